This design comes from an exercise in tuning for small area on the open sky130 flow, not from production work. At most, simulation tests tie the RTL to the original design; equivalence was not proved. Order is by start time. A run may have started before the one above it ended, and the first run may already hold edits. Not every run is shown, and edits may drop behaviour that the tests do not exercise. Only the layout flow was run in runs 1 to 5, 16 and 18; the RTL was not checked for function there. No driver is modelled on the clock port, so clocking that relies on it looks cheaper here than on a real chip.

==> flow/design.v <==
module FIR_FILTER (clk, rst, data_valid, data, fir_valid, fir_d);
  input clk, rst;
  input data_valid;
  input signed [15:0] data;
  output fir_valid;
  output signed [15:0] fir_d;
  parameter signed [19:0] FIR_C00 = 20'hFFF9E ;   
  parameter signed [19:0] FIR_C01 = 20'hFFF86 ;   
  parameter signed [19:0] FIR_C02 = 20'hFFFA7 ;   
  parameter signed [19:0] FIR_C03 = 20'h0003B ;   
  parameter signed [19:0] FIR_C04 = 20'h0014B ;   
  parameter signed [19:0] FIR_C05 = 20'h0024A ;   
  parameter signed [19:0] FIR_C06 = 20'h00222 ;   
  parameter signed [19:0] FIR_C07 = 20'hFFFE4 ;   
  parameter signed [19:0] FIR_C08 = 20'hFFBC5 ;   
  parameter signed [19:0] FIR_C09 = 20'hFF7CA ;   
  parameter signed [19:0] FIR_C10 = 20'hFF74E ;   
  parameter signed [19:0] FIR_C11 = 20'hFFD74 ;   
  parameter signed [19:0] FIR_C12 = 20'h00B1A ;   
  parameter signed [19:0] FIR_C13 = 20'h01DAC ;   
  parameter signed [19:0] FIR_C14 = 20'h02F9E ;   
  parameter signed [19:0] FIR_C15 = 20'h03AA9 ;   
  parameter signed [19:0] FIR_C16 = 20'h03AA9 ;   
  parameter signed [19:0] FIR_C17 = 20'h02F9E ;   
  parameter signed [19:0] FIR_C18 = 20'h01DAC ;   
  parameter signed [19:0] FIR_C19 = 20'h00B1A ;   
  parameter signed [19:0] FIR_C20 = 20'hFFD74 ;   
  parameter signed [19:0] FIR_C21 = 20'hFF74E ;   
  parameter signed [19:0] FIR_C22 = 20'hFF7CA ;   
  parameter signed [19:0] FIR_C23 = 20'hFFBC5 ;   
  parameter signed [19:0] FIR_C24 = 20'hFFFE4 ;   
  parameter signed [19:0] FIR_C25 = 20'h00222 ;   
  parameter signed [19:0] FIR_C26 = 20'h0024A ;   
  parameter signed [19:0] FIR_C27 = 20'h0014B ;   
  parameter signed [19:0] FIR_C28 = 20'h0003B ;   
  parameter signed [19:0] FIR_C29 = 20'hFFFA7 ;   
  parameter signed [19:0] FIR_C30 = 20'hFFF86 ;   
  parameter signed [19:0] FIR_C31 = 20'hFFF9E ;   
  reg [5:0] fir_cnt_r, fir_cnt_w;
  reg signed [66:0] sum_r, sum_w;
  reg signed [15:0] x_00_r, x_01_r, x_02_r, x_03_r, x_04_r, x_05_r, x_06_r, x_07_r,
                    x_08_r, x_09_r, x_10_r, x_11_r, x_12_r, x_13_r, x_14_r, x_15_r,
                    x_16_r, x_17_r, x_18_r, x_19_r, x_20_r, x_21_r, x_22_r, x_23_r,
                    x_24_r, x_25_r, x_26_r, x_27_r, x_28_r, x_29_r, x_30_r, x_31_r;
  reg signed [15:0] x_00_w, x_01_w, x_02_w, x_03_w, x_04_w, x_05_w, x_06_w, x_07_w,
                    x_08_w, x_09_w, x_10_w, x_11_w, x_12_w, x_13_w, x_14_w, x_15_w,
                    x_16_w, x_17_w, x_18_w, x_19_w, x_20_w, x_21_w, x_22_w, x_23_w,
                    x_24_w, x_25_w, x_26_w, x_27_w, x_28_w, x_29_w, x_30_w, x_31_w;
  assign fir_valid = (fir_cnt_r > 33);
  assign fir_d = sum_r >= 0 ? {sum_r[66], sum_r[30:24], sum_r[23:16]} : {sum_r[66], sum_r[30:24], sum_r[23:16]} + 16'd1;
  always@ (*) begin
    x_00_w    = x_00_r; 
    x_01_w    = x_01_r; 
    x_02_w    = x_02_r; 
    x_03_w    = x_03_r; 
    x_04_w    = x_04_r;  
    x_05_w    = x_05_r;  
    x_06_w    = x_06_r;  
    x_07_w    = x_07_r;  
    x_08_w    = x_08_r;  
    x_09_w    = x_09_r;  
    x_10_w    = x_10_r;  
    x_11_w    = x_11_r;  
    x_12_w    = x_12_r;  
    x_13_w    = x_13_r;  
    x_14_w    = x_14_r;  
    x_15_w    = x_15_r;  
    x_16_w    = x_16_r;  
    x_17_w    = x_17_r;  
    x_18_w    = x_18_r;  
    x_19_w    = x_19_r;  
    x_20_w    = x_20_r;  
    x_21_w    = x_21_r;  
    x_22_w    = x_22_r;  
    x_23_w    = x_23_r;  
    x_24_w    = x_24_r;  
    x_25_w    = x_25_r;  
    x_26_w    = x_26_r;  
    x_27_w    = x_27_r;  
    x_28_w    = x_28_r;  
    x_29_w    = x_29_r;  
    x_30_w    = x_30_r;  
    x_31_w    = x_31_r;  
    sum_w     = sum_r;
    fir_cnt_w = fir_cnt_r;
    if (data_valid) begin
      if (fir_cnt_r <= 33) begin 
        fir_cnt_w = fir_cnt_r + 1;
      end
      x_31_w = data;
      x_30_w = x_31_r;
      x_29_w = x_30_r;
      x_28_w = x_29_r;
      x_27_w = x_28_r;
      x_26_w = x_27_r;
      x_25_w = x_26_r;
      x_24_w = x_25_r;
      x_23_w = x_24_r;
      x_22_w = x_23_r;
      x_21_w = x_22_r;
      x_20_w = x_21_r;
      x_19_w = x_20_r;
      x_18_w = x_19_r;
      x_17_w = x_18_r;
      x_16_w = x_17_r;
      x_15_w = x_16_r;
      x_14_w = x_15_r;
      x_13_w = x_14_r;
      x_12_w = x_13_r;
      x_11_w = x_12_r;
      x_10_w = x_11_r;
      x_09_w = x_10_r;
      x_08_w = x_09_r;
      x_07_w = x_08_r;
      x_06_w = x_07_r;
      x_05_w = x_06_r;
      x_04_w = x_05_r;
      x_03_w = x_04_r;
      x_02_w = x_03_r;
      x_01_w = x_02_r;
      x_00_w = x_01_r;
      sum_w = x_31_r * FIR_C00
            + x_30_r * FIR_C01
            + x_29_r * FIR_C02
            + x_28_r * FIR_C03
            + x_27_r * FIR_C04
            + x_26_r * FIR_C05
            + x_25_r * FIR_C06
            + x_24_r * FIR_C07
            + x_23_r * FIR_C08
            + x_22_r * FIR_C09
            + x_21_r * FIR_C10
            + x_20_r * FIR_C11
            + x_19_r * FIR_C12
            + x_18_r * FIR_C13
            + x_17_r * FIR_C14
            + x_16_r * FIR_C15
            + x_15_r * FIR_C16
            + x_14_r * FIR_C17
            + x_13_r * FIR_C18
            + x_12_r * FIR_C19
            + x_11_r * FIR_C20
            + x_10_r * FIR_C21
            + x_09_r * FIR_C22
            + x_08_r * FIR_C23
            + x_07_r * FIR_C24
            + x_06_r * FIR_C25
            + x_05_r * FIR_C26
            + x_04_r * FIR_C27
            + x_03_r * FIR_C28
            + x_02_r * FIR_C29
            + x_01_r * FIR_C30
            + x_00_r * FIR_C31;
    end else begin
      sum_w     = 0;
      fir_cnt_w = 0;
    end
  end
  always@ (posedge clk or posedge rst) begin 
    if (rst) begin
      x_00_r    <= 0;
      x_01_r    <= 0;
      x_02_r    <= 0;
      x_03_r    <= 0;
      x_04_r    <= 0;
      x_05_r    <= 0;
      x_06_r    <= 0;
      x_07_r    <= 0;
      x_08_r    <= 0;
      x_09_r    <= 0;
      x_10_r    <= 0;
      x_11_r    <= 0;
      x_12_r    <= 0;
      x_13_r    <= 0;
      x_14_r    <= 0;
      x_15_r    <= 0;
      x_16_r    <= 0;
      x_17_r    <= 0;
      x_18_r    <= 0;
      x_19_r    <= 0;
      x_20_r    <= 0;
      x_21_r    <= 0;
      x_22_r    <= 0;
      x_23_r    <= 0;
      x_24_r    <= 0;
      x_25_r    <= 0;
      x_26_r    <= 0;
      x_27_r    <= 0;
      x_28_r    <= 0;
      x_29_r    <= 0;
      x_30_r    <= 0;
      x_31_r    <= 0;
      sum_r     <= 0;
      fir_cnt_r <= 0;
    end else begin
      x_00_r    <= x_00_w;   
      x_01_r    <= x_01_w;   
      x_02_r    <= x_02_w;   
      x_03_r    <= x_03_w;   
      x_04_r    <= x_04_w;   
      x_05_r    <= x_05_w;   
      x_06_r    <= x_06_w;   
      x_07_r    <= x_07_w;   
      x_08_r    <= x_08_w;   
      x_09_r    <= x_09_w;   
      x_10_r    <= x_10_w;  
      x_11_r    <= x_11_w;  
      x_12_r    <= x_12_w;  
      x_13_r    <= x_13_w;  
      x_14_r    <= x_14_w;  
      x_15_r    <= x_15_w;  
      x_16_r    <= x_16_w;  
      x_17_r    <= x_17_w;  
      x_18_r    <= x_18_w;  
      x_19_r    <= x_19_w;  
      x_20_r    <= x_20_w;  
      x_21_r    <= x_21_w;  
      x_22_r    <= x_22_w;  
      x_23_r    <= x_23_w;  
      x_24_r    <= x_24_w;  
      x_25_r    <= x_25_w;  
      x_26_r    <= x_26_w;  
      x_27_r    <= x_27_w;  
      x_28_r    <= x_28_w;  
      x_29_r    <= x_29_w;  
      x_30_r    <= x_30_w;  
      x_31_r    <= x_31_w;  
      sum_r     <= sum_w;
      fir_cnt_r <= fir_cnt_w;
    end
  end
endmodule
==> flow/run.sh <==
#!/bin/bash
# synth_recipe.tcl (not shown) runs the flow's synth.tcl, then flattens the netlist and writes it again
# the make line also repeats each setting of config.mk as NAME=value (left out here)
make -C /OpenROAD-flow-scripts/flow DESIGN_CONFIG=/design/flow/config.mk WORK_HOME=/design/flow/orfs CLKGATE_MAP_FILE= SYNTH_SCRIPT=/design/flow/synth_recipe.tcl finish
==> flow/config.mk <==
export PLATFORM = sky130hd
export DESIGN_NAME = FIR_FILTER
export DESIGN_NICKNAME = FIR_FILTER
export VERILOG_FILES = /design/flow/design.v
export SDC_FILE = /design/flow/constraint.sdc
export NUM_CORES = 4
export LEC_CHECK = 0
export CAP_MARGIN = 20
export CORE_MARGIN = 2
export CORE_UTILIZATION = 40
export SLEW_MARGIN = 20
==> flow/constraint.sdc <==
create_clock -name core_clock -period 15.0 [get_ports {clk}]
set_input_delay 3.0000 -clock core_clock [delete_from_list [all_inputs] [get_ports {clk}]]
set_output_delay 3.0000 -clock core_clock [all_outputs]
set_load 0.01 [all_outputs]
==> key figures, run 1 <==
Setup path
  • CP required: 15790 ps
  • R2R Setup Slk: about 1300 ps
  • Crit path DAT: ~15000 ps
  • WS Path Type: register to register
  • Crit Reg-Reg Startpoint: x_17_r[7]
  • Reg-to-Reg End: sum_r[65]
  • CP max stage delay: between 800 and 900 ps
  • CP most frequent cell: fa_1
  • Delay-heaviest family, CP: adder cells
  • CP Capture Type: register
  • Worst reg2reg path depth: 47
  • Crit-path slowest cell: fa_1
  • WP buf/inv: 12
  • Crit-path max FO: 9
  • Startpoint Class: register

Timing
  • Final setup viols: 0
  • Max Freq: 0.07278 GHz
  • Final Critical Period: ~14000 ps
  • Final Max Tran Viols: 0
  • Fin. Hold Viols: 0
  • Relative slew slack: about 21%
  • Period utilization: 91.60%
  • Final Skew: between 70 and 80 ps
  • Setup TNS: 0 ps
  • Unrepaired setup endpoints after global routing: no
  • Least-Margin Pin Slew: 1181 ps

Placed design
  • Post-DP HPWL: ~380000 um
  • IO buf count: 35
  • Placer Congestion: roughly 1.0

Synthesis
  • #FFs+latches synth: about 530
  • Mapped cell area: ~140000 um2
  • Synth async-reset ratio: 100.0%
  • Ys Warns: 1
  • Synth Flop Type: dfrtp_1
  • Number of synthesized flops with an enable pin: 0
  • Cell variety after synth: 84
  • Sequential area share after synthesis: 9.270%
  • Syn Nets: ~20000
  • Post-Synthesis Cells: between 10000 and 15000
  • Syn avg cell area: around 10 um2

Min path
  • WHS Path Cells: 1
  • Hold Startpoint: x_16_r[13]
  • Hold crit path type: register to register
  • Hold Crit Endpoint: x_16_r[13]

Route
  • Antenna Nets Post-Route: 0
  • DRC viols: 0
  • Initial DRC Count: approximately 6900
  • Vias: about 94000
  • Final WL: roughly 430000 um
  • WL/cell: around 22 um
  • First-pass DRT Iterations: 12
  • Avg Vias per Cell: 4.914

Clocking
  • Clock slew at reported path FFs: 60 ps
  • Skew-Pair Late Insertion Delay: around 860 ps
  • Post-CTS Resized: 0
  • Post-CTS setup buffers: 0
  • CTS Root Cell: clkbuf_16
  • Total CTS buffers: 86
  • TritonCTS clock tree: built
  • H-tree Lvls: 3
  • Clock buffer depth: 4
  • Cts hold-fix bufs: 0
  • Clock sink total: ~530

Status
  • Run status: no timing/DRC/antenna violations

Global routing
  • Overflow left after global routing: 0
  • First-pass GRT wire length: between 600000 and 700000 um
  • Total GRT Usage: between 20% and 30%
  • Largest net degree at the start of global routing: between 150 and 200
  • Vias in the first global route: ~100000
  • Initial antenna violation count: 19

Finish
  • Layout cells sized above 1: about 3.3%
  • Nets: 19770
  • P&R area growth vs syn: 6.471%

Die
  • Core ar.: roughly 360000 um2
  • Area of the die: 365200 um2
  • Die width: ~600 um
  • Chip Height: 604.3 um
  • Rows: between 200 and 250
  • Initial Utilization: between 40% and 50%
  • IO Pins: 36

Run
  • Maximum capacitance violations: 0
cells in the mapped netlist, types with 25 or more instances:
| cell | instances | area share, % |
|---|---|---|
| a211oi_1 | 40 | 0.21 |
| a21o_1 | 167 | 0.87 |
| a21oi_1 | 319 | 1.1 |
| a31oi_1 | 33 | 0.14 |
| and2_1 | 36 | 0.16 |
| and3_1 | 37 | 0.16 |
| clkbuf_1 | 118 | 0.31 |
| dfrtp_1 | 534 | 9.3 |
| fa_1 | 2970 | 41 |
| ha_1 | 2558 | 22 |
| inv_1 | 4559 | 12 |
| mux2_2 | 199 | 1.6 |
| nand2_1 | 518 | 1.3 |
| nand2b_1 | 43 | 0.19 |
| nand3_1 | 80 | 0.28 |
| nand4_1 | 25 | 0.11 |
| nor2_1 | 254 | 0.66 |
| nor2b_1 | 53 | 0.23 |
| nor3_1 | 87 | 0.30 |
| o21a_1 | 74 | 0.39 |
| o21ai_0 | 508 | 1.8 |
| o21bai_1 | 55 | 0.29 |
| or2_2 | 35 | 0.15 |
| or3_1 | 25 | 0.11 |
| xnor2_1 | 405 | 2.5 |
| xor2_1 | 161 | 0.98 |
worst max-delay path by stage:
stage / cells after the start / from / end
after floorplan: 47 / x_14_r[15] / sum_r[65]
after global placement: 44 / x_14_r[4] / sum_r[65]
after detailed placement: 44 / x_14_r[4] / sum_r[65]
after CTS: 44 / x_14_r[4] / sum_r[65]
after global routing: 45 / x_09_r[5] / sum_r[30]
final: 47 / x_17_r[7] / sum_r[65]
layer usage:
metal | wire length, um | share of wire, % | vias up | global-route usage [%]
li1 | - | - | 42980 | -
met2 | 190000 | 45 | 2188 | 37.66
met3 | 24900 | 5.9 | 404 | 3.171
met5 | 43 | 0.010 | - | 0
met1 | 190700 | 45 | 48190 | 33.71
met4 | 19420 | 4.6 | 6 | 9.099
final cells by class:
type | count | area [um2]
fill | 34930 | 205500
multi-input combinational | 8954 | 113200
inverter | 4559 | 17120
sequential | 534 | 13370
tap | 4773 | 5972
clock buffer | 106 | 2349
timing repair buffer | 91 | 838.3
clock inverter | 45 | 593.1
antenna | 17 | 42.54
kinds of logic (layout without fill, tap and decap cells):
| group | Yosys count | count (layout) | synth area share [%] |
|---|---|---|---|
| xor+xnor | 566 | 566 | 3.439 |
| compound gates | 1407 | 1407 | 6.021 |
| flops | 534 | 534 | 9.270 |
| fa+ha+maj | 5528 | 5528 | 63.45 |
| simple gates | 1239 | 1239 | 3.949 |
| mux | 214 | 214 | 1.659 |
| buf+inv | 4689 | 4801 | 12.21 |
| other cells | 0 | 17 | 0 |
stage by stage:
stage                     area [um2]  instances  util, %  setup slack (ps)  hold WS [ps]
after floorplan               144100      14180        -              1737         478.2
after global placement        150500      18910    41.92              1215         495.2
after detailed placement      150500      18910    41.92              1250         496.7
after CTS                     153400      19060    42.74              1276         508.3
after global routing          153500      19070    42.75             636.5         540.2
final                         153500      19080    42.76              1260         517.6
worst register-to-register path, delay by kind of cell, from the launching register on:
family,cells,cell delay (ps)
buffers and inverters,12,680
flip-flops,1,640
AND/OR/NAND/NOR,4,440
AO/OA/AOI/OAI,11,2680
adder cells (fa/ha/maj),19,9100
XOR/XNOR,1,190
layout by cell type, fill, tap and decap left out, drive strengths merged, types with 80 or more instances in the layout:
| master | count |
|---|---|
| a21o | 167 |
| a21oi | 324 |
| clkbuf | 106 |
| dfrtp | 534 |
| fa | 2970 |
| ha | 2558 |
| inv | 4565 |
| mux2 | 199 |
| nand2 | 518 |
| nand3 | 80 |
| nor2 | 254 |
| nor3 | 88 |
| o21ai | 521 |
| xnor2 | 405 |
| xor2 | 161 |
Power of run 1 is left out: the tool's default activity adds up to more than one toggle a clock period on the data nets, which glitch-free logic cannot reach.
--- run 2: outline of the changes from run 1 ---
flow/design.v: 232 -> 1477 lines; modules unchanged: 0
  FIR_FILTER: edited, 232 -> 1465 lines, shown in part
  fir_fa: new, 6 lines
  fir_ha: new, 6 lines
==> module FIR_FILTER as of run 2, first 48 of 1465 lines <==
module FIR_FILTER (clk, rst, data_valid, data, fir_valid, fir_d);
  input clk, rst;
  input data_valid;
  input signed [15:0] data;
  output fir_valid;
  output signed [15:0] fir_d;
  reg [15:0] x0, x1, x2, x3, x4, x5, x6, x7, x8, x9, x10, x11, x12, x13, x14, x15, x16, x17, x18, x19, x20, x21, x22, x23, x24, x25, x26, x27, x28, x29, x30, x31;
  always @(posedge clk) begin
    x31 <= {~data[15], data[14:0]};
    x0 <= x1;
    x1 <= x2;
    x2 <= x3;
    x3 <= x4;
    x4 <= x5;
    x5 <= x6;
    x6 <= x7;
    x7 <= x8;
    x8 <= x9;
    x9 <= x10;
    x10 <= x11;
    x11 <= x12;
    x12 <= x13;
    x13 <= x14;
    x14 <= x15;
    x15 <= x16;
    x16 <= x17;
    x17 <= x18;
    x18 <= x19;
    x19 <= x20;
    x20 <= x21;
    x21 <= x22;
    x22 <= x23;
    x23 <= x24;
    x24 <= x25;
    x25 <= x26;
    x26 <= x27;
    x27 <= x28;
    x28 <= x29;
    x29 <= x30;
    x30 <= x31;
  end
  reg [5:0] cnt;
  always @(posedge clk or posedge rst) begin
    if (rst) cnt <= 6'd0;
    else if (!data_valid) cnt <= 6'd0;
    else if (cnt != 6'd34) cnt <= cnt + 6'd1;
  end
  assign fir_valid = (cnt == 6'd34);
==> module fir_fa as of run 2 <==
module fir_fa (a, b, c, s, co);
  input a, b, c;
  output s, co;
  assign s = a ^ b ^ c;
  assign co = (a & b) | (c & (a ^ b));
endmodule
==> module fir_ha as of run 2 <==
module fir_ha (a, b, s, co);
  input a, b;
  output s, co;
  assign s = a ^ b;
  assign co = a & b;
endmodule
--- a/flow/config.mk
+++ b/flow/config.mk
@@ -10,2 +10,3 @@
 export CORE_UTILIZATION = 40
 export SLEW_MARGIN = 20
+export SYNTH_HIERARCHICAL = 1
==> run 2 against run 1 <==
  * Worst setup slack worse by 5000 ps
  * Non-clock buffer count grew 374
  * Global-route usage rose by 5.4 points
  * Now fails the layout checks on setup timing
  * Routed wire length shrank 68%
  * Utilization grew 6.1 points
  * Register-to-register slack lost 5000 ps
  * Critical path type unchanged
  * Clock skew fell by 34 ps
  * Sequential cell count is the same
  * Clock-buffer cell count decreased by 28
==> key figures, run 2 <==
Finish
  • Layout cells sized above 1: 24.26% (+21 points)
  • Commonest non-fill, non-tap cell in the layout: fa_1
  • Final Non-Filler Cells: 3895 (-80%)
  • Nets: 3983 (-80%)
  • Flip-flop and latch area: 10730 um2 (-20%)
  • Total of fill cells in the finished design: 8027 (-77%)
  • Area of the multi-input gates: 28290 um2 (-75%)
  • Most frequent cells in the layout: fa_1, dfxtp_1, buf_4, clkbuf_16, fa_2
  • P&R area growth vs syn: 21.27%

Min path
  • Hold Startpoint: x8[0]
  • Hold crit path type: register to register

Synthesis
  • Syn avg cell area: 19.09 um2 (+88%)
  • Synth async-reset ratio: 1.124% (-99 points)
  • Syn Nets: 3456 (-82%)
  • Sequential area share after synthesis: 27.55% (+18 points)
  • Most common library cells after synthesis: fa_1, dfxtp_1, ha_1
  • Synth Flop Type: dfxtp_1
  • #FFs+latches synth: 534 (unchanged)
  • Largest cells by area after synthesis: fa_1, dfxtp_1, ha_1
  • Cell variety after synth: 25 (-70%)
  • Ys Warns: 7 (+6)
  • Mapped cell area: 38910 um2 (-73%)
  • Cell with the most instances after synthesis: fa_1
  • Number of synthesized flops with an enable pin: 0 (unchanged)
  • Leading area contributor after synthesis: fa_1
  • Post-Synthesis Cells: 2038 (-86%)
  • Synth top area share: 69.24% (+28 points)

Global routing
  • Total GRT Usage: 29.39% (+5.4 points)
  • Overflow left after global routing: 0 (unchanged)
  • First-pass GRT wire length: 192500 um (-70%)
  • Largest net degree at the start of global routing: 19 (-90%)
  • Initial antenna violation count: 2 (-17)
  • Vias in the first global route: 24200 (-76%)

Die
  • Rows: 114 (-48%)
  • Area of the die: 99800 um2 (-73%)
  • IO Pins: 36 (unchanged)
  • Initial Utilization: 40.30% (+0.14 points)
  • Die width: 315.9 um (-48%)
  • Core ar.: 96570 um2 (-73%)
  • Chip Height: 315.9 um (-48%)

Placed design
  • IO buf count: 35 (unchanged)
  • Post-DP HPWL: 126600 um (-66%)
  • Placer Congestion: 1.015 (about the same)
  • Worst slack at placement: -3960 ps (-5210 ps)
  • Dpl cells: 3775 (-80%)

Clocking
  • H-tree Lvls: 2 (-1)
  • CTS Root Cell: clkbuf_16
  • Total CTS buffers: 61 (-29%)
  • Cts hold-fix bufs: 0 (unchanged)
  • Clock sink total: 534 (unchanged)
  • TritonCTS clock tree: built
  • Clock slew at reported path FFs: 70 ps (about the same)
  • Clock buffer depth: 3 (-1)
  • Skew-Pair Late Insertion Delay: 700 ps (-160 ps)

Timing
  • Final Skew: 39.32 ps (-33.95 ps)
  • Final Max Tran Viols: 0 (unchanged)
  • Final setup viols: 8 (+8)
  • Final Critical Period: 18760 ps (+5021 ps)
  • Max Freq: 0.05330 GHz (-27%)
  • Final setup margin: -3762 ps (-5021 ps)
  • Period utilization: 125.1% (+33 points)
  • Fin. Hold Viols: 0 (unchanged)
  • Unrepaired setup endpoints after global routing: yes

Status
  • Failed Checks: setup timing
  • Run status: failed layout checks

Route
  • Initial DRC Count: 1781 (-74%)
  • Avg Vias per Cell: 4.999 (+1.7%)
  • First-pass DRT Iterations: 5 (-7)
  • Final WL: 138100 um (-68%)
  • Antenna Nets Post-Route: 0 (unchanged)
  • WL/cell: 35.46 um (+59%)
  • Vias: 19470 (-79%)
  • DRC viols: 0 (unchanged)

Setup path
  • Crit-path slowest cell: fa_2
  • CP required: 15610 ps (-180 ps)
  • Crit Reg-Reg Startpoint: x29[0]
  • CP max stage delay: 560 ps (-280 ps)
  • Crit-path max FO: 2 (-7)
  • WS Path Type: register to register
  • Crit path DAT: 19370 ps (+4840 ps)
  • Crit path from: x29[0]
  • Startpoint Class: register
  • CP most frequent cell: fa_2
  • CP Capture Type: register
  • R2R Setup Slk: -3760 ps (-5020 ps)

Run
  • Maximum capacitance violations: 0 (unchanged)
run 2: stage by stage:
stage | setup TNS [ps] | util [%] | hold WS, ps | cell area, um2
after floorplan | -12610 | - | 334.3 | 39070
after global placement | -18460 | 46.37 | 335.8 | 44780
after detailed placement | -19150 | 46.37 | 345.0 | 44780
after CTS | -18620 | 48.81 | 350.6 | 47130
after global routing | -20590 | 48.86 | 359.9 | 47190
final | -17740 | 48.87 | 353.7 | 47190
run 2: path summary, 6_finish.rpt:
path,endpoint,cells past startpoint
worst max-delay path,r[15],53
worst min-delay path,x7[0],0
worst max register to register,r[15],53
worst min register to register,x7[0],0
max in group asynchronous,cnt[3],2
min in group asynchronous,cnt[4],2
run 2: logic make-up (layout without fill, tap and decap cells):
logic type | Yosys count | count (layout) | share of synthesized area (%)
buf+inv | 47 | 626 | 0.4566
fa+ha+maj | 1399 | 1399 | 70.95
simple gates | 35 | 35 | 0.5787
other cells | 1 | 3 | 0.009636
xor+xnor | 17 | 17 | 0.3826
compound gates | 5 | 5 | 0.07714
flops | 534 | 534 | 27.55
run 2: layout make-up:
type | count | area share (%)
clock inverters | 37 | 1.108
multi-input cells | 1457 | 59.96
clock buffers | 78 | 3.667
well taps | 1276 | 3.383
repair buffers | 465 | 8.776
flip-flops and latches | 534 | 22.73
inverters | 46 | 0.3659
diodes | 2 | 0.01061
run 2: layer usage:
metal,part of all wire (%),track usage [%]
met5,0.22,2.131
met2,41,39.02
met4,1.6,5.213
met1,43,42.44
met3,14,16.16
run 2: critical path, delay by kind of cell, from the launching register on:
family                     cells  cell delay [ps]
buffers and inverters          3              170
DFF                            1              340
adders and majority gates     50            18150
run 2: Yosys stat by module (local to each module, per instance):
module	times used	cells	area (um2)	flops+latches
FIR_FILTER	1	643	11360	534
fir_fa	1346	1	20.02	0
fir_ha	49	1	12.51	0
run 2: what timing repair did:
item                                   in CTS  in global routing
buffers inserted                            2                  1
setup endpoints to repair                   9                  9
endpoints found under the hold margin       0                  0
pin swaps                                   3                  4
gates resized for setup                    20                 13
Power of run 2 is left out for the same reason.
--- run 3: outline of the changes from run 2 ---
flow/design.v: 1477 -> 1526 lines; modules unchanged: 2
  FIR_FILTER: edited, 1465 -> 1514 lines, shown in part
==> module FIR_FILTER as of run 3, first 48 of 1514 lines <==
module FIR_FILTER (clk, rst, data_valid, data, fir_valid, fir_d);
  input clk, rst;
  input data_valid;
  input signed [15:0] data;
  output fir_valid;
  output signed [15:0] fir_d;
  reg [15:0] x0, x1, x2, x3, x4, x5, x6, x7, x8, x9, x10, x11, x12, x13, x14, x15, x16, x17, x18, x19, x20, x21, x22, x23, x24, x25, x26, x27, x28, x29, x30, x31;
  always @(posedge clk) begin
    x31 <= {~data[15], data[14:0]};
    x0 <= x1;
    x1 <= x2;
    x2 <= x3;
    x3 <= x4;
    x4 <= x5;
    x5 <= x6;
    x6 <= x7;
    x7 <= x8;
    x8 <= x9;
    x9 <= x10;
    x10 <= x11;
    x11 <= x12;
    x12 <= x13;
    x13 <= x14;
    x14 <= x15;
    x15 <= x16;
    x16 <= x17;
    x17 <= x18;
    x18 <= x19;
    x19 <= x20;
    x20 <= x21;
    x21 <= x22;
    x22 <= x23;
    x23 <= x24;
    x24 <= x25;
    x25 <= x26;
    x26 <= x27;
    x27 <= x28;
    x28 <= x29;
    x29 <= x30;
    x30 <= x31;
  end
  reg [5:0] cnt;
  always @(posedge clk or posedge rst) begin
    if (rst) cnt <= 6'd0;
    else if (!data_valid) cnt <= 6'd0;
    else if (cnt != 6'd34) cnt <= cnt + 6'd1;
  end
  assign fir_valid = (cnt == 6'd34);
==> run 3 against run 2 <==
  * The run now finishes clean
  * Cell count down 7.3%
  * Non-clock buffer count shrank 368
  * Routed wire length fell by 13%
  * Critical path depth shrank 20
  * Worst setup slack better by 4700 ps
  * Register-to-register slack improved by 4700 ps
  * Global-route usage is 4.5 points lower
  * Synthesized cell count is 3.9% higher
==> key figures, run 3 <==
Timing
  • Fin. Hold Viols: 0 (unchanged)
  • Final Skew: 23.29 ps (-16.03 ps)
  • Final setup viols: 0 (-8)
  • Max Freq: 0.07111 GHz (+33%)
  • Period utilization: 93.75% (-31 points)
  • Least-Margin Pin Slew: 727.6 ps
  • Final Critical Period: 14060 ps (-4700 ps)
  • Relative slew slack: approximately half
  • Unrepaired setup endpoints after global routing: no
  • Final hold slack: 356.0 ps (+2.240 ps)
  • Setup TNS: 0 ps (+17740 ps)
  • Final Max Tran Viols: 0 (unchanged)

Placed design
  • Post-DP HPWL: 109500 um (-14%)
  • IO buf count: 35 (unchanged)
  • Placer Congestion: 0.9953 (-2.0%)
  • Placed Area: 41790 um2 (-6.7%)

Clocking
  • Clock sink total: 534 (unchanged)
  • Clock slew at reported path FFs: 60 ps (about the same)
  • Cts hold-fix bufs: 0 (unchanged)
  • Total CTS buffers: 60 (-1.6%)
  • Post-CTS Resized: 0 (-100%)
  • Clock buffer depth: 3 (unchanged)
  • H-tree Lvls: 2 (unchanged)
  • CTS Root Cell: clkbuf_16
  • Post-CTS setup buffers: 0 (-2)
  • TritonCTS clock tree: built
  • Skew-Pair Late Insertion Delay: 670 ps (-30 ps)

Route
  • DRC viols: 0 (unchanged)
  • Final WL: 119800 um (-13%)
  • WL/cell: 33.16 um (-6.5%)
  • Vias: 18430 (-5.4%)
  • Antenna Nets Post-Route: 0 (unchanged)
  • First-pass DRT Iterations: 5 (unchanged)
  • Avg Vias per Cell: 5.101 (+2.0%)
  • Initial DRC Count: 1715 (-3.7%)

Synthesis
  • Cell variety after synth: 32 (+28%)
  • Leading area contributor after synthesis: fa_1
  • Synth async-reset ratio: 1.124% (unchanged)
  • Mapped cell area: 39380 um2 (+1.2%)
  • Number of synthesized flops with an enable pin: 0 (unchanged)
  • Cell with the most instances after synthesis: fa_1
  • Synth Flop Type: dfxtp_1
  • #FFs+latches synth: 534 (unchanged)
  • Largest cells by area after synthesis: fa_1, dfxtp_1, ha_1
  • Sequential area share after synthesis: 27.23% (-0.32 points)
  • Most common library cells after synthesis: fa_1, dfxtp_1, inv_1
  • Ys Warns: 7 (unchanged)
  • Syn avg cell area: 18.59 um2 (-2.6%)
  • Post-Synthesis Cells: 2118 (+3.9%)
  • Syn Nets: 3543 (+2.5%)
  • Synth top area share: 68.33% (-0.91 points)

Die
  • IO Pins: 36 (unchanged)
  • Die width: 317.8 um (+0.58%)
  • Rows: 115 (+0.88%)
  • Chip Height: 317.8 um (+0.58%)
  • Area of the die: 101000 um2 (+1.2%)
  • Initial Utilization: 40.18% (-0.12 points)
  • Core ar.: 97990 um2 (+1.5%)

Min path
  • Hold crit path type: register to register
  • Hold Crit Endpoint: x11[0]
  • WHS Path Cells: 0 (unchanged)
  • Hold Startpoint: x12[0]

Global routing
  • Overflow left after global routing: 0 (unchanged)
  • Total GRT Usage: 24.88% (-4.5 points)
  • Largest net degree at the start of global routing: 18 (-1)
  • First-pass GRT wire length: 171000 um (-11%)
  • Initial antenna violation count: 2 (unchanged)
  • Vias in the first global route: 23100 (-4.5%)

Setup path
  • Crit-path slowest cell: fa_1
  • CP Capture Type: register
  • Crit path DAT: 14640 ps (-4730 ps)
  • Reg-to-Reg End: r[15]
  • Worst reg2reg path depth: 33 (-38%)
  • Crit path from: x16[0]
  • R2R Setup Slk: 940 ps (+4700 ps)
  • CP required: 15580 ps (-30 ps)
  • Crit Reg-Reg Startpoint: x16[0]
  • CP most frequent cell: fa_1
  • CP max stage delay: 960 ps (+400 ps)
  • WS Path Type: register to register
  • Startpoint Class: register
  • Crit-path max FO: 7 (+5)

Finish
  • Total of fill cells in the finished design: 8379 (+4.4%)
  • P&R area growth vs syn: 11.53%
  • Post-layout util: 44.82% (-4.1 points)
  • Commonest non-fill, non-tap cell in the layout: fa_1
  • Post-route cell area: 43910 um2 (-6.9%)
  • Most frequent cells in the layout: fa_1, dfxtp_1, inv_1, ha_1, buf_4
  • Area of the multi-input gates: 28290 um2 (about the same)
  • Flip-flop and latch area: 10720 um2 (about the same)
  • Nets: 3701 (-7.1%)
  • Layout cells sized above 1: 7.447% (-17 points)

Run
  • Maximum capacitance violations: 0 (unchanged)

Status
  • Run status: no timing/DRC/antenna violations
run 3: cell types whose count changed in the layout (fill, tap and decap cells not counted), moves of 8 or more:
cell and change:
fa_1 +56, ha_4 -9, xor2_1 -8, ha_2 -8, inv_1 +55, xnor2_1 +10, ha_1 +26, buf_12 -45
fa_2 -58, buf_4 -323
run 3: how the worst max path moves through the flow:
stage                     depth (start not counted)     to  slack, ps
after CTS                                        33  r[15]        830
after global placement                           33  r[15]        960
final                                            33  r[15]        940
after floorplan                                  35  r[15]       2010
after detailed placement                         33  r[15]        870
after global routing                             33  r[15]        520
run 3: per-stage QoR:
stage	worst slack [ps]	std cells
2_1_floorplan	2009	2118
3_3_place_gp	962.6	3501
3_5_place_dp	865.5	3501
4_1_cts	830.8	3610
5_1_grt	517.7	3610
6_report	937.9	3612
run 3: worst max-delay path, delay by kind of cell, from the launching register on:
kind / cells / cell delay (ps)
flip-flops: 1 / 320
buffers and inverters: 2 / 100
AO/OA/AOI/OAI: 1 / 100
multiplexers: 2 / 660
AND/OR/NAND/NOR: 1 / 70
adder cells (fa/ha/maj): 27 / 12710
run 3: per-layer routing:
| metal | global-route usage, % | share of wire, % | vias to the layer above |
|---|---|---|---|
| met5 | 0 | 0 | - |
| met2 | 33.65 | 42 | 791 |
| met4 | 4.603 | 1.6 | 0 |
| met3 | 10.32 | 12 | 93 |
| met1 | 37.73 | 45 | 10750 |
| li1 | - | - | 6789 |
run 3: layout make-up:
| cell class | instances | area share [%] |
|---|---|---|
| Timing Repair Buffer | 97 | 1.858 |
| Tap cell | 1287 | 3.667 |
| Multi-Input combinational cell | 1489 | 64.42 |
| Antenna cell | 2 | 0.01140 |
| Inverter | 94 | 0.8035 |
| Clock inverter | 36 | 1.134 |
| Sequential cell | 534 | 24.41 |
| Clock buffer | 73 | 3.690 |
run 3: modules after synthesis, one instance, submodules excluded:
module	times used	flip-flops and latches
FIR_FILTER	1	534
fir_fa	1344	0
fir_ha	52	0
run 3: cell families after synthesis:
| group | count (synthesis) | synth area share, % |
|---|---|---|
| flip-flops | 534 | 27.23 |
| adder cells (fa/ha/maj) | 1407 | 70.33 |
| AO/OA/AOI/OAI | 9 | 0.1748 |
| AND/OR/NAND/NOR | 43 | 0.6037 |
| multiplexers | 11 | 0.3209 |
| buffers and inverters | 95 | 0.9247 |
| XOR/XNOR | 19 | 0.4226 |
Power of run 3 is left out for the same reason.
==> run 4, diff against run 3 <==
--- a/flow/config.mk
+++ b/flow/config.mk
@@ -8,5 +8,7 @@
 export CAP_MARGIN = 20
 export CORE_MARGIN = 2
-export CORE_UTILIZATION = 40
+export CORE_UTILIZATION = 55
+export CTS_BUF_LIST = sky130_fd_sc_hd__clkbuf_8
+export CTS_CLUSTER_SIZE = 30
 export SLEW_MARGIN = 20
 export SYNTH_HIERARCHICAL = 1
==> run 4 against run 3 <==
  * Still clean on timing, DRC and antenna
  * Sequential share of layout area is 0.40 points higher
  * Hold slack worse by 29 ps
  * Worst setup slack worse by 76 ps
  * Clock skew is 29 ps higher
  * Area after synthesis stayed put
  * Utilization is 16 points higher
  * First-iteration DRC count is 2.9% lower
  * Sequential cell count stayed put
  * Critical endpoint unchanged
==> key figures, run 4 <==
Status
  • Run status: no timing/DRC/antenna violations

Clocking
  • Cts hold-fix bufs: 0 (unchanged)
  • H-tree Lvls: 3 (+1)
  • CTS Root Cell: clkbuf_8
  • Clock buffer depth: 3 (unchanged)
  • Total CTS buffers: 87 (+45%)
  • Post-CTS Resized: 0 (unchanged)
  • TritonCTS clock tree: built
  • Skew-Pair Late Insertion Delay: 710 ps (+40 ps)
  • Clock slew at reported path FFs: 60 ps (about the same)
  • Clock sink total: 534 (unchanged)
  • Post-CTS setup buffers: 0 (unchanged)

Run
  • Maximum capacitance violations: 0 (unchanged)

Finish
  • Most frequent cells in the layout: fa_1, dfxtp_1, inv_1, clkbuf_8, ha_1
  • Post-route cell area: 43210 um2 (-1.6%)
  • Layout cells sized above 1: 8.277% (+0.83 points)
  • P&R area growth vs syn: 9.739%
  • Post-layout util: 60.65% (+16 points)
  • Nets: 3712 (+0.30%)
  • Commonest non-fill, non-tap cell in the layout: fa_1

Timing
  • Least-Margin Pin Slew: 851.7 ps (+124.1 ps)
  • Fin. Hold Viols: 0 (unchanged)
  • Final Max Tran Viols: 0 (unchanged)
  • Unrepaired setup endpoints after global routing: no
  • Max Freq: 0.07073 GHz (-0.54%)
  • Final Skew: 52.67 ps (+29.38 ps)
  • Final setup viols: 0 (unchanged)
  • Relative slew slack: 43.15% (-8.3 points)
  • Final Critical Period: 14140 ps (+75.77 ps)
  • Period utilization: 94.25% (+0.51 points)
  • Setup TNS: 0 ps (unchanged)

Min path
  • Hold crit path type: register to register

Setup path
  • WS Path Type: register to register
  • Startpoint Class: register
  • CP required: 15550 ps (-30 ps)
  • WP buf/inv: 3 (+1)
  • CP Capture Type: register
  • CP most frequent cell: fa_1
  • Crit-path max FO: 6 (-1)
  • Delay-heaviest family, CP: adder cells
  • Crit path DAT: 14680 ps (+40 ps)
  • Crit-path slowest cell: fa_1
  • CP max stage delay: 980 ps (+20 ps)

Route
  • Initial DRC Count: 1666 (-2.9%)
  • WL/cell: 38.55 um (+16%)
  • Final WL: 127500 um (+6.4%)
  • First-pass DRT Iterations: 5 (unchanged)
  • DRC viols: 0 (unchanged)
  • Avg Vias per Cell: 5.763 (+13%)
  • Vias: 19060 (+3.4%)
  • Antenna Nets Post-Route: 0 (unchanged)

Synthesis
  • Cell variety after synth: 32 (unchanged)
  • Leading area contributor after synthesis: fa_1
  • Syn Nets: 3543 (unchanged)
  • Synth Flop Type: dfxtp_1
  • Synth async-reset ratio: 1.124% (unchanged)
  • Cell with the most instances after synthesis: fa_1
  • Number of synthesized flops with an enable pin: 0 (unchanged)
  • Most common library cells after synthesis: fa_1, dfxtp_1, inv_1
  • Synth top area share: 68.33% (unchanged)
  • Largest cells by area after synthesis: fa_1, dfxtp_1, ha_1
  • Ys Warns: 7 (unchanged)
  • Sequential area share after synthesis: 27.23% (unchanged)
  • Post-Synthesis Cells: 2118 (unchanged)
  • #FFs+latches synth: 534 (unchanged)
  • Syn avg cell area: 18.59 um2 (unchanged)
  • Mapped cell area: 39380 um2 (unchanged)

Die
  • Core ar.: 71240 um2 (-27%)
  • Die width: 271.6 um (-15%)
  • Initial Utilization: 55.27% (+15 points)
  • Chip Height: 271.6 um (-15%)
  • Rows: 98 (-15%)
  • Area of the die: 73750 um2 (-27%)
  • IO Pins: 36 (unchanged)

Global routing
  • First-pass GRT wire length: 183800 um (+7.5%)
  • Initial antenna violation count: 2 (unchanged)
  • Total GRT Usage: 37.49% (+13 points)
  • Overflow left after global routing: 0 (unchanged)
  • Vias in the first global route: 23960 (+3.7%)
  • Largest net degree at the start of global routing: 15 (-3)

Placed design
  • Placer Congestion: 1.026 (+3.1%)
  • IO buf count: 35 (unchanged)
  • Post-DP HPWL: 116500 um (+6.4%)
  • Placed Area: 41250 um2 (-1.3%)
[run 4: cell families after synthesis]
| family | synth area share [%] |
|---|---|
| AOI/OAI and AO/OA | 0.1748 |
| adders and majority gates | 70.33 |
| xor gates and xnor gates | 0.4226 |
| and+or+nand+nor | 0.6037 |
| muxes | 0.3209 |
| buffers and inverters | 0.9247 |
| DFF | 27.23 |
[run 4: final timing paths]
path	from	end	slack [ps]	cells past startpoint
max	x17[0]	r[15]	860	34
min	x2[0]	x1[0]	330	0
max reg2reg	x17[0]	r[15]	860	34
min reg2reg	x2[0]	x1[0]	330	0
max in group asynchronous	rst	cnt[2]	12290	2
min in group asynchronous	rst	cnt[3]	2520	2
[run 4: stage by stage]
step,cells,hold WS [ps],setup slack [ps]
CTS,3306,323.3,720.0
detailed placement,3148,346.5,783.1
global placement,3148,343.1,751.4
floorplan,2118,334.5,2009
global route,3307,336.5,365.7
finish,3307,326.6,862.1
[run 4: cell type report]
cell class / count / area [um2]
tap: 950 / 1189
clock inverter: 48 / 445.4
clock buffer: 110 / 1514
inverter: 94 / 352.8
antenna: 1 / 2.502
fill: 5293 / 28030
multi-input combinational: 1489 / 28290
timing repair buffer: 81 / 695.7
sequential: 534 / 10720
[run 4: Yosys stat by module (local to each module, per instance)]
| module | copies in the design | cell area [um2] | cells inside | flops+latches |
|---|---|---|---|---|
| FIR_FILTER | 1 | 11820 | 722 | 534 |
| fir_ha | 52 | 12.51 | 1 | 0 |
| fir_fa | 1344 | 20.02 | 1 | 0 |
[run 4: metal layers]
layer	vias to the layer above	wire (um)	track usage [%]
met3	297	9275	7.943
met2	960	62130	59.57
met1	10960	47760	49.43
met4	0	8339	19.71
li1	6836	-	-
met5	-	0	0
Power of run 4 is left out for the same reason.
==> run 5, diff against run 4 <==
--- a/flow/config.mk
+++ b/flow/config.mk
@@ -8,7 +8,7 @@
 export CAP_MARGIN = 20
 export CORE_MARGIN = 2
-export CORE_UTILIZATION = 55
-export CTS_BUF_LIST = sky130_fd_sc_hd__clkbuf_8
-export CTS_CLUSTER_SIZE = 30
+export CORE_UTILIZATION = 65
+export CTS_BUF_LIST = sky130_fd_sc_hd__clkbuf_4
+export GPL_TIMING_DRIVEN = 0
 export SLEW_MARGIN = 20
 export SYNTH_HIERARCHICAL = 1
==> run 5 against run 4 <==
  * Via count is 1.6% higher
  * First-iteration DRC count rose by 12%
  * Hold slack worse by 3.8 ps
  * Routed wire length down 9.6%
  * Synthesized cell count stayed put
  * Critical endpoint unchanged
  * Largest cell class unchanged
==> key figures, run 5 <==
Synthesis
  • Synth async-reset ratio: 1.124% (unchanged)
  • Synth Flop Type: dfxtp_1
  • Most common library cells after synthesis: fa_1, dfxtp_1, inv_1
  • Syn Nets: 3543 (unchanged)
  • Ys Warns: 7 (unchanged)
  • Sequential area share after synthesis: 27.23% (unchanged)
  • Largest cells by area after synthesis: fa_1, dfxtp_1, ha_1
  • Leading area contributor after synthesis: fa_1
  • Cell variety after synth: 32 (unchanged)
  • Cell with the most instances after synthesis: fa_1
  • Syn avg cell area: 18.59 um2 (unchanged)
  • Number of synthesized flops with an enable pin: 0 (unchanged)
  • Synth top area share: 68.33% (unchanged)
  • Post-Synthesis Cells: 2118 (unchanged)
  • #FFs+latches synth: 534 (unchanged)
  • Mapped cell area: 39380 um2 (unchanged)

Global routing
  • Initial antenna violation count: 2 (unchanged)
  • Overflow left after global routing: 0 (unchanged)
  • Largest net degree at the start of global routing: 17 (+2)
  • Vias in the first global route: 23720 (-1.0%)
  • Total GRT Usage: 40.26% (+2.8 points)
  • First-pass GRT wire length: 167900 um (-8.7%)

Clocking
  • Post-CTS setup buffers: 0 (unchanged)
  • Clock slew at reported path FFs: 60 ps (about the same)
  • Clock buffer depth: 3 (unchanged)
  • Cts hold-fix bufs: 0 (unchanged)
  • Clock sink total: 534 (unchanged)
  • CTS Root Cell: clkbuf_4
  • H-tree Lvls: 4 (+1)
  • Skew-Pair Late Insertion Delay: 970 ps (+260 ps)
  • TritonCTS clock tree: built
  • Total CTS buffers: 135 (+55%)
  • Post-CTS Resized: 0 (unchanged)

Status
  • Run status: no timing/DRC/antenna violations

Die
  • Chip Height: 250.1 um (-7.9%)
  • Core ar.: 60130 um2 (-16%)
  • Die width: 250.1 um (-7.9%)
  • IO Pins: 36 (unchanged)
  • Initial Utilization: 65.48% (+10 points)
  • Rows: 90 (-8.2%)
  • Area of the die: 62560 um2 (-15%)

Timing
  • Final Critical Period: 14430 ps (+294.2 ps)
  • Least-Margin Pin Slew: 979.0 ps (+127.3 ps)
  • Unrepaired setup endpoints after global routing: no
  • Final setup margin: 567.9 ps (-294.2 ps)
  • Final hold slack: 322.8 ps (-3.787 ps)
  • Period utilization: 96.21% (+2.0 points)
  • Final setup viols: 0 (unchanged)
  • Fin. Hold Viols: 0 (unchanged)
  • Setup TNS: 0 ps (unchanged)
  • Final Max Tran Viols: 0 (unchanged)
  • Max Freq: 0.06929 GHz (-2.0%)
  • Final Skew: 59.17 ps (+6.501 ps)
  • Relative slew slack: 34.66% (-8.5 points)

Setup path
  • WS Path Type: register to register
  • CP required: 15830 ps (+280 ps)
  • Crit-path slowest cell: fa_1
  • CP most frequent cell: fa_1
  • CP Capture Type: register
  • Delay-heaviest family, CP: adder cells
  • WP buf/inv: 4 (+1)
  • Crit-path max FO: 6 (unchanged)
  • Startpoint Class: register
  • Crit path DAT: 15260 ps (+580 ps)
  • CP max stage delay: 960 ps (-20 ps)
  • R2R Setup Slk: 570 ps (-290 ps)

Route
  • Avg Vias per Cell: 6.138 (+6.5%)
  • Initial DRC Count: 1866 (+12%)
  • First-pass DRT Iterations: 7 (+2)
  • DRC viols: 0 (unchanged)
  • Vias: 19360 (+1.6%)
  • Antenna Nets Post-Route: 0 (unchanged)
  • Final WL: 115200 um (-9.6%)
  • WL/cell: 36.51 um (-5.3%)

Placed design
  • Post-DP HPWL: 102900 um (-12%)
  • Worst slack at placement: 632.5 ps (-150.6 ps)
  • Placer Congestion: 1.083 (+5.6%)
  • IO buf count: 35 (unchanged)

Min path
  • Hold crit path type: register to register

Finish
  • Layout cells sized above 1: 8.653% (+0.38 points)
  • Total of fill cells in the finished design: 3930 (-26%)
  • Most frequent cells in the layout: fa_1, dfxtp_1, clkbuf_4, inv_1, ha_1
  • Nets: 3715 (+0.081%)
  • Commonest non-fill, non-tap cell in the layout: fa_1
  • P&R area growth vs syn: 7.572%

Run
  • Maximum capacitance violations: 0 (unchanged)
-- run 5: per-layer routing --
metal  GRT usage [%]  part of all wire, %
met1           55.92                   38
met2           57.47                   45
met3           15.69                   12
met4           18.46                  5.0
met5               0                    0
-- run 5: per-module statistics from Yosys (local to each module, per instance) --
module      times used  cells inside  flops+latches  cell area [um2]
fir_ha              52             1              0            12.51
FIR_FILTER           1           722            534            11820
fir_fa            1344             1              0            20.02
-- run 5: kinds of logic (layout without fill, tap and decap cells) --
kind of cell,after synthesis,after routing,synth area share [%]
flops,534,534,27.23
xor+xnor,19,19,0.4226
mux,11,11,0.3209
fa+ha+maj,1407,1407,70.33
buf+inv,95,346,0.9247
simple gates,43,43,0.6037
compound gates,9,9,0.1748
other cells,0,4,0
-- run 5: final cells by class --
class | count | area [um2] | area share [%]
inverter | 94 | 352.8 | 0.8330
clock buffer | 178 | 1336 | 3.155
multi-input combinational | 1489 | 28290 | 66.79
antenna | 4 | 10.01 | 0.02363
buffer | 1 | 11.26 | 0.02659
sequential | 534 | 10720 | 25.31
clock inverter | 38 | 306.5 | 0.7237
tap | 782 | 978.4 | 2.310
timing repair buffer | 35 | 350.3 | 0.8271
-- run 5: worst paths after layout --
kind                             start  endpoint  cells after the start
worst min-delay path            x15[2]    x14[2]                      0
worst max-delay path            x17[0]     r[15]                     36
worst max register to register  x17[0]     r[15]                     36
max in group asynchronous          rst    cnt[0]                      2
worst min register to register  x15[2]    x14[2]                      0
min in group asynchronous          rst    cnt[4]                      2
-- run 5: stage by stage --
step | instances | utilization, % | cell area (um2)
detailed placement | 2935 | 67.69 | 40700
floorplan | 2118 | - | 39380
global route | 3155 | 70.44 | 42360
global placement | 2935 | 67.69 | 40700
CTS | 3151 | 70.42 | 42350
finish | 3155 | 70.44 | 42360
Power of run 5 is left out for the same reason.
==> run 6: too many edits to list; what changed since run 5 <==
flow/design.v: 1526 -> 1252 lines; modules unchanged: 2
  FIR_FILTER: edited, 1514 -> 1240 lines, shown in part
==> module FIR_FILTER as of run 6, first 48 of 1240 lines <==
module FIR_FILTER (clk, rst, data_valid, data, fir_valid, fir_d);
  input clk, rst;
  input data_valid;
  input signed [15:0] data;
  output fir_valid;
  output signed [15:0] fir_d;
  reg [15:0] x0, x1, x2, x3, x4, x5, x6, x7, x8, x9, x10, x11, x12, x13, x14, x15, x16, x17, x18, x19, x20, x21, x22, x23, x24, x25, x26, x27, x28, x29, x30, x31;
  always @(posedge clk) begin
    x31 <= {~data[15], data[14:0]};
    x0 <= x1;
    x1 <= x2;
    x2 <= x3;
    x3 <= x4;
    x4 <= x5;
    x5 <= x6;
    x6 <= x7;
    x7 <= x8;
    x8 <= x9;
    x9 <= x10;
    x10 <= x11;
    x11 <= x12;
    x12 <= x13;
    x13 <= x14;
    x14 <= x15;
    x15 <= x16;
    x16 <= x17;
    x17 <= x18;
    x18 <= x19;
    x19 <= x20;
    x20 <= x21;
    x21 <= x22;
    x22 <= x23;
    x23 <= x24;
    x24 <= x25;
    x25 <= x26;
    x26 <= x27;
    x27 <= x28;
    x28 <= x29;
    x29 <= x30;
    x30 <= x31;
  end
  reg [5:0] cnt;
  always @(posedge clk or posedge rst) begin
    if (rst) cnt <= 6'd0;
    else if (!data_valid) cnt <= 6'd0;
    else if (cnt != 6'd34) cnt <= cnt + 6'd1;
  end
  assign fir_valid = (cnt == 6'd34);
==> run 6 against run 5 <==
  * Die area down 13%
  * Hold slack lost 9.1 ps
  * Fmax shrank 1.8%
  * Design area down 13%
  * Largest cell class unchanged
  * Critical path depth is 2 lower
  * Clock skew grew 25 ps
  * Clock-buffer cell count shrank 2
  * Via count fell by 14%
  * Cell count fell by 9.7%
  * Non-clock buffer count is 4 higher
  * Synthesized cell count is 9.9% lower
  * Global-route usage fell by 1.9 points
  * Highest routed layer unchanged
==> key figures, run 6 <==
Synthesis
  • Leading area contributor after synthesis: fa_1
  • Cell variety after synth: 31 (-3.1%)
  • Syn Nets: 3060 (-14%)
  • Largest cells by area after synthesis: fa_1, dfxtp_1, ha_1
  • Cell with the most instances after synthesis: fa_1
  • Mapped cell area: 34020 um2 (-14%)
  • Post-Synthesis Cells: 1909 (-9.9%)
  • Synth async-reset ratio: 1.124% (unchanged)
  • Most common library cells after synthesis: fa_1, dfxtp_1, inv_1
  • Syn avg cell area: 17.82 um2 (-4.1%)
  • Number of synthesized flops with an enable pin: 0 (unchanged)
  • #FFs+latches synth: 534 (unchanged)
  • Ys Warns: 7 (unchanged)
  • Synth Flop Type: dfxtp_1
  • Synth top area share: 62.08% (-6.3 points)
  • Sequential area share after synthesis: 31.51% (+4.3 points)

Setup path
  • WS Path Type: register to register
  • R2R Setup Slk: 300 ps (-270 ps)
  • CP Capture Type: register
  • Startpoint Class: register
  • Delay-heaviest family, CP: adder cells
  • Crit Reg-Reg Startpoint: x17[0]
  • Crit path DAT: 15570 ps (+310 ps)
  • Crit-path max FO: 5 (-1)
  • Crit-path slowest cell: fa_1
  • WP buf/inv: 2 (-2)
  • Worst reg2reg path depth: 34 (-5.6%)
  • CP most frequent cell: fa_1
  • CP max stage delay: 650 ps (-310 ps)
  • CP required: 15870 ps (+40 ps)
  • Reg-to-Reg End: r[15]

Route
  • Avg Vias per Cell: 5.826 (-5.1%)
  • First-pass DRT Iterations: 6 (-1)
  • Antenna Nets Post-Route: 0 (unchanged)
  • DRC viols: 0 (unchanged)
  • Initial DRC Count: 1415 (-24%)
  • WL/cell: 33.16 um (-9.2%)
  • Vias: 16600 (-14%)
  • Final WL: 94490 um (-18%)

Die
  • Rows: 83 (-7.8%)
  • Area of the die: 54180 um2 (-13%)
  • Die width: 232.8 um (-6.9%)
  • Initial Utilization: 66.05% (+0.57 points)
  • Core ar.: 51510 um2 (-14%)
  • IO Pins: 36 (unchanged)
  • Chip Height: 232.8 um (-6.9%)

Placed design
  • IO buf count: 35 (unchanged)
  • Post-DP HPWL: 82690 um (-20%)
  • Placer Congestion: 0.9983 (-7.9%)

Global routing
  • Vias in the first global route: 20400 (-14%)
  • Initial antenna violation count: 2 (unchanged)
  • First-pass GRT wire length: 137700 um (-18%)
  • Overflow left after global routing: 0 (unchanged)
  • Total GRT Usage: 38.35% (-1.9 points)
  • Largest net degree at the start of global routing: 17 (unchanged)

Status
  • Run status: no timing/DRC/antenna violations

Clocking
  • Clock sink total: 534 (unchanged)
  • Cts hold-fix bufs: 0 (unchanged)
  • Clock slew at reported path FFs: 90 ps (+30 ps)
  • CTS Root Cell: clkbuf_4
  • TritonCTS clock tree: built
  • Total CTS buffers: 134 (-0.74%)
  • Skew-Pair Late Insertion Delay: 970 ps (about the same)
  • Clock buffer depth: 3 (unchanged)
  • H-tree Lvls: 4 (unchanged)

Min path
  • Hold Crit Endpoint: x30[0]
  • Hold Startpoint: x31[0]
  • Hold crit path type: register to register
  • WHS Path Cells: 0 (unchanged)

Finish
  • Most frequent cells in the layout: fa_1, dfxtp_1, clkbuf_4, inv_1, ha_1
  • Total of fill cells in the finished design: 3140 (-20%)
  • Commonest non-fill, non-tap cell in the layout: fa_1
  • Nets: 3235 (-13%)
  • P&R area growth vs syn: 8.588%
  • Layout cells sized above 1: 10.75% (+2.1 points)

Timing
  • Final setup viols: 0 (unchanged)
  • Least-Margin Pin Slew: 665.7 ps (-313.3 ps)
  • Final Critical Period: 14700 ps (+265.1 ps)
  • Relative slew slack: 55.57% (+21 points)
  • Fin. Hold Viols: 0 (unchanged)
  • Final Skew: 84.06 ps (+24.89 ps)
  • Max Freq: 0.06804 GHz (-1.8%)
  • Setup TNS: 0 ps (unchanged)
  • Final Max Tran Viols: 0 (unchanged)
  • Period utilization: 97.98% (+1.8 points)

Run
  • Maximum capacitance violations: 0 (unchanged)
## run 6: cell families after synthesis
kind of cell    synth area share (%)
fa+ha+maj                      64.97
mux                           0.2317
flops                          31.51
compound gates                0.2942
simple gates                  0.8533
buf+inv                        1.648
xor+xnor                      0.4892
## run 6: worst max path at each step
stage | start | to | slack (ps) | depth (start not counted)
floorplan | x29[0] | r[15] | 1510 | 35
global placement | x16[0] | r[15] | 70 | 37
detailed placement | x16[0] | r[15] | -30 | 39
CTS | x16[0] | r[15] | 20 | 37
global route | x27[0] | r[15] | -7 | 38
finish | x17[0] | r[15] | 300 | 34
## run 6: layer usage
layer	GRT usage (%)	up-vias	wire, um
met3	19.80	166	12870
met4	11.84	0	2808
met1	52.58	9230	37540
li1	-	6217	-
met5	0	-	0
met2	54.17	991	41270
## run 6: final cells by class
cell class              count  area [um2]  area share, %
multi-input cells        1226       22800          61.71
flip-flops and latches    534       10720          29.02
clock buffers             176        1321          3.577
well taps                 680       850.8          2.303
inverters                 148       555.5          1.504
repair buffers             39       380.4          1.030
clock inverters            44       306.5         0.8298
plain buffers               1       5.005        0.01355
diodes                      2       5.005        0.01355
## run 6: repair_timing
action,CTS,global route
gates cloned,0,0
gates resized for setup,3,20
endpoints found under the setup margin,1,3
buffers inserted,0,4
pin swaps,0,2
## run 6: per-module statistics from Yosys, one instance, submodules excluded
| module | times used | cells | cell area [um2] |
|---|---|---|---|
| fir_fa | 1055 | 1 | 20.02 |
| FIR_FILTER | 1 | 787 | 12060 |
| fir_ha | 67 | 1 | 12.51 |
## run 6: stage by stage
stage	worst slack (ps)	util (%)	hold WS [ps]	instance area (um2)	std cells
5_1_grt	-6.560	71.72	317.8	36940	2850
2_1_floorplan	1509	-	334.5	34020	1909
3_5_place_dp	-34.96	68.38	347.0	35220	2624
4_1_cts	22.18	71.55	316.4	36860	2844
3_3_place_gp	72.71	68.38	343.2	35220	2624
6_report	302.8	71.72	313.7	36940	2850
Power of run 6 is left out for the same reason.
==> run 7, diff against run 6 <==
==> flow/flow/run.sh (new file) <==
#!/bin/bash
set -euo pipefail
export CTS_ARGS="-sink_clustering_enable -repair_clock_nets -buf_list sky130_fd_sc_hd__clkbuf_4 -dont_use_dummy_load"
bash standard.sh > standard.log 2>&1
==> flow/standard.sh (new file) <==
#!/bin/bash
# synth_recipe.tcl (not shown) runs the flow's synth.tcl, then flattens the netlist and writes it again
# the make line also repeats each setting of config.mk as NAME=value (left out here)
make -C /OpenROAD-flow-scripts/flow DESIGN_CONFIG=/design/flow/config.mk WORK_HOME=/design/flow/orfs CLKGATE_MAP_FILE= SYNTH_SCRIPT=/design/flow/synth_recipe.tcl "${@:-finish}"
removed: flow/run.sh
==> run 7 against run 6 <==
  * Global-route usage decreased by 1.0 points
  * Still clean
  * Critical path depth up 5
  * Largest cell class unchanged
  * Design area decreased by 1.7%
==> key figures, run 7 <==
Clocking
  • TritonCTS clock tree: built
  • Clock slew at reported path FFs: 70 ps (-20 ps)
  • Skew-Pair Late Insertion Delay: 950 ps (-20 ps)
  • CTS Root Cell: clkbuf_4
  • H-tree Lvls: 4 (unchanged)
  • Clock sink total: 534 (unchanged)
  • Cts hold-fix bufs: 0 (unchanged)
  • Clock buffer depth: 3 (unchanged)
  • Total CTS buffers: 134 (unchanged)

Global routing
  • First-pass GRT wire length: 133500 um (-3.0%)
  • Initial antenna violation count: 3 (+1)
  • M2 GR Usage: 52.56% (-1.6 points)
  • Grt met1 use: 51.53% (-1.0 points)
  • Largest net degree at the start of global routing: 17 (unchanged)
  • Vias in the first global route: 19990 (-2.0%)
  • Total GRT Usage: 37.34% (-1.0 points)
  • Met3 usage: 19.28% (-0.53 points)
  • Overflow left after global routing: 0 (unchanged)
  • Gr busiest metal: met2

Route
  • DRC viols: 0 (unchanged)
  • Final WL: 91850 um (-2.8%)
  • Vias: 16290 (-1.9%)
  • Initial DRC Count: 1397 (-1.3%)
  • First-pass DRT Iterations: 5 (-1)
  • WL/cell: 33.20 um (+0.15%)
  • Avg Vias per Cell: 5.888 (+1.1%)
  • Antenna Nets Post-Route: 0 (unchanged)

Synthesis
  • #FFs+latches synth: 534 (unchanged)
  • Synth Flop Type: dfxtp_1
  • Syn avg cell area: 17.82 um2 (unchanged)
  • Syn Nets: 3060 (unchanged)
  • Synth top area share: 62.08% (unchanged)
  • Sequential area share after synthesis: 31.51% (unchanged)
  • Largest cells by area after synthesis: fa_1, dfxtp_1, ha_1
  • Cell with the most instances after synthesis: fa_1
  • Most common library cells after synthesis: fa_1, dfxtp_1, inv_1
  • Number of synthesized flops with an enable pin: 0 (unchanged)
  • Post-Synthesis Cells: 1909 (unchanged)
  • Ys Warns: 7 (unchanged)
  • Cell variety after synth: 31 (unchanged)
  • Leading area contributor after synthesis: fa_1
  • Mapped cell area: 34020 um2 (unchanged)
  • Synth async-reset ratio: 1.124% (unchanged)

Die
  • Area of the die: 54180 um2 (unchanged)
  • Die width: 232.8 um (unchanged)
  • Initial Utilization: 66.05% (unchanged)
  • Core ar.: 51510 um2 (unchanged)
  • Chip Height: 232.8 um (unchanged)
  • IO Pins: 36 (unchanged)
  • Rows: 83 (unchanged)

Setup path
  • Delay-heaviest family, CP: adder cells
  • CP required: 15840 ps (-30 ps)
  • Crit-path slowest cell: fa_1
  • CP Capture Type: register
  • Startpoint Class: register
  • CP max stage delay: 550 ps (-100 ps)
  • Crit-path max FO: 5 (unchanged)
  • Crit path DAT: 15530 ps (-40 ps)
  • WS Path Type: register to register
  • WP buf/inv: 3 (+1)
  • CP most frequent cell: fa_1

Placed design
  • IO buf count: 35 (unchanged)
  • Placed Area: 35220 um2 (unchanged)
  • Placer Congestion: 0.9983 (unchanged)
  • Post-DP HPWL: 82690 um (unchanged)

Timing
  • Final hold slack: 287.1 ps (-26.60 ps)
  • Final Critical Period: 14680 ps (-13.97 ps)
  • Max Freq: 0.06810 GHz (about the same)
  • Least-Margin Pin Slew: 671.3 ps (+5.603 ps)
  • Final Max Tran Viols: 0 (unchanged)
  • Relative slew slack: 55.20% (-0.37 points)
  • Fin. Hold Viols: 0 (unchanged)
  • Period utilization: 97.89% (about the same)
  • Final Skew: 118.5 ps (+34.48 ps)
  • Final setup viols: 0 (unchanged)

Finish
  • Nets: 3236 (+0.031%)
  • Total of fill cells in the finished design: 3255 (+3.7%)
  • Commonest non-fill, non-tap cell in the layout: fa_1
  • Flip-flop and latch area: 10720 um2 (unchanged)
  • Area of the multi-input gates: 22790 um2 (about the same)
  • Post-route cell area: 36330 um2 (-1.7%)
  • P&R area growth vs syn: 6.782%
  • Layout cells sized above 1: 8.209% (-2.5 points)
  • Most frequent cells in the layout: fa_1, dfxtp_1, inv_1, clkbuf_4, ha_1

Min path
  • Hold crit path type: register to register

Status
  • Run status: no timing/DRC/antenna violations

Run
  • Maximum capacitance violations: 0 (unchanged)
==> run 7: cell families (layout without fill, tap and decap cells) <==
kind of cell	Yosys count	count (layout)	synth area share (%)
other	0	3	0
muxes	6	6	0.2317
adders and majority gates	1134	1134	64.97
buffers and inverters	149	323	1.648
AOI/OAI and AO/OA	15	15	0.2942
xor gates and xnor gates	19	19	0.4892
and+or+nand+nor	52	52	0.8533
DFF	534	534	31.51
==> run 7: timing repair <==
item / 4_1_cts / 5_1_grt
setup endpoints to repair: 1 / 1
buffers inserted: 0 / 5
pin swaps: 0 / 1
hold endpoints to repair: 0 / 0
resized for setup: 4 / 18
==> run 7: area by class of cell <==
cell class              instances  share of cell area [%]
multi-input cells            1226                   62.75
repair buffers                 40                   1.068
diodes                          3                 0.02067
plain buffers                   1                 0.01378
well taps                     680                   2.342
inverters                     148                   1.529
clock buffers                 134                   2.769
flip-flops and latches        534                   29.51
==> run 7: metrics by stage <==
stage	util [%]	setup slack, ps	TNS (ps)	std cells
after global placement	68.38	72.71	0	2624
after CTS	70.35	25.55	0	2758
after floorplan	-	1509	0	1909
after detailed placement	68.38	-34.96	-34.96	2624
after global routing	70.52	-4.249	-4.249	2765
final	70.53	316.7	0	2766
==> run 7: per-layer routing <==
metal | up-vias | share of wire [%]
met3 | 148 | 14
met1 | 9085 | 40
met5 | - | 0.11
met4 | 2 | 2.8
met2 | 917 | 43
li1 | 6133 | -
==> run 7: worst paths after layout <==
check	slack, ps	cells past startpoint	from	end
worst max-delay path	320	39	x26[0]	r[15]
worst min-delay path	290	0	x24[15]	x23[15]
worst max register to register	320	39	x26[0]	r[15]
worst min register to register	290	0	x24[15]	x23[15]
max in group asynchronous	12510	2	rst	cnt[2]
min in group asynchronous	2280	2	rst	cnt[0]
==> run 7: Yosys stat by module, one instance, submodules excluded <==
| module | copies in the design | cells inside | cell area, um2 | flops+latches |
|---|---|---|---|---|
| FIR_FILTER | 1 | 787 | 12060 | 534 |
| fir_fa | 1055 | 1 | 20.02 | 0 |
| fir_ha | 67 | 1 | 12.51 | 0 |
Power of run 7 is left out for the same reason.
## Run 8: large edit since run 7, in outline
flow/design.v: 1252 -> 1242 lines; modules unchanged: 2
  FIR_FILTER: edited, 1240 -> 1230 lines, shown in part
==> module FIR_FILTER as of run 8, first 48 of 1230 lines <==
module FIR_FILTER (clk, rst, data_valid, data, fir_valid, fir_d);
  input clk, rst;
  input data_valid;
  input signed [15:0] data;
  output fir_valid;
  output signed [15:0] fir_d;
  reg [15:0] x0, x1, x2, x3, x4, x5, x6, x7, x8, x9, x10, x11, x12, x13, x14, x15, x16, x17, x18, x19, x20, x21, x22, x23, x24, x25, x26, x27, x28, x29, x30, x31;
  always @(posedge clk) begin
    x31 <= {~data[15], data[14:0]};
    x0 <= x1;
    x1 <= x2;
    x2 <= x3;
    x3 <= x4;
    x4 <= x5;
    x5 <= x6;
    x6 <= x7;
    x7 <= x8;
    x8 <= x9;
    x9 <= x10;
    x10 <= x11;
    x11 <= x12;
    x12 <= x13;
    x13 <= x14;
    x14 <= x15;
    x15 <= x16;
    x16 <= x17;
    x17 <= x18;
    x18 <= x19;
    x19 <= x20;
    x20 <= x21;
    x21 <= x22;
    x22 <= x23;
    x23 <= x24;
    x24 <= x25;
    x25 <= x26;
    x26 <= x27;
    x27 <= x28;
    x28 <= x29;
    x29 <= x30;
    x30 <= x31;
  end
  reg [5:0] cnt;
  always @(posedge clk or posedge rst) begin
    if (rst) cnt <= 6'd0;
    else if (!data_valid) cnt <= 6'd0;
    else if (cnt != 6'd34) cnt <= cnt + 6'd1;
  end
  assign fir_valid = (cnt == 6'd34);
==> flow/flow/run.sh (replaced) <==
#!/bin/bash
set -euo pipefail
export CTS_ARGS="-sink_clustering_enable -repair_clock_nets -buf_list sky130_fd_sc_hd__clkbuf_8 -sink_clustering_size 14 -sink_clustering_max_diameter 80 -dont_use_dummy_load"
export BUFFER_PORTS_ARGS="-buffer_cell sky130_fd_sc_hd__buf_1"
bash standard.sh > standard.log 2>&1
--- a/flow/config.mk
+++ b/flow/config.mk
@@ -8,6 +8,5 @@
 export CAP_MARGIN = 20
 export CORE_MARGIN = 2
-export CORE_UTILIZATION = 65
-export CTS_BUF_LIST = sky130_fd_sc_hd__clkbuf_4
+export CORE_UTILIZATION = 60
 export GPL_TIMING_DRIVEN = 0
 export SLEW_MARGIN = 20
==> run 8 against run 7 <==
  * Die area grew 7.2%
  * Routed wire length fell by 2.7%
  * Register-to-register slack improved by 40 ps
  * Critical endpoint unchanged
  * Still clean on timing, DRC and antenna
  * Hold slack gained 21 ps
  * Utilization decreased by 6.1 points
  * Non-clock buffer count up 7
  * Sequential cell count unchanged
  * Via count is 7.0% lower
==> key figures, run 8 <==
Status
  • Run status: no timing/DRC/antenna violations

Synthesis
  • Cell variety after synth: 34 (+9.7%)
  • Synth Flop Type: dfxtp_1
  • Leading area contributor after synthesis: fa_1
  • Mapped cell area: 33720 um2 (-0.89%)
  • Ys Warns: 7 (unchanged)
  • Largest cells by area after synthesis: fa_1, dfxtp_1, ha_1
  • Post-Synthesis Cells: 1858 (-2.7%)
  • Number of synthesized flops with an enable pin: 0 (unchanged)
  • Most common library cells after synthesis: fa_1, dfxtp_1, inv_1
  • #FFs+latches synth: 534 (unchanged)
  • Synth top area share: 62.04% (about the same)
  • Cell with the most instances after synthesis: fa_1
  • Syn Nets: 3003 (-1.9%)
  • Sequential area share after synthesis: 31.79% (+0.28 points)
  • Syn avg cell area: 18.15 um2 (+1.8%)
  • Synth async-reset ratio: 1.124% (unchanged)

Die
  • Area of the die: 58110 um2 (+7.2%)
  • IO Pins: 36 (unchanged)
  • Die width: 241.1 um (+3.6%)
  • Initial Utilization: 60.97% (-5.1 points)
  • Chip Height: 241.1 um (+3.6%)
  • Rows: 86 (+3.6%)
  • Core ar.: 55310 um2 (+7.4%)

Clocking
  • TritonCTS clock tree: built
  • H-tree Lvls: 2 (-2)
  • Clock slew at reported path FFs: 90 ps (+20 ps)
  • Skew-Pair Late Insertion Delay: 680 ps (-270 ps)
  • CTS Root Cell: clkbuf_8
  • Total CTS buffers: 46 (-66%)
  • Clock sink total: 534 (unchanged)
  • Clock buffer depth: 3 (unchanged)

Timing
  • Final Skew: 76.95 ps (-41.59 ps)
  • Final setup viols: 0 (unchanged)
  • Max Freq: 0.06830 GHz (+0.29%)
  • Final hold slack: 307.8 ps (+20.70 ps)
  • Least-Margin Pin Slew: 590.3 ps (-81.01 ps)
  • Period utilization: 97.61% (-0.28 points)
  • Relative slew slack: 60.60% (+5.4 points)
  • Final Critical Period: 14640 ps (-42.06 ps)
  • Final Max Tran Viols: 0 (unchanged)
  • Fin. Hold Viols: 0 (unchanged)

Setup path
  • Crit Reg-Reg Startpoint: x5[0]
  • WS Path Type: register to register
  • Crit-path slowest cell: fa_1
  • CP Capture Type: register
  • CP most frequent cell: fa_1
  • Crit path DAT: 15170 ps (-360 ps)
  • Crit-path max FO: 5 (unchanged)
  • CP max stage delay: 700 ps (+150 ps)
  • Startpoint Class: register
  • Crit path from: x5[0]
  • CP required: 15530 ps (-310 ps)

Finish
  • Most frequent cells in the layout: fa_1, dfxtp_1, inv_1, ha_1, clkbuf_8
  • Layout cells sized above 1: 5.638% (-2.6 points)
  • P&R area growth vs syn: 5.644%
  • Commonest non-fill, non-tap cell in the layout: fa_1
  • Post-route cell area: 35620 um2 (-1.9%)
  • Total of fill cells in the finished design: 3921 (+20%)
  • Nets: 3098 (-4.3%)
  • Post-layout util: 64.41% (-6.1 points)

Min path
  • Hold crit path type: register to register
  • Hold Startpoint: x1[9]

Route
  • DRC viols: 0 (unchanged)
  • Initial DRC Count: 1262 (-9.7%)
  • First-pass DRT Iterations: 5 (unchanged)
  • Final WL: 89410 um (-2.7%)
  • Avg Vias per Cell: 5.607 (-4.8%)
  • WL/cell: 33.11 um (-0.27%)
  • Vias: 15140 (-7.0%)
  • Antenna Nets Post-Route: 0 (unchanged)

Global routing
  • Vias in the first global route: 18660 (-6.6%)
  • Initial antenna violation count: 1 (-2)
  • Overflow left after global routing: 0 (unchanged)
  • First-pass GRT wire length: 128400 um (-3.8%)
  • Total GRT Usage: 33.42% (-3.9 points)
  • Largest net degree at the start of global routing: 16 (-1)

Placed design
  • Placed Area: 34790 um2 (-1.2%)
  • Post-DP HPWL: 81660 um (-1.2%)
  • IO buf count: 35 (unchanged)
  • Placer Congestion: 0.9832 (-1.5%)

Run
  • Maximum capacitance violations: 0 (unchanged)
-- run 8: area by class of cell --
class,instances,area (um2),share of cell area [%]
tap,748,935.9,2.627
antenna,1,2.502,0.007025
sequential,534,10720,30.09
timing repair buffer,47,221.5,0.6217
buffer,1,11.26,0.03161
multi-input combinational,1209,22670,63.64
clock buffer,46,633.1,1.777
inverter,114,427.9,1.201
-- run 8: final timing paths --
| path | endpoint | slack (ps) | cells after the start |
|---|---|---|---|
| setup / recovery | r[15] | 360 | 36 |
| hold / removal | x0[9] | 310 | 0 |
| setup reg to reg | r[15] | 360 | 36 |
| hold reg to reg | x0[9] | 310 | 0 |
| max in group asynchronous | cnt[0] | 12550 | 2 |
| min in group asynchronous | cnt[5] | 2250 | 2 |
-- run 8: logic make-up after synthesis --
kind of cell / after synthesis / share of synthesized area [%]
xor gates and xnor gates: 19 / 0.4935
adders and majority gates: 1129 / 65.14
muxes: 11 / 0.3859
and+or+nand+nor: 41 / 0.6865
AOI/OAI and AO/OA: 9 / 0.2004
DFF: 534 / 31.79
buffers and inverters: 115 / 1.302
-- run 8: per-stage QoR --
| stage | TNS [ps] | setup WS [ps] | std cells |
|---|---|---|---|
| after floorplan | 0 | 1369 | 1858 |
| after global placement | 0 | 9.410 | 2641 |
| after detailed placement | -83.81 | -83.81 | 2641 |
| after CTS | 0 | 15.56 | 2687 |
| after global routing | -2.759 | -2.759 | 2700 |
| final | 0 | 358.8 | 2700 |
-- run 8: per-module statistics from Yosys (local to each module, per instance) --
module,times used,area [um2],flip-flops and latches
fir_ha,73,12.51,0
FIR_FILTER,1,11890,534
fir_fa,1045,20.02,0
-- run 8: routing by layer --
metal	track usage [%]	wire, um
met3	17.39	12400
met1	49.05	38280
met5	0	0
met2	45.27	37200
met4	6.528	1529
-- run 8: repair_timing --
action,4_1_cts,5_1_grt
pin swaps,0,7
hold buffers,0,0
endpoints found under the setup margin,1,2
setup buffers,0,12
gates resized for setup,3,42
-- run 8: critical path, delay by kind of cell (launching register included) --
kind	cells	cell delay, ps
fa+ha+maj	31	13200
mux	3	870
flops	1	330
buf+inv	2	130
Power of run 8 is left out for the same reason.
==> run 9, diff against run 8 <==
==> flow/flow/run.sh (replaced) <==
#!/bin/bash
set -euo pipefail
export CTS_ARGS="-sink_clustering_enable -repair_clock_nets -buf_list sky130_fd_sc_hd__clkbuf_4 -sink_clustering_size 10 -sink_clustering_max_diameter 60 -dont_use_dummy_load"
export BUFFER_PORTS_ARGS="-buffer_cell sky130_fd_sc_hd__buf_1"
bash standard.sh > standard.log 2>&1
==> run 9 against run 8 <==
  * Die area unchanged
  * Hold slack lost 35 ps
  * Cell count grew 0.78%
  * Sequential share of layout area increased by 0.10 points
  * Fmax fell by 0.49%
  * Still clean on timing, DRC and antenna
  * Synthesized cell count is the same
  * Register-to-register slack worse by 70 ps
  * Critical path type unchanged
  * Design area shrank 0.34%
  * Area after synthesis did not move
  * Worst setup slack got worse by 72 ps
  * Clock skew up 60 ps
  * Sequential cell count did not move
==> key figures, run 9 <==
Clocking
  • CTS Root Cell: clkbuf_4
  • H-tree Lvls: 3 (+1)
  • TritonCTS clock tree: built
  • Skew-Pair Late Insertion Delay: 860 ps (+180 ps)
  • Clock buffer depth: 3 (unchanged)
  • Clock sink total: 534 (unchanged)
  • Clock slew at reported path FFs: 100 ps (about the same)
  • Total CTS buffers: 66 (+43%)

Finish
  • Layout cells sized above 1: 6.900% (+1.3 points)
  • Nets: 3118 (+0.65%)
  • P&R area growth vs syn: 5.288%
  • Commonest non-fill, non-tap cell in the layout: fa_1
  • Final Non-Filler Cells: 2721 (+0.78%)
  • Post-layout util: 64.19% (-0.22 points)
  • Most frequent cells in the layout: fa_1, dfxtp_1, inv_1, ha_1, clkbuf_4

Synthesis
  • Mux cell area share after synthesis: 0.3859% (unchanged)
  • Cell with the most instances after synthesis: fa_1
  • Number of synthesized flops with an enable pin: 0 (unchanged)
  • Simple-gate share of the synthesized area: 0.6865% (unchanged)
  • Largest family of logic cells by synthesized area: adder cells
  • Synth top area share: 62.04% (unchanged)
  • Synth async-reset ratio: 1.124% (unchanged)
  • Synth Flop Type: dfxtp_1
  • Most common library cells after synthesis: fa_1, dfxtp_1, inv_1
  • Sequential area share after synthesis: 31.79% (unchanged)
  • #FFs+latches synth: 534 (unchanged)
  • Post-synthesis adder-cell area fraction: 65.14% (unchanged)
  • Cell variety after synth: 34 (unchanged)
  • Leading area contributor after synthesis: fa_1
  • Largest cells by area after synthesis: fa_1, dfxtp_1, ha_1
  • Mapped cell area: 33720 um2 (unchanged)
  • Syn avg cell area: 18.15 um2 (unchanged)
  • XOR/XNOR Fraction of Synth Area: 0.4935% (unchanged)
  • Ys Warns: 7 (unchanged)
  • Post-Synthesis Cells: 1858 (unchanged)
  • Post-synthesis compound-gate area fraction: 0.2004% (unchanged)
  • Syn Nets: 3003 (unchanged)

Timing
  • Relative slew slack: 60.38% (-0.22 points)
  • Final setup viols: 0 (unchanged)
  • Least-Margin Pin Slew: 593.6 ps (+3.359 ps)
  • Final setup margin: 286.5 ps (-72.26 ps)
  • Max Freq: 0.06797 GHz (-0.49%)
  • Fin. Hold Viols: 0 (unchanged)
  • Final Skew: 136.9 ps (+59.94 ps)
  • Period utilization: 98.09% (+0.48 points)
  • Setup TNS: 0 ps (unchanged)
  • Final Critical Period: 14710 ps (+72.26 ps)
  • Final Max Tran Viols: 0 (unchanged)

Route
  • Initial DRC Count: 1202 (-4.8%)
  • M1 WL: 37720 um (-1.5%)
  • Antenna Nets Post-Route: 0 (unchanged)
  • Top sig layer: met5
  • DRC viols: 0 (unchanged)
  • DR WL met2: 37120 um (-0.22%)
  • Final WL: 89730 um (+0.36%)
  • Avg Vias per Cell: 5.671 (+1.1%)
  • Met3 wire length: 12850 um (+3.7%)
  • First-pass DRT Iterations: 5 (unchanged)
  • WL/cell: 32.98 um (-0.42%)
  • Vias: 15430 (+1.9%)

Die
  • Area of the die: 58110 um2 (unchanged)
  • Core ar.: 55310 um2 (unchanged)
  • Initial Utilization: 60.97% (unchanged)
  • IO Pins: 36 (unchanged)
  • Chip Height: 241.1 um (unchanged)
  • Die width: 241.1 um (unchanged)
  • Rows: 86 (unchanged)

Setup path
  • Crit-path max FO: 5 (unchanged)
  • Delay-heaviest family, CP: adder cells
  • Crit-path slowest cell: fa_1
  • CP Capture Type: register
  • WP buf/inv: 2 (unchanged)
  • CP most frequent cell: fa_1
  • Startpoint Class: register
  • CP required: 15640 ps (+110 ps)
  • CP max stage delay: 750 ps (+50 ps)
  • Crit path DAT: 15350 ps (+180 ps)
  • WS Path Type: register to register

Global routing
  • First-pass GRT wire length: 128600 um (+0.11%)
  • Overflow left after global routing: 0 (unchanged)
  • Total GRT Usage: 33.59% (+0.18 points)
  • Initial antenna violation count: 3 (+2)
  • Vias in the first global route: 18820 (+0.85%)
  • Largest net degree at the start of global routing: 13 (-3)

Placed design
  • Placer Congestion: 0.9832 (unchanged)
  • Dpl cells: 2641 (unchanged)
  • Worst slack at placement: -83.81 ps (unchanged)
  • IO buf count: 35 (unchanged)
  • Post-DP HPWL: 81660 um (unchanged)

Run
  • Maximum capacitance violations: 0 (unchanged)

Status
  • Run status: no timing/DRC/antenna violations

Min path
  • Hold crit path type: register to register
-- run 9: cell types whose count changed in the layout (fill, tap and decap cells not counted) --
cell,change
clkbuf_8,-46
diode_2,+1
clkbuf_4,+66
fa_1,-6
fa_2,+6
-- run 9: path summary, 6_finish.rpt --
kind                              from     end  slack (ps)  cells after the start
worst min register to register  x26[2]  x25[2]         270                      0
worst min-delay path            x26[2]  x25[2]         270                      0
min in group asynchronous          rst  cnt[5]        2120                      2
worst max-delay path             x5[0]   r[15]         290                     36
worst max register to register   x5[0]   r[15]         290                     36
max in group asynchronous          rst  cnt[3]       12690                      2
-- run 9: what timing repair did --
action | in CTS | in global routing
hold buffers | 0 | 0
resized for setup | 3 | 48
endpoints found under the setup margin | 1 | 2
endpoints found under the hold margin | 0 | 0
pin swaps | 0 | 7
setup buffers | 0 | 12
-- run 9: cells by family (layout without fill, tap and decap cells) --
| logic type | after synthesis | in the layout |
|---|---|---|
| AO/OA/AOI/OAI | 9 | 9 |
| XOR/XNOR | 19 | 19 |
| adder cells (fa/ha/maj) | 1129 | 1129 |
| buffers and inverters | 115 | 228 |
| flip-flops | 534 | 534 |
| multiplexers | 11 | 11 |
| other | 0 | 2 |
| AND/OR/NAND/NOR | 41 | 41 |
-- run 9: area by class of cell --
type / count / area (um2)
Sequential cell: 534 / 10720
Tap cell: 748 / 935.9
Inverter: 114 / 427.9
Multi-Input combinational cell: 1209 / 22680
Timing Repair Buffer: 47 / 221.5
Buffer: 1 / 11.26
Fill cell: 3944 / 19810
Antenna cell: 2 / 5.005
Clock buffer: 66 / 495.5
-- run 9: metal layers --
metal	global-route usage (%)	vias to the layer above
met1	49.29	8722
met4	7.669	4
li1	-	5882
met2	45.12	707
met5	0	-
met3	17.34	115
-- run 9: modules after synthesis (local to each module, per instance) --
module,times used,cells,flip-flops and latches,area [um2]
fir_fa,1045,1,0,20.02
FIR_FILTER,1,740,534,11890
fir_ha,73,1,0,12.51
-- run 9: through the flow --
stage,cell area [um2],hold slack (ps)
floorplan,33720,334.5
global placement,34790,345.8
detailed placement,34790,346.9
CTS,35290,276.2
global route,35500,317.6
finish,35500,273.1
Power of run 9 is left out for the same reason.
==> run 10, diff against run 9 <==
==> flow/flow/run.sh (replaced) <==
#!/bin/bash
# The standard layout, run stage by stage:
# - floorplan: pre-CTS setup repair only for paths worse than -3 ns (the clock skew
#   added after CTS gives the adder paths into the output register more time)
# - CTS: no dummy loads, sink clusters of up to 10 flops on clkbuf_4, then
#   flow/skew.tcl delays the output register's clock and repairs timing
# - port buffers: buf_1
set -euo pipefail
here=$(pwd)
export CTS_ARGS="-sink_clustering_enable -repair_clock_nets -buf_list sky130_fd_sc_hd__clkbuf_4 -sink_clustering_size 10 -sink_clustering_max_diameter 60 -dont_use_dummy_load"
export BUFFER_PORTS_ARGS="-buffer_cell sky130_fd_sc_hd__buf_1"
export SKEW_CELLS="dlygate4sd3_1 dlygate4sd3_1 dlygate4sd3_1 clkbuf_4"
SETUP_SLACK_MARGIN=-3 bash standard.sh floorplan > floorplan.log 2>&1
bash standard.sh place > place.log 2>&1
SKIP_CTS_REPAIR_TIMING=1 POST_CTS_TCL=$here/flow/skew.tcl bash standard.sh cts > cts.log 2>&1
bash standard.sh > finish.log 2>&1
==> flow/flow/skew.tcl (new file) <==
# Post-CTS hook: delay the clock of the output register r (its D inputs end the
# long adder paths; its Q outputs only feed the output ports through a short
# incrementer). Useful skew on the register-to-register paths into r.
set block [ord::get_db_block]
set db [ord::get_db]
set rinsts {}
foreach inst [$block getInsts] {
  if {[regexp {^r\[\d+\]\$_DFF_P_$} [$inst getName]]} { lappend rinsts $inst }
}
puts "skew: [llength $rinsts] output-register flops"
set srcnet [[[lindex $rinsts 0] findITerm CLK] getNet]
set sx 0; set sy 0
foreach r $rinsts { set loc [$r getLocation]; set sx [expr {$sx + [lindex $loc 0]}]; set sy [expr {$sy + [lindex $loc 1]}] }
set cx [expr {int($sx / [llength $rinsts])}]
set cy [expr {int($sy / [llength $rinsts])}]
set prev $srcnet
set i 0
foreach c $::env(SKEW_CELLS) {
  set m [$db findMaster sky130_fd_sc_hd__$c]
  set inst [odb::dbInst_create $block $m "skew_dly_$i"]
  set net [odb::dbNet_create $block "skew_net_$i"]
  $net setSigType CLOCK
  [$inst findITerm A] connect $prev
  [$inst findITerm X] connect $net
  $inst setLocation $cx $cy
  $inst setPlacementStatus PLACED
  set prev $net
  incr i
}
foreach r $rinsts {
  set it [$r findITerm CLK]
  $it disconnect
  $it connect $prev
}
global_connect
detailed_placement
estimate_parasitics -placement
report_clock_skew
repair_timing_helper
detailed_placement
check_placement -verbose
estimate_parasitics -placement
report_checks -path_delay max -format end
report_checks -path_delay min -format end
==> run 10 against run 9 <==
  * The flow now stops in clock tree synthesis
  * Synthesized cell count unchanged
  * Area after synthesis unchanged
==> key figures, run 10 <==
Status
  • Run status: aborted with a tool error
  • Failing step: clock tree synthesis
  • Err: Error: cts.tcl, 90 Empty command name ""

Synthesis
  • Largest cells by area after synthesis: fa_1, dfxtp_1, ha_1
  • Ys Warns: 7 (unchanged)
  • Synth async-reset ratio: 1.124% (unchanged)
  • Mapped cell area: 33720 um2 (unchanged)
  • Most common library cells after synthesis: fa_1, dfxtp_1, inv_1
  • Syn Nets: 3003 (unchanged)
  • Sequential area share after synthesis: 31.79% (unchanged)
  • Synth top area share: 62.04% (unchanged)
  • Post-Synthesis Cells: 1858 (unchanged)
  • Cell with the most instances after synthesis: fa_1
  • Synth Flop Type: dfxtp_1
  • #FFs+latches synth: 534 (unchanged)
  • Leading area contributor after synthesis: fa_1
  • Cell variety after synth: 34 (unchanged)
  • Number of synthesized flops with an enable pin: 0 (unchanged)
  • Syn avg cell area: 18.15 um2 (unchanged)

Die
  • IO Pins: 36 (unchanged)
  • Die width: 241.1 um (unchanged)
  • Chip Height: 241.1 um (unchanged)
  • Initial Utilization: 60.97% (unchanged)
  • Rows: 86 (unchanged)

Placed design
  • Placed Area: 34790 um2 (unchanged)
  • Placer Congestion: 0.9832 (unchanged)
  • IO buf count: 35 (unchanged)
  • Post-DP HPWL: 81660 um (unchanged)

Clocking
  • Clock sink total: 534 (unchanged)
## run 10: cell counts after synthesis
Identical to the previous run, type by type.
## run 10: worst min-delay path by stage
stage	start	to	slack [ps]	cells past startpoint
2_1_floorplan	x1[0]	x0[0]	330	0
3_3_place_gp	x22[0]	x21[0]	350	0
3_5_place_dp	x17[0]	x16[0]	350	0
## run 10: metrics by stage
step | worst slack, ps | std cells | setup TNS (ps) | util [%]
after floorplan | 1369 | 1858 | 0 | -
after global placement | 9.410 | 2641 | 0 | 62.89
after detailed placement | -83.81 | 2641 | -83.81 | 62.89
## run 10: modules after synthesis (local to each module, per instance)
module | cells | cell area, um2 | copies in the design | flip-flops and latches
FIR_FILTER | 740 | 11890 | 1 | 534
fir_fa | 1 | 20.02 | 1045 | 0
fir_ha | 1 | 12.51 | 73 | 0
## run 10: logic make-up after synthesis
| group | synth area share, % |
|---|---|
| buffers and inverters | 1.302 |
| XOR/XNOR | 0.4935 |
| AND/OR/NAND/NOR | 0.6865 |
| flip-flops | 31.79 |
| multiplexers | 0.3859 |
| adder cells (fa/ha/maj) | 65.14 |
| AO/OA/AOI/OAI | 0.2004 |
==> run 11: too many edits to list; what changed since run 10 <==
flow/design.v: 1242 -> 1209 lines; modules unchanged: 2
  FIR_FILTER: edited, 1230 -> 1197 lines, shown in part
==> module FIR_FILTER as of run 11, first 48 of 1197 lines <==
module FIR_FILTER (clk, rst, data_valid, data, fir_valid, fir_d);
  input clk, rst;
  input data_valid;
  input signed [15:0] data;
  output fir_valid;
  output signed [15:0] fir_d;
  reg [15:0] x0, x1, x2, x3, x4, x5, x6, x7, x8, x9, x10, x11, x12, x13, x14, x15, x16, x17, x18, x19, x20, x21, x22, x23, x24, x25, x26, x27, x28, x29, x30, x31;
  always @(posedge clk) begin
    x31 <= {~data[15], data[14:0]};
    x0 <= x1;
    x1 <= x2;
    x2 <= x3;
    x3 <= x4;
    x4 <= x5;
    x5 <= x6;
    x6 <= x7;
    x7 <= x8;
    x8 <= x9;
    x9 <= x10;
    x10 <= x11;
    x11 <= x12;
    x12 <= x13;
    x13 <= x14;
    x14 <= x15;
    x15 <= x16;
    x16 <= x17;
    x17 <= x18;
    x18 <= x19;
    x19 <= x20;
    x20 <= x21;
    x21 <= x22;
    x22 <= x23;
    x23 <= x24;
    x24 <= x25;
    x25 <= x26;
    x26 <= x27;
    x27 <= x28;
    x28 <= x29;
    x29 <= x30;
    x30 <= x31;
  end
  reg [5:0] cnt;
  always @(posedge clk or posedge rst) begin
    if (rst) cnt <= 6'd0;
    else if (!data_valid) cnt <= 6'd0;
    else if (cnt != 6'd34) cnt <= cnt + 6'd1;
  end
  assign fir_valid = (cnt == 6'd34);
--- a/flow/flow/run.sh
+++ b/flow/flow/run.sh
@@ -10,5 +10,5 @@
 export CTS_ARGS="-sink_clustering_enable -repair_clock_nets -buf_list sky130_fd_sc_hd__clkbuf_4 -sink_clustering_size 10 -sink_clustering_max_diameter 60 -dont_use_dummy_load"
 export BUFFER_PORTS_ARGS="-buffer_cell sky130_fd_sc_hd__buf_1"
-export SKEW_CELLS="dlygate4sd3_1 dlygate4sd3_1 dlygate4sd3_1 clkbuf_4"
+export SKEW_CELLS="dlygate4sd3_1 dlygate4sd3_1 dlygate4sd3_1 dlygate4sd3_1 clkbuf_8"
 SETUP_SLACK_MARGIN=-3 bash standard.sh floorplan > floorplan.log 2>&1
 bash standard.sh place > place.log 2>&1
--- a/flow/flow/skew.tcl
+++ b/flow/flow/skew.tcl
@@ -6,7 +6,8 @@
 set rinsts {}
 foreach inst [$block getInsts] {
-  if {[regexp {^r\[\d+\]\$_DFF_P_$} [$inst getName]]} { lappend rinsts $inst }
+  if {[regexp {^r\\?\[\d+\\?\]\$_DFF_P_$} [$inst getName]]} { lappend rinsts $inst }
 }
 puts "skew: [llength $rinsts] output-register flops"
+if {[llength $rinsts] != 16} { error "skew: expected 16 output-register flops" }
 set srcnet [[[lindex $rinsts 0] findITerm CLK] getNet]
 set sx 0; set sy 0
==> run 11 against run 10 <==
  * Now clean on timing, DRC and antenna
  * Area after synthesis is 1.3% lower
  * Synthesized cell count is 0.91% lower
==> key figures, run 11 <==
Global routing
  • Largest net degree at the start of global routing: 20
  • Total GRT Usage: roughly 33%
  • Initial antenna violation count: 2
  • Overflow left after global routing: 0
  • Vias in the first global route: around 19000
  • First-pass GRT wire length: ~130000 um

Synthesis
  • Simple-gate share of the synthesized area: 0.8722% (+0.19 points)
  • Mapped cell area: 33280 um2 (-1.3%)
  • Post-Synthesis Cells: 1841 (-0.91%)
  • Sequential area share after synthesis: 32.21% (+0.42 points)
  • Syn avg cell area: 18.08 um2 (-0.38%)
  • Cell with the most instances after synthesis: fa_1
  • Mux cell area share after synthesis: 0.1278% (-0.26 points)
  • Most common library cells after synthesis: fa_1, dfxtp_1, inv_1
  • Largest family of logic cells by synthesized area: adder cells
  • #FFs+latches synth: 534 (unchanged)
  • Syn Nets: 2963 (-1.3%)
  • Post-synthesis adder-cell area fraction: 64.63% (-0.51 points)
  • Cell variety after synth: 36 (+5.9%)
  • Largest cells by area after synthesis: fa_1, dfxtp_1, ha_1
  • Synth Flop Type: dfxtp_1
  • XOR/XNOR Fraction of Synth Area: 0.5000% (+0.0065 points)
  • Post-synthesis compound-gate area fraction: 0.2970% (+0.097 points)
  • Synth async-reset ratio: 1.124% (unchanged)
  • Synth top area share: 61.59% (-0.45 points)
  • Ys Warns: 7 (unchanged)
  • Number of synthesized flops with an enable pin: 0 (unchanged)
  • Leading area contributor after synthesis: fa_1

Finish
  • Layout cells sized above 1: 4.474%
  • Most frequent cells in the layout: fa_1, dfxtp_1, inv_1, dlygate4sd3_1, ha_1
  • Post-layout util: between 60% and 70%
  • Nets: roughly 3200
  • Commonest non-fill, non-tap cell in the layout: fa_1
  • Total of fill cells in the finished design: 3975
  • P&R area growth vs syn: 7.654%
  • Area of the multi-input gates: between 20000 and 25000 um2
  • Flip-flop and latch area: 10720 um2
  • Final Non-Filler Cells: around 2800

Timing
  • Relative slew slack: 47.32%
  • Final hold slack: 29.36 ps
  • Final Critical Period: about 15000 ps
  • Setup TNS: 0 ps
  • Final setup viols: 0
  • Max Freq: a little under 0.07 GHz
  • Final Skew: 2378 ps
  • Least-Margin Pin Slew: just under 800 ps
  • Unrepaired setup endpoints after global routing: no
  • Fin. Hold Viols: 0
  • Period utilization: 98.09%
  • Final Max Tran Viols: 0

Placed design
  • IO buf count: 35 (unchanged)
  • Post-DP HPWL: 78950 um (-3.3%)
  • Placer Congestion: 0.9683 (-1.5%)
  • Dpl cells: 2624 (-0.64%)

Route
  • Vias: 15390
  • Initial DRC Count: about 1200
  • First-pass DRT Iterations: 5
  • Final WL: a little under 90000 um
  • WL/cell: between 30 and 40 um
  • Avg Vias per Cell: ~5.5
  • DRC viols: 0
  • Antenna Nets Post-Route: 0

Setup path
  • WP buf/inv: 7
  • Crit path DAT: between 15000 and 20000 ps
  • R2R Setup Slk: 290 ps
  • CP most frequent cell: fa_1
  • CP required: 18030 ps
  • WS Path Type: register to register
  • Reg-to-Reg End: r[15]
  • Crit Reg-Reg Startpoint: x19[0]
  • Crit-path max FO: 4
  • CP Capture Type: register
  • Startpoint Class: register
  • CP max stage delay: roughly 640 ps
  • Crit-path slowest cell: dlygate4sd3_1
  • Delay-heaviest family, CP: adder cells
  • Worst reg2reg path depth: 39

Min path
  • Hold Startpoint: x3[0]
  • WHS Path Cells: 9
  • Hold crit path type: register to register
  • Hold Crit Endpoint: r[0]

Clocking
  • Skew-Pair Late Insertion Delay: 3130 ps
  • TritonCTS clock tree: built
  • Clock sink total: 534 (unchanged)
  • Clock slew at reported path FFs: roughly 100 ps

Status
  • Run status: no timing/DRC/antenna violations

Die
  • Core ar.: between 50000 and 60000 um2
  • Area of the die: ~57000 um2
  • Chip Height: 239.5 um (-0.64%)
  • Rows: 86 (unchanged)
  • Die width: 239.5 um (-0.64%)
  • Initial Utilization: 60.53% (-0.44 points)
  • IO Pins: 36 (unchanged)

Run
  • Maximum capacitance violations: 0
==> run 11: metal layers <==
layer / vias to the layer above / wire length [um] / track usage, %
met5: - / 0 / 0
met4: 0 / 1676 / 6.629
met3: 104 / 9212 / 12.32
met2: 642 / 38220 / 47.08
met1: 8675 / 37570 / 48.58
li1: 5965 / - / -
==> run 11: worst max path at each step <==
stage	from	end	cells past startpoint
final	x19[0]	r[15]	39
after global routing	x27[0]	r[15]	38
after detailed placement	x25[0]	r[13]	35
after global placement	x25[0]	r[13]	35
after floorplan	x23[0]	r[13]	38
==> run 11: modules after synthesis (local to each module, per instance) <==
module	flops+latches	cells	copies in the design	area (um2)
fir_fa	0	1	1024	20.02
FIR_FILTER	534	746	1	11890
fir_ha	0	1	71	12.51
==> run 11: layout make-up, without the clock buffers <==
type	instances	share of cell area (%)
Multi-Input combinational cell	1186	61.82
Sequential cell	534	29.92
Timing Repair Buffer	127	2.937
Tap cell	748	2.612
Inverter	121	1.268
Buffer	5	0.1502
Antenna cell	2	0.01397
==> run 11: kinds of logic after synthesis <==
family	count (synthesis)
DFF	534
and+or+nand+nor	46
muxes	4
adders and majority gates	1105
xor gates and xnor gates	19
buffers and inverters	121
AOI/OAI and AO/OA	12
==> run 11: worst register-to-register path, delay by kind of cell, from the launching register on <==
family / cells / cell delay, ps
adders and majority gates: 31 / 13250
DFF: 1 / 340
muxes: 1 / 290
buffers and inverters: 7 / 3050
==> run 11: per-stage QoR <==
stage	cell area [um2]	worst slack, ps
finish	35830	286.9
global route	35830	30.49
detailed placement	34350	-1125
global placement	34350	-1099
floorplan	33280	260.8
Power of run 11 is left out for the same reason.
==> run 12, diff against run 11 <==
--- a/flow/flow/run.sh
+++ b/flow/flow/run.sh
@@ -10,5 +10,5 @@
 export CTS_ARGS="-sink_clustering_enable -repair_clock_nets -buf_list sky130_fd_sc_hd__clkbuf_4 -sink_clustering_size 10 -sink_clustering_max_diameter 60 -dont_use_dummy_load"
 export BUFFER_PORTS_ARGS="-buffer_cell sky130_fd_sc_hd__buf_1"
-export SKEW_CELLS="dlygate4sd3_1 dlygate4sd3_1 dlygate4sd3_1 dlygate4sd3_1 clkbuf_8"
+export SKEW_CELLS="dlygate4sd3_1 dlygate4sd3_1 dlygate4sd3_1 clkbuf_8"
 SETUP_SLACK_MARGIN=-3 bash standard.sh floorplan > floorplan.log 2>&1
 bash standard.sh place > place.log 2>&1
==> run 12 against run 11 <==
  * Still clean
  * Routed wire length decreased by 0.89%
  * Synthesized cell count unchanged
  * Die area unchanged
  * Design area decreased by 2.4%
  * Area after synthesis unchanged
  * Worst setup slack got worse by 58 ps
  * Sequential share of layout area increased by 0.74 points
  * Clock skew decreased by 520 ps
  * Critical path depth decreased by 3
  * Critical path type unchanged
  * Critical endpoint unchanged
  * Highest routed layer unchanged
==> key figures, run 12 <==
Finish
  • Final Non-Filler Cells: 2701 (-3.0%)
  • Most frequent cells in the layout: fa_1, dfxtp_1, inv_1, ha_1, clkbuf_4
  • Commonest non-fill, non-tap cell in the layout: fa_1
  • Nets: 3075 (-2.6%)
  • Post-route cell area: 34970 um2 (-2.4%)
  • P&R area growth vs syn: 5.068%
  • Layout cells sized above 1: 4.049% (-0.42 points)

Timing
  • Final Critical Period: 14770 ps (+58.39 ps)
  • Final Skew: 1854 ps (-524.2 ps)
  • Period utilization: 98.48% (+0.39 points)
  • Fin. Hold Viols: 0 (unchanged)
  • Final Max Tran Viols: 0 (unchanged)
  • Final hold slack: 27.60 ps (-1.759 ps)
  • Final setup viols: 0 (unchanged)
  • Max Freq: 0.06770 GHz (-0.40%)
  • Relative slew slack: 47.44% (+0.12 points)
  • Unrepaired setup endpoints after global routing: no
  • Least-Margin Pin Slew: 768.5 ps (-1.772 ps)
  • Final setup margin: 228.5 ps (-58.39 ps)

Synthesis
  • Post-Synthesis Cells: 1841 (unchanged)
  • Cell variety after synth: 36 (unchanged)
  • Leading area contributor after synthesis: fa_1
  • Synth Flop Type: dfxtp_1
  • Ys Warns: 7 (unchanged)
  • Synth top area share: 61.59% (unchanged)
  • Sequential area share after synthesis: 32.21% (unchanged)
  • Most common library cells after synthesis: fa_1, dfxtp_1, inv_1
  • Synth async-reset ratio: 1.124% (unchanged)
  • Cell with the most instances after synthesis: fa_1
  • Syn avg cell area: 18.08 um2 (unchanged)
  • #FFs+latches synth: 534 (unchanged)
  • Largest cells by area after synthesis: fa_1, dfxtp_1, ha_1
  • Number of synthesized flops with an enable pin: 0 (unchanged)
  • Mapped cell area: 33280 um2 (unchanged)
  • Syn Nets: 2963 (unchanged)

Placed design
  • Dpl cells: 2624 (unchanged)
  • Placer Congestion: 0.9683 (unchanged)
  • Placed Area: 34350 um2 (unchanged)
  • IO buf count: 35 (unchanged)
  • Worst slack at placement: -1125 ps (unchanged)
  • Post-DP HPWL: 78950 um (unchanged)

Global routing
  • First-pass GRT wire length: 124200 um (-1.3%)
  • Total GRT Usage: 32.41% (-0.31 points)
  • Vias in the first global route: 18330 (-2.8%)
  • Largest net degree at the start of global routing: 20 (unchanged)
  • Initial antenna violation count: 2 (unchanged)
  • Overflow left after global routing: 0 (unchanged)

Setup path
  • WP buf/inv: 1 (-6)
  • CP Capture Type: register
  • Crit path DAT: 17270 ps (-470 ps)
  • Crit-path max FO: 4 (unchanged)
  • WS Path Type: register to register
  • Crit-path slowest cell: fa_2
  • Delay-heaviest family, CP: adder cells
  • Startpoint Class: register
  • CP most frequent cell: fa_1
  • CP max stage delay: 640 ps (about the same)
  • CP required: 17500 ps (-530 ps)

Route
  • Final WL: 85910 um (-0.89%)
  • WL/cell: 31.81 um (+2.2%)
  • Initial DRC Count: 1240 (+0.57%)
  • First-pass DRT Iterations: 5 (unchanged)
  • Avg Vias per Cell: 5.600 (+1.3%)
  • DRC viols: 0 (unchanged)
  • Vias: 15130 (-1.7%)
  • Antenna Nets Post-Route: 0 (unchanged)

Clocking
  • Clock slew at reported path FFs: 100 ps (about the same)
  • Clock sink total: 534 (unchanged)
  • Skew-Pair Late Insertion Delay: 2600 ps (-530 ps)
  • TritonCTS clock tree: built

Die
  • Die width: 239.5 um (unchanged)
  • Area of the die: 57370 um2 (unchanged)
  • Initial Utilization: 60.53% (unchanged)
  • Core ar.: 54990 um2 (unchanged)
  • IO Pins: 36 (unchanged)
  • Rows: 86 (unchanged)
  • Chip Height: 239.5 um (unchanged)

Min path
  • Hold crit path type: register to register

Run
  • Maximum capacitance violations: 0 (unchanged)

Status
  • Run status: no timing/DRC/antenna violations
## run 12: cell counts after synthesis
No cell type changed its count.
## run 12: area by class of cell, without the clock buffers
type / instances / area [um2]
Timing Repair Buffer: 45 / 231.5
Multi-Input combinational cell: 1186 / 22120
Fill cell: 4023 / 20020
Buffer: 4 / 43.79
Tap cell: 748 / 935.9
Antenna cell: 2 / 5.005
Inverter: 121 / 454.2
Sequential cell: 534 / 10720
## run 12: worst reg2reg max path: cells and delay by family, from the launching register on
kind	cells	cell delay, ps
adder cells (fa/ha/maj)	34	15310
buffers and inverters	1	550
flip-flops	1	330
multiplexers	1	310
## run 12: through the flow
| stage | util [%] | TNS [ps] |
|---|---|---|
| after floorplan | - | 0 |
| after global placement | 62.47 | -5181 |
| after detailed placement | 62.47 | -5304 |
| after global routing | 63.60 | 0 |
| final | 63.60 | 0 |
## run 12: logic make-up after synthesis
logic type	share of synthesized area [%]
AO/OA/AOI/OAI	0.2970
multiplexers	0.1278
XOR/XNOR	0.5000
buffers and inverters	1.365
flip-flops	32.21
AND/OR/NAND/NOR	0.8722
adder cells (fa/ha/maj)	64.63
## run 12: final timing paths
check | to | depth (start not counted) | from | slack, ps
worst min-delay path | r[0] | 8 | x3[0] | 30
worst max register to register | r[15] | 36 | x6[0] | 230
min in group asynchronous | cnt[1] | 2 | rst | 2060
worst min register to register | r[0] | 8 | x3[0] | 30
max in group asynchronous | cnt[4] | 2 | rst | 12750
worst max-delay path | r[15] | 36 | x6[0] | 230
## run 12: Yosys stat by module (local to each module, per instance)
module      flip-flops and latches  cells
FIR_FILTER                     534    746
fir_fa                           0      1
fir_ha                           0      1
## run 12: per-layer routing
metal	global-route usage, %	part of all wire, %
met2	46.26	44
met1	48.95	43
met4	6.458	1.8
met3	11.63	11
met5	0	0
Power of run 12 is left out for the same reason.
==> run 13, diff against run 12 <==
--- a/flow/flow/run.sh
+++ b/flow/flow/run.sh
@@ -8,5 +8,5 @@
 set -euo pipefail
 here=$(pwd)
-export CTS_ARGS="-sink_clustering_enable -repair_clock_nets -buf_list sky130_fd_sc_hd__clkbuf_4 -sink_clustering_size 10 -sink_clustering_max_diameter 60 -dont_use_dummy_load"
+export CTS_ARGS="-sink_clustering_enable -repair_clock_nets -buf_list sky130_fd_sc_hd__clkbuf_4 -sink_clustering_size 12 -sink_clustering_max_diameter 40 -dont_use_dummy_load"
 export BUFFER_PORTS_ARGS="-buffer_cell sky130_fd_sc_hd__buf_1"
 export SKEW_CELLS="dlygate4sd3_1 dlygate4sd3_1 dlygate4sd3_1 clkbuf_8"
==> run 13 against run 12 <==
  * Clock skew shrank 48 ps
  * Die area did not move
  * Sequential cell count is the same
  * Critical path depth is 1 lower
  * Via count rose by 0.39%
  * Design area is essentially flat
  * Still clean on timing, DRC and antenna
==> key figures, run 13 <==
Synthesis
  • Syn avg cell area: 18.08 um2 (unchanged)
  • Syn Nets: 2963 (unchanged)
  • Mapped cell area: 33280 um2 (unchanged)
  • Leading area contributor after synthesis: fa_1
  • Synth async-reset ratio: 1.124% (unchanged)
  • Largest cells by area after synthesis: fa_1, dfxtp_1, ha_1
  • #FFs+latches synth: 534 (unchanged)
  • Post-Synthesis Cells: 1841 (unchanged)
  • Cell variety after synth: 36 (unchanged)
  • Synth Flop Type: dfxtp_1
  • Most common library cells after synthesis: fa_1, dfxtp_1, inv_1
  • Number of synthesized flops with an enable pin: 0 (unchanged)
  • Ys Warns: 7 (unchanged)
  • Sequential area share after synthesis: 32.21% (unchanged)
  • Cell with the most instances after synthesis: fa_1
  • Synth top area share: 61.59% (unchanged)

Clocking
  • Clock sink total: 534 (unchanged)
  • Clock slew at reported path FFs: 100 ps (about the same)
  • TritonCTS clock tree: built
  • Skew-Pair Late Insertion Delay: 2540 ps (-60 ps)

Setup path
  • CP required: 17440 ps (-60 ps)
  • CP Capture Type: register
  • R2R Setup Slk: 580 ps (+360 ps)
  • Reg-to-Reg End: r[13]
  • Crit-path max FO: 4 (unchanged)
  • Worst reg2reg path depth: 35 (-2.8%)
  • Delay-heaviest family, CP: adder cells
  • WP buf/inv: 0 (-1)
  • Crit-path slowest cell: fa_1
  • Crit path DAT: 16860 ps (-410 ps)
  • CP most frequent cell: fa_1
  • CP max stage delay: 690 ps (+50 ps)
  • WS Path Type: register to register
  • Crit Reg-Reg Startpoint: x25[0]
  • Startpoint Class: register

Route
  • Vias: 15180 (+0.39%)
  • WL/cell: 31.90 um (+0.30%)
  • Antenna Nets Post-Route: 0 (unchanged)
  • DRC viols: 0 (unchanged)
  • Initial DRC Count: 1283 (+3.5%)
  • Final WL: 86200 um (+0.34%)
  • Avg Vias per Cell: 5.620 (+0.35%)
  • First-pass DRT Iterations: 7 (+2)

Die
  • Chip Height: 239.5 um (unchanged)
  • Initial Utilization: 60.53% (unchanged)
  • Rows: 86 (unchanged)
  • Die width: 239.5 um (unchanged)
  • Core ar.: 54990 um2 (unchanged)
  • Area of the die: 57370 um2 (unchanged)
  • IO Pins: 36 (unchanged)

Global routing
  • Total GRT Usage: 32.68% (+0.27 points)
  • Vias in the first global route: 18340 (+0.044%)
  • Initial antenna violation count: 2 (unchanged)
  • Largest net degree at the start of global routing: 17 (-15%)
  • Overflow left after global routing: 0 (unchanged)
  • First-pass GRT wire length: 124600 um (+0.33%)

Finish
  • Area of the multi-input gates: 22110 um2 (about the same)
  • Post-route cell area: 34950 um2 (about the same)
  • Nets: 3077 (+0.065%)
  • Total of fill cells in the finished design: 4032 (+0.22%)
  • Layout cells sized above 1: 4.250% (+0.20 points)
  • Post-layout util: 63.56% (about the same)
  • Flip-flop and latch area: 10720 um2 (unchanged)
  • Commonest non-fill, non-tap cell in the layout: fa_1
  • Most frequent cells in the layout: fa_1, dfxtp_1, inv_1, ha_1, clkbuf_4
  • Final Non-Filler Cells: 2702 (+0.037%)
  • P&R area growth vs syn: 5.015% (about the same)

Placed design
  • Dpl cells: 2624 (unchanged)
  • Placer Congestion: 0.9683 (unchanged)
  • Worst slack at placement: -1125 ps (unchanged)
  • Placed Area: 34350 um2 (unchanged)
  • IO buf count: 35 (unchanged)
  • Post-DP HPWL: 78950 um (unchanged)

Timing
  • Relative slew slack: 47.44% (unchanged)
  • Max Freq: 0.06937 GHz (+2.5%)
  • Final setup viols: 0 (unchanged)
  • Final Max Tran Viols: 0 (unchanged)
  • Final Skew: 1807 ps (-47.70 ps)
  • Period utilization: 96.10% (-2.4 points)
  • Unrepaired setup endpoints after global routing: no
  • Fin. Hold Viols: 0 (unchanged)
  • Final setup margin: 584.6 ps (+356.1 ps)
  • Final Critical Period: 14420 ps (-356.1 ps)
  • Least-Margin Pin Slew: 768.5 ps (unchanged)

Min path
  • Hold Crit Endpoint: r[0]
  • Hold crit path type: register to register
  • Hold Startpoint: x5[2]
  • WHS Path Cells: 7 (-1)

Status
  • Run status: no timing/DRC/antenna violations

Run
  • Maximum capacitance violations: 0 (unchanged)
[run 13: cell counts after synthesis]
No cell type changed its count.
[run 13: worst max-delay path by stage]
stage / start / end / cells after the start
2_1_floorplan: x23[0] / r[13] / 38
3_3_place_gp: x25[0] / r[13] / 35
3_5_place_dp: x25[0] / r[13] / 35
5_1_grt: x25[0] / r[13] / 35
6_report: x25[0] / r[13] / 35
[run 13: cell type report, without the clock buffers]
class,instances,share of cell area (%)
Buffer,4,0.1253
Timing Repair Buffer,38,0.4618
Inverter,121,1.299
Tap cell,748,2.678
Antenna cell,1,0.007160
Sequential cell,534,30.67
Multi-Input combinational cell,1186,63.25
[run 13: routing by layer]
layer / up-vias / global-route usage [%] / share of wire [%]
li1: 5799 / - / -
met3: 104 / 12.07 / 11
met1: 8622 / 48.85 / 44
met2: 655 / 46.37 / 44
met5: - / 0.9524 / 0.094
met4: 4 / 7.500 / 1.9
[run 13: worst register-to-register path, delay by kind of cell (launching register included)]
kind | cells | cell delay [ps]
adders and majority gates | 34 | 15490
DFF | 1 | 320
muxes | 1 | 310
[run 13: Yosys stat by module (local to each module, per instance)]
module,copies in the design,flops+latches,area (um2)
fir_fa,1024,0,20.02
FIR_FILTER,1,534,11890
fir_ha,71,0,12.51
[run 13: stage by stage]
stage	TNS [ps]	hold slack, ps
after detailed placement	-5304	344.3
after global routing	0	117.5
after global placement	-5181	336.3
final	0	32.10
after floorplan	0	334.5
[run 13: kinds of logic after synthesis]
group / synth area share, %
AOI/OAI and AO/OA: 0.2970
DFF: 32.21
adders and majority gates: 64.63
muxes: 0.1278
and+or+nand+nor: 0.8722
xor gates and xnor gates: 0.5000
buffers and inverters: 1.365
Power of run 13 is left out for the same reason.
==> run 14: too many edits to list; what changed since run 13 <==
flow/design.v: 1209 -> 1211 lines; modules unchanged: 2
  FIR_FILTER: edited, 1197 -> 1199 lines, shown in part
==> module FIR_FILTER as of run 14, first 48 of 1199 lines <==
module FIR_FILTER (clk, rst, data_valid, data, fir_valid, fir_d);
  input clk, rst;
  input data_valid;
  input signed [15:0] data;
  output fir_valid;
  output signed [15:0] fir_d;
  reg [15:0] x0, x1, x2, x3, x4, x5, x6, x7, x8, x9, x10, x11, x12, x13, x14, x15, x16, x17, x18, x19, x20, x21, x22, x23, x24, x25, x26, x27, x28, x29, x30, x31;
  always @(posedge clk) begin
    x31 <= {~data[15], data[14:0]};
    x0 <= x1;
    x1 <= x2;
    x2 <= x3;
    x3 <= x4;
    x4 <= x5;
    x5 <= x6;
    x6 <= x7;
    x7 <= x8;
    x8 <= x9;
    x9 <= x10;
    x10 <= x11;
    x11 <= x12;
    x12 <= x13;
    x13 <= x14;
    x14 <= x15;
    x15 <= x16;
    x16 <= x17;
    x17 <= x18;
    x18 <= x19;
    x19 <= x20;
    x20 <= x21;
    x21 <= x22;
    x22 <= x23;
    x23 <= x24;
    x24 <= x25;
    x25 <= x26;
    x26 <= x27;
    x27 <= x28;
    x28 <= x29;
    x29 <= x30;
    x30 <= x31;
  end
  reg [5:0] cnt;
  always @(posedge clk or posedge rst) begin
    if (rst) cnt <= 6'd0;
    else if (!data_valid) cnt <= 6'd0;
    else if (cnt != 6'd34) cnt <= cnt + 6'd1;
  end
  assign fir_valid = (cnt == 6'd34);
--- a/flow/flow/run.sh
+++ b/flow/flow/run.sh
@@ -8,5 +8,5 @@
 set -euo pipefail
 here=$(pwd)
-export CTS_ARGS="-sink_clustering_enable -repair_clock_nets -buf_list sky130_fd_sc_hd__clkbuf_4 -sink_clustering_size 12 -sink_clustering_max_diameter 40 -dont_use_dummy_load"
+export CTS_ARGS="-sink_clustering_enable -repair_clock_nets -buf_list sky130_fd_sc_hd__clkbuf_4 -sink_clustering_size 10 -sink_clustering_max_diameter 60 -dont_use_dummy_load"
 export BUFFER_PORTS_ARGS="-buffer_cell sky130_fd_sc_hd__buf_1"
 export SKEW_CELLS="dlygate4sd3_1 dlygate4sd3_1 dlygate4sd3_1 clkbuf_8"
--- a/flow/flow/skew.tcl
+++ b/flow/flow/skew.tcl
@@ -5,9 +5,14 @@
 set db [ord::get_db]
 set rinsts {}
+set nr 0
+set minbit [expr {[info exists ::env(SKEW_MIN_BIT)] ? $::env(SKEW_MIN_BIT) : 0}]
 foreach inst [$block getInsts] {
-  if {[regexp {^r\\?\[\d+\\?\]\$_DFF_P_$} [$inst getName]]} { lappend rinsts $inst }
+  if {[regexp {^r\\?\[(\d+)\\?\]\$_DFF_P_$} [$inst getName] -> bit]} {
+    incr nr
+    if {$bit >= $minbit} { lappend rinsts $inst }
+  }
 }
-puts "skew: [llength $rinsts] output-register flops"
-if {[llength $rinsts] != 16} { error "skew: expected 16 output-register flops" }
+puts "skew: delaying [llength $rinsts] of $nr output-register flops"
+if {$nr != 16} { error "skew: expected 16 output-register flops" }
 set srcnet [[[lindex $rinsts 0] findITerm CLK] getNet]
 set sx 0; set sy 0
==> run 14 against run 13 <==
  * Fmax decreased by 0.98%
  * Critical path depth rose by 6
  * Routed wire length shrank 2.1%
  * Sequential cell count unchanged
  * Worst setup slack worse by 140 ps
  * Global-route usage decreased by 0.58 points
  * Register-to-register slack worse by 140 ps
  * Hold slack got worse by 6.6 ps
  * First-iteration DRC count rose by 2.4%
  * Utilization down 0.23 points
  * Die area decreased by 0.31%
  * Largest cell class unchanged
==> key figures, run 14 <==
Setup path
  • CP most frequent cell: fa_1
  • Crit Reg-Reg Startpoint: x3[0]
  • Crit-path slowest cell: fa_2
  • CP max stage delay: 660 ps (-30 ps)
  • WS Path Type: register to register
  • Delay-heaviest family, CP: adder cells
  • R2R Setup Slk: 440 ps (-140 ps)
  • Startpoint Class: register
  • Crit path DAT: 17060 ps (+200 ps)
  • Worst reg2reg path depth: 41 (+17%)
  • CP required: 17500 ps (+60 ps)
  • Crit-path max FO: 4 (unchanged)
  • Reg-to-Reg End: r[15]
  • CP Capture Type: register
  • WP buf/inv: 5 (+5)

Synthesis
  • Synth top area share: 61.91% (+0.32 points)
  • Mapped cell area: 33180 um2 (-0.32%)
  • #FFs+latches synth: 534 (unchanged)
  • Synth Flop Type: dfxtp_1
  • Synth async-reset ratio: 1.124% (unchanged)
  • Most common library cells after synthesis: fa_1, dfxtp_1, inv_1
  • Largest cells by area after synthesis: fa_1, dfxtp_1, ha_1
  • Number of synthesized flops with an enable pin: 0 (unchanged)
  • Syn avg cell area: 18.23 um2 (+0.83%)
  • Cell variety after synth: 30 (-17%)
  • Syn Nets: 2943 (-0.67%)
  • Post-Synthesis Cells: 1820 (-1.1%)
  • Cell with the most instances after synthesis: fa_1
  • Sequential area share after synthesis: 32.31% (+0.10 points)
  • Ys Warns: 7 (unchanged)
  • Leading area contributor after synthesis: fa_1

Die
  • Core ar.: 54880 um2 (-0.20%)
  • Initial Utilization: 60.46% (-0.073 points)
  • Die width: 239.2 um (-0.15%)
  • Chip Height: 239.2 um (-0.15%)
  • Rows: 86 (unchanged)
  • IO Pins: 36 (unchanged)
  • Area of the die: 57190 um2 (-0.31%)

Clocking
  • Skew-Pair Late Insertion Delay: 2610 ps (+70 ps)
  • Clock slew at reported path FFs: 100 ps (about the same)
  • TritonCTS clock tree: built
  • Clock sink total: 534 (unchanged)

Min path
  • Hold crit path type: register to register
  • Hold Crit Endpoint: r[15]
  • WHS Path Cells: 5 (-2)
  • Hold Startpoint: x16[15]

Placed design
  • Post-DP HPWL: 77810 um (-1.4%)
  • Dpl cells: 2559 (-2.5%)
  • IO buf count: 35 (unchanged)
  • Placer Congestion: 0.9742 (+0.61%)

Global routing
  • Initial antenna violation count: 4 (+2)
  • First-pass GRT wire length: 124000 um (-0.47%)
  • Largest net degree at the start of global routing: 19 (+2)
  • Total GRT Usage: 32.10% (-0.58 points)
  • Overflow left after global routing: 0 (unchanged)
  • Vias in the first global route: 17990 (-1.9%)

Finish
  • Layout cells sized above 1: 3.792% (-0.46 points)
  • Final Non-Filler Cells: 2632 (-2.6%)
  • Most frequent cells in the layout: fa_1, dfxtp_1, inv_1, ha_1, clkbuf_4
  • P&R area growth vs syn: 4.759%
  • Nets: 3050 (-0.88%)
  • Post-layout util: 63.33% (-0.23 points)
  • Commonest non-fill, non-tap cell in the layout: fa_1

Run
  • Maximum capacitance violations: 0 (unchanged)

Status
  • Run status: no timing/DRC/antenna violations

Route
  • DRC viols: 0 (unchanged)
  • WL/cell: 32.07 um (+0.52%)
  • First-pass DRT Iterations: 5 (-2)
  • Final WL: 84400 um (-2.1%)
  • Antenna Nets Post-Route: 0 (unchanged)
  • Avg Vias per Cell: 5.681 (+1.1%)
  • Initial DRC Count: 1314 (+2.4%)
  • Vias: 14950 (-1.5%)

Timing
  • Final setup viols: 0 (unchanged)
  • Unrepaired setup endpoints after global routing: no
  • Final hold slack: 25.49 ps (-6.608 ps)
  • Final Critical Period: 14560 ps (+142.3 ps)
  • Period utilization: 97.05% (+0.95 points)
  • Final Skew: 1872 ps (+65.12 ps)
  • Relative slew slack: 52.33% (+4.9 points)
  • Max Freq: 0.06869 GHz (-0.98%)
  • Setup TNS: 0 ps (unchanged)
  • Fin. Hold Viols: 0 (unchanged)
  • Least-Margin Pin Slew: 714.3 ps (-54.17 ps)
  • Final Max Tran Viols: 0 (unchanged)
[run 14: changes by cell type after synthesis, sizes merged, moves of 3 or more]
cell,before,now
nand2,13,7
nand3,8,11
nor2,8,5
inv,121,104
[run 14: logic make-up (layout without fill, tap and decap cells)]
family                   Yosys count  count (layout)  synth area share [%]
AO/OA/AOI/OAI                      7               7                0.1659
XOR/XNOR                          19              19                0.5016
adder cells (fa/ha/maj)         1106            1106                 64.92
buffers and inverters            104             209                 1.177
flip-flops                       534             534                 32.31
multiplexers                       4               4                0.1320
other                              0               3                     0
AND/OR/NAND/NOR                   46              46                0.7920
[run 14: layout make-up, without the clock buffers]
type / instances / area (um2)
tap: 704 / 880.8
timing repair buffer: 40 / 181.4
inverter: 104 / 390.4
fill: 4014 / 20120
buffer: 4 / 43.79
multi-input combinational: 1182 / 22070
antenna: 3 / 7.507
sequential: 534 / 10720
[run 14: per-stage QoR]
stage,worst slack (ps),cell area (um2)
finish,442.3,34760
global route,27.35,34760
detailed placement,-744.2,34190
global placement,-719.3,34190
floorplan,405.5,33180
[run 14: worst max-delay path by stage]
stage | from | slack (ps) | depth (start not counted) | to
after floorplan | x23[0] | 410 | 38 | r[13]
after global placement | x4[0] | -720 | 39 | r[15]
after detailed placement | x28[0] | -740 | 39 | r[15]
after global routing | x3[0] | 30 | 41 | r[15]
final | x3[0] | 440 | 41 | r[15]
[run 14: routing by layer]
metal / routed length [um] / track usage, %
met1: 38850 / 50.72
met2: 35550 / 43.71
met3: 8989 / 12.01
met4: 996 / 5.284
met5: 13 / 0
[run 14: tightest hold or removal path, stage by stage (launching register included)]
cell	delay, ps
dfxtp_1	370
fa_1	500
fa_1	310
fa_1	260
fa_1	190
mux2_2	140
[run 14: modules after synthesis, one instance, submodules excluded]
module	copies in the design	cells	flip-flops and latches
FIR_FILTER	1	723	534
fir_ha	71	1	0
fir_fa	1026	1	0
Power of run 14 is left out for the same reason.
==> run 15, diff against run 14 <==
--- a/flow/flow/run.sh
+++ b/flow/flow/run.sh
@@ -10,4 +10,5 @@
 export CTS_ARGS="-sink_clustering_enable -repair_clock_nets -buf_list sky130_fd_sc_hd__clkbuf_4 -sink_clustering_size 10 -sink_clustering_max_diameter 60 -dont_use_dummy_load"
 export BUFFER_PORTS_ARGS="-buffer_cell sky130_fd_sc_hd__buf_1"
+export SKEW_MIN_BIT=7
 export SKEW_CELLS="dlygate4sd3_1 dlygate4sd3_1 dlygate4sd3_1 clkbuf_8"
 SETUP_SLACK_MARGIN=-3 bash standard.sh floorplan > floorplan.log 2>&1
==> run 15 against run 14 <==
  * Sequential share of layout area about the same
  * Design area about the same
  * Register-to-register slack improved by 600 ps
  * Clock skew decreased by 1.2 ps
  * Worst setup slack improved by 600 ps
  * Fmax increased by 4.3%
  * Routed wire length about the same
  * Critical endpoint unchanged
  * Critical path depth decreased by 3
  * Highest routed layer unchanged
==> key figures, run 15 <==
Die
  • Rows: 86 (unchanged)
  • Die width: 239.2 um (unchanged)
  • Area of the die: 57190 um2 (unchanged)
  • IO Pins: 36 (unchanged)
  • Core ar.: 54880 um2 (unchanged)
  • Chip Height: 239.2 um (unchanged)
  • Initial Utilization: 60.46% (unchanged)

Timing
  • Least-Margin Pin Slew: 712.7 ps (-1.638 ps)
  • Final Max Tran Viols: 0 (unchanged)
  • Fin. Hold Viols: 0 (unchanged)
  • Setup TNS: 0 ps (unchanged)
  • Final Critical Period: 13950 ps (-602.7 ps)
  • Final Skew: 1870 ps (-1.250 ps)
  • Relative slew slack: 52.43% (+0.11 points)
  • Max Freq: 0.07166 GHz (+4.3%)
  • Final setup viols: 0 (unchanged)
  • Unrepaired setup endpoints after global routing: no
  • Period utilization: 93.03% (-4.0 points)

Synthesis
  • Leading area contributor after synthesis: fa_1
  • Sequential area share after synthesis: 32.31% (unchanged)
  • Syn avg cell area: 18.23 um2 (unchanged)
  • Synth Flop Type: dfxtp_1
  • #FFs+latches synth: 534 (unchanged)
  • Syn Nets: 2943 (unchanged)
  • Number of synthesized flops with an enable pin: 0 (unchanged)
  • Synth async-reset ratio: 1.124% (unchanged)
  • Cell with the most instances after synthesis: fa_1
  • Cell variety after synth: 30 (unchanged)
  • Post-Synthesis Cells: 1820 (unchanged)
  • Largest cells by area after synthesis: fa_1, dfxtp_1, ha_1
  • Most common library cells after synthesis: fa_1, dfxtp_1, inv_1
  • Synth top area share: 61.91% (unchanged)
  • Mapped cell area: 33180 um2 (unchanged)
  • Ys Warns: 7 (unchanged)

Clocking
  • Clock sink total: 534 (unchanged)
  • TritonCTS clock tree: built
  • Skew-Pair Late Insertion Delay: 2600 ps (about the same)
  • Clock slew at reported path FFs: 100 ps (about the same)

Route
  • First-pass DRT Iterations: 5 (unchanged)
  • Antenna Nets Post-Route: 0 (unchanged)
  • Final WL: 84420 um (about the same)
  • Avg Vias per Cell: 5.691 (+0.19%)
  • Vias: 14970 (+0.15%)
  • DRC viols: 0 (unchanged)
  • WL/cell: 32.08 um (about the same)
  • Initial DRC Count: 1309 (-0.38%)

Setup path
  • Delay-heaviest family, CP: adder cells
  • CP required: 17490 ps (about the same)
  • CP max stage delay: 650 ps (about the same)
  • WS Path Type: register to register
  • Crit-path slowest cell: fa_1
  • Startpoint Class: register
  • Crit-path max FO: 4 (unchanged)
  • CP Capture Type: register
  • Crit path DAT: 16440 ps (-620 ps)
  • R2R Setup Slk: 1050 ps (+600 ps)
  • CP most frequent cell: fa_1
  • WP buf/inv: 2 (-3)

Global routing
  • First-pass GRT wire length: 124100 um (about the same)
  • Initial antenna violation count: 4 (unchanged)
  • Overflow left after global routing: 0 (unchanged)
  • Total GRT Usage: 32.10% (about the same)
  • Largest net degree at the start of global routing: 19 (unchanged)
  • Vias in the first global route: 18010 (+0.10%)

Finish
  • Nets: 3048 (-0.066%)
  • P&R area growth vs syn: 4.684% (about the same)
  • Most frequent cells in the layout: fa_1, dfxtp_1, inv_1, ha_1, clkbuf_4
  • Commonest non-fill, non-tap cell in the layout: fa_1
  • Post-layout util: 63.29% (about the same)
  • Total of fill cells in the finished design: 4012 (-0.050%)
  • Layout cells sized above 1: 3.640% (-0.15 points)

Placed design
  • Placer Congestion: 0.9742 (unchanged)
  • Post-DP HPWL: 77810 um (unchanged)
  • IO buf count: 35 (unchanged)

Min path
  • Hold crit path type: register to register

Status
  • Run status: no timing/DRC/antenna violations

Run
  • Maximum capacitance violations: 0 (unchanged)
-- run 15: final timing paths --
kind	from	end	cells past startpoint
hold / removal	x16[15]	r[15]	5
setup reg to reg	x23[0]	r[15]	38
max in group asynchronous	rst	cnt[2]	2
min in group asynchronous	rst	cnt[5]	2
setup / recovery	x23[0]	r[15]	38
hold reg to reg	x16[15]	r[15]	5
-- run 15: layer usage --
layer | up-vias | global-route usage [%] | wire (um)
li1 | 5739 | - | -
met3 | 79 | 12.01 | 9216
met5 | - | 0 | 13
met1 | 8595 | 50.73 | 38640
met2 | 559 | 43.72 | 35540
met4 | 2 | 5.303 | 1004
-- run 15: area by class of cell, without the clock buffers --
class	count	area [um2]	share of cell area (%)
Antenna cell	4	10.01	0.02882
Buffer	4	43.79	0.1261
Inverter	104	390.4	1.124
Multi-Input combinational cell	1182	22070	63.53
Sequential cell	534	10720	30.87
Tap cell	704	880.8	2.536
Timing Repair Buffer	38	161.4	0.4647
-- run 15: metrics by stage --
| step | cell area [um2] | hold WS, ps | setup WS, ps | cells |
|---|---|---|---|---|
| 2_1_floorplan | 33180 | 334.5 | 405.5 | 1820 |
| 3_3_place_gp | 34190 | 342.9 | -719.3 | 2559 |
| 3_5_place_dp | 34190 | 342.3 | -744.2 | 2559 |
| 5_1_grt | 34730 | 137.7 | 616.9 | 2630 |
| 6_report | 34730 | 40.27 | 1045 | 2631 |
-- run 15: Yosys stat by module, one instance, submodules excluded --
| module | area, um2 | cells inside |
|---|---|---|
| fir_fa | 20.02 | 1 |
| fir_ha | 12.51 | 1 |
| FIR_FILTER | 11750 | 723 |
-- run 15: cell families (layout without fill, tap and decap cells) --
family | count (synthesis) | count (layout) | synth area share, %
AND/OR/NAND/NOR | 46 | 46 | 0.7920
flip-flops | 534 | 534 | 32.31
other | 0 | 4 | 0
buffers and inverters | 104 | 207 | 1.177
multiplexers | 4 | 4 | 0.1320
AO/OA/AOI/OAI | 7 | 7 | 0.1659
adder cells (fa/ha/maj) | 1106 | 1106 | 64.92
XOR/XNOR | 19 | 19 | 0.5016
-- run 15: worst reg2reg max path, delay by kind of cell (launching register included) --
kind / cells / cell delay, ps
fa+ha+maj: 35 / 14920
buf+inv: 2 / 90
flops: 1 / 350
mux: 1 / 310
Power of run 15 is left out for the same reason.
==> run 16: too many edits to list; what changed since run 15 <==
flow/design.v: 1211 -> 1205 lines; modules unchanged: 2
  FIR_FILTER: edited, 1199 -> 1193 lines, shown in part
==> module FIR_FILTER as of run 16, first 48 of 1193 lines <==
module FIR_FILTER (clk, rst, data_valid, data, fir_valid, fir_d);
  input clk, rst;
  input data_valid;
  input signed [15:0] data;
  output fir_valid;
  output signed [15:0] fir_d;
  reg [15:0] x0, x1, x2, x3, x4, x5, x6, x7, x8, x9, x10, x11, x12, x13, x14, x15, x16, x17, x18, x19, x20, x21, x22, x23, x24, x25, x26, x27, x28, x29, x30, x31;
  always @(posedge clk) begin
    x31 <= {~data[15], data[14:0]};
    x0 <= x1;
    x1 <= x2;
    x2 <= x3;
    x3 <= x4;
    x4 <= x5;
    x5 <= x6;
    x6 <= x7;
    x7 <= x8;
    x8 <= x9;
    x9 <= x10;
    x10 <= x11;
    x11 <= x12;
    x12 <= x13;
    x13 <= x14;
    x14 <= x15;
    x15 <= x16;
    x16 <= x17;
    x17 <= x18;
    x18 <= x19;
    x19 <= x20;
    x20 <= x21;
    x21 <= x22;
    x22 <= x23;
    x23 <= x24;
    x24 <= x25;
    x25 <= x26;
    x26 <= x27;
    x27 <= x28;
    x28 <= x29;
    x29 <= x30;
    x30 <= x31;
  end
  reg [5:0] cnt;
  always @(posedge clk or posedge rst) begin
    if (rst) cnt <= 6'd0;
    else if (!data_valid) cnt <= 6'd0;
    else if (cnt != 6'd34) cnt <= cnt + 6'd1;
  end
  assign fir_valid = (cnt == 6'd34);
==> run 16 against run 15 <==
  * Utilization rose by 0.54 points
  * Via count fell by 0.38%
  * Worst setup slack improved by 300 ps
  * Sequential cell count did not move
  * Design area fell by 0.52%
  * Critical path type unchanged
  * Highest routed layer unchanged
==> key figures, run 16 <==
Status
  • Run status: no timing/DRC/antenna violations

Route
  • Avg Vias per Cell: 5.715 (+0.42%)
  • DRC viols: 0 (unchanged)
  • WL/cell: 33.13 um (+3.3%)
  • Antenna Nets Post-Route: 0 (unchanged)
  • Final WL: 86460 um (+2.4%)
  • Initial DRC Count: 1284 (-1.9%)
  • First-pass DRT Iterations: 5 (unchanged)
  • Vias: 14920 (-0.38%)

Setup path
  • CP max stage delay: 630 ps (-20 ps)
  • WP buf/inv: 0 (-2)
  • CP most frequent cell: fa_1
  • CP Capture Type: register
  • WS Path Type: register to register
  • Crit-path max FO: 2 (-2)
  • Crit-path slowest cell: fa_1
  • CP required: 17460 ps (-30 ps)
  • Startpoint Class: register
  • Crit path DAT: 16120 ps (-320 ps)
  • Delay-heaviest family, CP: adder cells

Placed design
  • Placed Area: 34030 um2 (-0.46%)
  • Worst slack at placement: -430.1 ps (+314.1 ps)
  • Post-DP HPWL: 79410 um (+2.1%)
  • Placer Congestion: 1.013 (+4.0%)
  • IO buf count: 35 (unchanged)

Synthesis
  • Leading area contributor after synthesis: fa_1
  • Sequential area share after synthesis: 32.46% (+0.15 points)
  • Synth top area share: 61.28% (-0.63 points)
  • Syn avg cell area: 18.25 um2 (+0.10%)
  • Synth Flop Type: dfxtp_1
  • Cell with the most instances after synthesis: fa_1
  • Mapped cell area: 33030 um2 (-0.45%)
  • Cell variety after synth: 32 (+6.7%)
  • Number of synthesized flops with an enable pin: 0 (unchanged)
  • Synth async-reset ratio: 1.124% (unchanged)
  • Post-Synthesis Cells: 1810 (-0.55%)
  • Largest cells by area after synthesis: fa_1, dfxtp_1, ha_1
  • Syn Nets: 2931 (-0.41%)
  • #FFs+latches synth: 534 (unchanged)
  • Ys Warns: 7 (unchanged)
  • Most common library cells after synthesis: fa_1, dfxtp_1, ha_1

Finish
  • Commonest non-fill, non-tap cell in the layout: fa_1
  • Nets: 3034 (-0.46%)
  • P&R area growth vs syn: 4.614% (about the same)
  • Post-layout util: 63.83% (+0.54 points)
  • Post-route cell area: 34550 um2 (-0.52%)
  • Layout cells sized above 1: 3.663% (+0.023 points)
  • Most frequent cells in the layout: fa_1, dfxtp_1, ha_1, inv_1, clkbuf_4

Timing
  • Period utilization: 91.04% (-2.0 points)
  • Relative slew slack: 51.69% (-0.74 points)
  • Final setup margin: 1343 ps (+298.3 ps)
  • Final Max Tran Viols: 0 (unchanged)
  • Fin. Hold Viols: 0 (unchanged)
  • Unrepaired setup endpoints after global routing: no
  • Final setup viols: 0 (unchanged)
  • Least-Margin Pin Slew: 723.8 ps (+11.09 ps)
  • Final Skew: 1806 ps (-64.87 ps)
  • Setup TNS: 0 ps (unchanged)
  • Final Critical Period: 13660 ps (-298.3 ps)
  • Max Freq: 0.07322 GHz (+2.2%)

Global routing
  • Initial antenna violation count: 3 (-1)
  • First-pass GRT wire length: 124700 um (+0.48%)
  • Total GRT Usage: 32.91% (+0.81 points)
  • Overflow left after global routing: 0 (unchanged)
  • Vias in the first global route: 18130 (+0.65%)
  • Largest net degree at the start of global routing: 19 (unchanged)

Die
  • Die width: 238.6 um (-0.22%)
  • IO Pins: 36 (unchanged)
  • Rows: 85 (-1.2%)
  • Chip Height: 238.6 um (-0.22%)
  • Initial Utilization: 61.01% (+0.56 points)
  • Core ar.: 54130 um2 (-1.4%)
  • Area of the die: 56940 um2 (-0.44%)

Clocking
  • Clock slew at reported path FFs: 110 ps (about the same)
  • Clock sink total: 534 (unchanged)
  • Skew-Pair Late Insertion Delay: 2570 ps (-30 ps)
  • TritonCTS clock tree: built

Min path
  • Hold crit path type: register to register

Run
  • Maximum capacitance violations: 0 (unchanged)
-- run 16: cell count changes after synthesis, sizes merged, moves of 3 or more --
cell   before   now
fa       1026  1011
ha         78    91
inv       104    90
nand2       7    10
nand3      11     8
xnor2      13    17
-- run 16: worst paths after layout --
| kind | startpoint | to | slack, ps | cells past startpoint |
|---|---|---|---|---|
| hold reg to reg | x16[15] | r[14] | 40 | 6 |
| max in group asynchronous | rst | cnt[0] | 12720 | 2 |
| hold / removal | x16[15] | r[14] | 40 | 6 |
| min in group asynchronous | rst | cnt[5] | 2060 | 2 |
| setup / recovery | x17[0] | r[15] | 1340 | 36 |
| setup reg to reg | x17[0] | r[15] | 1340 | 36 |
-- run 16: worst reg2reg max path: cells and delay by family (launching register included) --
| kind | cells | cell delay [ps] |
|---|---|---|
| adder cells (fa/ha/maj) | 35 | 14710 |
| flip-flops | 1 | 320 |
| multiplexers | 1 | 270 |
-- run 16: area by class of cell, without the clock buffers --
type / count / area [um2]
fillers: 3913 / 19580
flip-flops and latches: 534 / 10720
inverters: 90 / 337.8
plain buffers: 4 / 43.79
repair buffers: 37 / 151.4
multi-input cells: 1186 / 21970
well taps: 696 / 870.8
diodes: 3 / 7.507
-- run 16: layer usage --
| metal | share of wire, % | global-route usage (%) | wire length [um] |
|---|---|---|---|
| met4 | 1.8 | 6.420 | 1547 |
| met1 | 42 | 48.03 | 36550 |
| met3 | 13 | 16.00 | 11500 |
| met2 | 43 | 45.54 | 36760 |
| met5 | 0.12 | 1.385 | 107 |
-- run 16: modules after synthesis, one instance, submodules excluded --
module,flip-flops and latches,cells inside
FIR_FILTER,534,712
fir_fa,0,1
fir_ha,0,1
-- run 16: cell families (layout without fill, tap and decap cells) --
group / count (synthesis) / count (layout) / share of synthesized area, %
adder cells (fa/ha/maj): 1104 / 1104 / 64.79
flip-flops: 534 / 534 / 32.46
buffers and inverters: 90 / 191 / 1.023
AND/OR/NAND/NOR: 49 / 49 / 0.8751
XOR/XNOR: 21 / 21 / 0.5569
AO/OA/AOI/OAI: 8 / 8 / 0.1743
multiplexers: 4 / 4 / 0.1250
other: 0 / 3 / 0
-- run 16: per-stage QoR --
stage,hold slack [ps],cells
finish,40.37,2610
global placement,337.8,2541
global route,148.9,2610
detailed placement,343.1,2541
floorplan,334.5,1810
Power of run 16 is left out for the same reason.
--- run 17: outline of the changes from run 16 ---
flow/design.v: 1205 -> 1196 lines; modules unchanged: 2
  FIR_FILTER: edited, 1193 -> 1184 lines, shown in part
==> module FIR_FILTER as of run 17, first 48 of 1184 lines <==
module FIR_FILTER (clk, rst, data_valid, data, fir_valid, fir_d);
  input clk, rst;
  input data_valid;
  input signed [15:0] data;
  output fir_valid;
  output signed [15:0] fir_d;
  reg [15:0] x0, x1, x2, x3, x4, x5, x6, x7, x8, x9, x10, x11, x12, x13, x14, x15, x16, x17, x18, x19, x20, x21, x22, x23, x24, x25, x26, x27, x28, x29, x30, x31;
  always @(posedge clk) begin
    x31 <= {~data[15], data[14:0]};
    x0 <= x1;
    x1 <= x2;
    x2 <= x3;
    x3 <= x4;
    x4 <= x5;
    x5 <= x6;
    x6 <= x7;
    x7 <= x8;
    x8 <= x9;
    x9 <= x10;
    x10 <= x11;
    x11 <= x12;
    x12 <= x13;
    x13 <= x14;
    x14 <= x15;
    x15 <= x16;
    x16 <= x17;
    x17 <= x18;
    x18 <= x19;
    x19 <= x20;
    x20 <= x21;
    x21 <= x22;
    x22 <= x23;
    x23 <= x24;
    x24 <= x25;
    x25 <= x26;
    x26 <= x27;
    x27 <= x28;
    x28 <= x29;
    x29 <= x30;
    x30 <= x31;
  end
  reg [5:0] cnt;
  always @(posedge clk or posedge rst) begin
    if (rst) cnt <= 6'd0;
    else if (!data_valid) cnt <= 6'd0;
    else if (cnt != 6'd34) cnt <= cnt + 6'd1;
  end
  assign fir_valid = (cnt == 6'd34);
==> run 17 against run 16 <==
  * Sequential share of layout area grew 0.081 points
  * Still clean on timing, DRC and antenna
  * Sequential cell count is the same
  * Via count grew 1.6%
  * Critical path depth rose by 2
  * Fmax shrank 6.8%
  * Die area fell by 0.34%
  * Global-route usage up 0.11 points
  * Critical path type unchanged
  * First-iteration DRC count increased by 9.3%
==> key figures, run 17 <==
Setup path
  • Crit-path max FO: 5 (+3)
  • R2R Setup Slk: 340 ps (-1000 ps)
  • CP Depth: 38 (+5.6%)
  • Critical path endpoint: r[15]
  • Crit path DAT: 17180 ps (+1060 ps)
  • Crit Reg-Reg Startpoint: x23[0]
  • WP buf/inv: 2 (+2)
  • Crit path from: x23[0]
  • WS Path Type: register to register
  • Delay-heaviest family, CP: adder cells
  • Reg-to-Reg End: r[15]
  • Crit-path slowest cell: fa_1
  • CP required: 17520 ps (+60 ps)
  • Startpoint Class: register
  • CP most frequent cell: fa_1
  • CP Capture Type: register
  • CP max stage delay: 660 ps (+30 ps)
  • Worst reg2reg path depth: 38 (+5.6%)

Synthesis
  • Cell with the most instances after synthesis: fa_1
  • Mux cell area share after synthesis: 0.1026% (-0.022 points)
  • Largest cells by area after synthesis: fa_1, dfxtp_1, ha_1
  • Largest family of logic cells by synthesized area: adder cells
  • Cell variety after synth: 33 (+3.1%)
  • Synth Flop Type: dfxtp_1
  • Number of synthesized flops with an enable pin: 0 (unchanged)
  • Leading area contributor after synthesis: fa_1
  • Mapped cell area: 32910 um2 (-0.35%)
  • Sequential area share after synthesis: 32.57% (+0.11 points)
  • Post-synthesis adder-cell area fraction: 64.40% (-0.39 points)
  • Post-synthesis compound-gate area fraction: 0.2737% (+0.099 points)
  • Simple-gate share of the synthesized area: 0.7413% (-0.13 points)
  • Syn Nets: 2932 (+0.034%)
  • XOR/XNOR Fraction of Synth Area: 0.5056% (-0.051 points)
  • Most common library cells after synthesis: fa_1, dfxtp_1, inv_1
  • #FFs+latches synth: 534 (unchanged)
  • Ys Warns: 7 (unchanged)
  • Synth async-reset ratio: 1.124% (unchanged)
  • Post-Synthesis Cells: 1823 (+0.72%)
  • Synth top area share: 61.07% (-0.21 points)
  • Syn avg cell area: 18.05 um2 (-1.1%)

Clocking
  • Skew-Pair Late Insertion Delay: 2630 ps (+60 ps)
  • Clock slew at reported path FFs: 90 ps (-20 ps)
  • Clock sink total: 534 (unchanged)
  • TritonCTS clock tree: built

Die
  • Core ar.: 54030 um2 (-0.20%)
  • Die width: 238.2 um (-0.17%)
  • Area of the die: 56740 um2 (-0.34%)
  • Rows: 85 (unchanged)
  • Initial Utilization: 60.92% (-0.093 points)
  • IO Pins: 36 (unchanged)
  • Chip Height: 238.2 um (-0.17%)

Global routing
  • Total GRT Usage: 33.02% (+0.11 points)
  • Largest net degree at the start of global routing: 19 (unchanged)
  • Vias in the first global route: 18040 (-0.47%)
  • Overflow left after global routing: 0 (unchanged)
  • Initial antenna violation count: 1 (-2)
  • First-pass GRT wire length: 125800 um (+0.90%)

Finish
  • Nets: 3037 (+0.099%)
  • Layout cells sized above 1: 3.946% (+0.28 points)
  • Commonest non-fill, non-tap cell in the layout: fa_1
  • P&R area growth vs syn: 4.706% (about the same)
  • Most frequent cells in the layout: fa_1, dfxtp_1, inv_1, ha_1, clkbuf_4

Timing
  • Period utilization: 97.72% (+6.7 points)
  • Final Critical Period: 14660 ps (+1001 ps)
  • Least-Margin Pin Slew: 612.2 ps (-111.5 ps)
  • Setup TNS: 0 ps (unchanged)
  • Fin. Hold Viols: 0 (unchanged)
  • Final Skew: 1855 ps (+49.13 ps)
  • Final Max Tran Viols: 0 (unchanged)
  • Final setup viols: 0 (unchanged)
  • Max Freq: 0.06822 GHz (-6.8%)
  • Unrepaired setup endpoints after global routing: no
  • Relative slew slack: 59.14% (+7.4 points)

Placed design
  • IO buf count: 35 (unchanged)
  • Placer Congestion: 0.9746 (-3.8%)
  • Post-DP HPWL: 79820 um (+0.51%)

Min path
  • Hold crit path type: register to register
  • Hold Startpoint: x15[15]

Route
  • Antenna Nets Post-Route: 0 (unchanged)
  • WL/cell: 33.15 um (about the same)
  • Avg Vias per Cell: 5.778 (+1.1%)
  • Vias: 15160 (+1.6%)
  • Initial DRC Count: 1404 (+9.3%)
  • First-pass DRT Iterations: 7 (+2)
  • Final WL: 86970 um (+0.59%)
  • DRC viols: 0 (unchanged)

Status
  • Run status: no timing/DRC/antenna violations

Run
  • Maximum capacitance violations: 0 (unchanged)
-- run 17: cell types whose count changed in the layout (fill, tap and decap cells not counted), moves of 3 or more --
cell and change:
xnor2_1 -4, mux2i_1 -3, inv_1 +33, fa_1 -11, ha_1 -5, fa_2 +4, nand2b_1 -3
-- run 17: how the worst min path moves through the flow --
stage	endpoint	cells past startpoint
global route	r[15]	5
finish	r[15]	5
detailed placement	x21[0]	0
floorplan	x0[0]	0
global placement	x20[0]	0
-- run 17: cells by family after synthesis --
logic type	count (synthesis)
flops	534
fa+ha+maj	1092
simple gates	40
buf+inv	123
compound gates	12
mux	3
xor+xnor	19
-- run 17: per-layer routing --
| layer | vias to the layer above | GRT usage [%] | share of wire [%] |
|---|---|---|---|
| met5 | - | 0 | 0 |
| met4 | 0 | 5.549 | 1.5 |
| met3 | 92 | 9.868 | 10 |
| met2 | 585 | 45.46 | 42 |
| met1 | 8742 | 53.57 | 46 |
| li1 | 5742 | - | - |
-- run 17: stage by stage --
stage	hold WS, ps	std cells	util (%)	setup slack, ps	cell area [um2]
3_5_place_dp	345.6	2554	62.77	-1542	33920
2_1_floorplan	334.5	1823	-	-229.0	32910
6_report	3.607	2624	63.79	342.3	34460
5_1_grt	78.60	2624	63.79	22.50	34460
3_3_place_gp	344.5	2554	62.77	-1494	33920
-- run 17: Yosys stat by module, one instance, submodules excluded --
module | flops+latches | cells inside | area, um2 | copies in the design
FIR_FILTER | 534 | 741 | 11840 | 1
fir_fa | 0 | 1 | 20.02 | 1004
fir_ha | 0 | 1 | 12.51 | 78
-- run 17: layout make-up, without the clock buffers --
type | instances | area [um2]
repair buffers | 38 | 161.4
well taps | 696 | 870.8
multi-input cells | 1166 | 21740
inverters | 123 | 461.7
fillers | 3926 | 19570
flip-flops and latches | 534 | 10720
plain buffers | 4 | 43.79
diodes | 2 | 5.005
-- run 17: worst register-to-register path: cells and delay by family, from the launching register on --
family / cells / cell delay, ps
fa+ha+maj: 35 / 15670
flops: 1 / 330
mux: 1 / 310
buf+inv: 2 / 100
Power of run 17 is left out for the same reason.
## Run 18: large edit since run 17, in outline
flow/design.v: 1196 -> 1188 lines; modules unchanged: 2
  FIR_FILTER: edited, 1184 -> 1176 lines, shown in part
==> module FIR_FILTER as of run 18, first 48 of 1176 lines <==
module FIR_FILTER (clk, rst, data_valid, data, fir_valid, fir_d);
  input clk, rst;
  input data_valid;
  input signed [15:0] data;
  output fir_valid;
  output signed [15:0] fir_d;
  reg [15:0] x0, x1, x2, x3, x4, x5, x6, x7, x8, x9, x10, x11, x12, x13, x14, x15, x16, x17, x18, x19, x20, x21, x22, x23, x24, x25, x26, x27, x28, x29, x30, x31;
  always @(posedge clk) begin
    x31 <= {~data[15], data[14:0]};
    x0 <= x1;
    x1 <= x2;
    x2 <= x3;
    x3 <= x4;
    x4 <= x5;
    x5 <= x6;
    x6 <= x7;
    x7 <= x8;
    x8 <= x9;
    x9 <= x10;
    x10 <= x11;
    x11 <= x12;
    x12 <= x13;
    x13 <= x14;
    x14 <= x15;
    x15 <= x16;
    x16 <= x17;
    x17 <= x18;
    x18 <= x19;
    x19 <= x20;
    x20 <= x21;
    x21 <= x22;
    x22 <= x23;
    x23 <= x24;
    x24 <= x25;
    x25 <= x26;
    x26 <= x27;
    x27 <= x28;
    x28 <= x29;
    x29 <= x30;
    x30 <= x31;
  end
  reg [5:0] cnt;
  always @(posedge clk or posedge rst) begin
    if (rst) cnt <= 6'd0;
    else if (!data_valid) cnt <= 6'd0;
    else if (cnt != 6'd34) cnt <= cnt + 6'd1;
  end
  assign fir_valid = (cnt == 6'd34);
==> run 18 against run 17 <==
  * Still clean on timing, DRC and antenna
  * Critical path depth grew 1
  * First-iteration DRC count shrank 16%
  * Register-to-register slack gained 440 ps
  * Via count shrank 3.2%
  * Cell count grew 0.15%
  * Sequential share of layout area grew 0.14 points
  * Hold slack gained 21 ps
  * Critical endpoint unchanged
==> key figures, run 18 <==
Status
  • Run status: no timing/DRC/antenna violations

Setup path
  • Crit-path slowest cell: fa_1
  • R2R Setup Slk: 780 ps (+440 ps)
  • WP buf/inv: 3 (+1)
  • Delay-heaviest family, CP: adder cells
  • CP most frequent cell: fa_1
  • Crit-path max FO: 5 (unchanged)
  • CP Capture Type: register
  • Crit path DAT: 16710 ps (-470 ps)
  • Startpoint Class: register
  • CP required: 17490 ps (-30 ps)
  • WS Path Type: register to register
  • CP max stage delay: 580 ps (-80 ps)

Placed design
  • Post-DP HPWL: 77780 um (-2.6%)
  • IO buf count: 35 (unchanged)
  • Placed Area: 33800 um2 (-0.34%)
  • Placer Congestion: 0.9679 (-0.69%)

Route
  • Avg Vias per Cell: 5.586 (-3.3%)
  • Initial DRC Count: 1181 (-16%)
  • Antenna Nets Post-Route: 0 (unchanged)
  • First-pass DRT Iterations: 5 (-2)
  • Vias: 14680 (-3.2%)
  • WL/cell: 32.29 um (-2.6%)
  • Final WL: 84860 um (-2.4%)
  • DRC viols: 0 (unchanged)

Synthesis
  • Sequential area share after synthesis: 32.68% (+0.11 points)
  • Mapped cell area: 32800 um2 (-0.35%)
  • Post-Synthesis Cells: 1830 (+0.38%)
  • Syn avg cell area: 17.92 um2 (-0.73%)
  • Largest cells by area after synthesis: fa_1, dfxtp_1, ha_1
  • Synth async-reset ratio: 1.124% (unchanged)
  • Cell with the most instances after synthesis: fa_1
  • Synth Flop Type: dfxtp_1
  • Syn Nets: 2924 (-0.27%)
  • Leading area contributor after synthesis: fa_1
  • Ys Warns: 7 (unchanged)
  • #FFs+latches synth: 534 (unchanged)
  • Most common library cells after synthesis: fa_1, dfxtp_1, inv_1
  • Synth top area share: 60.91% (-0.15 points)
  • Number of synthesized flops with an enable pin: 0 (unchanged)
  • Cell variety after synth: 35 (+6.1%)

Clocking
  • Clock sink total: 534 (unchanged)
  • Skew-Pair Late Insertion Delay: 2600 ps (-30 ps)
  • Clock slew at reported path FFs: 110 ps (+20 ps)
  • TritonCTS clock tree: built

Timing
  • Least-Margin Pin Slew: 689.2 ps (+76.98 ps)
  • Final Skew: 1848 ps (-6.570 ps)
  • Final Max Tran Viols: 0 (unchanged)
  • Period utilization: 94.80% (-2.9 points)
  • Unrepaired setup endpoints after global routing: no
  • Final setup viols: 0 (unchanged)
  • Final Critical Period: 14220 ps (-437.7 ps)
  • Relative slew slack: 54.00% (-5.1 points)
  • Max Freq: 0.07032 GHz (+3.1%)
  • Final hold slack: 24.18 ps (+20.57 ps)
  • Fin. Hold Viols: 0 (unchanged)
  • Setup TNS: 0 ps (unchanged)

Die
  • Rows: 85 (unchanged)
  • Chip Height: 237.8 um (-0.17%)
  • Area of the die: 56550 um2 (-0.34%)
  • Core ar.: 53920 um2 (-0.20%)
  • Die width: 237.8 um (-0.17%)
  • IO Pins: 36 (unchanged)
  • Initial Utilization: 60.83% (-0.091 points)

Finish
  • Nets: 3025 (-0.40%)
  • Commonest non-fill, non-tap cell in the layout: fa_1
  • Layout cells sized above 1: 3.681% (-0.27 points)
  • Post-route cell area: 34300 um2 (-0.46%)
  • P&R area growth vs syn: 4.585%
  • Most frequent cells in the layout: fa_1, dfxtp_1, inv_1, ha_1, clkbuf_4

Min path
  • Hold crit path type: register to register

Global routing
  • Total GRT Usage: 32.58% (-0.44 points)
  • Initial antenna violation count: 2 (+1)
  • Vias in the first global route: 18300 (+1.4%)
  • Overflow left after global routing: 0 (unchanged)
  • First-pass GRT wire length: 123700 um (-1.7%)
  • Largest net degree at the start of global routing: 18 (-1)

Run
  • Maximum capacitance violations: 0 (unchanged)
run 18: metal layers:
layer	global-route usage (%)	up-vias	wire, um
met1	47.37	8255	36380
met4	6.537	0	1689
li1	-	5738	-
met5	0	-	0
met3	14.35	95	9933
met2	46.47	591	36860
run 18: kinds of logic (layout without fill, tap and decap cells):
| family | Yosys count | in the layout | synth area share [%] |
|---|---|---|---|
| AO/OA/AOI/OAI | 12 | 12 | 0.2175 |
| XOR/XNOR | 20 | 20 | 0.5341 |
| adder cells (fa/ha/maj) | 1081 | 1081 | 64.04 |
| buffers and inverters | 136 | 235 | 1.560 |
| flip-flops | 534 | 534 | 32.68 |
| multiplexers | 7 | 7 | 0.2174 |
| other | 0 | 3 | 0 |
| AND/OR/NAND/NOR | 40 | 40 | 0.7439 |
run 18: layout make-up, without the clock buffers:
class | instances | area (um2)
tap | 696 | 870.8
buffer | 5 | 48.80
multi-input combinational | 1160 | 21570
antenna | 3 | 7.507
timing repair buffer | 35 | 131.4
inverter | 135 | 506.7
sequential | 534 | 10720
fill | 3948 | 19620
run 18: metrics by stage:
step                      cells  worst slack [ps]  utilization, %
after global routing       2628             520.0           63.62
final                      2628             779.9           63.62
after floorplan            1830             178.8               -
after detailed placement   2561             -1031           62.69
after global placement     2561            -848.9           62.69
run 18: modules after synthesis (local to each module, per instance):
module / cell area (um2) / copies in the design
FIR_FILTER: 11940 / 1
fir_fa: 20.02 / 998
fir_ha: 12.51 / 70
run 18: worst reg2reg max path: cells and delay by family (launching register included):
family | cells | cell delay (ps)
fa+ha+maj | 34 | 14700
buf+inv | 3 | 280
flops | 1 | 330
mux | 2 | 620
run 18: final timing paths:
kind / start / end / cells past startpoint
setup / recovery: x23[0] / r[15] / 39
hold / removal: x13[15] / r[15] / 5
setup reg to reg: x23[0] / r[15] / 39
hold reg to reg: x13[15] / r[15] / 5
max in group asynchronous: rst / cnt[3] / 2
min in group asynchronous: rst / cnt[5] / 2
Power of run 18 is left out for the same reason.
==> run 19, diff against run 18 <==
--- a/flow/design.v
+++ b/flow/design.v
@@ -47,5 +47,5 @@
   end
   assign fir_valid = (cnt == 6'd34);
-  wire n1, n2, n3, n4, n5, n6, n7, n8, n9, n10, n11, n12, n13, n14, n15, n16, n17, n18, n19, n20, n21, n22, n23, n24, n25, n26, n27, n28, n29, n30, n31, n32, n33, n34, n35, n36, n37, n38, n39, n40, n41, n42, n43, n44, n45, n46, n47, n48, n49, n50, n51, n52, n53, n54, n55, n56, n57, n58, n59, n60, n61, n62, n63, n64, n65, n66, n67, n68, n69, n70, n71, n72, n73, n74, n75, n76, n77, n78, n79, n80, n81, n82, n83, n84, n85, n86, n87, n88, n89, n90, n91, n92, n93, n94, n95, n96, n97, n98, n99, n100, n101, n102, n103, n104, n105, n106, n107, n108, n109, n110, n111, n112, n113, n114, n115, n116, n117, n118, n119, n120, n121, n122, n123, n124, n125, n126, n127, n128, n129, n130, n131, n132, n133, n134, n135, n136, n137, n138, n139, n140, n141, n142, n143, n144, n145, n146, n147, n148, n149, n150, n151, n152, n153, n154, n155, n156, n157, n158, n159, n160, n161, n162, n163, n164, n165, n166, n167, n168, n169, n170, n171, n172, n173, n174, n175, n176, n177, n178, n179, n180, n181, n182, n183, n184, n185, n186, n187, n188, n189, n190, n191, n192, n193, n194, n195, n196, n197, n198, n199, n200, n201, n202, n203, n204, n205, n206, n207, n208, n209, n210, n211, n212, n213, n214, n215, n216, n217, n218, n219, n220, n221, n222, n223, n224, n225, n226, n227, n228, n229, n230, n231, n232, n233, n234, n235, n236, n237, n238, n239, n240, n241, n242, n243, n244, n245, n246, n247, n248, n249, n250, n251, n252, n253, n254, n255, n256, n257, n258, n259, n260, n261, n262, n263, n264, n265, n266, n267, n268, n269, n270, n271, n272, n273, n274, n275, n276, n277, n278, n279, n280, n281, n282, n283, n284, n285, n286, n287, n288, n289, n290, n291, n292, n293, n294, n295, n296, n297, n298, n299, n300, n301, n302, n303, n304, n305, n306, n307, n308, n309, n310, n311, n312, n313, n314, n315, n316, n317, n318, n319, n320, n321, n322, n323, n324, n325, n326, n327, n328, n329, n330, n331, n332, n333, n334, n335, n336, n337, n338, n339, n340, n341, n342, n343, n344, n345, n346, n347, n348, n349, n350, n351, n352, n353, n354, n355, n356, n357, n358, n359, n360, n361, n362, n363, n364, n365, n366, n367, n368, n369, n370, n371, n372, n373, n374, n375, n376, n377, n378, n379, n380, n381, n382, n383, n384, n385, n386, n387, n388, n389, n390, n391, n392, n393, n394, n395, n396, n397, n398, n399, n400, n401, n402, n403, n404, n405, n406, n407, n408, n409, n410, n411, n412, n413, n414, n415, n416, n417, n418, n419, n420, n421, n422, n423, n424, n425, n426, n427, n428, n429, n430, n431, n432, n433, n434, n435, n436, n437, n438, n439, n440, n441, n442, n443, n444, n445, n446, n447, n448, n449, n450, n451, n452, n453, n454, n455, n456, n457, n458, n459, n460, n461, n462, n463, n464, n465, n466, n467, n468, n469, n470, n471, n472, n473, n474, n475, n476, n477, n478, n479, n480, n481, n482, n483, n484, n485, n486, n487, n488, n489, n490, n491, n492, n493, n494, n495, n496, n497, n498, n499, n500, n501, n502, n503, n504, n505, n506, n507, n508, n509, n510, n511, n512, n513, n514, n515, n516, n517, n518, n519, n520, n521, n522, n523, n524, n525, n526, n527, n528, n529, n530, n531, n532, n533, n534, n535, n536, n537, n538, n539, n540, n541, n542, n543, n544, n545, n546, n547, n548, n549, n550, n551, n552, n553, n554, n555, n556, n557, n558, n559, n560, n561, n562, n563, n564, n565, n566, n567, n568, n569, n570, n571, n572, n573, n574, n575, n576, n577, n578, n579, n580, n581, n582, n583, n584, n585, n586, n587, n588, n589, n590, n591, n592, n593, n594, n595, n596, n597, n598, n599, n600, n601, n602, n603, n604, n605, n606, n607, n608, n609, n610, n611, n612, n613, n614, n615, n616, n617, n618, n619, n620, n621, n622, n623, n624, n625, n626, n627, n628, n629, n630, n631, n632, n633, n634, n635, n636, n637, n638, n639, n640, n641, n642, n643, n644, n645, n646, n647, n648, n649, n650, n651, n652, n653, n654, n655, n656, n657, n658, n659, n660, n661, n662, n663, n664, n665, n666, n667, n668, n669, n670, n671, n672, n673, n674, n675, n676, n677, n678, n679, n680, n681, n682, n683, n684, n685, n686, n687, n688, n689, n690, n691, n692, n693, n694, n695, n696, n697, n698, n699, n700, n701, n702, n703, n704, n705, n706, n707, n708, n709, n710, n711, n712, n713, n714, n715, n716, n717, n718, n719, n720, n721, n722, n723, n724, n725, n726, n727, n728, n729, n730, n731, n732, n733, n734, n735, n736, n737, n738, n739, n740, n741, n742, n743, n744, n745, n746, n747, n748, n749, n750, n751, n752, n753, n754, n755, n756, n757, n758, n759, n760, n761, n762, n763, n764, n765, n766, n767, n768, n769, n770, n771, n772, n773, n774, n775, n776, n777, n778, n779, n780, n781, n782, n783, n784, n785, n786, n787, n788, n789, n790, n791, n792, n793, n794, n795, n796, n797, n798, n799, n800, n801, n802, n803, n804, n805, n806, n807, n808, n809, n810, n811, n812, n813, n814, n815, n816, n817, n818, n819, n820, n821, n822, n823, n824, n825, n826, n827, n828, n829, n830, n831, n832, n833, n834, n835, n836, n837, n838, n839, n840, n841, n842, n843, n844, n845, n846, n847, n848, n849, n850, n851, n852, n853, n854, n855, n856, n857, n858, n859, n860, n861, n862, n863, n864, n865, n866, n867, n868, n869, n870, n871, n872, n873, n874, n875, n876, n877, n878, n879, n880, n881, n882, n883, n884, n885, n886, n887, n888, n889, n890, n891, n892, n893, n894, n895, n896, n897, n898, n899, n900, n901, n902, n903, n904, n905, n906, n907, n908, n909, n910, n911, n912, n913, n914, n915, n916, n917, n918, n919, n920, n921, n922, n923, n924, n925, n926, n927, n928, n929, n930, n931, n932, n933, n934, n935, n936, n937, n938, n939, n940, n941, n942, n943, n944, n945, n946, n947, n948, n949, n950, n951, n952, n953, n954, n955, n956, n957, n958, n959, n960, n961, n962, n963, n964, n965, n966, n967, n968, n969, n970, n971, n972, n973, n974, n975, n976, n977, n978, n979, n980, n981, n982, n983, n984, n985, n986, n987, n988, n989, n990, n991, n992, n993, n994, n995, n996, n997, n998, n999, n1000, n1001, n1002, n1003, n1004, n1005, n1006, n1007, n1008, n1009, n1010, n1011, n1012, n1013, n1014, n1015, n1016, n1017, n1018, n1019, n1020, n1021, n1022, n1023, n1024, n1025, n1026, n1027, n1028, n1029, n1030, n1031, n1032, n1033, n1034, n1035, n1036, n1037, n1038, n1039, n1040, n1041, n1042, n1043, n1044, n1045, n1046, n1047, n1048, n1049, n1050, n1051, n1052, n1053, n1054, n1055, n1056, n1057, n1058, n1059, n1060, n1061, n1062, n1063, n1064, n1065, n1066, n1067, n1068, n1069, n1070, n1071, n1072, n1073, n1074, n1075, n1076, n1077, n1078, n1079, n1080, n1081, n1082, n1083, n1084, n1085, n1086, n1087, n1088, n1089, n1090, n1091, n1092, n1093, n1094, n1095, n1096, n1097, n1098, n1099, n1100, n1101, n1102, n1103, n1104, n1105, n1106, n1107, n1108, n1109, n1110, n1111, n1112, n1113, n1114, n1115, n1116, n1117, n1118, n1119, n1120, n1121, n1122, n1123, n1124, n1125, n1126, n1127, n1128, n1129, n1130, n1131, n1132, n1133, n1134, n1135, n1136, n1137, n1138, n1139, n1140, n1141, n1142, n1143, n1144, n1145, n1146, n1147, n1148, n1149, n1150, n1151, n1152, n1153, n1154, n1155, n1156, n1157, n1158, n1159, n1160, n1161, n1162, n1163, n1164, n1165, n1166, n1167, n1168, n1169, n1170, n1171, n1172, n1173, n1174, n1175, n1176, n1177, n1178, n1179, n1180, n1181, n1182, n1183, n1184, n1185, n1186, n1187, n1188, n1189, n1190, n1191, n1192, n1193, n1194, n1195, n1196, n1197, n1198, n1199, n1200, n1201, n1202, n1203, n1204, n1205, n1206, n1207, n1208, n1209, n1210, n1211, n1212, n1213, n1214, n1215, n1216, n1217, n1218, n1219, n1220, n1221, n1222, n1223, n1224, n1225, n1226, n1227, n1228, n1229, n1230, n1231, n1232, n1233, n1234, n1235, n1236, n1237, n1238, n1239, n1240, n1241, n1242, n1243, n1244, n1245, n1246, n1247, n1248, n1249, n1250, n1251, n1252, n1253, n1254, n1255, n1256, n1257, n1258, n1259, n1260, n1261, n1262, n1263, n1264, n1265, n1266, n1267, n1268, n1269, n1270, n1271, n1272, n1273, n1274, n1275, n1276, n1277, n1278, n1279, n1280, n1281, n1282, n1283, n1284, n1285, n1286, n1287, n1288, n1289, n1290, n1291, n1292, n1293, n1294, n1295, n1296, n1297, n1298, n1299, n1300, n1301, n1302, n1303, n1304, n1305, n1306, n1307, n1308, n1309, n1310, n1311, n1312, n1313, n1314, n1315, n1316, n1317, n1318, n1319, n1320, n1321, n1322, n1323, n1324, n1325, n1326, n1327, n1328, n1329, n1330, n1331, n1332, n1333, n1334, n1335, n1336, n1337, n1338, n1339, n1340, n1341, n1342, n1343, n1344, n1345, n1346, n1347, n1348, n1349, n1350, n1351, n1352, n1353, n1354, n1355, n1356, n1357, n1358, n1359, n1360, n1361, n1362, n1363, n1364, n1365, n1366, n1367, n1368, n1369, n1370, n1371, n1372, n1373, n1374, n1375, n1376, n1377, n1378, n1379, n1380, n1381, n1382, n1383, n1384, n1385, n1386, n1387, n1388, n1389, n1390, n1391, n1392, n1393, n1394, n1395, n1396, n1397, n1398, n1399, n1400, n1401, n1402, n1403, n1404, n1405, n1406, n1407, n1408, n1409, n1410, n1411, n1412, n1413, n1414, n1415, n1416, n1417, n1418, n1419, n1420, n1421, n1422, n1423, n1424, n1425, n1426, n1427, n1428, n1429, n1430, n1431, n1432, n1433, n1434, n1435, n1436, n1437, n1438, n1439, n1440, n1441, n1442, n1443, n1444, n1445, n1446, n1447, n1448, n1449, n1450, n1451, n1452, n1453, n1454, n1455, n1456, n1457, n1458, n1459, n1460, n1461, n1462, n1463, n1464, n1465, n1466, n1467, n1468, n1469, n1470, n1471, n1472, n1473, n1474, n1475, n1476, n1477, n1478, n1479, n1480, n1481, n1482, n1483, n1484, n1485, n1486, n1487, n1488, n1489, n1490, n1491, n1492, n1493, n1494, n1495, n1496, n1497, n1498, n1499, n1500, n1501, n1502, n1503, n1504, n1505, n1506, n1507, n1508, n1509, n1510, n1511, n1512, n1513, n1514, n1515, n1516, n1517, n1518, n1519, n1520, n1521, n1522, n1523, n1524, n1525, n1526, n1527, n1528, n1529, n1530, n1531, n1532, n1533, n1534, n1535, n1536, n1537, n1538, n1539, n1540, n1541, n1542, n1543, n1544, n1545, n1546, n1547, n1548, n1549, n1550, n1551, n1552, n1553, n1554, n1555, n1556, n1557, n1558, n1559, n1560, n1561, n1562, n1563, n1564, n1565, n1566, n1567, n1568, n1569, n1570, n1571, n1572, n1573, n1574, n1575, n1576, n1577, n1578, n1579, n1580, n1581, n1582, n1583, n1584, n1585, n1586, n1587, n1588, n1589, n1590, n1591, n1592, n1593, n1594, n1595, n1596, n1597, n1598, n1599, n1600, n1601, n1602, n1603, n1604, n1605, n1606, n1607, n1608, n1609, n1610, n1611, n1612, n1613, n1614, n1615, n1616, n1617, n1618, n1619, n1620, n1621, n1622, n1623, n1624, n1625, n1626, n1627, n1628, n1629, n1630, n1631, n1632, n1633, n1634, n1635, n1636, n1637, n1638, n1639, n1640, n1641, n1642, n1643, n1644, n1645, n1646, n1647, n1648, n1649, n1650, n1651, n1652, n1653, n1654, n1655, n1656, n1657, n1658, n1659, n1660, n1661, n1662, n1663, n1664, n1665, n1666, n1667, n1668, n1669, n1670, n1671, n1672, n1673, n1674, n1675, n1676, n1677, n1678, n1679, n1680, n1681, n1682, n1683, n1684, n1685, n1686, n1687, n1688, n1689, n1690, n1691, n1692, n1693, n1694, n1695, n1696, n1697, n1698, n1699, n1700, n1701, n1702, n1703, n1704, n1705, n1706, n1707, n1708, n1709, n1710, n1711, n1712, n1713, n1714, n1715, n1716, n1717, n1718, n1719, n1720, n1721, n1722, n1723, n1724, n1725, n1726, n1727, n1728, n1729, n1730, n1731, n1732, n1733, n1734, n1735, n1736, n1737, n1738, n1739, n1740, n1741, n1742, n1743, n1744, n1745, n1746, n1747, n1748, n1749, n1750, n1751, n1752, n1753, n1754, n1755, n1756, n1757, n1758, n1759, n1760, n1761, n1762, n1763, n1764, n1765, n1766, n1767, n1768, n1769, n1770, n1771, n1772, n1773, n1774, n1775, n1776, n1777, n1778, n1779, n1780, n1781, n1782, n1783, n1784, n1785, n1786, n1787, n1788, n1789, n1790, n1791, n1792, n1793, n1794, n1795, n1796, n1797, n1798, n1799, n1800, n1801, n1802, n1803, n1804, n1805, n1806, n1807, n1808, n1809, n1810, n1811, n1812, n1813, n1814, n1815, n1816, n1817, n1818, n1819, n1820, n1821, n1822, n1823, n1824, n1825, n1826, n1827, n1828, n1829, n1830, n1831, n1832, n1833, n1834, n1835, n1836, n1837, n1838, n1839, n1840, n1841, n1842, n1843, n1844, n1845, n1846, n1847, n1848, n1849, n1850, n1851, n1852, n1853, n1854, n1855, n1856, n1857, n1858, n1859, n1860, n1861, n1862, n1863, n1864, n1865, n1866, n1867, n1868, n1869, n1870, n1871, n1872, n1873, n1874, n1875, n1876, n1877, n1878, n1879, n1880, n1881, n1882, n1883, n1884, n1885, n1886, n1887, n1888, n1889, n1890, n1891, n1892, n1893, n1894, n1895, n1896, n1897, n1898, n1899, n1900, n1901, n1902, n1903, n1904, n1905, n1906, n1907, n1908, n1909, n1910, n1911, n1912, n1913, n1914, n1915, n1916, n1917, n1918, n1919, n1920, n1921, n1922, n1923, n1924, n1925, n1926, n1927, n1928, n1929, n1930, n1931, n1932, n1933, n1934, n1935, n1936, n1937, n1938, n1939, n1940, n1941, n1942, n1943, n1944, n1945, n1946, n1947, n1948, n1949, n1950, n1951, n1952, n1953, n1954, n1955, n1956, n1957, n1958, n1959, n1960, n1961, n1962, n1963, n1964, n1965, n1966, n1967, n1968, n1969, n1970, n1971, n1972, n1973, n1974, n1975, n1976, n1977, n1978, n1979, n1980, n1981, n1982, n1983, n1984, n1985, n1986, n1987, n1988, n1989, n1990, n1991, n1992, n1993, n1994, n1995, n1996, n1997, n1998, n1999, n2000, n2001, n2002, n2003, n2004, n2005, n2006, n2007, n2008, n2009, n2010, n2011, n2012, n2013, n2014, n2015, n2016, n2017, n2018, n2019, n2020, n2021, n2022, n2023, n2024, n2025, n2026, n2027, n2028, n2029, n2030, n2031, n2032, n2033, n2034, n2035, n2036, n2037, n2038, n2039, n2040, n2041, n2042, n2043, n2044, n2045, n2046, n2047, n2048, n2049, n2050, n2051, n2052, n2053, n2054, n2055, n2056, n2057, n2058, n2059, n2060, n2061, n2062, n2063, n2064, n2065, n2066, n2067, n2068, n2069, n2070, n2071, n2072, n2073, n2074, n2075, n2076, n2077, n2078, n2079, n2080, n2081, n2082, n2083, n2084, n2085, n2086, n2087, n2088, n2089, n2090, n2091, n2092, n2093, n2094, n2095, n2096, n2097, n2098, n2099, n2100, n2101, n2102, n2103, n2104, n2105, n2106, n2107, n2108, n2109, n2110, n2111, n2112, n2113, n2114, n2115, n2116, n2117, n2118, n2119, n2120, n2121, n2122, n2123, n2124, n2125, n2126, n2127, n2128, n2129, n2130, n2131, n2132, n2133, n2134, n2135, n2136, n2137, n2138, n2139, n2140, n2141, n2142, n2143, n2144, n2145, n2146, n2147, n2148, n2149, n2150, n2151, n2152, n2153, n2154, n2155, n2156, n2157, n2158, n2159, n2160, n2161, n2162, n2163, n2164, n2165, n2166, n2167, n2168, n2169, n2170, n2171, n2172, n2173, n2174, n2175, n2176, n2177, n2178, n2179, n2180, n2181, n2182, n2183, n2184, n2185, n2186, n2187, n2188, n2189, n2190, n2191;
+  wire n1, n2, n3, n4, n5, n6, n7, n8, n9, n10, n11, n12, n13, n14, n15, n16, n17, n18, n19, n20, n21, n22, n23, n24, n25, n26, n27, n28, n29, n30, n31, n32, n33, n34, n35, n36, n37, n38, n39, n40, n41, n42, n43, n44, n45, n46, n47, n48, n49, n50, n51, n52, n53, n54, n55, n56, n57, n58, n59, n60, n61, n62, n63, n64, n65, n66, n67, n68, n69, n70, n71, n72, n73, n74, n75, n76, n77, n78, n79, n80, n81, n82, n83, n84, n85, n86, n87, n88, n89, n90, n91, n92, n93, n94, n95, n96, n97, n98, n99, n100, n101, n102, n103, n104, n105, n106, n107, n108, n109, n110, n111, n112, n113, n114, n115, n116, n117, n118, n119, n120, n121, n122, n123, n124, n125, n126, n127, n128, n129, n130, n131, n132, n133, n134, n135, n136, n137, n138, n139, n140, n141, n142, n143, n144, n145, n146, n147, n148, n149, n150, n151, n152, n153, n154, n155, n156, n157, n158, n159, n160, n161, n162, n163, n164, n165, n166, n167, n168, n169, n170, n171, n172, n173, n174, n175, n176, n177, n178, n179, n180, n181, n182, n183, n184, n185, n186, n187, n188, n189, n190, n191, n192, n193, n194, n195, n196, n197, n198, n199, n200, n201, n202, n203, n204, n205, n206, n207, n208, n209, n210, n211, n212, n213, n214, n215, n216, n217, n218, n219, n220, n221, n222, n223, n224, n225, n226, n227, n228, n229, n230, n231, n232, n233, n234, n235, n236, n237, n238, n239, n240, n241, n242, n243, n244, n245, n246, n247, n248, n249, n250, n251, n252, n253, n254, n255, n256, n257, n258, n259, n260, n261, n262, n263, n264, n265, n266, n267, n268, n269, n270, n271, n272, n273, n274, n275, n276, n277, n278, n279, n280, n281, n282, n283, n284, n285, n286, n287, n288, n289, n290, n291, n292, n293, n294, n295, n296, n297, n298, n299, n300, n301, n302, n303, n304, n305, n306, n307, n308, n309, n310, n311, n312, n313, n314, n315, n316, n317, n318, n319, n320, n321, n322, n323, n324, n325, n326, n327, n328, n329, n330, n331, n332, n333, n334, n335, n336, n337, n338, n339, n340, n341, n342, n343, n344, n345, n346, n347, n348, n349, n350, n351, n352, n353, n354, n355, n356, n357, n358, n359, n360, n361, n362, n363, n364, n365, n366, n367, n368, n369, n370, n371, n372, n373, n374, n375, n376, n377, n378, n379, n380, n381, n382, n383, n384, n385, n386, n387, n388, n389, n390, n391, n392, n393, n394, n395, n396, n397, n398, n399, n400, n401, n402, n403, n404, n405, n406, n407, n408, n409, n410, n411, n412, n413, n414, n415, n416, n417, n418, n419, n420, n421, n422, n423, n424, n425, n426, n427, n428, n429, n430, n431, n432, n433, n434, n435, n436, n437, n438, n439, n440, n441, n442, n443, n444, n445, n446, n447, n448, n449, n450, n451, n452, n453, n454, n455, n456, n457, n458, n459, n460, n461, n462, n463, n464, n465, n466, n467, n468, n469, n470, n471, n472, n473, n474, n475, n476, n477, n478, n479, n480, n481, n482, n483, n484, n485, n486, n487, n488, n489, n490, n491, n492, n493, n494, n495, n496, n497, n498, n499, n500, n501, n502, n503, n504, n505, n506, n507, n508, n509, n510, n511, n512, n513, n514, n515, n516, n517, n518, n519, n520, n521, n522, n523, n524, n525, n526, n527, n528, n529, n530, n531, n532, n533, n534, n535, n536, n537, n538, n539, n540, n541, n542, n543, n544, n545, n546, n547, n548, n549, n550, n551, n552, n553, n554, n555, n556, n557, n558, n559, n560, n561, n562, n563, n564, n565, n566, n567, n568, n569, n570, n571, n572, n573, n574, n575, n576, n577, n578, n579, n580, n581, n582, n583, n584, n585, n586, n587, n588, n589, n590, n591, n592, n593, n594, n595, n596, n597, n598, n599, n600, n601, n602, n603, n604, n605, n606, n607, n608, n609, n610, n611, n612, n613, n614, n615, n616, n617, n618, n619, n620, n621, n622, n623, n624, n625, n626, n627, n628, n629, n630, n631, n632, n633, n634, n635, n636, n637, n638, n639, n640, n641, n642, n643, n644, n645, n646, n647, n648, n649, n650, n651, n652, n653, n654, n655, n656, n657, n658, n659, n660, n661, n662, n663, n664, n665, n666, n667, n668, n669, n670, n671, n672, n673, n674, n675, n676, n677, n678, n679, n680, n681, n682, n683, n684, n685, n686, n687, n688, n689, n690, n691, n692, n693, n694, n695, n696, n697, n698, n699, n700, n701, n702, n703, n704, n705, n706, n707, n708, n709, n710, n711, n712, n713, n714, n715, n716, n717, n718, n719, n720, n721, n722, n723, n724, n725, n726, n727, n728, n729, n730, n731, n732, n733, n734, n735, n736, n737, n738, n739, n740, n741, n742, n743, n744, n745, n746, n747, n748, n749, n750, n751, n752, n753, n754, n755, n756, n757, n758, n759, n760, n761, n762, n763, n764, n765, n766, n767, n768, n769, n770, n771, n772, n773, n774, n775, n776, n777, n778, n779, n780, n781, n782, n783, n784, n785, n786, n787, n788, n789, n790, n791, n792, n793, n794, n795, n796, n797, n798, n799, n800, n801, n802, n803, n804, n805, n806, n807, n808, n809, n810, n811, n812, n813, n814, n815, n816, n817, n818, n819, n820, n821, n822, n823, n824, n825, n826, n827, n828, n829, n830, n831, n832, n833, n834, n835, n836, n837, n838, n839, n840, n841, n842, n843, n844, n845, n846, n847, n848, n849, n850, n851, n852, n853, n854, n855, n856, n857, n858, n859, n860, n861, n862, n863, n864, n865, n866, n867, n868, n869, n870, n871, n872, n873, n874, n875, n876, n877, n878, n879, n880, n881, n882, n883, n884, n885, n886, n887, n888, n889, n890, n891, n892, n893, n894, n895, n896, n897, n898, n899, n900, n901, n902, n903, n904, n905, n906, n907, n908, n909, n910, n911, n912, n913, n914, n915, n916, n917, n918, n919, n920, n921, n922, n923, n924, n925, n926, n927, n928, n929, n930, n931, n932, n933, n934, n935, n936, n937, n938, n939, n940, n941, n942, n943, n944, n945, n946, n947, n948, n949, n950, n951, n952, n953, n954, n955, n956, n957, n958, n959, n960, n961, n962, n963, n964, n965, n966, n967, n968, n969, n970, n971, n972, n973, n974, n975, n976, n977, n978, n979, n980, n981, n982, n983, n984, n985, n986, n987, n988, n989, n990, n991, n992, n993, n994, n995, n996, n997, n998, n999, n1000, n1001, n1002, n1003, n1004, n1005, n1006, n1007, n1008, n1009, n1010, n1011, n1012, n1013, n1014, n1015, n1016, n1017, n1018, n1019, n1020, n1021, n1022, n1023, n1024, n1025, n1026, n1027, n1028, n1029, n1030, n1031, n1032, n1033, n1034, n1035, n1036, n1037, n1038, n1039, n1040, n1041, n1042, n1043, n1044, n1045, n1046, n1047, n1048, n1049, n1050, n1051, n1052, n1053, n1054, n1055, n1056, n1057, n1058, n1059, n1060, n1061, n1062, n1063, n1064, n1065, n1066, n1067, n1068, n1069, n1070, n1071, n1072, n1073, n1074, n1075, n1076, n1077, n1078, n1079, n1080, n1081, n1082, n1083, n1084, n1085, n1086, n1087, n1088, n1089, n1090, n1091, n1092, n1093, n1094, n1095, n1096, n1097, n1098, n1099, n1100, n1101, n1102, n1103, n1104, n1105, n1106, n1107, n1108, n1109, n1110, n1111, n1112, n1113, n1114, n1115, n1116, n1117, n1118, n1119, n1120, n1121, n1122, n1123, n1124, n1125, n1126, n1127, n1128, n1129, n1130, n1131, n1132, n1133, n1134, n1135, n1136, n1137, n1138, n1139, n1140, n1141, n1142, n1143, n1144, n1145, n1146, n1147, n1148, n1149, n1150, n1151, n1152, n1153, n1154, n1155, n1156, n1157, n1158, n1159, n1160, n1161, n1162, n1163, n1164, n1165, n1166, n1167, n1168, n1169, n1170, n1171, n1172, n1173, n1174, n1175, n1176, n1177, n1178, n1179, n1180, n1181, n1182, n1183, n1184, n1185, n1186, n1187, n1188, n1189, n1190, n1191, n1192, n1193, n1194, n1195, n1196, n1197, n1198, n1199, n1200, n1201, n1202, n1203, n1204, n1205, n1206, n1207, n1208, n1209, n1210, n1211, n1212, n1213, n1214, n1215, n1216, n1217, n1218, n1219, n1220, n1221, n1222, n1223, n1224, n1225, n1226, n1227, n1228, n1229, n1230, n1231, n1232, n1233, n1234, n1235, n1236, n1237, n1238, n1239, n1240, n1241, n1242, n1243, n1244, n1245, n1246, n1247, n1248, n1249, n1250, n1251, n1252, n1253, n1254, n1255, n1256, n1257, n1258, n1259, n1260, n1261, n1262, n1263, n1264, n1265, n1266, n1267, n1268, n1269, n1270, n1271, n1272, n1273, n1274, n1275, n1276, n1277, n1278, n1279, n1280, n1281, n1282, n1283, n1284, n1285, n1286, n1287, n1288, n1289, n1290, n1291, n1292, n1293, n1294, n1295, n1296, n1297, n1298, n1299, n1300, n1301, n1302, n1303, n1304, n1305, n1306, n1307, n1308, n1309, n1310, n1311, n1312, n1313, n1314, n1315, n1316, n1317, n1318, n1319, n1320, n1321, n1322, n1323, n1324, n1325, n1326, n1327, n1328, n1329, n1330, n1331, n1332, n1333, n1334, n1335, n1336, n1337, n1338, n1339, n1340, n1341, n1342, n1343, n1344, n1345, n1346, n1347, n1348, n1349, n1350, n1351, n1352, n1353, n1354, n1355, n1356, n1357, n1358, n1359, n1360, n1361, n1362, n1363, n1364, n1365, n1366, n1367, n1368, n1369, n1370, n1371, n1372, n1373, n1374, n1375, n1376, n1377, n1378, n1379, n1380, n1381, n1382, n1383, n1384, n1385, n1386, n1387, n1388, n1389, n1390, n1391, n1392, n1393, n1394, n1395, n1396, n1397, n1398, n1399, n1400, n1401, n1402, n1403, n1404, n1405, n1406, n1407, n1408, n1409, n1410, n1411, n1412, n1413, n1414, n1415, n1416, n1417, n1418, n1419, n1420, n1421, n1422, n1423, n1424, n1425, n1426, n1427, n1428, n1429, n1430, n1431, n1432, n1433, n1434, n1435, n1436, n1437, n1438, n1439, n1440, n1441, n1442, n1443, n1444, n1445, n1446, n1447, n1448, n1449, n1450, n1451, n1452, n1453, n1454, n1455, n1456, n1457, n1458, n1459, n1460, n1461, n1462, n1463, n1464, n1465, n1466, n1467, n1468, n1469, n1470, n1471, n1472, n1473, n1474, n1475, n1476, n1477, n1478, n1479, n1480, n1481, n1482, n1483, n1484, n1485, n1486, n1487, n1488, n1489, n1490, n1491, n1492, n1493, n1494, n1495, n1496, n1497, n1498, n1499, n1500, n1501, n1502, n1503, n1504, n1505, n1506, n1507, n1508, n1509, n1510, n1511, n1512, n1513, n1514, n1515, n1516, n1517, n1518, n1519, n1520, n1521, n1522, n1523, n1524, n1525, n1526, n1527, n1528, n1529, n1530, n1531, n1532, n1533, n1534, n1535, n1536, n1537, n1538, n1539, n1540, n1541, n1542, n1543, n1544, n1545, n1546, n1547, n1548, n1549, n1550, n1551, n1552, n1553, n1554, n1555, n1556, n1557, n1558, n1559, n1560, n1561, n1562, n1563, n1564, n1565, n1566, n1567, n1568, n1569, n1570, n1571, n1572, n1573, n1574, n1575, n1576, n1577, n1578, n1579, n1580, n1581, n1582, n1583, n1584, n1585, n1586, n1587, n1588, n1589, n1590, n1591, n1592, n1593, n1594, n1595, n1596, n1597, n1598, n1599, n1600, n1601, n1602, n1603, n1604, n1605, n1606, n1607, n1608, n1609, n1610, n1611, n1612, n1613, n1614, n1615, n1616, n1617, n1618, n1619, n1620, n1621, n1622, n1623, n1624, n1625, n1626, n1627, n1628, n1629, n1630, n1631, n1632, n1633, n1634, n1635, n1636, n1637, n1638, n1639, n1640, n1641, n1642, n1643, n1644, n1645, n1646, n1647, n1648, n1649, n1650, n1651, n1652, n1653, n1654, n1655, n1656, n1657, n1658, n1659, n1660, n1661, n1662, n1663, n1664, n1665, n1666, n1667, n1668, n1669, n1670, n1671, n1672, n1673, n1674, n1675, n1676, n1677, n1678, n1679, n1680, n1681, n1682, n1683, n1684, n1685, n1686, n1687, n1688, n1689, n1690, n1691, n1692, n1693, n1694, n1695, n1696, n1697, n1698, n1699, n1700, n1701, n1702, n1703, n1704, n1705, n1706, n1707, n1708, n1709, n1710, n1711, n1712, n1713, n1714, n1715, n1716, n1717, n1718, n1719, n1720, n1721, n1722, n1723, n1724, n1725, n1726, n1727, n1728, n1729, n1730, n1731, n1732, n1733, n1734, n1735, n1736, n1737, n1738, n1739, n1740, n1741, n1742, n1743, n1744, n1745, n1746, n1747, n1748, n1749, n1750, n1751, n1752, n1753, n1754, n1755, n1756, n1757, n1758, n1759, n1760, n1761, n1762, n1763, n1764, n1765, n1766, n1767, n1768, n1769, n1770, n1771, n1772, n1773, n1774, n1775, n1776, n1777, n1778, n1779, n1780, n1781, n1782, n1783, n1784, n1785, n1786, n1787, n1788, n1789, n1790, n1791, n1792, n1793, n1794, n1795, n1796, n1797, n1798, n1799, n1800, n1801, n1802, n1803, n1804, n1805, n1806, n1807, n1808, n1809, n1810, n1811, n1812, n1813, n1814, n1815, n1816, n1817, n1818, n1819, n1820, n1821, n1822, n1823, n1824, n1825, n1826, n1827, n1828, n1829, n1830, n1831, n1832, n1833, n1834, n1835, n1836, n1837, n1838, n1839, n1840, n1841, n1842, n1843, n1844, n1845, n1846, n1847, n1848, n1849, n1850, n1851, n1852, n1853, n1854, n1855, n1856, n1857, n1858, n1859, n1860, n1861, n1862, n1863, n1864, n1865, n1866, n1867, n1868, n1869, n1870, n1871, n1872, n1873, n1874, n1875, n1876, n1877, n1878, n1879, n1880, n1881, n1882, n1883, n1884, n1885, n1886, n1887, n1888, n1889, n1890, n1891, n1892, n1893, n1894, n1895, n1896, n1897, n1898, n1899, n1900, n1901, n1902, n1903, n1904, n1905, n1906, n1907, n1908, n1909, n1910, n1911, n1912, n1913, n1914, n1915, n1916, n1917, n1918, n1919, n1920, n1921, n1922, n1923, n1924, n1925, n1926, n1927, n1928, n1929, n1930, n1931, n1932, n1933, n1934, n1935, n1936, n1937, n1938, n1939, n1940, n1941, n1942, n1943, n1944, n1945, n1946, n1947, n1948, n1949, n1950, n1951, n1952, n1953, n1954, n1955, n1956, n1957, n1958, n1959, n1960, n1961, n1962, n1963, n1964, n1965, n1966, n1967, n1968, n1969, n1970, n1971, n1972, n1973, n1974, n1975, n1976, n1977, n1978, n1979, n1980, n1981, n1982, n1983, n1984, n1985, n1986, n1987, n1988, n1989, n1990, n1991, n1992, n1993, n1994, n1995, n1996, n1997, n1998, n1999, n2000, n2001, n2002, n2003, n2004, n2005, n2006, n2007, n2008, n2009, n2010, n2011, n2012, n2013, n2014, n2015, n2016, n2017, n2018, n2019, n2020, n2021, n2022, n2023, n2024, n2025, n2026, n2027, n2028, n2029, n2030, n2031, n2032, n2033, n2034, n2035, n2036, n2037, n2038, n2039, n2040, n2041, n2042, n2043, n2044, n2045, n2046, n2047, n2048, n2049, n2050, n2051, n2052, n2053, n2054, n2055, n2056, n2057, n2058, n2059, n2060, n2061, n2062, n2063, n2064, n2065, n2066, n2067, n2068, n2069, n2070, n2071, n2072, n2073, n2074, n2075, n2076, n2077, n2078, n2079, n2080, n2081, n2082, n2083, n2084, n2085, n2086, n2087, n2088, n2089, n2090, n2091, n2092, n2093, n2094, n2095, n2096, n2097, n2098, n2099, n2100, n2101, n2102, n2103, n2104, n2105, n2106, n2107, n2108, n2109, n2110, n2111, n2112, n2113, n2114, n2115, n2116, n2117, n2118, n2119, n2120, n2121, n2122, n2123, n2124, n2125, n2126, n2127, n2128, n2129, n2130, n2131, n2132, n2133, n2134, n2135, n2136, n2137, n2138, n2139, n2140, n2141, n2142, n2143, n2144, n2145, n2146, n2147, n2148, n2149, n2150, n2151, n2152, n2153, n2154, n2155, n2156, n2157, n2158, n2159, n2160, n2161, n2162, n2163, n2164, n2165, n2166, n2167, n2168, n2169, n2170, n2171, n2172, n2173, n2174, n2175, n2176, n2177, n2178, n2179, n2180, n2181, n2182, n2183, n2184;
   fir_ha hn1 (.a(x31[0]), .b(x0[0]), .s(n1), .co(n2));
   fir_fa fn3 (.a(x31[1]), .b(x0[1]), .c(n2), .s(n3), .co(n4));
@@ -1131,27 +1131,23 @@
   fir_fa fn2151 (.a(n2091), .b(n2090), .c(n2150), .s(n2151), .co(n2152));
   fir_fa fn2153 (.a(n2092), .b(n2093), .c(n2152), .s(n2153), .co(n2154));
-  fir_ha hn2155 (.a(n2094), .b(~n2095), .s(n2155), .co(n2156));
-  fir_fa fn2157 (.a(n2096), .b(~n2156), .c(n2097), .s(n2157), .co(n2158));
-  fir_fa fn2159 (.a(n2098), .b(n2099), .c(n2158), .s(n2159), .co(n2160));
+  fir_fa fn2155 (.a(n2094), .b(~n2095), .c(n2154), .s(n2155), .co(n2156));
+  fir_fa fn2157 (.a(n2096), .b(n2097), .c(~n2156), .s(n2157), .co(n2158));
+  assign n2159 = 1'b1 ^ n2098 ^ n2099;
+  assign n2160 = (1'b1 & n2098) | (n2099 & (1'b1 | n2098));
   fir_fa fn2161 (.a(n2100), .b(n2101), .c(n2160), .s(n2161), .co(n2162));
-  fir_ha hn2163 (.a(~n2094), .b(n2095), .s(n2163), .co(n2164));
-  fir_fa fn2165 (.a(n2096), .b(n2164), .c(n2097), .s(n2165), .co(n2166));
-  fir_fa fn2167 (.a(n2098), .b(n2099), .c(n2166), .s(n2167), .co(n2168));
-  fir_fa fn2169 (.a(n2100), .b(n2101), .c(n2168), .s(n2169), .co(n2170));
-  assign n2171 = n2154 ? ~n2163 : n2155;
-  assign n2172 = n2154 ? ~n2165 : ~n2157;
-  assign n2173 = n2154 ? ~n2167 : ~n2159;
-  assign n2174 = n2154 ? ~n2169 : ~n2161;
-  assign n2175 = n2154 ? ~n2170 : ~n2162;
-  fir_ha hn2176 (.a(n2103), .b(~n2102), .s(n2176), .co(n2177));
-  fir_fa fn2178 (.a(n2105), .b(n2104), .c(n2177), .s(n2178), .co(n2179));
-  fir_fa fn2180 (.a(~n2107), .b(n2106), .c(n2179), .s(n2180), .co(n2181));
-  fir_ha hn2182 (.a(~n2103), .b(n2102), .s(n2182), .co(n2183));
-  fir_fa fn2184 (.a(n2105), .b(n2104), .c(~n2183), .s(n2184), .co(n2185));
-  fir_fa fn2186 (.a(~n2107), .b(n2106), .c(n2185), .s(n2186), .co(n2187));
-  assign n2188 = n2175 ? ~n2182 : n2176;
-  assign n2189 = n2175 ? n2184 : n2178;
-  assign n2190 = n2175 ? n2186 : n2180;
-  assign n2191 = n2175 ? n2187 : n2181;
+  fir_fa fn2163 (.a(~n2103), .b(n2102), .c(n2162), .s(n2163), .co(n2164));
+  fir_fa fn2165 (.a(n2105), .b(n2104), .c(~n2164), .s(n2165), .co(n2166));
+  fir_fa fn2167 (.a(~n2107), .b(n2106), .c(n2166), .s(n2167), .co(n2168));
+  fir_ha hn2169 (.a(n2098), .b(n2099), .s(n2169), .co(n2170));
+  fir_fa fn2171 (.a(n2100), .b(n2101), .c(n2170), .s(n2171), .co(n2172));
+  fir_fa fn2173 (.a(~n2103), .b(n2102), .c(n2172), .s(n2173), .co(n2174));
+  fir_fa fn2175 (.a(n2105), .b(n2104), .c(~n2174), .s(n2175), .co(n2176));
+  fir_fa fn2177 (.a(~n2107), .b(n2106), .c(n2176), .s(n2177), .co(n2178));
+  assign n2179 = ~n2158 ? ~n2169 : ~n2159;
+  assign n2180 = ~n2158 ? ~n2171 : ~n2161;
+  assign n2181 = ~n2158 ? ~n2173 : ~n2163;
+  assign n2182 = ~n2158 ? n2175 : n2165;
+  assign n2183 = ~n2158 ? n2177 : n2167;
+  assign n2184 = ~n2158 ? n2178 : n2168;
   wire [15:0] sres;
   assign sres[0] = n2135;
@@ -1165,10 +1161,10 @@
   assign sres[8] = n2151;
   assign sres[9] = n2153;
-  assign sres[10] = n2171;
-  assign sres[11] = n2172;
-  assign sres[12] = n2173;
-  assign sres[13] = n2174;
-  assign sres[14] = n2188;
-  assign sres[15] = n2190;
+  assign sres[10] = n2155;
+  assign sres[11] = ~n2157;
+  assign sres[12] = n2179;
+  assign sres[13] = n2180;
+  assign sres[14] = n2181;
+  assign sres[15] = n2183;
   reg [15:0] r;
   always @(posedge clk) r <= sres;
==> run 19 against run 18 <==
  * Still clean on timing, DRC and antenna
  * Via count fell by 0.26%
  * Sequential share of layout area about the same
  * Critical path depth is 1 higher
  * Fmax shrank 2.2%
  * Hold slack worse by 21 ps
  * Register-to-register slack got worse by 320 ps
  * Sequential cell count unchanged
  * Clock skew down 1.1 ps
==> key figures, run 19 <==
Status
  • Run status: no timing/DRC/antenna violations

Synthesis
  • Cell with the most instances after synthesis: fa_1
  • Number of synthesized flops with an enable pin: 0 (unchanged)
  • Syn avg cell area: 17.94 um2 (about the same)
  • Syn Nets: 2917 (-0.24%)
  • Largest cells by area after synthesis: fa_1, dfxtp_1, ha_1
  • Synth Flop Type: dfxtp_1
  • Synth top area share: 61.03% (+0.12 points)
  • Sequential area share after synthesis: 32.75% (+0.062 points)
  • Ys Warns: 7 (unchanged)
  • Cell variety after synth: 33 (-5.7%)
  • Post-Synthesis Cells: 1825 (-0.27%)
  • Leading area contributor after synthesis: fa_1
  • Most common library cells after synthesis: fa_1, dfxtp_1, inv_1
  • Synth async-reset ratio: 1.124% (unchanged)
  • #FFs+latches synth: 534 (unchanged)
  • Mapped cell area: 32740 um2 (-0.19%)

Route
  • First-pass DRT Iterations: 5 (unchanged)
  • Initial DRC Count: 1214 (+2.8%)
  • Avg Vias per Cell: 5.580 (-0.11%)
  • DRC viols: 0 (unchanged)
  • Vias: 14640 (-0.26%)
  • Final WL: 84650 um (-0.25%)
  • Antenna Nets Post-Route: 0 (unchanged)
  • WL/cell: 32.26 um (about the same)

Timing
  • Period utilization: 96.94% (+2.1 points)
  • Fin. Hold Viols: 0 (unchanged)
  • Final hold slack: 3.017 ps (-21.16 ps)
  • Max Freq: 0.06877 GHz (-2.2%)
  • Final setup viols: 0 (unchanged)
  • Least-Margin Pin Slew: 668.9 ps (-20.32 ps)
  • Final Critical Period: 14540 ps (+321.2 ps)
  • Unrepaired setup endpoints after global routing: no
  • Relative slew slack: 55.36% (+1.4 points)
  • Final Max Tran Viols: 0 (unchanged)
  • Final Skew: 1847 ps (-1.130 ps)

Die
  • Chip Height: 237.6 um (about the same)
  • Die width: 237.6 um (about the same)
  • Core ar.: 53920 um2 (unchanged)
  • Rows: 85 (unchanged)
  • IO Pins: 36 (unchanged)
  • Area of the die: 56440 um2 (-0.19%)
  • Initial Utilization: 60.71% (-0.12 points)

Finish
  • P&R area growth vs syn: 4.671% (about the same)
  • Layout cells sized above 1: 3.633% (-0.048 points)
  • Most frequent cells in the layout: fa_1, dfxtp_1, inv_1, ha_1, clkbuf_4
  • Post-route cell area: 34270 um2 (-0.11%)
  • Nets: 3021 (-0.13%)
  • Commonest non-fill, non-tap cell in the layout: fa_1
  • Total of fill cells in the finished design: 3950 (+0.051%)

Setup path
  • CP max stage delay: 880 ps (+300 ps)
  • Startpoint Class: register
  • R2R Setup Slk: 460 ps (-320 ps)
  • Crit-path slowest cell: fa_1
  • CP required: 17500 ps (about the same)
  • CP Capture Type: register
  • Crit path DAT: 17040 ps (+330 ps)
  • WS Path Type: register to register
  • CP most frequent cell: fa_1
  • Crit-path max FO: 5 (unchanged)

Run
  • Maximum capacitance violations: 0 (unchanged)

Clocking
  • Clock sink total: 534 (unchanged)
  • Skew-Pair Late Insertion Delay: 2610 ps (about the same)
  • Clock slew at reported path FFs: 100 ps (about the same)
  • TritonCTS clock tree: built

Global routing
  • Vias in the first global route: 18080 (-1.2%)
  • First-pass GRT wire length: 123300 um (-0.27%)
  • Largest net degree at the start of global routing: 18 (unchanged)
  • Total GRT Usage: 32.54% (-0.038 points)
  • Overflow left after global routing: 0 (unchanged)
  • Initial antenna violation count: 2 (unchanged)

Placed design
  • Post-DP HPWL: 77290 um (-0.63%)
  • Placer Congestion: 0.9769 (+0.93%)
  • Placed Area: 33740 um2 (-0.19%)
  • IO buf count: 35 (unchanged)

Min path
  • Hold crit path type: register to register
[run 19: cell types whose count changed after synthesis, moves of 3 or more]
cell / change
xnor2_1: +3
mux2i_1: -4
nand2_1: +7
xor2_1: -3
[run 19: layout make-up, without the clock buffers]
class	instances	area, um2	share of cell area, %
multi-input combinational	1155	21510	62.77
sequential	534	10720	31.29
tap	696	870.8	2.541
inverter	136	510.5	1.490
antenna	1	2.502	0.007303
timing repair buffer	37	151.4	0.4418
buffer	4	43.79	0.1278
[run 19: stage by stage]
stage	setup slack, ps	setup TNS (ps)	cells	util, %
finish	458.8	0	2624	63.55
global route	36.39	0	2624	63.55
detailed placement	-1334	-6730	2556	62.57
global placement	-1188	-5649	2556	62.57
floorplan	-137.3	-137.3	1825	-
[run 19: critical path: cells and delay by family, from the launching register on]
kind / cells / cell delay (ps)
fa+ha+maj: 36 / 15310
mux: 1 / 360
flops: 1 / 330
buf+inv: 3 / 160
[run 19: logic make-up after synthesis]
kind of cell,count (synthesis),synth area share [%]
compound gates,14,0.3134
xor+xnor,20,0.5351
fa+ha+maj,1076,63.99
buf+inv,136,1.559
flops,534,32.75
mux,3,0.09555
simple gates,42,0.7606
[run 19: routing by layer]
metal	global-route usage (%)	vias up	share of wire [%]
met5	0	-	0.015
met4	7.662	2	2.4
met3	14.24	112	12
li1	-	5710	-
met1	48.32	8223	43
met2	44.97	594	42
[run 19: Yosys stat by module, one instance, submodules excluded]
module / cell area (um2) / cells
fir_fa: 20.02 / 1
FIR_FILTER: 11920 / 760
fir_ha: 12.51 / 1
[run 19: path summary, 6_finish.rpt]
path                         start     end  depth (start not counted)
min in group asynchronous      rst  cnt[0]                          2
min reg2reg                x15[15]   r[15]                          5
max                         x16[0]   r[15]                         40
max reg2reg                 x16[0]   r[15]                         40
max in group asynchronous      rst  cnt[4]                          2
min                        x15[15]   r[15]                          5
Power of run 19 is left out for the same reason.

==> afterwards: timing with drivers on the ports <==
Ports are ideal in the flow. The routed layouts listed here were re-timed in OpenROAD. Step 1: set_driving_cell puts a clkbuf_16 on clk and a buf_2 on each other input, an assumption about the parent block. Step 2, shift: input delay + t, output delay - t, t = (earliest + latest rising clock arrival at the registers) / 2. This alone moves slack from input paths to output paths. Slacks: no drivers / after step 1 / after step 2; pairs: no drivers / after step 1.
run	t, ns	setup WS [ns]	worst setup path after step 2	clock arrival spread, ns
run 1	0.934	1.260 / 1.260 / 1.260	register to register	0.081 / 0.080
run 2	0.748	-3.762 / -3.762 / -3.762	register to register	0.039 / 0.040
run 3	0.735	0.938 / 0.938 / 0.938	register to register	0.024 / 0.024
run 4	0.750	0.862 / 0.862 / 0.862	register to register	0.063 / 0.063
run 5	0.992	0.568 / 0.568 / 0.568	register to register	0.064 / 0.064
run 6	0.989	0.303 / 0.303 / 0.303	register to register	0.085 / 0.084
run 7	0.964	0.317 / 0.317 / 0.317	register to register	0.140 / 0.141
run 8	0.704	0.359 / 0.359 / 0.359	register to register	0.087 / 0.087
run 9	0.851	0.287 / 0.287 / 0.287	register to register	0.137 / 0.137
run 11	1.998	0.287 / 0.287 / 0.287	register to register	2.378 / 2.378
run 12	1.726	0.228 / 0.228 / 0.228	register to register	1.854 / 1.855
run 13	1.701	0.585 / 0.585 / 0.585	register to register	1.807 / 1.807
run 14	1.722	0.442 / 0.442 / 0.442	register to register	1.872 / 1.871
run 15	1.713	1.045 / 1.045 / 1.045	register to register	1.870 / 1.870
run 16	1.724	1.343 / 1.343 / 1.343	register to register	1.805 / 1.805
run 17	1.759	0.342 / 0.342 / 0.342	register to register	1.855 / 1.855
run 18	1.728	0.780 / 0.780 / 0.780	register to register	1.848 / 1.848
run 19	1.742	0.459 / 0.459 / 0.459	register to register	1.847 / 1.847
Clock arrivals are far apart in 9 of these runs, so t is only a midpoint there and step 2 fits no single register.
